Context: an optimization exercise on an open-source flow, tuned for small area, a short achievable clock period and few clock cycles. The choices shown serve that exercise and are no tape-out recipe.
The RTL was checked by simulation tests, not by an equivalence proof against the original design.
The runs stand in the order in which they began. Some may have run side by side, so a run need not build on the results above it, and the first need not be the original design.
Some runs may be left out. An edit can pass the tests and still lose a function that they never use.

## flow/design.v

```verilog
module spatial_encoder_ping_pong
(
	input Clk_CI, Reset_RI,
	input ValidIn_SI, ReadyIn_SI,
	output ReadyOut_SO, ValidOut_SO,
	input [2-1:0] ModeIn_SI,
	input [5-1:0] LabelIn_DI,
	input [6*64-1:0] ChannelsIn_DI,
	output [2-1:0] ModeOut_SO,
	output [5-1:0] LabelOut_DO,
	output [0:1000-1] HypervectorOut_DO
);
localparam LAST = 4;
reg [2:0] DigitA_SP, DigitB_SP, DigitC_SP;
reg ValidB_SP, ValidC_SP, ValidOut_SP;
wire Advance_S = ~ValidOut_SP | ReadyIn_SI;
wire LastA_S = (DigitA_SP == LAST);
assign ReadyOut_SO = Advance_S & LastA_S;
assign ValidOut_SO = ValidOut_SP;
wire FirstA_S = (DigitA_SP == 0);
wire FirstB_S = (DigitB_SP == 0);
wire LastB_S = (DigitB_SP == LAST);
wire FirstC_S = (DigitC_SP == 0);
wire Finish_S = ValidC_SP & (DigitC_SP == LAST);
always @(posedge Clk_CI) begin
	if (Reset_RI) begin
		DigitA_SP <= 0;
		DigitB_SP <= 0;
		DigitC_SP <= 0;
		ValidB_SP <= 1'b0;
		ValidC_SP <= 1'b0;
		ValidOut_SP <= 1'b0;
	end else if (Advance_S) begin
		DigitA_SP <= (ValidIn_SI & ~LastA_S) ? DigitA_SP + 1 : 0;
		ValidB_SP <= ValidIn_SI;
		DigitB_SP <= DigitA_SP;
		ValidC_SP <= ValidB_SP;
		DigitC_SP <= DigitB_SP;
		ValidOut_SP <= Finish_S;
	end
end
reg [2-1:0] ModeIn_DP, ModeOut_DP;
reg [5-1:0] LabelIn_DP, LabelOut_DP;
always @(posedge Clk_CI) begin
	if (Advance_S & ValidIn_SI & LastA_S) begin
		ModeIn_DP <= ModeIn_SI;
		LabelIn_DP <= LabelIn_DI;
	end
	if (Advance_S & Finish_S) begin
		ModeOut_DP <= ModeIn_DP;
		LabelOut_DP <= LabelIn_DP;
	end
end
assign ModeOut_SO = ModeOut_DP;
assign LabelOut_DO = LabelOut_DP;
genvar i, j, q;
wire [32*2*2-1:0] PairDig_DN;
wire [32*2-1:0] PairCarry_DN;
reg [32*2*2-1:0] PairDig_DP;
reg [32*2-1:0] PairCarry_DP;
generate
	for (j = 0; j < 32; j = j + 1) begin : g_pair
		wire [9:0] fa = {4'b0000, ChannelsIn_DI[12*j +: 6]};
		wire [9:0] fb = {4'b0000, ChannelsIn_DI[12*j+6 +: 6]};
		wire [1:0] a = fa[2*DigitA_SP +: 2];
		wire [1:0] b = fb[2*DigitA_SP +: 2];
		digit_adder u_add (.A_DI(a), .B_DI(b), .C_DI(~FirstA_S & PairCarry_DP[2*j]), .S_DO(PairDig_DN[2*(2*j) +: 2]), .C_DO(PairCarry_DN[2*j]));
		digit_adder u_sub (.A_DI(a), .B_DI(~b), .C_DI(FirstA_S | PairCarry_DP[2*j+1]), .S_DO(PairDig_DN[2*(2*j+1) +: 2]), .C_DO(PairCarry_DN[2*j+1]));
	end
endgenerate
always @(posedge Clk_CI) begin
	if (Advance_S) begin
		PairDig_DP <= PairDig_DN;
		PairCarry_DP <= PairCarry_DN;
	end
end
wire [16*8*2-1:0] QuadDig_D;
wire [16*8-1:0] QuadCarry_DN;
reg [16*8-1:0] QuadCarry_DP;
generate
	for (j = 0; j < 16; j = j + 1) begin : g_quad
		for (q = 0; q < 8; q = q + 1) begin : g_cls
			wire [1:0] x = PairDig_DP[2*(2*(2*j) + (q%2)) +: 2];
			wire [1:0] y = PairDig_DP[2*(2*(2*j+1) + (((q/2)%2)^(q/4))) +: 2];
			if ((q/2)%2) begin : g_sub
				digit_adder u_add (.A_DI(x), .B_DI(~y), .C_DI(FirstB_S | QuadCarry_DP[8*j+q]), .S_DO(QuadDig_D[2*(8*j+q) +: 2]), .C_DO(QuadCarry_DN[8*j+q]));
			end else begin : g_add
				digit_adder u_add (.A_DI(x), .B_DI(y), .C_DI(~FirstB_S & QuadCarry_DP[8*j+q]), .S_DO(QuadDig_D[2*(8*j+q) +: 2]), .C_DO(QuadCarry_DN[8*j+q]));
			end
		end
	end
endgenerate
always @(posedge Clk_CI) begin
	if (Advance_S)
		QuadCarry_DP <= QuadCarry_DN;
end
wire [128*2-1:0] Block0_DN;
wire [127:0] Block0Carry_DN;
reg [127:0] Block0Carry_DP;
reg [128*2-1:0] Block0_DP;
generate
	for (q = 0; q < 128; q = q + 1) begin : g_block0
		wire [1:0] x = QuadDig_D[2*(8*0 + (q%8)) +: 2];
		wire [1:0] y = QuadDig_D[2*(8*1 + ((q/16)^(7*((q/8)%2)))) +: 2];
		wire [1:0] s;
		if ((q/8)%2) begin : g_sub
			digit_adder u_add (.A_DI(x), .B_DI(~y), .C_DI(FirstB_S | Block0Carry_DP[q]), .S_DO(s), .C_DO(Block0Carry_DN[q]));
		end else begin : g_add
			digit_adder u_add (.A_DI(x), .B_DI(y), .C_DI(~FirstB_S & Block0Carry_DP[q]), .S_DO(s), .C_DO(Block0Carry_DN[q]));
		end
		assign Block0_DN[2*q +: 2] = {s[1] ^ LastB_S, s[0:0]};
	end
endgenerate
always @(posedge Clk_CI) begin
	if (Advance_S) begin
		Block0Carry_DP <= Block0Carry_DN;
		Block0_DP <= Block0_DN;
	end
end
wire [128*2-1:0] Block1_DN;
wire [127:0] Block1Carry_DN;
reg [127:0] Block1Carry_DP;
reg [128*2-1:0] Block1_DP;
generate
	for (q = 0; q < 128; q = q + 1) begin : g_block1
		wire [1:0] x = QuadDig_D[2*(8*2 + (q%8)) +: 2];
		wire [1:0] y = QuadDig_D[2*(8*3 + ((q/16)^(7*((q/8)%2)))) +: 2];
		wire [1:0] s;
		if ((q/8)%2) begin : g_sub
			digit_adder u_add (.A_DI(x), .B_DI(~y), .C_DI(FirstB_S | Block1Carry_DP[q]), .S_DO(s), .C_DO(Block1Carry_DN[q]));
		end else begin : g_add
			digit_adder u_add (.A_DI(x), .B_DI(y), .C_DI(~FirstB_S & Block1Carry_DP[q]), .S_DO(s), .C_DO(Block1Carry_DN[q]));
		end
		assign Block1_DN[2*q +: 2] = {s[1] ^ LastB_S, s[0:0]};
	end
endgenerate
always @(posedge Clk_CI) begin
	if (Advance_S) begin
		Block1Carry_DP <= Block1Carry_DN;
		Block1_DP <= Block1_DN;
	end
end
wire [128*2-1:0] Block2_DN;
wire [127:0] Block2Carry_DN;
reg [127:0] Block2Carry_DP;
reg [128*2-1:0] Block2_DP;
generate
	for (q = 0; q < 128; q = q + 1) begin : g_block2
		wire [1:0] x = QuadDig_D[2*(8*4 + (q%8)) +: 2];
		wire [1:0] y = QuadDig_D[2*(8*5 + ((q/16)^(7*((q/8)%2)))) +: 2];
		wire [1:0] s;
		if ((q/8)%2) begin : g_sub
			digit_adder u_add (.A_DI(x), .B_DI(~y), .C_DI(FirstB_S | Block2Carry_DP[q]), .S_DO(s), .C_DO(Block2Carry_DN[q]));
		end else begin : g_add
			digit_adder u_add (.A_DI(x), .B_DI(y), .C_DI(~FirstB_S & Block2Carry_DP[q]), .S_DO(s), .C_DO(Block2Carry_DN[q]));
		end
		assign Block2_DN[2*q +: 2] = {s[1] ^ LastB_S, s[0:0]};
	end
endgenerate
always @(posedge Clk_CI) begin
	if (Advance_S) begin
		Block2Carry_DP <= Block2Carry_DN;
		Block2_DP <= Block2_DN;
	end
end
wire [128*2-1:0] Block3_DN;
wire [127:0] Block3Carry_DN;
reg [127:0] Block3Carry_DP;
reg [128*2-1:0] Block3_DP;
generate
	for (q = 0; q < 128; q = q + 1) begin : g_block3
		wire [1:0] x = QuadDig_D[2*(8*6 + (q%8)) +: 2];
		wire [1:0] y = QuadDig_D[2*(8*7 + ((q/16)^(7*((q/8)%2)))) +: 2];
		wire [1:0] s;
		if ((q/8)%2) begin : g_sub
			digit_adder u_add (.A_DI(x), .B_DI(~y), .C_DI(FirstB_S | Block3Carry_DP[q]), .S_DO(s), .C_DO(Block3Carry_DN[q]));
		end else begin : g_add
			digit_adder u_add (.A_DI(x), .B_DI(y), .C_DI(~FirstB_S & Block3Carry_DP[q]), .S_DO(s), .C_DO(Block3Carry_DN[q]));
		end
		assign Block3_DN[2*q +: 2] = {s[1] ^ LastB_S, s[0:0]};
	end
endgenerate
always @(posedge Clk_CI) begin
	if (Advance_S) begin
		Block3Carry_DP <= Block3Carry_DN;
		Block3_DP <= Block3_DN;
	end
end
wire [128*2-1:0] Block4_DN;
wire [127:0] Block4Carry_DN;
reg [127:0] Block4Carry_DP;
reg [128*2-1:0] Block4_DP;
generate
	for (q = 0; q < 128; q = q + 1) begin : g_block4
		wire [1:0] x = QuadDig_D[2*(8*8 + (q%8)) +: 2];
		wire [1:0] y = QuadDig_D[2*(8*9 + ((q/16)^(7*((q/8)%2)))) +: 2];
		wire [1:0] s;
		if ((q/8)%2) begin : g_sub
			digit_adder u_add (.A_DI(x), .B_DI(~y), .C_DI(FirstB_S | Block4Carry_DP[q]), .S_DO(s), .C_DO(Block4Carry_DN[q]));
		end else begin : g_add
			digit_adder u_add (.A_DI(x), .B_DI(y), .C_DI(~FirstB_S & Block4Carry_DP[q]), .S_DO(s), .C_DO(Block4Carry_DN[q]));
		end
		assign Block4_DN[2*q +: 2] = {s[1] ^ LastB_S, s[0:0]};
	end
endgenerate
always @(posedge Clk_CI) begin
	if (Advance_S) begin
		Block4Carry_DP <= Block4Carry_DN;
		Block4_DP <= Block4_DN;
	end
end
wire [128*2-1:0] Block5_DN;
wire [127:0] Block5Carry_DN;
reg [127:0] Block5Carry_DP;
reg [128*2-1:0] Block5_DP;
generate
	for (q = 0; q < 128; q = q + 1) begin : g_block5
		wire [1:0] x = QuadDig_D[2*(8*10 + (q%8)) +: 2];
		wire [1:0] y = QuadDig_D[2*(8*11 + ((q/16)^(7*((q/8)%2)))) +: 2];
		wire [1:0] s;
		if ((q/8)%2) begin : g_sub
			digit_adder u_add (.A_DI(x), .B_DI(~y), .C_DI(FirstB_S | Block5Carry_DP[q]), .S_DO(s), .C_DO(Block5Carry_DN[q]));
		end else begin : g_add
			digit_adder u_add (.A_DI(x), .B_DI(y), .C_DI(~FirstB_S & Block5Carry_DP[q]), .S_DO(s), .C_DO(Block5Carry_DN[q]));
		end
		assign Block5_DN[2*q +: 2] = {s[1] ^ LastB_S, s[0:0]};
	end
endgenerate
always @(posedge Clk_CI) begin
	if (Advance_S) begin
		Block5Carry_DP <= Block5Carry_DN;
		Block5_DP <= Block5_DN;
	end
end
wire [128*2-1:0] Block6_DN;
wire [127:0] Block6Carry_DN;
reg [127:0] Block6Carry_DP;
reg [128*2-1:0] Block6_DP;
generate
	for (q = 0; q < 128; q = q + 1) begin : g_block6
		wire [1:0] x = QuadDig_D[2*(8*12 + (q%8)) +: 2];
		wire [1:0] y = QuadDig_D[2*(8*13 + ((q/16)^(7*((q/8)%2)))) +: 2];
		wire [1:0] s;
		if ((q/8)%2) begin : g_sub
			digit_adder u_add (.A_DI(x), .B_DI(~y), .C_DI(FirstB_S | Block6Carry_DP[q]), .S_DO(s), .C_DO(Block6Carry_DN[q]));
		end else begin : g_add
			digit_adder u_add (.A_DI(x), .B_DI(y), .C_DI(~FirstB_S & Block6Carry_DP[q]), .S_DO(s), .C_DO(Block6Carry_DN[q]));
		end
		assign Block6_DN[2*q +: 2] = {s[1] ^ LastB_S, s[0:0]};
	end
endgenerate
always @(posedge Clk_CI) begin
	if (Advance_S) begin
		Block6Carry_DP <= Block6Carry_DN;
		Block6_DP <= Block6_DN;
	end
end
wire [128*2-1:0] Block7_DN;
wire [127:0] Block7Carry_DN;
reg [127:0] Block7Carry_DP;
reg [128*2-1:0] Block7_DP;
generate
	for (q = 0; q < 128; q = q + 1) begin : g_block7
		wire [1:0] x = QuadDig_D[2*(8*14 + (q%8)) +: 2];
		wire [1:0] y = QuadDig_D[2*(8*15 + ((q/16)^(7*((q/8)%2)))) +: 2];
		wire [1:0] s;
		if ((q/8)%2) begin : g_sub
			digit_adder u_add (.A_DI(x), .B_DI(~y), .C_DI(FirstB_S | Block7Carry_DP[q]), .S_DO(s), .C_DO(Block7Carry_DN[q]));
		end else begin : g_add
			digit_adder u_add (.A_DI(x), .B_DI(y), .C_DI(~FirstB_S & Block7Carry_DP[q]), .S_DO(s), .C_DO(Block7Carry_DN[q]));
		end
		assign Block7_DN[2*q +: 2] = {s[1] ^ LastB_S, s[0:0]};
	end
endgenerate
always @(posedge Clk_CI) begin
	if (Advance_S) begin
		Block7Carry_DP <= Block7Carry_DN;
		Block7_DP <= Block7_DN;
	end
end
localparam [64*1000-1:0] SELECT = 64000'hc3448adbebfff2f9df044d9be1c329c393065ba9ae9d79dfe5458da237f0fad3ccdabd312c683f852237ec2529a420bc9d2c5a98c6566f5aac69895465cba7895ae6bae24f93ecfa89751513f7b51235ba075f16b4f4a52f55cb8f1c6e0ec8973fd2f850a7f764e49f2b3434adb5fa76f07ad26e8cd027fb68062b094a38748ba47d3a94a1dc4db156fe265ece6ae4a6cb7d6daf67e152339303a689048ecd62f5c151f22547d402949f317988542e235ef1d6414c3dc7cdaf966de6a69cdd95891b1b55310e94f0b2368d7761975e285964bdf3bea5efc47144acc601e8e966be467a610154a2f31125b949fe8271d7198aa2f2010305c7aa4f310b417e88db3718650a9e404c912c53b80e511ea6a6698d444959517113e6b5da948a88415235e0371e070cee7a67506c8f74865907bb8849b90d413583fa0cf6aac45998be07c64d3d62ca441d44212b63b567fa53252985b1b00447c988c2b9f7282564934c63e2f5c4c855b7e64e51b0666ce0b751087568f3b650d3314ab0a49709c885966f5816e70d6cfc0de78cab8bb4b67a2b8c02c3f92a09f9c542cd9dcac14d82d9edd4f06d9ed44192e46e280b4f3a1d5956e7c49548d9ac518b8d66e12bd2368eb3fcf38ec139d349e532d7079f61d75dac95c734b1f6c78c72f09b6db62d9b46f568f1f46b7bb1ab80e4962a1ebdb6c300361b8170a52b9dc0db76be06883eb0609b045f35446048f0a93470d2aa4ed468e26e472b3f093ee45109ab3a60b49f76359482664f6ef1fb905e030db7a7d6cb08ef7e9694ed3b91d4a900591eec66b67ec23e558f1a4c4bff616188b9a9486e810db04ceaca6858bed448e65d2d1c525f7ad451332b327370b97e3199c567b547a2ff96bb99bba1eb71c10dfbf2bacee205de2bb929672753c82f859a795424762c78b915fa1d354cd643a23f7fecd05839e5719f4056683025a905b01f83a460d08ac848efbf1600380d6cd4e8a3eb60dc7bb67e5ccda3102afd49ff8ed8cd38c1852d810524d864def8c4be378a240e2f3c621f934f8a6938deb550b6584fe4232df03749335876953b48d36ddd73bba19d94d6e4ddfdabeef51e7932cccdc117d0cf45dd6a94de5c3899e0dcf14e6f31dcba107296f7589a2a05a8b51bf5134781477ce036f0ed44bedbbe502408a5255fca1dc864f488c8702f136c560e046c0728e9b65df78ab68b3be3098ef50f09f299ef0d05b0384d7bf3abb4376863944297c12a93a4b55a1aa7dec1f616f1e957ab6f9e69ebb6eacb89184f5de32b5dd2f23348aced3e732b399d6b36a860b93a21bde1d37c0eab66d6bccf97fe69830d3d2299a73de4bdd6238dbaeb6376e07991b405e9f1bb5005a71e07e2d7ebc880adeffb5185e12c00cca9ba75b8ae96806ac227b05c371900f1613418ce6c7580960d2dec6509b8401bd4d412079654e0763a7ae59b5dc25004d9b9a8ea1363c874d2e2343fe94e6c0e3911d220e308b67921156b6fef0a49fcd6e01aa7eb4f6d7a7d5076aca1d7a4b943884572cec412e2e14caab56766ed51efe67fe004b3e435e911005025b756d0e2513f88c897cb2851c69f4c6ce3d3847565f0e6b68d9506f04f281109f8e4c378f784114d74369ffcb446a694b2dbb33a2ee3751a1b9bf59987af078952a9f4f2fd8bcbba32a24e29c4f192152b71d73926c60b1fd145859ad3632aefc7e8b80f870a3ee89d1c1c28bf6e211cf4aeae3ba719d0ee6e3535998b8c3855e76f6fb3f9429c7f8df7b7b7caad4affbcd4f4d76dc4f180127e0ec30b66f600e5bff7ddd5f30bc0e8e1b59081d74e2054eed018fe8728d0821738cc7fbb3a38035cdc2200e167dc7e712a9d7faef32a00bac1acff77d6817e579e1ac04c39fe017c4fe92019257fc04148ea90eed04020e26b1d1811781fd053e1138c19bcaf38368fa942aa5ac89c6cb9c3ed77c96c0a08aadfe44c9af691687d9356594529e61c43a5cb8e473d7332a1acd301dbdc42278f3295318a6e12dbb9d5a4d64fe75bcaea90166d188dc92f1d18eb5b53bcdb68138ce3ed8d529b1be942adadf5c5a9c9e3ed88c4c0d8e29bafe40c26606c11fbcb56c6d3b0a61599d1cb21870811a0aa96d369fff451701d1b95e2c74ec6b85376a433dbd76514c9445666d1c50fa293148b448698d773f71eb304430c84069751a5061a964634a3c88c451659e32cad2c02da1555af6a88968d77a2888b1b4c19f40c330cf1c9a6757e396686869b31f8bfde444103fb2174e16944597a999eb2ae1d668a46aa111b37cc15471d5d39526c268254ae73da7249db433d75f92f0bb6cb1e9c4f8b78816d91104ee7b303bf1bb616b7ace5c5a1cd4b5d9532ec99ce9d2e8ea0d512f227fc38451090a56964626217a858c81955ad4be37cec64caa0a4f1aefe52fa273036f7353dc56764989bf52f2398145544fbb0d7d14c3da0ba9928c487f6dc7027eac466fd096ef8747d66b3844da7740d43b3f706d4adf284a1b7b7c37acc3b02cfd7d39ff96a628599c3c5f3c2f14ab8fa9d9cd561d60f5c25f00a840d3bf78e37689146d426f40593a4e6e33a6c0e37b61673ef9958f7d349eb02ebf210f5962de332e12910f019c4ed6bee7918083522a8f117fa14f4d8d57cd75c7f560e6480fec531407df7aa403dd8da5fbef51fe0232c67cf5db0105091c6549833685788a7611d44d9a4834ced49acbadb16fee6acf276278beb7d113a4bf374b1a30311996a870da6cdc1e6b25ebfc473d89f550911a7620224f13749a88bf572ca96d3927cf9d00b2f1b961bbe8a78c1287659325d0dfcdf7b445522337b7a91f954882399bdb9a6c33e4c8dbbe5e2139f21a6b5fbe81112b39071e0f954551ab5180150fac2801794cc8e88452300ab5e62090c672e8082efbd7d86ab384003e9fcfc41a262a07ee2023e19730b700011bddfaa0691b87e159c913734a71401e052e62c2cade28010e573696a8c5300a8a802a65b4a36807c343255a9a16c40fe922b778bce08a07d0b91b3f3272870036aa7e6c5643cb8815ead11dc152254ff118c512ac02f8281e84ac6c1208743fe5ce1659e90bc1e7fceae0f4f181a10406537d7488ca9165f476cc46b42ca5d8fbb4926e1ad6dceb8daf6d3cfc40b6514370d879926d547a22c0bbffa93c1fb7369f5a765e79efa06a6f1cb178f0f473455b6d983bf28642c776b9afeef7b552ab35e557de7f9a03ba6105f03ebc3309971168fc1e99fd8b3011db89fa2f364f7ceee54f131d5eab76955c2d625c43fd30d7f633b98266085d4bf4e2654934fbc7ae0082ca2a7f75af9500a7873eff4c982c80f4046af4eda012cb7585487d7253dd694347cbbc577dc391e2642a198f32e658f655f8e0cc687b0b9aa8f47d621fd08ea1ff814396984f45d10741d25a2464e3357b2ecd053e39799c35b567836afe5fb9e3283bc6c8bc8db4d22bf1a08b164890b23a3e968a6fab2f5cd8daa1c732719f195f83d32423451b6f0342327522d8e6b2892d1db7bd4491ec44b878af93a1d70260abd0fc399ac06d34ea438dff23635c7297663d329d392dfc4bbb5c579d70b9766ebf19cfac72aa3f3a1f60a3f9b3eadd7ce4bd120b1218887272ec66fb6904cfb647823e76b18e68115422a8c1ecc51fec05b3e423062317f60c921ad26bd9640b09b908465fc0d1f48fb1806ea022baf9499cc837fbdc5881eea62ff009c990ccf7dfd833f52f2c6d9039cfd9fa569619ac152c0f0c81949559fe5202824cab25fb1e890c4da272bcfb654186637647a982bc28cb36c5546443e6302f709a05dba204e8db79670ce676e48b4d35df86514596a5ec55374077dac5f8fdc89b29bbc72efb96af31bea1ef5a8eae187127fef803c1dcebf5240e900de1327e73b5fe2c02da924abd98f11607b83758993f855b0bdbff0f2e734c048e5e33879cf9260d4a8ed9c01df0bf07e34a80a86df2a68ff927cd1458f7ea4810bfec65fb70156fe2a7d638fa3c08b7f7e434af8cd60f30041a14e34d8f0853fa08f29d22428fc9f70f9c42b8ac47af0f88a663a4f66f968340df32658b382e4d27b972d73b701366bfda786bd973ddb5a85eb01ede39cdb16b8e979a4cd0e89155ca2fa7698d7b2a28e717ffb448519330505408bfab8116677881fb1071cae44b34cafa644ae7904a6e688332575054671110c22884f8065411186224ce740eaaee64173a6ace07f395519b5713210006577eaa10195e87fb0b357ceceb05cff48e63c676908ce80d45121444db465003e319245b46e0780df961bd86ae79b40910d7274e18deae0a62b42b28efc3f101385535b073260e852b9c57274d54f1c3aa299024dd0f7ee6771b233a438f455f3450995729c0e3f96e849b1fd4ab79f591c92b6ccf195f015ee1b2b6af6e028e815327eb10b30841c5f2240b64ed846ae8f235e6b2824e375f8cd715e7acaaf0f74d5f850472fcbc7b2d03436a328919c1b38926d8e7bb60a129c4bf645f94bd1120a0a6917832ec65b914e5da3bf3823c9a629ac8ee3622a9b13c47605ed0b3ebb5226f377e8d121b97ad387f31c87909a07c7ffc6aebd1815c3dfc76135e4cc7fde979b096f5662ff6de3f1d2b78bbd801b8dd67bf4f3fc008db87b024ec502c0fd14067a97dcbd20cce27c47a56adc906a5300a3a8e17218b1767c8e34cef58cf60c4245d227c0024b385f572b6420cd6e208f833a55d0d41828b8fe66a0386e323c543d0d709ca76322822396b84aedbd2f43915914f1acbd875ea715a2b63adcfc30ade8732bd9723a268c5c067ed2f5d9254ace74403980928aa1650c5e2140190fce077a71d6e0717867db43b83d10fe4344cae55463e871e5452fe9c2b15c09a9d828ea23f78e828a347b1d6eb545030d92b9135890577e7b4be3a95258c340bd4aafc333acde1ea52e8bdfd5722d118839b19391f57be8449ca6e5e6c0fd1cea4a33cc336085ae5ff1622262b0f83530b602dd42487c2f676b23cc0394bed7bb5ecd2afd5e5d84fa10d591fdef33460716d0e6bce999a3041d383322a2fbcf45eedc228d719bdbd8156a62b405a999345fa1535ec8a2ea928faee58f2c313d0bf837e9f99625236a742ceaca1998d15eb2291d6d355487115b86134bd8a2bde87245a9b52473e45c025f83d18a0656ce738fbfc60f348b65f5b8e363382cb3078114ed0a236aa5dbbee2e82ed51b8c8a1f535c79c1c9420f10768ebcdedbed78174c451a6fdbe403e35857a958c956c5ee30838a1392cbd95520be0ded09d3923f205d3be529d519df3073dde8c2c431d068b9d55423669e380cab80c22eb3419c6a83002378b7014a1bbdc02e4297feb189a060785ba341d6fb30f042c9ad217bcbd8681bdbc8ce46d164e4a9db2c691cd6ea76cbc9964d503b3ffb939219f47426208bf509354a0e2c2fb1d429d8917938c7a67e8224e6fc20dc33ff038a733a682a22817e4f02d95cc122be005872d212de735f3e734b39172ff57021bda121e3388107d0adcf96ee63becb38c4d91d55f55f92dc669a337f91304b2af35599bfa6274ac1971fbbe0139b6edee7efbb1012aa196fcba8d9a81a5fcc58d93cca3c57702213dade2dde8b47dded356d6b2df2ebcce56f5ba53b7be26ae8f7ada99d4213f114d4cdcaf51a1696a23ed42dd0171c5b339f2e6b38ab105626b187a5dc82547424b6fde96a033e4c346bc4eae17e615a2e5e265dce00b0732950d373273e48fdc476c7f92421948d660ddfcb75d05ef4f386d793f038ef7e970183f5389ca9ffa739bdd49c4ac2c1eb9aa07e0af1619ea90f30ff91b60d4fc2289881e62bd448617b44fe333e3a2b0db9ba7f6220d98194a32700422ed2ff5acf347f433939c1e99b6dbf9ddc21deaaf9f4a0ed6a962f7dda2a30c4e15d784335819826ce1343a12fbe049327e9a5cf975fdaa764e3c9d9e43037ef15efdada36272cafc0eb65759bdb298760a1174fbb8a86bbf08ec3e7b90f05e128079eecda387fae84744d123563bf77060d4ba52fb5a00c838495c897b13039bf02e164e4d6d8dea3c58efa763b6469cd980767fb26aa5d980c34548b6c5fec44d62d5db1187056fa39948ca630478347655a063360abbf24b0a9cb624082e33548cad3024043ed90946d9523605ee8081e0be48d50701cd48f9536f51846ee3ef9e19b801455159f8acefb0056821fb10d6799c07d43afb63b44aa60fe5e882b9d455df07d304c3eb5d833680366a620b03499a48145716e6892fb16fffa4159a44b9beb8107eeac560ae9a3fe445932cb4e82cd3f257595932941d86088b8b0f5c41d240f4c1408d466acca97a6a2b43ef3766fe431332e9f97f34876216687b1e7c70bbbde44bdf6cb9ff1ab7104a40b99b7b7c10946764ebaf3d5dec265bb6845b5c06f63eaab1a679460184e7fc137ab5ef07348409e9ba2af68fd6a5f4ffa33c9e48d1f8f486726d236f4cfb82b5424699b7e9814c15d3459bbff44e2dfcc2eaab9c1fa1391266937da9e0756a69ba46c750f447c53eb16494f6865407281ebf6a75ba85c4abea30dcce95c325f5fcd4b62ebce678f7098d5bde325fbb80744c1fcad679a14cbba9e02c8eb57e2d2274fbd6cc21c136b34489cf62311165a2d2b52296eea1c56d481a53d581f50753abfc89c521074b2d9e1240e33174e5b92ee9a9795e35972591717e5f1aecc42515c7c88d63522138e3141447b2fdda549daa2aa46d7ccc91d27333f1cc46adaec7466605026f125564d444f74d3967783a444b74ec71bf3bf72269419df3686e3bd755eecd76441edecf2af12830459e85a3bc9a5bd268a1c892292c8e07547aeba6a492410f25475151f49dae87b3d4f1f8f92375c029ca7efb81b6c8e7a4ecca81432494507b7623ce222b6578395fdde13636dc3bee0dc6d56ad5b9e1d30725b7ca5ed4d13d8b5ed4088ed0be924e0ad1c44a4f5e38a508412aa76b1af0fc846577ffb96cb386ca383408b1bd163b6cffe1fb136d6f549db3defa6643bd12d9963e8330426c6c4eaf11c22662c23623dd7ae2255382ab523c53573a2203eb0d1d82fb573682168c76c97a1065cd0a4dde6a4ce34523816943116276c77dcab5e61ab244ab32ac3efbe83754ba6819de901fdf09171fef0a2018038e7017f2871be409c8dce40c44561e04afc691f26e85150f1720dafd35ce688b6f5948887ce550c2bc01a0cff6537867e20c9868747934100d0da01fbfbb6197e38653981fa09ea41dc57dabe070d17e02ae32f1f44f41c5081ae7850250a5188be350377c8f18a4c1f2f85b32cb60fe650d7b9e6d66b385137c4e211391e2371932611512570d5b6b6931586d046c11d09e7a0453815de134d8f301f9ca22fa994bfd8af4a3378831aef64c8f16643bfc9a7ea6cf604a5a39acb3ff60b2489cd05d960694e36bad827da0f5d682d55648b35d7ac1ad67faab26fc4367739ff5f1bf726d3fb258030529493d7ca904027725ee7872f18e0db4baf8ffb288c508ae189ffc17b42c84feff2cf9eb9ad6c18e939970fe3c4f653e261b328ef2629cd11f6b57bab933d95556dd4f9c1e79cb0c05b7ec39ecf0e0820edbfdf0f9fd7b4d0ade19328bf852e78c4eee57bbff8c7bc6657ccb99f3c9d1af37c22e3ef9eb4e99701ddefc70d0eaae7c2cceb9b2bb77dcb636aa1f1859503d90eb18ed6f9e0c1da28b6477bc2309f757a6b14462198b10f475e1d5c2d44f6c7a350ac70c4ba4b9cce36760422272e4a252db376d57478b127d6a70dc00d42968b398fc620c45b5bf265bf619022c9567bf0af0958959b34426887d2aca0fb2c5aa4fb7b3210d96a7756810295a8ca1bbb8bfe3ab03c6dc9aaf33f6748de4bdb3fc520b3942df5db20dc6fb61e7bb1896f2ae769cfbd96f2e7c18c1dd9e51b39cc9e02ccdae83621220fcd26755464d6dd68d49b4f82443d8c1b2eebe74306234ac9c781ec1e45d1a1db9dfe52109ac7ce9bb43fc516579d27e94e60985d5cb46482974f4cce714e1541e5f7b665fa97805d88f4290777e500cc044e3d9b4c88c066ca97dcaa194460fb6fe56e1feeaab09b0888e750113f08e92b44cd371960b482c1aadcd3ea4f6e01df3f629657f7a77d9120ad593cb4edfce66fa415616eec3e73e776e8b2a71a9f028cfb1c0beda9b13242cbae4aaccaf62badd1352e7a2d0bd184962f79b92b0ec7061b97bca285089dc376a41a31f94af49f0456e965822f2ef3348beaf841c787956eb35d241ddcfde409a533caac2ac436d48cd92f3681669b3e029b6893beb3bb9f8dab1bb71ff7f9f1f4e1c9b710b7fad63eee9bd357d3457b9f17fbc5c3c52746b15c999cdedccb5cb631aa0a6d2a92306bda5dd15b814b245e2733c6edfe0a2650349923ed7f0e35762dbb6ae40009d24dd4bb1e163ff42be63ad931ebdf0e7a51998a98e390b74671b20d04ad18d51db6493b9a88cc80ee5d29dd570c6200553382d51c86bd807f9943801141bc00ffbb1e40aa5922c080fb10a07fca8d2000f956700067b49080fa3db87f441e180045de54ff45af8c80672dc280d8890200eb3b630034f2cd80829d4e80d279940003f508406b414ec07e900aa05ae6b72000584f701615d5907eac97b8551780180172e414c2a340cc80b576e263cee02200e0fb130e25109d8050cb566867e8ac00c8d13c5aeb1c1ac06c962057c2aea920f65b6c8b2335ca9069165ab26e6f6d181d54535b18b74b8c8c7c8d7272b4f5420602b502036ef1ed8b7fa033cda7f6e4f3ff709595ed4b56c5c0f8b1f0ec2e8bdc6034f6285a38b36af0d24bc48922a5e1686b2e66fa6b8ccee45a78b375e14267361642b70f8fed44db555b97c7b9e405dbc289a39cea56f8c923fbad0a1dcb04926e8b88d11393ba4918b14c86a9b5270972a6a643c3f434b24373311a9f0e6d6bed426156b3b7b45aa512be75b5d50a16881b41f294c0f15544a9617b1e60b6c2aa8bee428fb06b233ff3791ab9081e2e60854557aaf470384fbca08b7d4e0622b75a30f20397752b94c9d87bc1a5f2c15eda6402dfe83b9fef25ea7ad11462b1e9777f07c6a24ab6a2f3408323330f6b31c65fbe6a66b75e6521cf5d1e449410b829983371445e16448204d9b866af1d9a43dadb141589ae571e778be282b2351c504cb15303192f517659a6367e51d78a4d8e732c408ec40fe64102285e49663851117238715db32371e64b24b88cb795b615e12e5406d7e11d17af79828b83ce13e389fc43f3fd67a9aef23a1e85c0048375399950bc6025bf0f21b2365af0c8a3c7d6492d89686ccddc7d29d6bae4b6982a03823915360904c18143655fdb4d9adeff1eb08fdbd4576fc11048f8893a1c58de569474f29951532f3d5ef279f2ca8d389eaf7b01692ff5634dc902865928c0f54b923a45ea3b60d1d549675f5799f0c6c109b38f7cb368639ef2b6f801b7e44a4f4b2934c297760e486a7dd223e3fb496b5ebc2b6e8d8bd4a1515e7a58b8b13eefc88f465254a69fa92cf91d738273f1c2968aeeb543429621190d55e11e125b6d757b7fae101b56a4b8bdbf7756a9745214e5e00c7dcb0c8da2a81039be933ab43334a8de5db5635e26927c6933b4f58f244bfe5d996ed1f9744a7decbbe7c6ca0e6e4356fbcd636d3959a183b9dc0a4bdcac8fffda222eb52a32f9c335cd399181958a9d6f949ca6fef00df0f70e0a133f283b68d497915220c4dda43ee5e63a2f2695169fc83327c7d3a0ebb12462d3dc8710a3f6da42c66affe88d0b370321e1875cf84e6cbd298efbce7428499d8247c125f27ab6ac0314de677b076d1a3e5d2feb42831ba9208c38821abecd8a6e466343175ddd0d19abb55eeb739c3b8c83f130e2f9129d42fdf62613cb85b5ed804b6516d3f8f0e4002eaa1cd53c0856c0785f50c49ef48b20027074264d4ef3907b474ed30b978518f9ab59c7f5a5fccc83c2ccdff1e83a62ff232297f61499bd836edda30ba2b2fcfd18cced0e730902c0322ae8084649fd2063d11c4a5492fc90bdc6ae2f7c5b4218fd6335c742529d8cbc0a6fdc1f72ac02222eb72aef4b5acd8d39b481e8e189d4f49c6efe5ceffa6e3e0ae77fcee935e7df918d4065a26f8d91e6fc1f4771f7bce63332afbb4594123362d5c8dae85ee52242d02c371cefe8624338d62ceea954139ddc396915c2c285ad6a25a61f6123f9e4e19055af4d2e8216ce583788f43841ab27ac934c0a625d836432f6e6f14b8cbd15d56911b6f146e0c0901d116bf7eb506058cce65ef5e3c8b0ac265510f0ad2c08329b775608c896b495abf37df46c192ef0e1c6fe0ef6758768ee613db769f8bde4170923951d74e4765c92d1a0ccb256fb715b8710661bcbcbfa52bde8bb5293913732a45cfb32b5b66c6b76ceb92bb44b09b1bb65da916e2e96b7eb0775e7e7385dd5e1db4f8dcd225380ae8ae7bc9c2b8940370fec1202c1b3e06c7812e59d9fe7100943e5e8ecb1efa896a5e8543ab6af3c1dc954c2d92bc7de739ac263923e9b6df945230e5960b11b8b072e68514eb6cdb3fb385a8e096b9de5ba625749f45ebcec270b8b5d0e1042523491b2ccb7569d852da71b26953dacf894ad12dba0de5a3c1acc52cb506dc9de896a3bd1c85b9a6dfaf199d62ced451b75d6f37bd6ad078d4f3bd70639c4fbbde726c73c6566baecec6cdb60f0b3671a5218d10c68f714e98570c62ae4b73deaf800237b76d39c1d3c302ab9bb850e53de283ea3ebfcd7892d6c218fe13a85f37b5ad0bbae99b8c7fd5338e937f21c9fc5cddca22c69eeb798d56a31295915f30c90e165c6aa1fb5d658cef82537af9479ec27242f6c881e055264ca87494ccf8085552ffcf6a6d900f8e0283a0d319ac07c107b990b615560fee8b9b2b5be5fb07d5ce309d101cf48038eaf49860198d48145cb9243be443eff17915b1a61fadf81e3b61256514791feae0b5275a664a63f350e3bb2751553606f08d95b0780724fb70a93328b400ab7b44fa722b2e07f942ed7ef635b10ff5ec784efed72e880efdd06a7c5021c00e994c38b9833ee80e21e9fb90c95150051cfb3ead6b15f8075d9f55d79f6cf40f0daf433454bd8e078754e99a06e2410fc4f97bb3018cae87ae7a5bbd8722f5cf9ace8996403288e823214eaea8d3b4501d5e27d3ff599577dd053032080f3c3bc3836812f40d7de1e9c6cff87a0c76def4a08c1fc309b1be9f168de3ad8b1cde2f61c6f9924f69d514b3218b28a4bfc356e2773490f2e62d058dbbd697878ad2812caade24342a484532f8433e55b7606c5280666a9c9bb83997b;
generate
	for (i = 0; i < 1000; i = i + 1) begin : g_out
		localparam [63:0] E = SELECT[64*i +: 64];
		localparam integer K = E[7] + E[15] + E[23] + E[31] + E[39] + E[47] + E[55] + E[63];
		wire [15:0] ops;
		localparam [7:0] S0 = E[7:0];
		localparam integer N0 = 0;
		localparam integer P0 = S0[7] ? N0 : K + 0 - N0;
		assign ops[2*P0 +: 2] = Block0_DP[2*S0[6:0] +: 2];
		localparam [7:0] S1 = E[15:8];
		localparam integer N1 = 0 + E[7];
		localparam integer P1 = S1[7] ? N1 : K + 1 - N1;
		assign ops[2*P1 +: 2] = Block1_DP[2*S1[6:0] +: 2];
		localparam [7:0] S2 = E[23:16];
		localparam integer N2 = 0 + E[7] + E[15];
		localparam integer P2 = S2[7] ? N2 : K + 2 - N2;
		assign ops[2*P2 +: 2] = Block2_DP[2*S2[6:0] +: 2];
		localparam [7:0] S3 = E[31:24];
		localparam integer N3 = 0 + E[7] + E[15] + E[23];
		localparam integer P3 = S3[7] ? N3 : K + 3 - N3;
		assign ops[2*P3 +: 2] = Block3_DP[2*S3[6:0] +: 2];
		localparam [7:0] S4 = E[39:32];
		localparam integer N4 = 0 + E[7] + E[15] + E[23] + E[31];
		localparam integer P4 = S4[7] ? N4 : K + 4 - N4;
		assign ops[2*P4 +: 2] = Block4_DP[2*S4[6:0] +: 2];
		localparam [7:0] S5 = E[47:40];
		localparam integer N5 = 0 + E[7] + E[15] + E[23] + E[31] + E[39];
		localparam integer P5 = S5[7] ? N5 : K + 5 - N5;
		assign ops[2*P5 +: 2] = Block5_DP[2*S5[6:0] +: 2];
		localparam [7:0] S6 = E[55:48];
		localparam integer N6 = 0 + E[7] + E[15] + E[23] + E[31] + E[39] + E[47];
		localparam integer P6 = S6[7] ? N6 : K + 6 - N6;
		assign ops[2*P6 +: 2] = Block6_DP[2*S6[6:0] +: 2];
		localparam [7:0] S7 = E[63:56];
		localparam integer N7 = 0 + E[7] + E[15] + E[23] + E[31] + E[39] + E[47] + E[55];
		localparam integer P7 = S7[7] ? N7 : K + 7 - N7;
		assign ops[2*P7 +: 2] = Block7_DP[2*S7[6:0] +: 2];
		if (K > 7) begin : g_wide
			reg [3:0] Carry_DP;
			wire [3:0] carry;
			csa_digit_8 u_sum (.Ops_DI(ops), .Carry_DI(Carry_DP), .First_SI(FirstC_S), .Carry_DO(carry));
			always @(posedge Clk_CI)
				if (Advance_S & ValidC_SP)
					Carry_DP <= carry;
			assign HypervectorOut_DO[i] = ~(Carry_DP[3] | Carry_DP[2]);
		end else begin : g_narrow
			reg [2:0] Carry_DP;
			wire [2:0] carry;
			if (K == 0) begin : g_k0
				csa_digit_0 u_sum (.Ops_DI(ops), .Carry_DI(Carry_DP), .First_SI(FirstC_S), .Carry_DO(carry));
			end
			else if (K == 1) begin : g_k1
				csa_digit_1 u_sum (.Ops_DI(ops), .Carry_DI(Carry_DP), .First_SI(FirstC_S), .Carry_DO(carry));
			end
			else if (K == 2) begin : g_k2
				csa_digit_2 u_sum (.Ops_DI(ops), .Carry_DI(Carry_DP), .First_SI(FirstC_S), .Carry_DO(carry));
			end
			else if (K == 3) begin : g_k3
				csa_digit_3 u_sum (.Ops_DI(ops), .Carry_DI(Carry_DP), .First_SI(FirstC_S), .Carry_DO(carry));
			end
			else if (K == 4) begin : g_k4
				csa_digit_4 u_sum (.Ops_DI(ops), .Carry_DI(Carry_DP), .First_SI(FirstC_S), .Carry_DO(carry));
			end
			else if (K == 5) begin : g_k5
				csa_digit_5 u_sum (.Ops_DI(ops), .Carry_DI(Carry_DP), .First_SI(FirstC_S), .Carry_DO(carry));
			end
			else if (K == 6) begin : g_k6
				csa_digit_6 u_sum (.Ops_DI(ops), .Carry_DI(Carry_DP), .First_SI(FirstC_S), .Carry_DO(carry));
			end
			else if (K == 7) begin : g_k7
				csa_digit_7 u_sum (.Ops_DI(ops), .Carry_DI(Carry_DP), .First_SI(FirstC_S), .Carry_DO(carry));
			end
			always @(posedge Clk_CI)
				if (Advance_S & ValidC_SP)
					Carry_DP <= carry;
			assign HypervectorOut_DO[i] = ~Carry_DP[2];
		end
	end
endgenerate
endmodule
module csa_fa_row #(parameter W = 1) (
	input [W-1:0] A_DI, B_DI, C_DI,
	output [W-1:0] S_DO, C_DO
);
assign S_DO = A_DI ^ B_DI ^ C_DI;
assign C_DO = (A_DI & B_DI) | (A_DI & C_DI) | (B_DI & C_DI);
endmodule
module csa_ha_row #(parameter W = 1) (
	input [W-1:0] A_DI, B_DI,
	output [W-1:0] S_DO, C_DO
);
assign S_DO = A_DI ^ B_DI;
assign C_DO = A_DI & B_DI;
endmodule
module digit_adder (
	input [1:0] A_DI, B_DI,
	input C_DI,
	output [1:0] S_DO,
	output C_DO
);
wire [2:0] c;
assign c[0] = C_DI;
genvar k;
generate
	for (k = 0; k < 2; k = k + 1) begin : g_bit
		csa_fa_row #(.W(1)) u_fa (.A_DI(A_DI[k]), .B_DI(B_DI[k]), .C_DI(c[k]), .S_DO(S_DO[k]), .C_DO(c[k+1]));
	end
endgenerate
assign C_DO = c[2];
endmodule
module csa_digit_0 (
	input [15:0] Ops_DI,
	input [2:0] Carry_DI,
	input First_SI,
	output [2:0] Carry_DO
);
wire [2:0] Ext_D = {(~First_SI & Carry_DI[2]), (~First_SI & Carry_DI[1]), (~First_SI & Carry_DI[0])};
wire [3:0] S1, C1;
wire [1:0] S2, C2;
wire [1:0] S3, C3;
wire [1:0] S4, C4;
wire [1:0] HS1, HC1;
wire [2:0] HS2, HC2;
wire [0:0] HS4, HC4;
csa_ha_row #(.W(2)) u_hrow1 (.A_DI({Ops_DI[13], Ops_DI[6]}), .B_DI({Ops_DI[15], Ops_DI[8]}), .S_DO(HS1), .C_DO(HC1));
csa_ha_row #(.W(3)) u_hrow2 (.A_DI({HS1[0], Ext_D[0], S1[1]}), .B_DI({S1[3], S1[0], S1[2]}), .S_DO(HS2), .C_DO(HC2));
csa_ha_row #(.W(1)) u_hrow4 (.A_DI({C2[1]}), .B_DI({C3[1]}), .S_DO(HS4), .C_DO(HC4));
csa_fa_row #(.W(4)) u_row1 (.A_DI({Ops_DI[10], Ops_DI[7], Ops_DI[1], Ops_DI[0]}), .B_DI({Ops_DI[12], Ops_DI[9], Ops_DI[3], Ops_DI[2]}), .C_DI({Ops_DI[14], Ops_DI[11], Ops_DI[5], Ops_DI[4]}), .S_DO(S1), .C_DO(C1));
csa_fa_row #(.W(2)) u_row2 (.A_DI({Ext_D[2], Ext_D[1]}), .B_DI({C1[1], C1[0]}), .C_DI({C1[2], HC1[0]}), .S_DO(S2), .C_DO(C2));
csa_fa_row #(.W(2)) u_row3 (.A_DI({HC1[1], HS1[1]}), .B_DI({C2[0], C1[3]}), .C_DI({HC2[0], S2[0]}), .S_DO(S3), .C_DO(C3));
csa_fa_row #(.W(2)) u_row4 (.A_DI({S2[1], HS2[0]}), .B_DI({C3[0], HC2[1]}), .C_DI({S3[1], S3[0]}), .S_DO(S4), .C_DO(C4));
wire [4:0] Sum_D = {HC4[0], C4[1], C4[0], HC2[2], HS2[1]} + {1'b0, HS4[0], S4[1], S4[0], HS2[2]};
assign Carry_DO = Sum_D[4:2];
endmodule
module csa_digit_1 (
	input [15:0] Ops_DI,
	input [2:0] Carry_DI,
	input First_SI,
	output [2:0] Carry_DO
);
wire [2:0] Ext_D = {(~First_SI & Carry_DI[2]), (~First_SI & Carry_DI[1]), (First_SI | Carry_DI[0])};
wire [3:0] S1, C1;
wire [1:0] S2, C2;
wire [1:0] S3, C3;
wire [1:0] S4, C4;
wire [1:0] HS1, HC1;
wire [2:0] HS2, HC2;
wire [0:0] HS4, HC4;
csa_ha_row #(.W(2)) u_hrow1 (.A_DI({Ops_DI[13], Ops_DI[6]}), .B_DI({Ops_DI[15], Ops_DI[8]}), .S_DO(HS1), .C_DO(HC1));
csa_ha_row #(.W(3)) u_hrow2 (.A_DI({HS1[0], Ext_D[0], S1[1]}), .B_DI({S1[3], S1[0], S1[2]}), .S_DO(HS2), .C_DO(HC2));
csa_ha_row #(.W(1)) u_hrow4 (.A_DI({C2[1]}), .B_DI({C3[1]}), .S_DO(HS4), .C_DO(HC4));
csa_fa_row #(.W(4)) u_row1 (.A_DI({Ops_DI[10], Ops_DI[7], ~Ops_DI[1], ~Ops_DI[0]}), .B_DI({Ops_DI[12], Ops_DI[9], Ops_DI[3], Ops_DI[2]}), .C_DI({Ops_DI[14], Ops_DI[11], Ops_DI[5], Ops_DI[4]}), .S_DO(S1), .C_DO(C1));
csa_fa_row #(.W(2)) u_row2 (.A_DI({Ext_D[2], Ext_D[1]}), .B_DI({C1[1], C1[0]}), .C_DI({C1[2], HC1[0]}), .S_DO(S2), .C_DO(C2));
csa_fa_row #(.W(2)) u_row3 (.A_DI({HC1[1], HS1[1]}), .B_DI({C2[0], C1[3]}), .C_DI({HC2[0], S2[0]}), .S_DO(S3), .C_DO(C3));
csa_fa_row #(.W(2)) u_row4 (.A_DI({S2[1], HS2[0]}), .B_DI({C3[0], HC2[1]}), .C_DI({S3[1], S3[0]}), .S_DO(S4), .C_DO(C4));
wire [4:0] Sum_D = {HC4[0], C4[1], C4[0], HC2[2], HS2[1]} + {1'b0, HS4[0], S4[1], S4[0], HS2[2]};
assign Carry_DO = Sum_D[4:2];
endmodule
module csa_digit_2 (
	input [15:0] Ops_DI,
	input [2:0] Carry_DI,
	input First_SI,
	output [2:0] Carry_DO
);
wire [2:0] Ext_D = {(~First_SI & Carry_DI[2]), (First_SI | Carry_DI[1]), (~First_SI & Carry_DI[0])};
wire [2:0] S1, C1;
wire [2:0] S2, C2;
wire [1:0] S3, C3;
wire [1:0] S4, C4;
wire [2:0] HS1, HC1;
wire [0:0] HS2, HC2;
wire [0:0] HS3, HC3;
wire [0:0] HS4, HC4;
csa_ha_row #(.W(3)) u_hrow1 (.A_DI({Ops_DI[14], Ops_DI[13], Ops_DI[6]}), .B_DI({Ext_D[0], Ops_DI[15], Ops_DI[8]}), .S_DO(HS1), .C_DO(HC1));
csa_ha_row #(.W(1)) u_hrow2 (.A_DI({HC1[0]}), .B_DI({S1[2]}), .S_DO(HS2), .C_DO(HC2));
csa_ha_row #(.W(1)) u_hrow3 (.A_DI({HS1[0]}), .B_DI({S2[0]}), .S_DO(HS3), .C_DO(HC3));
csa_ha_row #(.W(1)) u_hrow4 (.A_DI({C2[2]}), .B_DI({C3[1]}), .S_DO(HS4), .C_DO(HC4));
csa_fa_row #(.W(3)) u_row1 (.A_DI({Ops_DI[7], Ops_DI[1], Ops_DI[0]}), .B_DI({Ops_DI[9], Ops_DI[3], Ops_DI[2]}), .C_DI({Ops_DI[11], ~Ops_DI[5], ~Ops_DI[4]}), .S_DO(S1), .C_DO(C1));
csa_fa_row #(.W(3)) u_row2 (.A_DI({~C1[1], C1[0], ~S1[0]}), .B_DI({Ext_D[2], S1[1], Ops_DI[10]}), .C_DI({C1[2], ~Ext_D[1], Ops_DI[12]}), .S_DO(S2), .C_DO(C2));
csa_fa_row #(.W(2)) u_row3 (.A_DI({~C2[1], ~S2[1]}), .B_DI({HC1[1], HS1[1]}), .C_DI({HC2[0], C2[0]}), .S_DO(S3), .C_DO(C3));
csa_fa_row #(.W(2)) u_row4 (.A_DI({S2[2], HS2[0]}), .B_DI({C3[0], HC1[2]}), .C_DI({S3[1], S3[0]}), .S_DO(S4), .C_DO(C4));
wire [4:0] Sum_D = {HC4[0], C4[1], C4[0], HC3[0], HS1[2]} + {1'b0, HS4[0], S4[1], S4[0], HS3[0]};
assign Carry_DO = Sum_D[4:2];
endmodule
module csa_digit_3 (
	input [15:0] Ops_DI,
	input [2:0] Carry_DI,
	input First_SI,
	output [2:0] Carry_DO
);
wire [2:0] Ext_D = {(~First_SI & Carry_DI[2]), (First_SI | Carry_DI[1]), (First_SI | Carry_DI[0])};
wire [2:0] S1, C1;
wire [2:0] S2, C2;
wire [1:0] S3, C3;
wire [1:0] S4, C4;
wire [2:0] HS1, HC1;
wire [0:0] HS2, HC2;
wire [0:0] HS3, HC3;
wire [0:0] HS4, HC4;
csa_ha_row #(.W(3)) u_hrow1 (.A_DI({Ops_DI[14], Ops_DI[13], Ops_DI[6]}), .B_DI({Ext_D[0], Ops_DI[15], Ops_DI[8]}), .S_DO(HS1), .C_DO(HC1));
csa_ha_row #(.W(1)) u_hrow2 (.A_DI({HC1[0]}), .B_DI({S1[2]}), .S_DO(HS2), .C_DO(HC2));
csa_ha_row #(.W(1)) u_hrow3 (.A_DI({HS1[0]}), .B_DI({S2[0]}), .S_DO(HS3), .C_DO(HC3));
csa_ha_row #(.W(1)) u_hrow4 (.A_DI({C2[2]}), .B_DI({C3[1]}), .S_DO(HS4), .C_DO(HC4));
csa_fa_row #(.W(3)) u_row1 (.A_DI({Ops_DI[7], Ops_DI[1], Ops_DI[0]}), .B_DI({Ops_DI[9], Ops_DI[3], Ops_DI[2]}), .C_DI({Ops_DI[11], Ops_DI[5], Ops_DI[4]}), .S_DO(S1), .C_DO(C1));
csa_fa_row #(.W(3)) u_row2 (.A_DI({~C1[1], C1[0], ~S1[0]}), .B_DI({Ext_D[2], S1[1], Ops_DI[10]}), .C_DI({C1[2], ~Ext_D[1], Ops_DI[12]}), .S_DO(S2), .C_DO(C2));
csa_fa_row #(.W(2)) u_row3 (.A_DI({~C2[1], ~S2[1]}), .B_DI({HC1[1], HS1[1]}), .C_DI({HC2[0], C2[0]}), .S_DO(S3), .C_DO(C3));
csa_fa_row #(.W(2)) u_row4 (.A_DI({S2[2], HS2[0]}), .B_DI({C3[0], HC1[2]}), .C_DI({S3[1], S3[0]}), .S_DO(S4), .C_DO(C4));
wire [4:0] Sum_D = {HC4[0], C4[1], C4[0], HC3[0], HS1[2]} + {1'b0, HS4[0], S4[1], S4[0], HS3[0]};
assign Carry_DO = Sum_D[4:2];
endmodule
module csa_digit_4 (
	input [15:0] Ops_DI,
	input [2:0] Carry_DI,
	input First_SI,
	output [2:0] Carry_DO
);
wire [2:0] Ext_D = {(First_SI | Carry_DI[2]), (~First_SI & Carry_DI[1]), (~First_SI & Carry_DI[0])};
wire [2:0] S1, C1;
wire [2:0] S2, C2;
wire [1:0] S3, C3;
wire [1:0] S4, C4;
wire [2:0] HS1, HC1;
wire [0:0] HS2, HC2;
wire [0:0] HS3, HC3;
wire [0:0] HS4, HC4;
csa_ha_row #(.W(3)) u_hrow1 (.A_DI({Ops_DI[14], Ops_DI[13], ~Ops_DI[6]}), .B_DI({Ext_D[0], Ops_DI[15], Ops_DI[8]}), .S_DO(HS1), .C_DO(HC1));
csa_ha_row #(.W(1)) u_hrow2 (.A_DI({HC1[0]}), .B_DI({S1[2]}), .S_DO(HS2), .C_DO(HC2));
csa_ha_row #(.W(1)) u_hrow3 (.A_DI({HS1[0]}), .B_DI({S2[0]}), .S_DO(HS3), .C_DO(HC3));
csa_ha_row #(.W(1)) u_hrow4 (.A_DI({C2[2]}), .B_DI({C3[1]}), .S_DO(HS4), .C_DO(HC4));
csa_fa_row #(.W(3)) u_row1 (.A_DI({~Ops_DI[7], Ops_DI[1], Ops_DI[0]}), .B_DI({Ops_DI[9], Ops_DI[3], Ops_DI[2]}), .C_DI({Ops_DI[11], Ops_DI[5], Ops_DI[4]}), .S_DO(S1), .C_DO(C1));
csa_fa_row #(.W(3)) u_row2 (.A_DI({~C1[1], C1[0], ~S1[0]}), .B_DI({Ext_D[2], S1[1], Ops_DI[10]}), .C_DI({C1[2], ~Ext_D[1], Ops_DI[12]}), .S_DO(S2), .C_DO(C2));
csa_fa_row #(.W(2)) u_row3 (.A_DI({~C2[1], ~S2[1]}), .B_DI({HC1[1], HS1[1]}), .C_DI({HC2[0], C2[0]}), .S_DO(S3), .C_DO(C3));
csa_fa_row #(.W(2)) u_row4 (.A_DI({S2[2], HS2[0]}), .B_DI({C3[0], HC1[2]}), .C_DI({S3[1], S3[0]}), .S_DO(S4), .C_DO(C4));
wire [4:0] Sum_D = {HC4[0], C4[1], C4[0], HC3[0], HS1[2]} + {1'b0, HS4[0], S4[1], S4[0], HS3[0]};
assign Carry_DO = Sum_D[4:2];
endmodule
module csa_digit_5 (
	input [15:0] Ops_DI,
	input [2:0] Carry_DI,
	input First_SI,
	output [2:0] Carry_DO
);
wire [2:0] Ext_D = {(First_SI | Carry_DI[2]), (~First_SI & Carry_DI[1]), (First_SI | Carry_DI[0])};
wire [2:0] S1, C1;
wire [2:0] S2, C2;
wire [1:0] S3, C3;
wire [1:0] S4, C4;
wire [2:0] HS1, HC1;
wire [0:0] HS2, HC2;
wire [0:0] HS3, HC3;
wire [0:0] HS4, HC4;
csa_ha_row #(.W(3)) u_hrow1 (.A_DI({Ops_DI[14], Ops_DI[13], ~Ops_DI[6]}), .B_DI({Ext_D[0], Ops_DI[15], ~Ops_DI[8]}), .S_DO(HS1), .C_DO(HC1));
csa_ha_row #(.W(1)) u_hrow2 (.A_DI({Ext_D[1]}), .B_DI({HC1[0]}), .S_DO(HS2), .C_DO(HC2));
csa_ha_row #(.W(1)) u_hrow3 (.A_DI({HS1[0]}), .B_DI({S2[0]}), .S_DO(HS3), .C_DO(HC3));
csa_ha_row #(.W(1)) u_hrow4 (.A_DI({~C2[2]}), .B_DI({~C3[1]}), .S_DO(HS4), .C_DO(HC4));
csa_fa_row #(.W(3)) u_row1 (.A_DI({Ops_DI[7], Ops_DI[1], Ops_DI[0]}), .B_DI({Ops_DI[9], Ops_DI[3], Ops_DI[2]}), .C_DI({~Ops_DI[11], Ops_DI[5], Ops_DI[4]}), .S_DO(S1), .C_DO(C1));
csa_fa_row #(.W(3)) u_row2 (.A_DI({C1[1], C1[0], ~S1[0]}), .B_DI({C1[2], S1[1], Ops_DI[10]}), .C_DI({~Ext_D[2], S1[2], Ops_DI[12]}), .S_DO(S2), .C_DO(C2));
csa_fa_row #(.W(2)) u_row3 (.A_DI({C2[1], ~S2[1]}), .B_DI({S2[2], HS1[1]}), .C_DI({~HC1[1], C2[0]}), .S_DO(S3), .C_DO(C3));
csa_fa_row #(.W(2)) u_row4 (.A_DI({~S3[1], HS2[0]}), .B_DI({HC2[0], HC1[2]}), .C_DI({C3[0], S3[0]}), .S_DO(S4), .C_DO(C4));
wire [4:0] Sum_D = {HC4[0], C4[1], C4[0], HC3[0], HS1[2]} + {1'b0, HS4[0], S4[1], S4[0], HS3[0]};
assign Carry_DO = Sum_D[4:2];
endmodule
module csa_digit_6 (
	input [15:0] Ops_DI,
	input [2:0] Carry_DI,
	input First_SI,
	output [2:0] Carry_DO
);
wire [2:0] Ext_D = {(First_SI | Carry_DI[2]), (First_SI | Carry_DI[1]), (~First_SI & Carry_DI[0])};
wire [2:0] S1, C1;
wire [2:0] S2, C2;
wire [1:0] S3, C3;
wire [1:0] S4, C4;
wire [1:0] HS1, HC1;
wire [1:0] HS2, HC2;
wire [0:0] HS3, HC3;
wire [0:0] HS4, HC4;
csa_ha_row #(.W(2)) u_hrow1 (.A_DI({Ops_DI[13], ~Ops_DI[6]}), .B_DI({Ops_DI[15], ~Ops_DI[8]}), .S_DO(HS1), .C_DO(HC1));
csa_ha_row #(.W(2)) u_hrow2 (.A_DI({Ext_D[0], Ext_D[1]}), .B_DI({HS1[0], HC1[0]}), .S_DO(HS2), .C_DO(HC2));
csa_ha_row #(.W(1)) u_hrow3 (.A_DI({~S2[0]}), .B_DI({Ops_DI[14]}), .S_DO(HS3), .C_DO(HC3));
csa_ha_row #(.W(1)) u_hrow4 (.A_DI({~C2[2]}), .B_DI({~C3[1]}), .S_DO(HS4), .C_DO(HC4));
csa_fa_row #(.W(3)) u_row1 (.A_DI({Ops_DI[7], Ops_DI[1], Ops_DI[0]}), .B_DI({Ops_DI[9], Ops_DI[3], Ops_DI[2]}), .C_DI({Ops_DI[11], Ops_DI[5], Ops_DI[4]}), .S_DO(S1), .C_DO(C1));
csa_fa_row #(.W(3)) u_row2 (.A_DI({C1[1], C1[0], Ops_DI[10]}), .B_DI({C1[2], S1[1], S1[0]}), .C_DI({~Ext_D[2], S1[2], ~Ops_DI[12]}), .S_DO(S2), .C_DO(C2));
csa_fa_row #(.W(2)) u_row3 (.A_DI({C2[1], C2[0]}), .B_DI({S2[2], S2[1]}), .C_DI({~HC1[1], ~HS1[1]}), .S_DO(S3), .C_DO(C3));
csa_fa_row #(.W(2)) u_row4 (.A_DI({C3[0], ~S3[0]}), .B_DI({S3[1], HS2[0]}), .C_DI({~HC2[0], HC3[0]}), .S_DO(S4), .C_DO(C4));
wire [4:0] Sum_D = {HC4[0], ~C4[1], C4[0], HC2[1], HS3[0]} + {1'b0, HS4[0], ~S4[1], S4[0], HS2[1]};
assign Carry_DO = Sum_D[4:2];
endmodule
module csa_digit_7 (
	input [15:0] Ops_DI,
	input [2:0] Carry_DI,
	input First_SI,
	output [2:0] Carry_DO
);
wire [2:0] Ext_D = {(First_SI | Carry_DI[2]), (First_SI | Carry_DI[1]), (First_SI | Carry_DI[0])};
wire [2:0] S1, C1;
wire [2:0] S2, C2;
wire [1:0] S3, C3;
wire [1:0] S4, C4;
wire [1:0] HS1, HC1;
wire [1:0] HS2, HC2;
wire [0:0] HS3, HC3;
wire [0:0] HS4, HC4;
csa_ha_row #(.W(2)) u_hrow1 (.A_DI({~Ops_DI[13], ~Ops_DI[6]}), .B_DI({Ops_DI[15], ~Ops_DI[8]}), .S_DO(HS1), .C_DO(HC1));
csa_ha_row #(.W(2)) u_hrow2 (.A_DI({Ext_D[0], Ext_D[1]}), .B_DI({HS1[0], HC1[0]}), .S_DO(HS2), .C_DO(HC2));
csa_ha_row #(.W(1)) u_hrow3 (.A_DI({~S2[0]}), .B_DI({Ops_DI[14]}), .S_DO(HS3), .C_DO(HC3));
csa_ha_row #(.W(1)) u_hrow4 (.A_DI({~C2[2]}), .B_DI({~C3[1]}), .S_DO(HS4), .C_DO(HC4));
csa_fa_row #(.W(3)) u_row1 (.A_DI({Ops_DI[7], Ops_DI[1], Ops_DI[0]}), .B_DI({Ops_DI[9], Ops_DI[3], Ops_DI[2]}), .C_DI({Ops_DI[11], Ops_DI[5], Ops_DI[4]}), .S_DO(S1), .C_DO(C1));
csa_fa_row #(.W(3)) u_row2 (.A_DI({C1[1], C1[0], Ops_DI[10]}), .B_DI({C1[2], S1[1], Ops_DI[12]}), .C_DI({~Ext_D[2], S1[2], S1[0]}), .S_DO(S2), .C_DO(C2));
csa_fa_row #(.W(2)) u_row3 (.A_DI({C2[1], C2[0]}), .B_DI({S2[2], S2[1]}), .C_DI({~HC1[1], ~HS1[1]}), .S_DO(S3), .C_DO(C3));
csa_fa_row #(.W(2)) u_row4 (.A_DI({C3[0], ~S3[0]}), .B_DI({S3[1], HS2[0]}), .C_DI({~HC2[0], HC3[0]}), .S_DO(S4), .C_DO(C4));
wire [4:0] Sum_D = {HC4[0], ~C4[1], C4[0], HC2[1], HS3[0]} + {1'b0, HS4[0], ~S4[1], S4[0], HS2[1]};
assign Carry_DO = Sum_D[4:2];
endmodule
module csa_digit_8 (
	input [15:0] Ops_DI,
	input [3:0] Carry_DI,
	input First_SI,
	output [3:0] Carry_DO
);
wire [3:0] Ext_D = {(First_SI | Carry_DI[3]), (~First_SI & Carry_DI[2]), (~First_SI & Carry_DI[1]), (~First_SI & Carry_DI[0])};
wire [3:0] S1, C1;
wire [1:0] S2, C2;
wire [1:0] S3, C3;
wire [2:0] S4, C4;
wire [1:0] HS1, HC1;
wire [2:0] HS2, HC2;
csa_ha_row #(.W(2)) u_hrow1 (.A_DI({~Ops_DI[13], ~Ops_DI[6]}), .B_DI({~Ops_DI[15], ~Ops_DI[8]}), .S_DO(HS1), .C_DO(HC1));
csa_ha_row #(.W(3)) u_hrow2 (.A_DI({Ext_D[0], ~S1[0], Ext_D[1]}), .B_DI({HS1[0], ~S1[3], HC1[0]}), .S_DO(HS2), .C_DO(HC2));
csa_fa_row #(.W(4)) u_row1 (.A_DI({Ops_DI[10], Ops_DI[7], Ops_DI[1], Ops_DI[0]}), .B_DI({Ops_DI[12], Ops_DI[9], Ops_DI[3], Ops_DI[2]}), .C_DI({Ops_DI[14], Ops_DI[11], Ops_DI[5], Ops_DI[4]}), .S_DO(S1), .C_DO(C1));
csa_fa_row #(.W(2)) u_row2 (.A_DI({C1[1], C1[0]}), .B_DI({C1[2], S1[1]}), .C_DI({~Ext_D[2], S1[2]}), .S_DO(S2), .C_DO(C2));
csa_fa_row #(.W(2)) u_row3 (.A_DI({C2[0], C1[3]}), .B_DI({S2[1], S2[0]}), .C_DI({~HC1[1], ~HS1[1]}), .S_DO(S3), .C_DO(C3));
csa_fa_row #(.W(3)) u_row4 (.A_DI({C2[1], C3[0], ~S3[0]}), .B_DI({C3[1], S3[1], HS2[0]}), .C_DI({~Ext_D[3], ~HC2[0], HC2[1]}), .S_DO(S4), .C_DO(C4));
wire [5:0] Sum_D = {1'b0, ~C4[2], ~C4[1], C4[0], HC2[2], HS2[1]} + {1'b0, 1'b0, ~S4[2], ~S4[1], S4[0], HS2[2]};
assign Carry_DO = Sum_D[5:2];
endmodule
```

## flow/run.sh

```bash
#!/bin/bash
# synth_recipe.tcl (not shown) runs the flow's synth.tcl, then flattens the netlist and writes it again
# the make line also repeats each setting of config.mk as NAME=value (left out here)
make -C /OpenROAD-flow-scripts/flow DESIGN_CONFIG=/design/flow/config.mk WORK_HOME=/design/flow/orfs CLKGATE_MAP_FILE= SYNTH_SCRIPT=/design/flow/synth_recipe.tcl finish
```

## flow/config.mk

```make
export PLATFORM = sky130hd
export DESIGN_NAME = spatial_encoder_ping_pong
export DESIGN_NICKNAME = spatial_encoder_ping_pong
export VERILOG_FILES = /design/flow/design.v
export SDC_FILE = /design/flow/constraint.sdc
export NUM_CORES = 8
export LEC_CHECK = 0
export CAP_MARGIN = 20
export CORE_MARGIN = 2
export CORE_UTILIZATION = 30
export PLACE_DENSITY = 0.5
export SLEW_MARGIN = 20
export SYNTH_HIERARCHICAL = 1
```

## flow/constraint.sdc

```tcl
create_clock -name core_clock -period 10.0 [get_ports {Clk_CI}]
set_input_delay 2.0000 -clock core_clock [delete_from_list [all_inputs] [get_ports {Clk_CI}]]
set_output_delay 2.0000 -clock core_clock [all_outputs]
set_load 0.01 [all_outputs]
```

==> results_dict.tcl, run 1 <==
set metrics [dict create \
    synth_top_family_by_area "adder cells" \
    io_buffers 1403 \
    cts.repair.resized 0 \
    syn_avg_cell_area_um2 13.7 \
    synthArstFlopShare_pct 0 \
    synth_xor_area_share_pct 5.11 \
    yosysUniqueCellTypes 34 \
    hpwlAfterDp_um 6560000 \
    failing_step "5_1_grt" \
    netlist_area_um2 689000 \
    synth_flop_cell "edfxtp_1" \
    synth_edf_count 6409 \
    ctsHoldBuffers 0 \
    gp_congestion 1.22 \
    muxShareOfSynthArea_pct 0.209 \
    synth_compound_area_share_pct 4.37 \
    yosys_warnings 7 \
    antenna_found_initial 2699 \
    synth_fp_nets 72100 \
    boundaryPins 1404 \
    synthCells 50200 \
    grt_max_degree 139 \
    status "stopped before the end" \
    yosys.area_share.adder_pct 52.5 \
    rows 556 \
    root_buffer "clkbuf_16" \
    place_ws_ps 4000 \
    htreeDepth 6 \
    initial_core_util_pct 30.1 \
    error_line "[ERROR GRT-0229] Vertical edge usage exceeds the maximum allowed. (183, 158) usage=65535 limit=2200" \
    clkSinkCount 6421 \
    synthSimpleGateAreaFrac_pct 5.20 \
    ys_ff_latch 6421 \
    fp.dieH_um 1520 \
    die_width_um 1520 \
    cts_buffers 976 \
    cts_setup_buffers 0 \
    ys_seq_area_share_pct 28.0 \
    clockBufferDepth 6 \
]
-- cell families after synthesis --
family                   after synthesis
adder cells (fa/ha/maj)            21400
buffers and inverters               8510
AND/OR/NAND/NOR                     6516
flip-flops                          6421
XOR/XNOR                            4024
AO/OA/AOI/OAI                       3205
multiplexers                         128
-- worst max path at each step --
| stage | from | to | slack (ps) | depth (start not counted) |
|---|---|---|---|---|
| 2_1_floorplan | DigitC_SP[0] | g_out[0].g_narrow.Carry_DP[2] | -38250 | 10 |
| 3_3_place_gp | DigitB_SP[0] | Block0_DP[209] | 2910 | 11 |
| 3_5_place_dp | Block0_DP[151] | g_out[824].g_narrow.Carry_DP[2] | 4000 | 11 |
| 4_1_cts | Block0_DP[151] | g_out[83].g_narrow.Carry_DP[2] | 3990 | 11 |
-- modules after synthesis, one instance, submodules excluded, excerpt --
| module | cells | flip-flops and latches | area [µm²] | copies in the design |
|---|---|---|---|---|
| spatial_encoder_ping_pong | 10800 | 6421 | 219000 | 1 |
| csa_digit_3 | 18 | 0 | 135 | 216 |
| csa_digit_0 | 14 | 0 | 123 | 4 |
| csa_digit_8 | 29 | 0 | 188 | 3 |
| csa_digit_5 | 23 | 0 | 154 | 219 |
| csa_digit_6 | 26 | 0 | 158 | 116 |
| csa_digit_2 | 20 | 0 | 143 | 104 |
| csa_digit_4 | 20 | 0 | 145 | 279 |
| csa_digit_7 | 26 | 0 | 158 | 32 |
| csa_digit_1 | 16 | 0 | 130 | 27 |
-- per-stage QoR --
| stage | hold slack [ps] | instances | cell area (µm²) |
|---|---|---|---|
| after CTS | 402 | 88400 | 814000 |
| after detailed placement | 406 | 86700 | 783000 |
| after global placement | 404 | 86500 | 779000 |
| after floorplan | 400 | 50200 | 689000 |
-- synthesized netlist by cell type, drive strengths merged, types with 315 or more instances --
cell type,n,share of area (%)
a31oi,2000,2.6
a311o,1000,1.6
nand2,1275,0.69
xnor2,2997,3.8
nor2,700,0.38
fa,12400,36
xor2,1027,1.3
nor2b,1688,1.5
edfxtp,6409,28
nand2b,315,0.29
ha,8999,16
inv,8194,4.5
or2,2497,2.3
Testbench counts, summed over its fixed seeds: cycles 1,464.
==> run 2, diff against run 1 <==
==> flow/design.v (replaced) <==
module spatial_encoder_ping_pong
(
	input Clk_CI, Reset_RI,
	input ValidIn_SI, ReadyIn_SI,
	output ReadyOut_SO, ValidOut_SO,
	input [2-1:0] ModeIn_SI,
	input [5-1:0] LabelIn_DI,
	input [6*64-1:0] ChannelsIn_DI,
	output [2-1:0] ModeOut_SO,
	output [5-1:0] LabelOut_DO,
	output [0:1000-1] HypervectorOut_DO
);
localparam LAST = 9;
reg [3:0] DigitA_SP, DigitB_SP, DigitC_SP;
reg ValidB_SP, ValidC_SP;
reg [1:0] InFlight_SP;   
reg Tail_SP, Head_SP;     
wire FirstA_S = (DigitA_SP == 0);
reg LastA_SP;           
wire LastA_S = LastA_SP;
wire [2:0] Used_S = InFlight_SP + Tail_SP + Head_SP;
wire Start_S = ValidIn_SI & FirstA_S & (Used_S < 3'd2);
wire StepA_S = Start_S | ~FirstA_S;
assign ReadyOut_SO = LastA_S;
wire KeepA_S = StepA_S & ~LastA_S & ~Reset_RI;
wire KeepB_S = ValidB_SP & (DigitB_SP != LAST) & ~Reset_RI;
wire Finish_S = ValidC_SP & (DigitC_SP == LAST);
wire Continue_S = ValidC_SP & (DigitC_SP != LAST);
wire Pop_S = Head_SP & ReadyIn_SI;
wire Move_S = Tail_SP & (~Head_SP | Pop_S);
assign ValidOut_SO = Head_SP;
always @(posedge Clk_CI) begin
	if (Reset_RI) begin
		DigitA_SP <= 0;
		LastA_SP <= 1'b0;
		DigitB_SP <= 0;
		DigitC_SP <= 0;
		ValidB_SP <= 1'b0;
		ValidC_SP <= 1'b0;
		InFlight_SP <= 2'd0;
		Tail_SP <= 1'b0;
		Head_SP <= 1'b0;
	end else begin
		DigitA_SP <= (StepA_S & ~LastA_S) ? DigitA_SP + 1 : 0;
		LastA_SP <= StepA_S & ~LastA_S & (DigitA_SP == LAST - 1);
		ValidB_SP <= StepA_S;
		DigitB_SP <= DigitA_SP;
		ValidC_SP <= ValidB_SP;
		DigitC_SP <= DigitB_SP;
		InFlight_SP <= InFlight_SP + Start_S - Finish_S;
		Tail_SP <= Finish_S | (Tail_SP & ~Move_S);
		Head_SP <= Move_S | (Head_SP & ~Pop_S);
	end
end
reg [2-1:0] ModeIn_DP, ModeTail_DP, ModeHead_DP;
reg [5-1:0] LabelIn_DP, LabelTail_DP, LabelHead_DP;
always @(posedge Clk_CI) begin
	if (LastA_S) begin
		ModeIn_DP <= ModeIn_SI;
		LabelIn_DP <= LabelIn_DI;
	end
	if (Finish_S) begin
		ModeTail_DP <= ModeIn_DP;
		LabelTail_DP <= LabelIn_DP;
	end
	if (Move_S) begin
		ModeHead_DP <= ModeTail_DP;
		LabelHead_DP <= LabelTail_DP;
	end
end
assign ModeOut_SO = ModeHead_DP;
assign LabelOut_DO = LabelHead_DP;
genvar i, j, q;
wire [32*2*1-1:0] PairDig_DN;
wire [32*2-1:0] PairCarry_DN;
reg [32*2*1-1:0] PairDig_DP;
reg [32*2-1:0] PairCarry_DP;
generate
	for (j = 0; j < 32; j = j + 1) begin : g_pair
		wire [9:0] fa = {(j % 4 == 0) ? 4'b1000 : 4'b0000, ChannelsIn_DI[12*j +: 6]};
		wire [9:0] fb = {4'b0000, ChannelsIn_DI[12*j+6 +: 6]};
		wire [0:0] a = fa[1*DigitA_SP +: 1];
		wire [0:0] b = fb[1*DigitA_SP +: 1];
		wire ca, cs;
		digit_adder u_add (.A_DI(a), .B_DI(b), .C_DI(PairCarry_DP[2*j]), .S_DO(PairDig_DN[1*(2*j) +: 1]), .C_DO(ca));
		digit_adder u_sub (.A_DI(a), .B_DI(~b), .C_DI(PairCarry_DP[2*j+1]), .S_DO(PairDig_DN[1*(2*j+1) +: 1]), .C_DO(cs));
		assign PairCarry_DN[2*j] = ca & KeepA_S;
		assign PairCarry_DN[2*j+1] = cs | ~KeepA_S;
	end
endgenerate
always @(posedge Clk_CI) begin
	PairDig_DP <= PairDig_DN;
	PairCarry_DP <= PairCarry_DN;
end
wire [16*8*1-1:0] QuadDig_D;
wire [16*8-1:0] QuadCarry_DN;
reg [16*8-1:0] QuadCarry_DP;
generate
	for (j = 0; j < 16; j = j + 1) begin : g_quad
		for (q = 0; q < 8; q = q + 1) begin : g_cls
			wire [0:0] x = PairDig_DP[1*(2*(2*j) + (q%2)) +: 1];
			wire [0:0] y = PairDig_DP[1*(2*(2*j+1) + (((q/2)%2)^(q/4))) +: 1];
			if ((q/2)%2) begin : g_sub
				wire c;
				digit_adder u_add (.A_DI(x), .B_DI(~y), .C_DI(QuadCarry_DP[8*j+q]), .S_DO(QuadDig_D[1*(8*j+q) +: 1]), .C_DO(c));
				assign QuadCarry_DN[8*j+q] = c | ~KeepB_S;
			end else begin : g_add
				wire c;
				digit_adder u_add (.A_DI(x), .B_DI(y), .C_DI(QuadCarry_DP[8*j+q]), .S_DO(QuadDig_D[1*(8*j+q) +: 1]), .C_DO(c));
				assign QuadCarry_DN[8*j+q] = c & KeepB_S;
			end
		end
	end
endgenerate
always @(posedge Clk_CI)
	QuadCarry_DP <= QuadCarry_DN;
wire [128*1-1:0] Block0_DN;
wire [127:0] Block0Carry_DN;
reg [127:0] Block0Carry_DP;
reg [128*1-1:0] Block0_DP;
generate
	for (q = 0; q < 128; q = q + 1) begin : g_block0
		wire [0:0] x = QuadDig_D[1*(8*0 + (q%8)) +: 1];
		wire [0:0] y = QuadDig_D[1*(8*1 + ((q/16)^(7*((q/8)%2)))) +: 1];
		wire [0:0] s;
		if ((q/8)%2) begin : g_sub
			wire c;
			digit_adder u_add (.A_DI(x), .B_DI(~y), .C_DI(Block0Carry_DP[q]), .S_DO(s), .C_DO(c));
			assign Block0Carry_DN[q] = c | ~KeepB_S;
		end else begin : g_add
			wire c;
			digit_adder u_add (.A_DI(x), .B_DI(y), .C_DI(Block0Carry_DP[q]), .S_DO(s), .C_DO(c));
			assign Block0Carry_DN[q] = c & KeepB_S;
		end
		assign Block0_DN[1*q +: 1] = s;
	end
endgenerate
always @(posedge Clk_CI) begin
	Block0Carry_DP <= Block0Carry_DN;
	Block0_DP <= Block0_DN;
end
wire [128*1-1:0] Block1_DN;
wire [127:0] Block1Carry_DN;
reg [127:0] Block1Carry_DP;
reg [128*1-1:0] Block1_DP;
generate
	for (q = 0; q < 128; q = q + 1) begin : g_block1
		wire [0:0] x = QuadDig_D[1*(8*2 + (q%8)) +: 1];
		wire [0:0] y = QuadDig_D[1*(8*3 + ((q/16)^(7*((q/8)%2)))) +: 1];
		wire [0:0] s;
		if ((q/8)%2) begin : g_sub
			wire c;
			digit_adder u_add (.A_DI(x), .B_DI(~y), .C_DI(Block1Carry_DP[q]), .S_DO(s), .C_DO(c));
			assign Block1Carry_DN[q] = c | ~KeepB_S;
		end else begin : g_add
			wire c;
			digit_adder u_add (.A_DI(x), .B_DI(y), .C_DI(Block1Carry_DP[q]), .S_DO(s), .C_DO(c));
			assign Block1Carry_DN[q] = c & KeepB_S;
		end
		assign Block1_DN[1*q +: 1] = s;
	end
endgenerate
always @(posedge Clk_CI) begin
	Block1Carry_DP <= Block1Carry_DN;
	Block1_DP <= Block1_DN;
end
wire [128*1-1:0] Block2_DN;
wire [127:0] Block2Carry_DN;
reg [127:0] Block2Carry_DP;
reg [128*1-1:0] Block2_DP;
generate
	for (q = 0; q < 128; q = q + 1) begin : g_block2
		wire [0:0] x = QuadDig_D[1*(8*4 + (q%8)) +: 1];
		wire [0:0] y = QuadDig_D[1*(8*5 + ((q/16)^(7*((q/8)%2)))) +: 1];
		wire [0:0] s;
		if ((q/8)%2) begin : g_sub
			wire c;
			digit_adder u_add (.A_DI(x), .B_DI(~y), .C_DI(Block2Carry_DP[q]), .S_DO(s), .C_DO(c));
			assign Block2Carry_DN[q] = c | ~KeepB_S;
		end else begin : g_add
			wire c;
			digit_adder u_add (.A_DI(x), .B_DI(y), .C_DI(Block2Carry_DP[q]), .S_DO(s), .C_DO(c));
			assign Block2Carry_DN[q] = c & KeepB_S;
		end
		assign Block2_DN[1*q +: 1] = s;
	end
endgenerate
always @(posedge Clk_CI) begin
	Block2Carry_DP <= Block2Carry_DN;
	Block2_DP <= Block2_DN;
end
wire [128*1-1:0] Block3_DN;
wire [127:0] Block3Carry_DN;
reg [127:0] Block3Carry_DP;
reg [128*1-1:0] Block3_DP;
generate
	for (q = 0; q < 128; q = q + 1) begin : g_block3
		wire [0:0] x = QuadDig_D[1*(8*6 + (q%8)) +: 1];
		wire [0:0] y = QuadDig_D[1*(8*7 + ((q/16)^(7*((q/8)%2)))) +: 1];
		wire [0:0] s;
		if ((q/8)%2) begin : g_sub
			wire c;
			digit_adder u_add (.A_DI(x), .B_DI(~y), .C_DI(Block3Carry_DP[q]), .S_DO(s), .C_DO(c));
			assign Block3Carry_DN[q] = c | ~KeepB_S;
		end else begin : g_add
			wire c;
			digit_adder u_add (.A_DI(x), .B_DI(y), .C_DI(Block3Carry_DP[q]), .S_DO(s), .C_DO(c));
			assign Block3Carry_DN[q] = c & KeepB_S;
		end
		assign Block3_DN[1*q +: 1] = s;
	end
endgenerate
always @(posedge Clk_CI) begin
	Block3Carry_DP <= Block3Carry_DN;
	Block3_DP <= Block3_DN;
end
wire [128*1-1:0] Block4_DN;
wire [127:0] Block4Carry_DN;
reg [127:0] Block4Carry_DP;
reg [128*1-1:0] Block4_DP;
generate
	for (q = 0; q < 128; q = q + 1) begin : g_block4
		wire [0:0] x = QuadDig_D[1*(8*8 + (q%8)) +: 1];
		wire [0:0] y = QuadDig_D[1*(8*9 + ((q/16)^(7*((q/8)%2)))) +: 1];
		wire [0:0] s;
		if ((q/8)%2) begin : g_sub
			wire c;
			digit_adder u_add (.A_DI(x), .B_DI(~y), .C_DI(Block4Carry_DP[q]), .S_DO(s), .C_DO(c));
			assign Block4Carry_DN[q] = c | ~KeepB_S;
		end else begin : g_add
			wire c;
			digit_adder u_add (.A_DI(x), .B_DI(y), .C_DI(Block4Carry_DP[q]), .S_DO(s), .C_DO(c));
			assign Block4Carry_DN[q] = c & KeepB_S;
		end
		assign Block4_DN[1*q +: 1] = s;
	end
endgenerate
always @(posedge Clk_CI) begin
	Block4Carry_DP <= Block4Carry_DN;
	Block4_DP <= Block4_DN;
end
wire [128*1-1:0] Block5_DN;
wire [127:0] Block5Carry_DN;
reg [127:0] Block5Carry_DP;
reg [128*1-1:0] Block5_DP;
generate
	for (q = 0; q < 128; q = q + 1) begin : g_block5
		wire [0:0] x = QuadDig_D[1*(8*10 + (q%8)) +: 1];
		wire [0:0] y = QuadDig_D[1*(8*11 + ((q/16)^(7*((q/8)%2)))) +: 1];
		wire [0:0] s;
		if ((q/8)%2) begin : g_sub
			wire c;
			digit_adder u_add (.A_DI(x), .B_DI(~y), .C_DI(Block5Carry_DP[q]), .S_DO(s), .C_DO(c));
			assign Block5Carry_DN[q] = c | ~KeepB_S;
		end else begin : g_add
			wire c;
			digit_adder u_add (.A_DI(x), .B_DI(y), .C_DI(Block5Carry_DP[q]), .S_DO(s), .C_DO(c));
			assign Block5Carry_DN[q] = c & KeepB_S;
		end
		assign Block5_DN[1*q +: 1] = s;
	end
endgenerate
always @(posedge Clk_CI) begin
	Block5Carry_DP <= Block5Carry_DN;
	Block5_DP <= Block5_DN;
end
wire [128*1-1:0] Block6_DN;
wire [127:0] Block6Carry_DN;
reg [127:0] Block6Carry_DP;
reg [128*1-1:0] Block6_DP;
generate
	for (q = 0; q < 128; q = q + 1) begin : g_block6
		wire [0:0] x = QuadDig_D[1*(8*12 + (q%8)) +: 1];
		wire [0:0] y = QuadDig_D[1*(8*13 + ((q/16)^(7*((q/8)%2)))) +: 1];
		wire [0:0] s;
		if ((q/8)%2) begin : g_sub
			wire c;
			digit_adder u_add (.A_DI(x), .B_DI(~y), .C_DI(Block6Carry_DP[q]), .S_DO(s), .C_DO(c));
			assign Block6Carry_DN[q] = c | ~KeepB_S;
		end else begin : g_add
			wire c;
			digit_adder u_add (.A_DI(x), .B_DI(y), .C_DI(Block6Carry_DP[q]), .S_DO(s), .C_DO(c));
			assign Block6Carry_DN[q] = c & KeepB_S;
		end
		assign Block6_DN[1*q +: 1] = s;
	end
endgenerate
always @(posedge Clk_CI) begin
	Block6Carry_DP <= Block6Carry_DN;
	Block6_DP <= Block6_DN;
end
wire [128*1-1:0] Block7_DN;
wire [127:0] Block7Carry_DN;
reg [127:0] Block7Carry_DP;
reg [128*1-1:0] Block7_DP;
generate
	for (q = 0; q < 128; q = q + 1) begin : g_block7
		wire [0:0] x = QuadDig_D[1*(8*14 + (q%8)) +: 1];
		wire [0:0] y = QuadDig_D[1*(8*15 + ((q/16)^(7*((q/8)%2)))) +: 1];
		wire [0:0] s;
		if ((q/8)%2) begin : g_sub
			wire c;
			digit_adder u_add (.A_DI(x), .B_DI(~y), .C_DI(Block7Carry_DP[q]), .S_DO(s), .C_DO(c));
			assign Block7Carry_DN[q] = c | ~KeepB_S;
		end else begin : g_add
			wire c;
			digit_adder u_add (.A_DI(x), .B_DI(y), .C_DI(Block7Carry_DP[q]), .S_DO(s), .C_DO(c));
			assign Block7Carry_DN[q] = c & KeepB_S;
		end
		assign Block7_DN[1*q +: 1] = s;
	end
endgenerate
always @(posedge Clk_CI) begin
	Block7Carry_DP <= Block7Carry_DN;
	Block7_DP <= Block7_DN;
end
localparam [64*1000-1:0] SELECT = 64000'hc3448adbebfff2f9df044d9be1c329c393065ba9ae9d79dfe5458da237f0fad3ccdabd312c683f852237ec2529a420bc9d2c5a98c6566f5aac69895465cba7895ae6bae24f93ecfa89751513f7b51235ba075f16b4f4a52f55cb8f1c6e0ec8973fd2f850a7f764e49f2b3434adb5fa76f07ad26e8cd027fb68062b094a38748ba47d3a94a1dc4db156fe265ece6ae4a6cb7d6daf67e152339303a689048ecd62f5c151f22547d402949f317988542e235ef1d6414c3dc7cdaf966de6a69cdd95891b1b55310e94f0b2368d7761975e285964bdf3bea5efc47144acc601e8e966be467a610154a2f31125b949fe8271d7198aa2f2010305c7aa4f310b417e88db3718650a9e404c912c53b80e511ea6a6698d444959517113e6b5da948a88415235e0371e070cee7a67506c8f74865907bb8849b90d413583fa0cf6aac45998be07c64d3d62ca441d44212b63b567fa53252985b1b00447c988c2b9f7282564934c63e2f5c4c855b7e64e51b0666ce0b751087568f3b650d3314ab0a49709c885966f5816e70d6cfc0de78cab8bb4b67a2b8c02c3f92a09f9c542cd9dcac14d82d9edd4f06d9ed44192e46e280b4f3a1d5956e7c49548d9ac518b8d66e12bd2368eb3fcf38ec139d349e532d7079f61d75dac95c734b1f6c78c72f09b6db62d9b46f568f1f46b7bb1ab80e4962a1ebdb6c300361b8170a52b9dc0db76be06883eb0609b045f35446048f0a93470d2aa4ed468e26e472b3f093ee45109ab3a60b49f76359482664f6ef1fb905e030db7a7d6cb08ef7e9694ed3b91d4a900591eec66b67ec23e558f1a4c4bff616188b9a9486e810db04ceaca6858bed448e65d2d1c525f7ad451332b327370b97e3199c567b547a2ff96bb99bba1eb71c10dfbf2bacee205de2bb929672753c82f859a795424762c78b915fa1d354cd643a23f7fecd05839e5719f4056683025a905b01f83a460d08ac848efbf1600380d6cd4e8a3eb60dc7bb67e5ccda3102afd49ff8ed8cd38c1852d810524d864def8c4be378a240e2f3c621f934f8a6938deb550b6584fe4232df03749335876953b48d36ddd73bba19d94d6e4ddfdabeef51e7932cccdc117d0cf45dd6a94de5c3899e0dcf14e6f31dcba107296f7589a2a05a8b51bf5134781477ce036f0ed44bedbbe502408a5255fca1dc864f488c8702f136c560e046c0728e9b65df78ab68b3be3098ef50f09f299ef0d05b0384d7bf3abb4376863944297c12a93a4b55a1aa7dec1f616f1e957ab6f9e69ebb6eacb89184f5de32b5dd2f23348aced3e732b399d6b36a860b93a21bde1d37c0eab66d6bccf97fe69830d3d2299a73de4bdd6238dbaeb6376e07991b405e9f1bb5005a71e07e2d7ebc880adeffb5185e12c00cca9ba75b8ae96806ac227b05c371900f1613418ce6c7580960d2dec6509b8401bd4d412079654e0763a7ae59b5dc25004d9b9a8ea1363c874d2e2343fe94e6c0e3911d220e308b67921156b6fef0a49fcd6e01aa7eb4f6d7a7d5076aca1d7a4b943884572cec412e2e14caab56766ed51efe67fe004b3e435e911005025b756d0e2513f88c897cb2851c69f4c6ce3d3847565f0e6b68d9506f04f281109f8e4c378f784114d74369ffcb446a694b2dbb33a2ee3751a1b9bf59987af078952a9f4f2fd8bcbba32a24e29c4f192152b71d73926c60b1fd145859ad3632aefc7e8b80f870a3ee89d1c1c28bf6e211cf4aeae3ba719d0ee6e3535998b8c3855e76f6fb3f9429c7f8df7b7b7caad4affbcd4f4d76dc4f180127e0ec30b66f600e5bff7ddd5f30bc0e8e1b59081d74e2054eed018fe8728d0821738cc7fbb3a38035cdc2200e167dc7e712a9d7faef32a00bac1acff77d6817e579e1ac04c39fe017c4fe92019257fc04148ea90eed04020e26b1d1811781fd053e1138c19bcaf38368fa942aa5ac89c6cb9c3ed77c96c0a08aadfe44c9af691687d9356594529e61c43a5cb8e473d7332a1acd301dbdc42278f3295318a6e12dbb9d5a4d64fe75bcaea90166d188dc92f1d18eb5b53bcdb68138ce3ed8d529b1be942adadf5c5a9c9e3ed88c4c0d8e29bafe40c26606c11fbcb56c6d3b0a61599d1cb21870811a0aa96d369fff451701d1b95e2c74ec6b85376a433dbd76514c9445666d1c50fa293148b448698d773f71eb304430c84069751a5061a964634a3c88c451659e32cad2c02da1555af6a88968d77a2888b1b4c19f40c330cf1c9a6757e396686869b31f8bfde444103fb2174e16944597a999eb2ae1d668a46aa111b37cc15471d5d39526c268254ae73da7249db433d75f92f0bb6cb1e9c4f8b78816d91104ee7b303bf1bb616b7ace5c5a1cd4b5d9532ec99ce9d2e8ea0d512f227fc38451090a56964626217a858c81955ad4be37cec64caa0a4f1aefe52fa273036f7353dc56764989bf52f2398145544fbb0d7d14c3da0ba9928c487f6dc7027eac466fd096ef8747d66b3844da7740d43b3f706d4adf284a1b7b7c37acc3b02cfd7d39ff96a628599c3c5f3c2f14ab8fa9d9cd561d60f5c25f00a840d3bf78e37689146d426f40593a4e6e33a6c0e37b61673ef9958f7d349eb02ebf210f5962de332e12910f019c4ed6bee7918083522a8f117fa14f4d8d57cd75c7f560e6480fec531407df7aa403dd8da5fbef51fe0232c67cf5db0105091c6549833685788a7611d44d9a4834ced49acbadb16fee6acf276278beb7d113a4bf374b1a30311996a870da6cdc1e6b25ebfc473d89f550911a7620224f13749a88bf572ca96d3927cf9d00b2f1b961bbe8a78c1287659325d0dfcdf7b445522337b7a91f954882399bdb9a6c33e4c8dbbe5e2139f21a6b5fbe81112b39071e0f954551ab5180150fac2801794cc8e88452300ab5e62090c672e8082efbd7d86ab384003e9fcfc41a262a07ee2023e19730b700011bddfaa0691b87e159c913734a71401e052e62c2cade28010e573696a8c5300a8a802a65b4a36807c343255a9a16c40fe922b778bce08a07d0b91b3f3272870036aa7e6c5643cb8815ead11dc152254ff118c512ac02f8281e84ac6c1208743fe5ce1659e90bc1e7fceae0f4f181a10406537d7488ca9165f476cc46b42ca5d8fbb4926e1ad6dceb8daf6d3cfc40b6514370d879926d547a22c0bbffa93c1fb7369f5a765e79efa06a6f1cb178f0f473455b6d983bf28642c776b9afeef7b552ab35e557de7f9a03ba6105f03ebc3309971168fc1e99fd8b3011db89fa2f364f7ceee54f131d5eab76955c2d625c43fd30d7f633b98266085d4bf4e2654934fbc7ae0082ca2a7f75af9500a7873eff4c982c80f4046af4eda012cb7585487d7253dd694347cbbc577dc391e2642a198f32e658f655f8e0cc687b0b9aa8f47d621fd08ea1ff814396984f45d10741d25a2464e3357b2ecd053e39799c35b567836afe5fb9e3283bc6c8bc8db4d22bf1a08b164890b23a3e968a6fab2f5cd8daa1c732719f195f83d32423451b6f0342327522d8e6b2892d1db7bd4491ec44b878af93a1d70260abd0fc399ac06d34ea438dff23635c7297663d329d392dfc4bbb5c579d70b9766ebf19cfac72aa3f3a1f60a3f9b3eadd7ce4bd120b1218887272ec66fb6904cfb647823e76b18e68115422a8c1ecc51fec05b3e423062317f60c921ad26bd9640b09b908465fc0d1f48fb1806ea022baf9499cc837fbdc5881eea62ff009c990ccf7dfd833f52f2c6d9039cfd9fa569619ac152c0f0c81949559fe5202824cab25fb1e890c4da272bcfb654186637647a982bc28cb36c5546443e6302f709a05dba204e8db79670ce676e48b4d35df86514596a5ec55374077dac5f8fdc89b29bbc72efb96af31bea1ef5a8eae187127fef803c1dcebf5240e900de1327e73b5fe2c02da924abd98f11607b83758993f855b0bdbff0f2e734c048e5e33879cf9260d4a8ed9c01df0bf07e34a80a86df2a68ff927cd1458f7ea4810bfec65fb70156fe2a7d638fa3c08b7f7e434af8cd60f30041a14e34d8f0853fa08f29d22428fc9f70f9c42b8ac47af0f88a663a4f66f968340df32658b382e4d27b972d73b701366bfda786bd973ddb5a85eb01ede39cdb16b8e979a4cd0e89155ca2fa7698d7b2a28e717ffb448519330505408bfab8116677881fb1071cae44b34cafa644ae7904a6e688332575054671110c22884f8065411186224ce740eaaee64173a6ace07f395519b5713210006577eaa10195e87fb0b357ceceb05cff48e63c676908ce80d45121444db465003e319245b46e0780df961bd86ae79b40910d7274e18deae0a62b42b28efc3f101385535b073260e852b9c57274d54f1c3aa299024dd0f7ee6771b233a438f455f3450995729c0e3f96e849b1fd4ab79f591c92b6ccf195f015ee1b2b6af6e028e815327eb10b30841c5f2240b64ed846ae8f235e6b2824e375f8cd715e7acaaf0f74d5f850472fcbc7b2d03436a328919c1b38926d8e7bb60a129c4bf645f94bd1120a0a6917832ec65b914e5da3bf3823c9a629ac8ee3622a9b13c47605ed0b3ebb5226f377e8d121b97ad387f31c87909a07c7ffc6aebd1815c3dfc76135e4cc7fde979b096f5662ff6de3f1d2b78bbd801b8dd67bf4f3fc008db87b024ec502c0fd14067a97dcbd20cce27c47a56adc906a5300a3a8e17218b1767c8e34cef58cf60c4245d227c0024b385f572b6420cd6e208f833a55d0d41828b8fe66a0386e323c543d0d709ca76322822396b84aedbd2f43915914f1acbd875ea715a2b63adcfc30ade8732bd9723a268c5c067ed2f5d9254ace74403980928aa1650c5e2140190fce077a71d6e0717867db43b83d10fe4344cae55463e871e5452fe9c2b15c09a9d828ea23f78e828a347b1d6eb545030d92b9135890577e7b4be3a95258c340bd4aafc333acde1ea52e8bdfd5722d118839b19391f57be8449ca6e5e6c0fd1cea4a33cc336085ae5ff1622262b0f83530b602dd42487c2f676b23cc0394bed7bb5ecd2afd5e5d84fa10d591fdef33460716d0e6bce999a3041d383322a2fbcf45eedc228d719bdbd8156a62b405a999345fa1535ec8a2ea928faee58f2c313d0bf837e9f99625236a742ceaca1998d15eb2291d6d355487115b86134bd8a2bde87245a9b52473e45c025f83d18a0656ce738fbfc60f348b65f5b8e363382cb3078114ed0a236aa5dbbee2e82ed51b8c8a1f535c79c1c9420f10768ebcdedbed78174c451a6fdbe403e35857a958c956c5ee30838a1392cbd95520be0ded09d3923f205d3be529d519df3073dde8c2c431d068b9d55423669e380cab80c22eb3419c6a83002378b7014a1bbdc02e4297feb189a060785ba341d6fb30f042c9ad217bcbd8681bdbc8ce46d164e4a9db2c691cd6ea76cbc9964d503b3ffb939219f47426208bf509354a0e2c2fb1d429d8917938c7a67e8224e6fc20dc33ff038a733a682a22817e4f02d95cc122be005872d212de735f3e734b39172ff57021bda121e3388107d0adcf96ee63becb38c4d91d55f55f92dc669a337f91304b2af35599bfa6274ac1971fbbe0139b6edee7efbb1012aa196fcba8d9a81a5fcc58d93cca3c57702213dade2dde8b47dded356d6b2df2ebcce56f5ba53b7be26ae8f7ada99d4213f114d4cdcaf51a1696a23ed42dd0171c5b339f2e6b38ab105626b187a5dc82547424b6fde96a033e4c346bc4eae17e615a2e5e265dce00b0732950d373273e48fdc476c7f92421948d660ddfcb75d05ef4f386d793f038ef7e970183f5389ca9ffa739bdd49c4ac2c1eb9aa07e0af1619ea90f30ff91b60d4fc2289881e62bd448617b44fe333e3a2b0db9ba7f6220d98194a32700422ed2ff5acf347f433939c1e99b6dbf9ddc21deaaf9f4a0ed6a962f7dda2a30c4e15d784335819826ce1343a12fbe049327e9a5cf975fdaa764e3c9d9e43037ef15efdada36272cafc0eb65759bdb298760a1174fbb8a86bbf08ec3e7b90f05e128079eecda387fae84744d123563bf77060d4ba52fb5a00c838495c897b13039bf02e164e4d6d8dea3c58efa763b6469cd980767fb26aa5d980c34548b6c5fec44d62d5db1187056fa39948ca630478347655a063360abbf24b0a9cb624082e33548cad3024043ed90946d9523605ee8081e0be48d50701cd48f9536f51846ee3ef9e19b801455159f8acefb0056821fb10d6799c07d43afb63b44aa60fe5e882b9d455df07d304c3eb5d833680366a620b03499a48145716e6892fb16fffa4159a44b9beb8107eeac560ae9a3fe445932cb4e82cd3f257595932941d86088b8b0f5c41d240f4c1408d466acca97a6a2b43ef3766fe431332e9f97f34876216687b1e7c70bbbde44bdf6cb9ff1ab7104a40b99b7b7c10946764ebaf3d5dec265bb6845b5c06f63eaab1a679460184e7fc137ab5ef07348409e9ba2af68fd6a5f4ffa33c9e48d1f8f486726d236f4cfb82b5424699b7e9814c15d3459bbff44e2dfcc2eaab9c1fa1391266937da9e0756a69ba46c750f447c53eb16494f6865407281ebf6a75ba85c4abea30dcce95c325f5fcd4b62ebce678f7098d5bde325fbb80744c1fcad679a14cbba9e02c8eb57e2d2274fbd6cc21c136b34489cf62311165a2d2b52296eea1c56d481a53d581f50753abfc89c521074b2d9e1240e33174e5b92ee9a9795e35972591717e5f1aecc42515c7c88d63522138e3141447b2fdda549daa2aa46d7ccc91d27333f1cc46adaec7466605026f125564d444f74d3967783a444b74ec71bf3bf72269419df3686e3bd755eecd76441edecf2af12830459e85a3bc9a5bd268a1c892292c8e07547aeba6a492410f25475151f49dae87b3d4f1f8f92375c029ca7efb81b6c8e7a4ecca81432494507b7623ce222b6578395fdde13636dc3bee0dc6d56ad5b9e1d30725b7ca5ed4d13d8b5ed4088ed0be924e0ad1c44a4f5e38a508412aa76b1af0fc846577ffb96cb386ca383408b1bd163b6cffe1fb136d6f549db3defa6643bd12d9963e8330426c6c4eaf11c22662c23623dd7ae2255382ab523c53573a2203eb0d1d82fb573682168c76c97a1065cd0a4dde6a4ce34523816943116276c77dcab5e61ab244ab32ac3efbe83754ba6819de901fdf09171fef0a2018038e7017f2871be409c8dce40c44561e04afc691f26e85150f1720dafd35ce688b6f5948887ce550c2bc01a0cff6537867e20c9868747934100d0da01fbfbb6197e38653981fa09ea41dc57dabe070d17e02ae32f1f44f41c5081ae7850250a5188be350377c8f18a4c1f2f85b32cb60fe650d7b9e6d66b385137c4e211391e2371932611512570d5b6b6931586d046c11d09e7a0453815de134d8f301f9ca22fa994bfd8af4a3378831aef64c8f16643bfc9a7ea6cf604a5a39acb3ff60b2489cd05d960694e36bad827da0f5d682d55648b35d7ac1ad67faab26fc4367739ff5f1bf726d3fb258030529493d7ca904027725ee7872f18e0db4baf8ffb288c508ae189ffc17b42c84feff2cf9eb9ad6c18e939970fe3c4f653e261b328ef2629cd11f6b57bab933d95556dd4f9c1e79cb0c05b7ec39ecf0e0820edbfdf0f9fd7b4d0ade19328bf852e78c4eee57bbff8c7bc6657ccb99f3c9d1af37c22e3ef9eb4e99701ddefc70d0eaae7c2cceb9b2bb77dcb636aa1f1859503d90eb18ed6f9e0c1da28b6477bc2309f757a6b14462198b10f475e1d5c2d44f6c7a350ac70c4ba4b9cce36760422272e4a252db376d57478b127d6a70dc00d42968b398fc620c45b5bf265bf619022c9567bf0af0958959b34426887d2aca0fb2c5aa4fb7b3210d96a7756810295a8ca1bbb8bfe3ab03c6dc9aaf33f6748de4bdb3fc520b3942df5db20dc6fb61e7bb1896f2ae769cfbd96f2e7c18c1dd9e51b39cc9e02ccdae83621220fcd26755464d6dd68d49b4f82443d8c1b2eebe74306234ac9c781ec1e45d1a1db9dfe52109ac7ce9bb43fc516579d27e94e60985d5cb46482974f4cce714e1541e5f7b665fa97805d88f4290777e500cc044e3d9b4c88c066ca97dcaa194460fb6fe56e1feeaab09b0888e750113f08e92b44cd371960b482c1aadcd3ea4f6e01df3f629657f7a77d9120ad593cb4edfce66fa415616eec3e73e776e8b2a71a9f028cfb1c0beda9b13242cbae4aaccaf62badd1352e7a2d0bd184962f79b92b0ec7061b97bca285089dc376a41a31f94af49f0456e965822f2ef3348beaf841c787956eb35d241ddcfde409a533caac2ac436d48cd92f3681669b3e029b6893beb3bb9f8dab1bb71ff7f9f1f4e1c9b710b7fad63eee9bd357d3457b9f17fbc5c3c52746b15c999cdedccb5cb631aa0a6d2a92306bda5dd15b814b245e2733c6edfe0a2650349923ed7f0e35762dbb6ae40009d24dd4bb1e163ff42be63ad931ebdf0e7a51998a98e390b74671b20d04ad18d51db6493b9a88cc80ee5d29dd570c6200553382d51c86bd807f9943801141bc00ffbb1e40aa5922c080fb10a07fca8d2000f956700067b49080fa3db87f441e180045de54ff45af8c80672dc280d8890200eb3b630034f2cd80829d4e80d279940003f508406b414ec07e900aa05ae6b72000584f701615d5907eac97b8551780180172e414c2a340cc80b576e263cee02200e0fb130e25109d8050cb566867e8ac00c8d13c5aeb1c1ac06c962057c2aea920f65b6c8b2335ca9069165ab26e6f6d181d54535b18b74b8c8c7c8d7272b4f5420602b502036ef1ed8b7fa033cda7f6e4f3ff709595ed4b56c5c0f8b1f0ec2e8bdc6034f6285a38b36af0d24bc48922a5e1686b2e66fa6b8ccee45a78b375e14267361642b70f8fed44db555b97c7b9e405dbc289a39cea56f8c923fbad0a1dcb04926e8b88d11393ba4918b14c86a9b5270972a6a643c3f434b24373311a9f0e6d6bed426156b3b7b45aa512be75b5d50a16881b41f294c0f15544a9617b1e60b6c2aa8bee428fb06b233ff3791ab9081e2e60854557aaf470384fbca08b7d4e0622b75a30f20397752b94c9d87bc1a5f2c15eda6402dfe83b9fef25ea7ad11462b1e9777f07c6a24ab6a2f3408323330f6b31c65fbe6a66b75e6521cf5d1e449410b829983371445e16448204d9b866af1d9a43dadb141589ae571e778be282b2351c504cb15303192f517659a6367e51d78a4d8e732c408ec40fe64102285e49663851117238715db32371e64b24b88cb795b615e12e5406d7e11d17af79828b83ce13e389fc43f3fd67a9aef23a1e85c0048375399950bc6025bf0f21b2365af0c8a3c7d6492d89686ccddc7d29d6bae4b6982a03823915360904c18143655fdb4d9adeff1eb08fdbd4576fc11048f8893a1c58de569474f29951532f3d5ef279f2ca8d389eaf7b01692ff5634dc902865928c0f54b923a45ea3b60d1d549675f5799f0c6c109b38f7cb368639ef2b6f801b7e44a4f4b2934c297760e486a7dd223e3fb496b5ebc2b6e8d8bd4a1515e7a58b8b13eefc88f465254a69fa92cf91d738273f1c2968aeeb543429621190d55e11e125b6d757b7fae101b56a4b8bdbf7756a9745214e5e00c7dcb0c8da2a81039be933ab43334a8de5db5635e26927c6933b4f58f244bfe5d996ed1f9744a7decbbe7c6ca0e6e4356fbcd636d3959a183b9dc0a4bdcac8fffda222eb52a32f9c335cd399181958a9d6f949ca6fef00df0f70e0a133f283b68d497915220c4dda43ee5e63a2f2695169fc83327c7d3a0ebb12462d3dc8710a3f6da42c66affe88d0b370321e1875cf84e6cbd298efbce7428499d8247c125f27ab6ac0314de677b076d1a3e5d2feb42831ba9208c38821abecd8a6e466343175ddd0d19abb55eeb739c3b8c83f130e2f9129d42fdf62613cb85b5ed804b6516d3f8f0e4002eaa1cd53c0856c0785f50c49ef48b20027074264d4ef3907b474ed30b978518f9ab59c7f5a5fccc83c2ccdff1e83a62ff232297f61499bd836edda30ba2b2fcfd18cced0e730902c0322ae8084649fd2063d11c4a5492fc90bdc6ae2f7c5b4218fd6335c742529d8cbc0a6fdc1f72ac02222eb72aef4b5acd8d39b481e8e189d4f49c6efe5ceffa6e3e0ae77fcee935e7df918d4065a26f8d91e6fc1f4771f7bce63332afbb4594123362d5c8dae85ee52242d02c371cefe8624338d62ceea954139ddc396915c2c285ad6a25a61f6123f9e4e19055af4d2e8216ce583788f43841ab27ac934c0a625d836432f6e6f14b8cbd15d56911b6f146e0c0901d116bf7eb506058cce65ef5e3c8b0ac265510f0ad2c08329b775608c896b495abf37df46c192ef0e1c6fe0ef6758768ee613db769f8bde4170923951d74e4765c92d1a0ccb256fb715b8710661bcbcbfa52bde8bb5293913732a45cfb32b5b66c6b76ceb92bb44b09b1bb65da916e2e96b7eb0775e7e7385dd5e1db4f8dcd225380ae8ae7bc9c2b8940370fec1202c1b3e06c7812e59d9fe7100943e5e8ecb1efa896a5e8543ab6af3c1dc954c2d92bc7de739ac263923e9b6df945230e5960b11b8b072e68514eb6cdb3fb385a8e096b9de5ba625749f45ebcec270b8b5d0e1042523491b2ccb7569d852da71b26953dacf894ad12dba0de5a3c1acc52cb506dc9de896a3bd1c85b9a6dfaf199d62ced451b75d6f37bd6ad078d4f3bd70639c4fbbde726c73c6566baecec6cdb60f0b3671a5218d10c68f714e98570c62ae4b73deaf800237b76d39c1d3c302ab9bb850e53de283ea3ebfcd7892d6c218fe13a85f37b5ad0bbae99b8c7fd5338e937f21c9fc5cddca22c69eeb798d56a31295915f30c90e165c6aa1fb5d658cef82537af9479ec27242f6c881e055264ca87494ccf8085552ffcf6a6d900f8e0283a0d319ac07c107b990b615560fee8b9b2b5be5fb07d5ce309d101cf48038eaf49860198d48145cb9243be443eff17915b1a61fadf81e3b61256514791feae0b5275a664a63f350e3bb2751553606f08d95b0780724fb70a93328b400ab7b44fa722b2e07f942ed7ef635b10ff5ec784efed72e880efdd06a7c5021c00e994c38b9833ee80e21e9fb90c95150051cfb3ead6b15f8075d9f55d79f6cf40f0daf433454bd8e078754e99a06e2410fc4f97bb3018cae87ae7a5bbd8722f5cf9ace8996403288e823214eaea8d3b4501d5e27d3ff599577dd053032080f3c3bc3836812f40d7de1e9c6cff87a0c76def4a08c1fc309b1be9f168de3ad8b1cde2f61c6f9924f69d514b3218b28a4bfc356e2773490f2e62d058dbbd697878ad2812caade24342a484532f8433e55b7606c5280666a9c9bb83997b;
wire [0:1000-1] Hv_DN;
reg [0:1000-1] HvTail_DP, HvHead_DP;
always @(posedge Clk_CI) begin
	if (Finish_S)
		HvTail_DP <= Hv_DN;
	if (Move_S)
		HvHead_DP <= HvTail_DP;
end
assign HypervectorOut_DO = HvHead_DP;
generate
	for (i = 0; i < 1000; i = i + 1) begin : g_out
		localparam [63:0] E = SELECT[64*i +: 64];
		localparam integer K = E[7] + E[15] + E[23] + E[31] + E[39] + E[47] + E[55] + E[63];
		wire [7:0] ops;
		localparam [7:0] S0 = E[7:0];
		localparam integer N0 = 0;
		localparam integer P0 = S0[7] ? N0 : K + 0 - N0;
		assign ops[1*P0 +: 1] = Block0_DP[1*S0[6:0] +: 1];
		localparam [7:0] S1 = E[15:8];
		localparam integer N1 = 0 + E[7];
		localparam integer P1 = S1[7] ? N1 : K + 1 - N1;
		assign ops[1*P1 +: 1] = Block1_DP[1*S1[6:0] +: 1];
		localparam [7:0] S2 = E[23:16];
		localparam integer N2 = 0 + E[7] + E[15];
		localparam integer P2 = S2[7] ? N2 : K + 2 - N2;
		assign ops[1*P2 +: 1] = Block2_DP[1*S2[6:0] +: 1];
		localparam [7:0] S3 = E[31:24];
		localparam integer N3 = 0 + E[7] + E[15] + E[23];
		localparam integer P3 = S3[7] ? N3 : K + 3 - N3;
		assign ops[1*P3 +: 1] = Block3_DP[1*S3[6:0] +: 1];
		localparam [7:0] S4 = E[39:32];
		localparam integer N4 = 0 + E[7] + E[15] + E[23] + E[31];
		localparam integer P4 = S4[7] ? N4 : K + 4 - N4;
		assign ops[1*P4 +: 1] = Block4_DP[1*S4[6:0] +: 1];
		localparam [7:0] S5 = E[47:40];
		localparam integer N5 = 0 + E[7] + E[15] + E[23] + E[31] + E[39];
		localparam integer P5 = S5[7] ? N5 : K + 5 - N5;
		assign ops[1*P5 +: 1] = Block5_DP[1*S5[6:0] +: 1];
		localparam [7:0] S6 = E[55:48];
		localparam integer N6 = 0 + E[7] + E[15] + E[23] + E[31] + E[39] + E[47];
		localparam integer P6 = S6[7] ? N6 : K + 6 - N6;
		assign ops[1*P6 +: 1] = Block6_DP[1*S6[6:0] +: 1];
		localparam [7:0] S7 = E[63:56];
		localparam integer N7 = 0 + E[7] + E[15] + E[23] + E[31] + E[39] + E[47] + E[55];
		localparam integer P7 = S7[7] ? N7 : K + 7 - N7;
		assign ops[1*P7 +: 1] = Block7_DP[1*S7[6:0] +: 1];
		if (K > 7) begin : g_wide
			reg [3:0] Carry_DP;
			wire [3:0] carry;
			csa_digit_8 u_sum (.Ops_DI(ops), .Carry_DI(Carry_DP), .Carry_DO(carry));
			always @(posedge Clk_CI)
				Carry_DP <= Continue_S ? carry : 4'd8;
			assign Hv_DN[i] = ~(carry[3] | carry[2]);
		end else begin : g_narrow
			reg [2:0] Carry_DP;
			wire [2:0] carry;
			if (K == 0) begin : g_k0
				csa_digit_0 u_sum (.Ops_DI(ops), .Carry_DI(Carry_DP), .Carry_DO(carry));
			end
			else if (K == 1) begin : g_k1
				csa_digit_1 u_sum (.Ops_DI(ops), .Carry_DI(Carry_DP), .Carry_DO(carry));
			end
			else if (K == 2) begin : g_k2
				csa_digit_2 u_sum (.Ops_DI(ops), .Carry_DI(Carry_DP), .Carry_DO(carry));
			end
			else if (K == 3) begin : g_k3
				csa_digit_3 u_sum (.Ops_DI(ops), .Carry_DI(Carry_DP), .Carry_DO(carry));
			end
			else if (K == 4) begin : g_k4
				csa_digit_4 u_sum (.Ops_DI(ops), .Carry_DI(Carry_DP), .Carry_DO(carry));
			end
			else if (K == 5) begin : g_k5
				csa_digit_5 u_sum (.Ops_DI(ops), .Carry_DI(Carry_DP), .Carry_DO(carry));
			end
			else if (K == 6) begin : g_k6
				csa_digit_6 u_sum (.Ops_DI(ops), .Carry_DI(Carry_DP), .Carry_DO(carry));
			end
			else if (K == 7) begin : g_k7
				csa_digit_7 u_sum (.Ops_DI(ops), .Carry_DI(Carry_DP), .Carry_DO(carry));
			end
			always @(posedge Clk_CI)
				Carry_DP <= Continue_S ? carry : K;
			assign Hv_DN[i] = ~carry[2];
		end
	end
endgenerate
endmodule
module csa_fa_row #(parameter W = 1) (
	input [W-1:0] A_DI, B_DI, C_DI,
	output [W-1:0] S_DO, C_DO
);
assign S_DO = A_DI ^ B_DI ^ C_DI;
assign C_DO = (A_DI & B_DI) | (A_DI & C_DI) | (B_DI & C_DI);
endmodule
module csa_ha_row #(parameter W = 1) (
	input [W-1:0] A_DI, B_DI,
	output [W-1:0] S_DO, C_DO
);
assign S_DO = A_DI ^ B_DI;
assign C_DO = A_DI & B_DI;
endmodule
module digit_adder (
	input [0:0] A_DI, B_DI,
	input C_DI,
	output [0:0] S_DO,
	output C_DO
);
wire [1:0] c;
assign c[0] = C_DI;
genvar k;
generate
	for (k = 0; k < 1; k = k + 1) begin : g_bit
		csa_fa_row #(.W(1)) u_fa (.A_DI(A_DI[k]), .B_DI(B_DI[k]), .C_DI(c[k]), .S_DO(S_DO[k]), .C_DO(c[k+1]));
	end
endgenerate
assign C_DO = c[1];
endmodule
module csa_digit_0 (
	input [7:0] Ops_DI,
	input [2:0] Carry_DI,
	output [2:0] Carry_DO
);
wire [2:0] Ext_D = Carry_DI;
wire [1:0] S1, C1;
wire [0:0] S2, C2;
wire [0:0] S3, C3;
wire [0:0] HS1, HC1;
wire [1:0] HS2, HC2;
wire [0:0] HS3, HC3;
csa_ha_row #(.W(1)) u_hrow1 (.A_DI({Ops_DI[3]}), .B_DI({Ops_DI[4]}), .S_DO(HS1), .C_DO(HC1));
csa_ha_row #(.W(2)) u_hrow2 (.A_DI({HS1[0], Ext_D[0]}), .B_DI({S1[1], S1[0]}), .S_DO(HS2), .C_DO(HC2));
csa_ha_row #(.W(1)) u_hrow3 (.A_DI({Ext_D[2]}), .B_DI({C2[0]}), .S_DO(HS3), .C_DO(HC3));
csa_fa_row #(.W(2)) u_row1 (.A_DI({Ops_DI[5], Ops_DI[0]}), .B_DI({Ops_DI[6], Ops_DI[1]}), .C_DI({Ops_DI[7], Ops_DI[2]}), .S_DO(S1), .C_DO(C1));
csa_fa_row #(.W(1)) u_row2 (.A_DI({Ext_D[1]}), .B_DI({C1[0]}), .C_DI({HC1[0]}), .S_DO(S2), .C_DO(C2));
csa_fa_row #(.W(1)) u_row3 (.A_DI({C1[1]}), .B_DI({HC2[0]}), .C_DI({S2[0]}), .S_DO(S3), .C_DO(C3));
wire [3:0] Sum_D = {HC3[0], C3[0], HC2[1], HS2[0]} + {1'b0, HS3[0], S3[0], HS2[1]};
assign Carry_DO = Sum_D[3:1];
endmodule
module csa_digit_1 (
	input [7:0] Ops_DI,
	input [2:0] Carry_DI,
	output [2:0] Carry_DO
);
wire [2:0] Ext_D = Carry_DI;
wire [1:0] S1, C1;
wire [0:0] S2, C2;
wire [0:0] S3, C3;
wire [0:0] HS1, HC1;
wire [1:0] HS2, HC2;
wire [0:0] HS3, HC3;
csa_ha_row #(.W(1)) u_hrow1 (.A_DI({Ops_DI[3]}), .B_DI({Ops_DI[4]}), .S_DO(HS1), .C_DO(HC1));
csa_ha_row #(.W(2)) u_hrow2 (.A_DI({HS1[0], Ext_D[0]}), .B_DI({S1[1], S1[0]}), .S_DO(HS2), .C_DO(HC2));
csa_ha_row #(.W(1)) u_hrow3 (.A_DI({Ext_D[2]}), .B_DI({C2[0]}), .S_DO(HS3), .C_DO(HC3));
csa_fa_row #(.W(2)) u_row1 (.A_DI({Ops_DI[5], ~Ops_DI[0]}), .B_DI({Ops_DI[6], Ops_DI[1]}), .C_DI({Ops_DI[7], Ops_DI[2]}), .S_DO(S1), .C_DO(C1));
csa_fa_row #(.W(1)) u_row2 (.A_DI({Ext_D[1]}), .B_DI({C1[0]}), .C_DI({HC1[0]}), .S_DO(S2), .C_DO(C2));
csa_fa_row #(.W(1)) u_row3 (.A_DI({C1[1]}), .B_DI({HC2[0]}), .C_DI({S2[0]}), .S_DO(S3), .C_DO(C3));
wire [3:0] Sum_D = {HC3[0], C3[0], HC2[1], HS2[0]} + {1'b0, HS3[0], S3[0], HS2[1]};
assign Carry_DO = Sum_D[3:1];
endmodule
module csa_digit_2 (
	input [7:0] Ops_DI,
	input [2:0] Carry_DI,
	output [2:0] Carry_DO
);
wire [2:0] Ext_D = Carry_DI;
wire [0:0] S1, C1;
wire [1:0] S2, C2;
wire [0:0] S3, C3;
wire [1:0] HS1, HC1;
wire [1:0] HS3, HC3;
csa_ha_row #(.W(2)) u_hrow1 (.A_DI({Ops_DI[7], Ops_DI[3]}), .B_DI({Ext_D[0], Ops_DI[4]}), .S_DO(HS1), .C_DO(HC1));
csa_ha_row #(.W(2)) u_hrow3 (.A_DI({Ext_D[2], HS1[0]}), .B_DI({C2[1], S2[0]}), .S_DO(HS3), .C_DO(HC3));
csa_fa_row #(.W(1)) u_row1 (.A_DI({Ops_DI[0]}), .B_DI({Ops_DI[1]}), .C_DI({~Ops_DI[2]}), .S_DO(S1), .C_DO(C1));
csa_fa_row #(.W(2)) u_row2 (.A_DI({~C1[0], ~S1[0]}), .B_DI({Ext_D[1], Ops_DI[5]}), .C_DI({HC1[0], Ops_DI[6]}), .S_DO(S2), .C_DO(C2));
csa_fa_row #(.W(1)) u_row3 (.A_DI({C2[0]}), .B_DI({HC1[1]}), .C_DI({S2[1]}), .S_DO(S3), .C_DO(C3));
wire [3:0] Sum_D = {HC3[1], C3[0], HC3[0], HS1[1]} + {1'b0, HS3[1], S3[0], HS3[0]};
assign Carry_DO = Sum_D[3:1];
endmodule
module csa_digit_3 (
	input [7:0] Ops_DI,
	input [2:0] Carry_DI,
	output [2:0] Carry_DO
);
wire [2:0] Ext_D = Carry_DI;
wire [0:0] S1, C1;
wire [1:0] S2, C2;
wire [0:0] S3, C3;
wire [1:0] HS1, HC1;
wire [1:0] HS3, HC3;
csa_ha_row #(.W(2)) u_hrow1 (.A_DI({Ops_DI[7], Ops_DI[3]}), .B_DI({Ext_D[0], Ops_DI[4]}), .S_DO(HS1), .C_DO(HC1));
csa_ha_row #(.W(2)) u_hrow3 (.A_DI({Ext_D[2], HS1[0]}), .B_DI({C2[1], S2[0]}), .S_DO(HS3), .C_DO(HC3));
csa_fa_row #(.W(1)) u_row1 (.A_DI({Ops_DI[0]}), .B_DI({Ops_DI[1]}), .C_DI({Ops_DI[2]}), .S_DO(S1), .C_DO(C1));
csa_fa_row #(.W(2)) u_row2 (.A_DI({~C1[0], ~S1[0]}), .B_DI({Ext_D[1], Ops_DI[5]}), .C_DI({HC1[0], Ops_DI[6]}), .S_DO(S2), .C_DO(C2));
csa_fa_row #(.W(1)) u_row3 (.A_DI({C2[0]}), .B_DI({HC1[1]}), .C_DI({S2[1]}), .S_DO(S3), .C_DO(C3));
wire [3:0] Sum_D = {HC3[1], C3[0], HC3[0], HS1[1]} + {1'b0, HS3[1], S3[0], HS3[0]};
assign Carry_DO = Sum_D[3:1];
endmodule
module csa_digit_4 (
	input [7:0] Ops_DI,
	input [2:0] Carry_DI,
	output [2:0] Carry_DO
);
wire [2:0] Ext_D = Carry_DI;
wire [0:0] S1, C1;
wire [1:0] S2, C2;
wire [0:0] S3, C3;
wire [1:0] HS1, HC1;
wire [1:0] HS3, HC3;
csa_ha_row #(.W(2)) u_hrow1 (.A_DI({Ops_DI[7], ~Ops_DI[3]}), .B_DI({Ext_D[0], Ops_DI[4]}), .S_DO(HS1), .C_DO(HC1));
csa_ha_row #(.W(2)) u_hrow3 (.A_DI({Ext_D[2], HS1[0]}), .B_DI({C2[1], S2[0]}), .S_DO(HS3), .C_DO(HC3));
csa_fa_row #(.W(1)) u_row1 (.A_DI({Ops_DI[0]}), .B_DI({Ops_DI[1]}), .C_DI({Ops_DI[2]}), .S_DO(S1), .C_DO(C1));
csa_fa_row #(.W(2)) u_row2 (.A_DI({~C1[0], ~S1[0]}), .B_DI({Ext_D[1], Ops_DI[5]}), .C_DI({HC1[0], Ops_DI[6]}), .S_DO(S2), .C_DO(C2));
csa_fa_row #(.W(1)) u_row3 (.A_DI({C2[0]}), .B_DI({HC1[1]}), .C_DI({S2[1]}), .S_DO(S3), .C_DO(C3));
wire [3:0] Sum_D = {HC3[1], C3[0], HC3[0], HS1[1]} + {1'b0, HS3[1], S3[0], HS3[0]};
assign Carry_DO = Sum_D[3:1];
endmodule
module csa_digit_5 (
	input [7:0] Ops_DI,
	input [2:0] Carry_DI,
	output [2:0] Carry_DO
);
wire [2:0] Ext_D = Carry_DI;
wire [0:0] S1, C1;
wire [1:0] S2, C2;
wire [0:0] S3, C3;
wire [1:0] HS1, HC1;
wire [1:0] HS3, HC3;
csa_ha_row #(.W(2)) u_hrow1 (.A_DI({Ops_DI[7], ~Ops_DI[3]}), .B_DI({Ext_D[0], ~Ops_DI[4]}), .S_DO(HS1), .C_DO(HC1));
csa_ha_row #(.W(2)) u_hrow3 (.A_DI({Ext_D[2], HS1[0]}), .B_DI({C2[1], S2[0]}), .S_DO(HS3), .C_DO(HC3));
csa_fa_row #(.W(1)) u_row1 (.A_DI({Ops_DI[0]}), .B_DI({Ops_DI[1]}), .C_DI({Ops_DI[2]}), .S_DO(S1), .C_DO(C1));
csa_fa_row #(.W(2)) u_row2 (.A_DI({~C1[0], ~S1[0]}), .B_DI({Ext_D[1], Ops_DI[5]}), .C_DI({HC1[0], Ops_DI[6]}), .S_DO(S2), .C_DO(C2));
csa_fa_row #(.W(1)) u_row3 (.A_DI({C2[0]}), .B_DI({HC1[1]}), .C_DI({S2[1]}), .S_DO(S3), .C_DO(C3));
wire [3:0] Sum_D = {HC3[1], C3[0], HC3[0], HS1[1]} + {1'b0, HS3[1], S3[0], HS3[0]};
assign Carry_DO = Sum_D[3:1];
endmodule
module csa_digit_6 (
	input [7:0] Ops_DI,
	input [2:0] Carry_DI,
	output [2:0] Carry_DO
);
wire [2:0] Ext_D = Carry_DI;
wire [0:0] S1, C1;
wire [0:0] S2, C2;
wire [0:0] S3, C3;
wire [0:0] S4, C4;
wire [0:0] HS1, HC1;
wire [0:0] HS2, HC2;
wire [0:0] HS3, HC3;
wire [0:0] HS4, HC4;
csa_ha_row #(.W(1)) u_hrow1 (.A_DI({~Ops_DI[3]}), .B_DI({~Ops_DI[4]}), .S_DO(HS1), .C_DO(HC1));
csa_ha_row #(.W(1)) u_hrow2 (.A_DI({Ext_D[0]}), .B_DI({HS1[0]}), .S_DO(HS2), .C_DO(HC2));
csa_ha_row #(.W(1)) u_hrow3 (.A_DI({~S2[0]}), .B_DI({Ops_DI[7]}), .S_DO(HS3), .C_DO(HC3));
csa_ha_row #(.W(1)) u_hrow4 (.A_DI({~C3[0]}), .B_DI({Ext_D[2]}), .S_DO(HS4), .C_DO(HC4));
csa_fa_row #(.W(1)) u_row1 (.A_DI({Ops_DI[0]}), .B_DI({Ops_DI[1]}), .C_DI({Ops_DI[2]}), .S_DO(S1), .C_DO(C1));
csa_fa_row #(.W(1)) u_row2 (.A_DI({Ops_DI[5]}), .B_DI({S1[0]}), .C_DI({~Ops_DI[6]}), .S_DO(S2), .C_DO(C2));
csa_fa_row #(.W(1)) u_row3 (.A_DI({C1[0]}), .B_DI({C2[0]}), .C_DI({~Ext_D[1]}), .S_DO(S3), .C_DO(C3));
csa_fa_row #(.W(1)) u_row4 (.A_DI({~S3[0]}), .B_DI({HC1[0]}), .C_DI({HC3[0]}), .S_DO(S4), .C_DO(C4));
wire [3:0] Sum_D = {HC4[0], C4[0], HC2[0], HS3[0]} + {1'b0, HS4[0], S4[0], HS2[0]};
assign Carry_DO = Sum_D[3:1];
endmodule
module csa_digit_7 (
	input [7:0] Ops_DI,
	input [2:0] Carry_DI,
	output [2:0] Carry_DO
);
wire [2:0] Ext_D = Carry_DI;
wire [0:0] S1, C1;
wire [0:0] S2, C2;
wire [0:0] S3, C3;
wire [0:0] S4, C4;
wire [0:0] HS1, HC1;
wire [0:0] HS2, HC2;
wire [0:0] HS3, HC3;
wire [0:0] HS4, HC4;
csa_ha_row #(.W(1)) u_hrow1 (.A_DI({~Ops_DI[3]}), .B_DI({~Ops_DI[4]}), .S_DO(HS1), .C_DO(HC1));
csa_ha_row #(.W(1)) u_hrow2 (.A_DI({Ext_D[0]}), .B_DI({HS1[0]}), .S_DO(HS2), .C_DO(HC2));
csa_ha_row #(.W(1)) u_hrow3 (.A_DI({~S2[0]}), .B_DI({Ops_DI[7]}), .S_DO(HS3), .C_DO(HC3));
csa_ha_row #(.W(1)) u_hrow4 (.A_DI({~C3[0]}), .B_DI({Ext_D[2]}), .S_DO(HS4), .C_DO(HC4));
csa_fa_row #(.W(1)) u_row1 (.A_DI({Ops_DI[0]}), .B_DI({Ops_DI[1]}), .C_DI({Ops_DI[2]}), .S_DO(S1), .C_DO(C1));
csa_fa_row #(.W(1)) u_row2 (.A_DI({Ops_DI[5]}), .B_DI({Ops_DI[6]}), .C_DI({S1[0]}), .S_DO(S2), .C_DO(C2));
csa_fa_row #(.W(1)) u_row3 (.A_DI({C1[0]}), .B_DI({C2[0]}), .C_DI({~Ext_D[1]}), .S_DO(S3), .C_DO(C3));
csa_fa_row #(.W(1)) u_row4 (.A_DI({~S3[0]}), .B_DI({HC1[0]}), .C_DI({HC3[0]}), .S_DO(S4), .C_DO(C4));
wire [3:0] Sum_D = {HC4[0], C4[0], HC2[0], HS3[0]} + {1'b0, HS4[0], S4[0], HS2[0]};
assign Carry_DO = Sum_D[3:1];
endmodule
module csa_digit_8 (
	input [7:0] Ops_DI,
	input [3:0] Carry_DI,
	output [3:0] Carry_DO
);
wire [3:0] Ext_D = Carry_DI;
wire [1:0] S1, C1;
wire [0:0] S2, C2;
wire [0:0] S3, C3;
wire [0:0] HS1, HC1;
wire [1:0] HS2, HC2;
wire [0:0] HS3, HC3;
csa_ha_row #(.W(1)) u_hrow1 (.A_DI({~Ops_DI[3]}), .B_DI({~Ops_DI[4]}), .S_DO(HS1), .C_DO(HC1));
csa_ha_row #(.W(2)) u_hrow2 (.A_DI({Ext_D[0], ~S1[0]}), .B_DI({HS1[0], ~S1[1]}), .S_DO(HS2), .C_DO(HC2));
csa_ha_row #(.W(1)) u_hrow3 (.A_DI({~C2[0]}), .B_DI({Ext_D[2]}), .S_DO(HS3), .C_DO(HC3));
csa_fa_row #(.W(2)) u_row1 (.A_DI({Ops_DI[5], Ops_DI[0]}), .B_DI({Ops_DI[6], Ops_DI[1]}), .C_DI({Ops_DI[7], Ops_DI[2]}), .S_DO(S1), .C_DO(C1));
csa_fa_row #(.W(1)) u_row2 (.A_DI({C1[0]}), .B_DI({C1[1]}), .C_DI({~Ext_D[1]}), .S_DO(S2), .C_DO(C2));
csa_fa_row #(.W(1)) u_row3 (.A_DI({~S2[0]}), .B_DI({HC1[0]}), .C_DI({HC2[0]}), .S_DO(S3), .C_DO(C3));
wire [4:0] Sum_D = {1'b0, Ext_D[3], C3[0], HC2[1], HS2[0]} + {1'b0, HC3[0], HS3[0], S3[0], HS2[1]};
assign Carry_DO = Sum_D[4:1];
endmodule
==> flow/flow/run.sh (new file) <==
#!/bin/bash
# Own flow: the standard layout (standard.sh) with one change in the global
# routing step: ORFS's antenna repair there (jumpers, then diodes) is replaced
# by a diode-only repair with a 40% ratio margin (flow/grt_diodes.tcl, run as
# the step's POST_GLOBAL_ROUTE_TCL hook, which also rewrites the route guides).
# The post-route antenna repair is unchanged.
# make's and the tools' full output goes to standard.log; ORFS also keeps each
# step's log under orfs/logs/.
set -euo pipefail
export POST_GLOBAL_ROUTE_TCL="$PWD/flow/grt_diodes.tcl"
bash standard.sh SKIP_ANTENNA_REPAIR=1 POST_GLOBAL_ROUTE_TCL="$PWD/flow/grt_diodes.tcl" finish > standard.log 2>&1
==> flow/flow/grt_diodes.tcl (new file) <==
puts "Repair antennas (diodes only, 40% margin)..."
repair_antennas -diode_only -ratio_margin 40 -iterations 5
check_placement -verbose
write_guides $::env(RESULTS_DIR)/route.guide
==> flow/standard.sh (new file) <==
#!/bin/bash
# synth_recipe.tcl (not shown) runs the flow's synth.tcl, then flattens the netlist and writes it again
# the make line also repeats each setting of config.mk as NAME=value (left out here)
make -C /OpenROAD-flow-scripts/flow DESIGN_CONFIG=/design/flow/config.mk WORK_HOME=/design/flow/orfs CLKGATE_MAP_FILE= SYNTH_SCRIPT=/design/flow/synth_recipe.tcl "${@:-finish}"
--- a/flow/config.mk
+++ b/flow/config.mk
@@ -7,7 +7,9 @@
 export LEC_CHECK = 0
 export CAP_MARGIN = 20
+export CELL_PAD_IN_SITES_DETAIL_PLACEMENT = 1
 export CORE_MARGIN = 2
 export CORE_UTILIZATION = 30
-export PLACE_DENSITY = 0.5
+export PLACE_DENSITY = 0.45
+export SETUP_SLACK_MARGIN = 4.5
 export SLEW_MARGIN = 20
 export SYNTH_HIERARCHICAL = 1
removed: flow/run.sh
==> results_dict.tcl, run 2 <==
set metrics [dict create \
    slew_headroom_pct -12.7 \
    crit_path_end_kind "register" \
    ys_ff_latch 7347 \
    syn_avg_cell_area_um2 13.3 \
    clockBufferDepth 5 \
    reg2reg_to "HvTail_DP[325]" \
    path_cells "buf_4 -> fa_2 -> inv_1 -> fa_1 -> fa_1 -> ha_1 -> a31o_1 -> a21oi_2 -> xnor2_1 -> inv_1" \
    gp_congestion 1.09 \
    synth_fp_nets 47000 \
    crit_start "Block0_DP[76]" \
    cts_setup_buffers 0 \
    synth_flop_cell "dfxtp_1" \
    place_ws_ps 4440 \
    boundaryPins 1404 \
    vias 332000 \
    yosys.area.top_type "fa_1" \
    yosys.area_share.adder_pct 43.7 \
    drc 0 \
    ant_nets 0 \
    final-max-slew-violation-count 44 \
    grt_pass1_wl_um 4280000 \
    cp_max_fo 18 \
    start_kind "register" \
    clk_pin_slew_ps 70 \
    yosysMostFrequentCell "fa_1" \
    core_um2 1520000 \
    ys_top_cells_by_count "fa_1 (6,216), ha_1 (6,009), dfxtp_1 (5,326)" \
    worst_pin_slew_ps 1690 \
    fin_nets 50500 \
    root_buffer "clkbuf_16" \
    htreeDepth 6 \
    layout_setup_ws_ps 4250 \
    firstDrtPassIters 6 \
    cp.depth 10 \
    clkSinkCount 7347 \
    ys_seq_area_share_pct 36.6 \
    synth_top_family_by_area "adder cells" \
    holdCritPathClass "register to register" \
    synth_xor_area_share_pct 3.84 \
    timing.rr.start "Block0_DP[76]" \
    fin_crit_sh_pct 57.5 \
    cp_data_arrival_time_ps 6770 \
    maxCapViolations 2 \
    clk_latency_ps 1420 \
    required_ps 11020 \
    vias_per_cell 5.04 \
    r2r_cells 10 \
    largest_reg_flops 2991 \
    crit_path_end "HvTail_DP[325]" \
    so_faults "capacitance limit, slew limit" \
    wl_met3_um 481000 \
    max_freq_mhz 174 \
    drt-total-wl_um 3600000 \
    synth_edf_count 2021 \
    netlist_area_um2 457000 \
    wl_met2_um 1370000 \
    grt_use_total_pct 45.9 \
    status "finished with violations" \
    dieArea_um2 1530000 \
    die_width_um 1240 \
    fp.dieH_um 1240 \
    met1_length_um 1330000 \
    drive_above_1_share_pct 15.2 \
    crit_slowest_cell "dfxtp_2" \
    yosys-top-cells-area "fa_1 (27%), dfxtp_1 (23%), ha_1 (16%)" \
    io_buffers 1403 \
    ctsHoldBuffers 0 \
    synth_top_area_share_pct 27.2 \
    top_regs "g_out.g_narrow.Carry_DP (2991), HvHead_DP (1000), HvTail_DP (1000)" \
    layout_commonest_cell "fa_1" \
    fin_skew_ps 187 \
    muxShareOfSynthArea_pct 0.420 \
    hpwlAfterDp_um 2870000 \
    fillerInstances 163000 \
    grt_max_degree 170 \
    grt_pass1_vias 318000 \
    antenna_found_initial 1807 \
    critPathMaxStageDelay_ps 1070 \
    yosysUniqueCellTypes 37 \
    layout_common_cells "fa_1 (6,138), ha_1 (6,009), dfxtp_1 (4,705)" \
    grt.overflow.total 0 \
    rows 453 \
    critPathBufInv 3 \
    yosys_warnings 7 \
    r2r_slack_ps 4250 \
    cts_buffers 933 \
    synthArstFlopShare_pct 0 \
    cts.repair.resized 0 \
    top_register "g_out.g_narrow.Carry_DP" \
    dr.first_iter.drc_count 41900 \
    hold_viol 0 \
    cts_tree "yes" \
    crit_family "adder cells" \
    top_layer "met5" \
    initial_core_util_pct 30.1 \
    syn_to_final_growth_pct 22.4 \
    timing.final.crit_period_ps 5750 \
    crit_type "register to register" \
    synthSimpleGateAreaFrac_pct 7.30 \
    synth_compound_area_share_pct 3.92 \
    routedWlPerCell_um 54.7 \
    synthCells 34400 \
    setup_viol 0 \
]
run 2: cell count changes after synthesis, sizes merged, moves of 860 or more:
cell	before	now
inv	8194	4615
nand2b	315	1544
a21oi	140	1000
dfxtp	12	5326
xnor2	2997	1004
fa	12435	6216
a31o	0	1000
nor2b	1688	15
and2	33	2967
a31oi	2000	0
a311o	1000	0
edfxtp	6409	2021
ha	8999	6009
or2	2497	1
run 2: modules after synthesis, one instance, submodules excluded, excerpt:
module / cells / flops+latches
csa_digit_0: 8 / 0
csa_digit_1: 9 / 0
csa_digit_2: 11 / 0
csa_digit_3: 10 / 0
csa_digit_4: 11 / 0
csa_digit_5: 12 / 0
csa_digit_6: 15 / 0
csa_digit_7: 14 / 0
csa_digit_8: 22 / 0
spatial_encoder_ping_pong: 13700 / 7347
run 2: how the worst min path moves through the flow:
stage / end / depth (start not counted) / from
4_1_cts: Block5_DP[114] / 1 / Block5Carry_DP[114]
2_1_floorplan: HvHead_DP[0] / 0 / HvTail_DP[0]
3_5_place_dp: HvHead_DP[247] / 0 / HvTail_DP[247]
6_report: Block5_DP[114] / 1 / Block5Carry_DP[114]
3_3_place_gp: LabelHead_DP[4] / 0 / LabelTail_DP[4]
run 2: final cells by class:
class,count,area [µm²],share of cell area [%]
timing repair buffer,3018,27500,4.91
multi-input combinational,21900,271000,48.5
clock buffer,1305,26600,4.76
sequential,7347,169000,30.2
antenna,6896,17300,3.08
inverter,4615,17300,3.10
tap,20200,25300,4.53
clock inverter,447,5400,0.964
run 2: cell families (layout without fill, tap and decap cells):
| logic type | Yosys count | in the layout |
|---|---|---|
| other | 0 | 6896 |
| flip-flops | 7347 | 7347 |
| AO/OA/AOI/OAI | 2063 | 2063 |
| adder cells (fa/ha/maj) | 12200 | 12200 |
| AND/OR/NAND/NOR | 5443 | 5443 |
| buffers and inverters | 5137 | 9385 |
| XOR/XNOR | 2003 | 2003 |
| multiplexers | 192 | 192 |
run 2: per-stage QoR:
step	util (%)	instances	hold slack [ps]	setup TNS, ps	instance area, µm²
floorplan	-	34400	400	-7361870	457000
global placement	33.5	57100	401	0	509000
detailed placement	33.5	57100	405	0	510000
CTS	35.6	58900	378	0	542000
finish	36.8	65800	380	0	559000
run 2: routing by layer:
metal,GRT usage [%],vias to the layer above
met4,41.9,28
li1,-,127000
met3,23.0,6567
met2,60.3,20400
met5,0.857,-
met1,54.0,178000
Testbench counts for the RTL of run 2, summed over its fixed seeds: cycles 2,912.
Power of run 2 is not shown: default switching activity piles up to over one toggle a cycle in this logic, so the estimate is an artifact.
==> run 3, diff against run 2 <==
--- a/flow/design.v
+++ b/flow/design.v
@@ -11,6 +11,6 @@
 	output [0:1000-1] HypervectorOut_DO
 );
-localparam LAST = 9;
-reg [3:0] DigitA_SP, DigitB_SP, DigitC_SP;
+localparam LAST = 4;
+reg [2:0] DigitA_SP, DigitB_SP, DigitC_SP;
 reg ValidB_SP, ValidC_SP;
 reg [1:0] InFlight_SP;   
@@ -72,7 +72,7 @@
 assign LabelOut_DO = LabelHead_DP;
 genvar i, j, q;
-wire [32*2*1-1:0] PairDig_DN;
+wire [32*2*2-1:0] PairDig_DN;
 wire [32*2-1:0] PairCarry_DN;
-reg [32*2*1-1:0] PairDig_DP;
+reg [32*2*2-1:0] PairDig_DP;
 reg [32*2-1:0] PairCarry_DP;
 generate
@@ -80,9 +80,9 @@
 		wire [9:0] fa = {(j % 4 == 0) ? 4'b1000 : 4'b0000, ChannelsIn_DI[12*j +: 6]};
 		wire [9:0] fb = {4'b0000, ChannelsIn_DI[12*j+6 +: 6]};
-		wire [0:0] a = fa[1*DigitA_SP +: 1];
-		wire [0:0] b = fb[1*DigitA_SP +: 1];
+		wire [1:0] a = fa[2*DigitA_SP +: 2];
+		wire [1:0] b = fb[2*DigitA_SP +: 2];
 		wire ca, cs;
-		digit_adder u_add (.A_DI(a), .B_DI(b), .C_DI(PairCarry_DP[2*j]), .S_DO(PairDig_DN[1*(2*j) +: 1]), .C_DO(ca));
-		digit_adder u_sub (.A_DI(a), .B_DI(~b), .C_DI(PairCarry_DP[2*j+1]), .S_DO(PairDig_DN[1*(2*j+1) +: 1]), .C_DO(cs));
+		digit_adder u_add (.A_DI(a), .B_DI(b), .C_DI(PairCarry_DP[2*j]), .S_DO(PairDig_DN[2*(2*j) +: 2]), .C_DO(ca));
+		digit_adder u_sub (.A_DI(a), .B_DI(~b), .C_DI(PairCarry_DP[2*j+1]), .S_DO(PairDig_DN[2*(2*j+1) +: 2]), .C_DO(cs));
 		assign PairCarry_DN[2*j] = ca & KeepA_S;
 		assign PairCarry_DN[2*j+1] = cs | ~KeepA_S;
@@ -93,5 +93,5 @@
 	PairCarry_DP <= PairCarry_DN;
 end
-wire [16*8*1-1:0] QuadDig_D;
+wire [16*8*2-1:0] QuadDig_D;
 wire [16*8-1:0] QuadCarry_DN;
 reg [16*8-1:0] QuadCarry_DP;
@@ -99,13 +99,13 @@
 	for (j = 0; j < 16; j = j + 1) begin : g_quad
 		for (q = 0; q < 8; q = q + 1) begin : g_cls
-			wire [0:0] x = PairDig_DP[1*(2*(2*j) + (q%2)) +: 1];
-			wire [0:0] y = PairDig_DP[1*(2*(2*j+1) + (((q/2)%2)^(q/4))) +: 1];
+			wire [1:0] x = PairDig_DP[2*(2*(2*j) + (q%2)) +: 2];
+			wire [1:0] y = PairDig_DP[2*(2*(2*j+1) + (((q/2)%2)^(q/4))) +: 2];
 			if ((q/2)%2) begin : g_sub
 				wire c;
-				digit_adder u_add (.A_DI(x), .B_DI(~y), .C_DI(QuadCarry_DP[8*j+q]), .S_DO(QuadDig_D[1*(8*j+q) +: 1]), .C_DO(c));
+				digit_adder u_add (.A_DI(x), .B_DI(~y), .C_DI(QuadCarry_DP[8*j+q]), .S_DO(QuadDig_D[2*(8*j+q) +: 2]), .C_DO(c));
 				assign QuadCarry_DN[8*j+q] = c | ~KeepB_S;
 			end else begin : g_add
 				wire c;
-				digit_adder u_add (.A_DI(x), .B_DI(y), .C_DI(QuadCarry_DP[8*j+q]), .S_DO(QuadDig_D[1*(8*j+q) +: 1]), .C_DO(c));
+				digit_adder u_add (.A_DI(x), .B_DI(y), .C_DI(QuadCarry_DP[8*j+q]), .S_DO(QuadDig_D[2*(8*j+q) +: 2]), .C_DO(c));
 				assign QuadCarry_DN[8*j+q] = c & KeepB_S;
 			end
@@ -115,13 +115,13 @@
 always @(posedge Clk_CI)
 	QuadCarry_DP <= QuadCarry_DN;
-wire [128*1-1:0] Block0_DN;
+wire [128*2-1:0] Block0_DN;
 wire [127:0] Block0Carry_DN;
 reg [127:0] Block0Carry_DP;
-reg [128*1-1:0] Block0_DP;
+reg [128*2-1:0] Block0_DP;
 generate
 	for (q = 0; q < 128; q = q + 1) begin : g_block0
-		wire [0:0] x = QuadDig_D[1*(8*0 + (q%8)) +: 1];
-		wire [0:0] y = QuadDig_D[1*(8*1 + ((q/16)^(7*((q/8)%2)))) +: 1];
-		wire [0:0] s;
+		wire [1:0] x = QuadDig_D[2*(8*0 + (q%8)) +: 2];
+		wire [1:0] y = QuadDig_D[2*(8*1 + ((q/16)^(7*((q/8)%2)))) +: 2];
+		wire [1:0] s;
 		if ((q/8)%2) begin : g_sub
 			wire c;
@@ -133,5 +133,5 @@
 			assign Block0Carry_DN[q] = c & KeepB_S;
 		end
-		assign Block0_DN[1*q +: 1] = s;
+		assign Block0_DN[2*q +: 2] = s;
 	end
 endgenerate
@@ -140,13 +140,13 @@
 	Block0_DP <= Block0_DN;
 end
-wire [128*1-1:0] Block1_DN;
+wire [128*2-1:0] Block1_DN;
 wire [127:0] Block1Carry_DN;
 reg [127:0] Block1Carry_DP;
-reg [128*1-1:0] Block1_DP;
+reg [128*2-1:0] Block1_DP;
 generate
 	for (q = 0; q < 128; q = q + 1) begin : g_block1
-		wire [0:0] x = QuadDig_D[1*(8*2 + (q%8)) +: 1];
-		wire [0:0] y = QuadDig_D[1*(8*3 + ((q/16)^(7*((q/8)%2)))) +: 1];
-		wire [0:0] s;
+		wire [1:0] x = QuadDig_D[2*(8*2 + (q%8)) +: 2];
+		wire [1:0] y = QuadDig_D[2*(8*3 + ((q/16)^(7*((q/8)%2)))) +: 2];
+		wire [1:0] s;
 		if ((q/8)%2) begin : g_sub
 			wire c;
@@ -158,5 +158,5 @@
 			assign Block1Carry_DN[q] = c & KeepB_S;
 		end
-		assign Block1_DN[1*q +: 1] = s;
+		assign Block1_DN[2*q +: 2] = s;
 	end
 endgenerate
@@ -165,13 +165,13 @@
 	Block1_DP <= Block1_DN;
 end
-wire [128*1-1:0] Block2_DN;
+wire [128*2-1:0] Block2_DN;
 wire [127:0] Block2Carry_DN;
 reg [127:0] Block2Carry_DP;
-reg [128*1-1:0] Block2_DP;
+reg [128*2-1:0] Block2_DP;
 generate
 	for (q = 0; q < 128; q = q + 1) begin : g_block2
-		wire [0:0] x = QuadDig_D[1*(8*4 + (q%8)) +: 1];
-		wire [0:0] y = QuadDig_D[1*(8*5 + ((q/16)^(7*((q/8)%2)))) +: 1];
-		wire [0:0] s;
+		wire [1:0] x = QuadDig_D[2*(8*4 + (q%8)) +: 2];
+		wire [1:0] y = QuadDig_D[2*(8*5 + ((q/16)^(7*((q/8)%2)))) +: 2];
+		wire [1:0] s;
 		if ((q/8)%2) begin : g_sub
 			wire c;
@@ -183,5 +183,5 @@
 			assign Block2Carry_DN[q] = c & KeepB_S;
 		end
-		assign Block2_DN[1*q +: 1] = s;
+		assign Block2_DN[2*q +: 2] = s;
 	end
 endgenerate
@@ -190,13 +190,13 @@
 	Block2_DP <= Block2_DN;
 end
-wire [128*1-1:0] Block3_DN;
+wire [128*2-1:0] Block3_DN;
 wire [127:0] Block3Carry_DN;
 reg [127:0] Block3Carry_DP;
-reg [128*1-1:0] Block3_DP;
+reg [128*2-1:0] Block3_DP;
 generate
 	for (q = 0; q < 128; q = q + 1) begin : g_block3
-		wire [0:0] x = QuadDig_D[1*(8*6 + (q%8)) +: 1];
-		wire [0:0] y = QuadDig_D[1*(8*7 + ((q/16)^(7*((q/8)%2)))) +: 1];
-		wire [0:0] s;
+		wire [1:0] x = QuadDig_D[2*(8*6 + (q%8)) +: 2];
+		wire [1:0] y = QuadDig_D[2*(8*7 + ((q/16)^(7*((q/8)%2)))) +: 2];
+		wire [1:0] s;
 		if ((q/8)%2) begin : g_sub
 			wire c;
@@ -208,5 +208,5 @@
 			assign Block3Carry_DN[q] = c & KeepB_S;
 		end
-		assign Block3_DN[1*q +: 1] = s;
+		assign Block3_DN[2*q +: 2] = s;
 	end
 endgenerate
@@ -215,13 +215,13 @@
 	Block3_DP <= Block3_DN;
 end
-wire [128*1-1:0] Block4_DN;
+wire [128*2-1:0] Block4_DN;
 wire [127:0] Block4Carry_DN;
 reg [127:0] Block4Carry_DP;
-reg [128*1-1:0] Block4_DP;
+reg [128*2-1:0] Block4_DP;
 generate
 	for (q = 0; q < 128; q = q + 1) begin : g_block4
-		wire [0:0] x = QuadDig_D[1*(8*8 + (q%8)) +: 1];
-		wire [0:0] y = QuadDig_D[1*(8*9 + ((q/16)^(7*((q/8)%2)))) +: 1];
-		wire [0:0] s;
+		wire [1:0] x = QuadDig_D[2*(8*8 + (q%8)) +: 2];
+		wire [1:0] y = QuadDig_D[2*(8*9 + ((q/16)^(7*((q/8)%2)))) +: 2];
+		wire [1:0] s;
 		if ((q/8)%2) begin : g_sub
 			wire c;
@@ -233,5 +233,5 @@
 			assign Block4Carry_DN[q] = c & KeepB_S;
 		end
-		assign Block4_DN[1*q +: 1] = s;
+		assign Block4_DN[2*q +: 2] = s;
 	end
 endgenerate
@@ -240,13 +240,13 @@
 	Block4_DP <= Block4_DN;
 end
-wire [128*1-1:0] Block5_DN;
+wire [128*2-1:0] Block5_DN;
 wire [127:0] Block5Carry_DN;
 reg [127:0] Block5Carry_DP;
-reg [128*1-1:0] Block5_DP;
+reg [128*2-1:0] Block5_DP;
 generate
 	for (q = 0; q < 128; q = q + 1) begin : g_block5
-		wire [0:0] x = QuadDig_D[1*(8*10 + (q%8)) +: 1];
-		wire [0:0] y = QuadDig_D[1*(8*11 + ((q/16)^(7*((q/8)%2)))) +: 1];
-		wire [0:0] s;
+		wire [1:0] x = QuadDig_D[2*(8*10 + (q%8)) +: 2];
+		wire [1:0] y = QuadDig_D[2*(8*11 + ((q/16)^(7*((q/8)%2)))) +: 2];
+		wire [1:0] s;
 		if ((q/8)%2) begin : g_sub
 			wire c;
@@ -258,5 +258,5 @@
 			assign Block5Carry_DN[q] = c & KeepB_S;
 		end
-		assign Block5_DN[1*q +: 1] = s;
+		assign Block5_DN[2*q +: 2] = s;
 	end
 endgenerate
@@ -265,13 +265,13 @@
 	Block5_DP <= Block5_DN;
 end
-wire [128*1-1:0] Block6_DN;
+wire [128*2-1:0] Block6_DN;
 wire [127:0] Block6Carry_DN;
 reg [127:0] Block6Carry_DP;
-reg [128*1-1:0] Block6_DP;
+reg [128*2-1:0] Block6_DP;
 generate
 	for (q = 0; q < 128; q = q + 1) begin : g_block6
-		wire [0:0] x = QuadDig_D[1*(8*12 + (q%8)) +: 1];
-		wire [0:0] y = QuadDig_D[1*(8*13 + ((q/16)^(7*((q/8)%2)))) +: 1];
-		wire [0:0] s;
+		wire [1:0] x = QuadDig_D[2*(8*12 + (q%8)) +: 2];
+		wire [1:0] y = QuadDig_D[2*(8*13 + ((q/16)^(7*((q/8)%2)))) +: 2];
+		wire [1:0] s;
 		if ((q/8)%2) begin : g_sub
 			wire c;
@@ -283,5 +283,5 @@
 			assign Block6Carry_DN[q] = c & KeepB_S;
 		end
-		assign Block6_DN[1*q +: 1] = s;
+		assign Block6_DN[2*q +: 2] = s;
 	end
 endgenerate
@@ -290,13 +290,13 @@
 	Block6_DP <= Block6_DN;
 end
-wire [128*1-1:0] Block7_DN;
+wire [128*2-1:0] Block7_DN;
 wire [127:0] Block7Carry_DN;
 reg [127:0] Block7Carry_DP;
-reg [128*1-1:0] Block7_DP;
+reg [128*2-1:0] Block7_DP;
 generate
 	for (q = 0; q < 128; q = q + 1) begin : g_block7
-		wire [0:0] x = QuadDig_D[1*(8*14 + (q%8)) +: 1];
-		wire [0:0] y = QuadDig_D[1*(8*15 + ((q/16)^(7*((q/8)%2)))) +: 1];
-		wire [0:0] s;
+		wire [1:0] x = QuadDig_D[2*(8*14 + (q%8)) +: 2];
+		wire [1:0] y = QuadDig_D[2*(8*15 + ((q/16)^(7*((q/8)%2)))) +: 2];
+		wire [1:0] s;
 		if ((q/8)%2) begin : g_sub
 			wire c;
@@ -308,5 +308,5 @@
 			assign Block7Carry_DN[q] = c & KeepB_S;
 		end
-		assign Block7_DN[1*q +: 1] = s;
+		assign Block7_DN[2*q +: 2] = s;
 	end
 endgenerate
@@ -329,37 +329,37 @@
 		localparam [63:0] E = SELECT[64*i +: 64];
 		localparam integer K = E[7] + E[15] + E[23] + E[31] + E[39] + E[47] + E[55] + E[63];
-		wire [7:0] ops;
+		wire [15:0] ops;
 		localparam [7:0] S0 = E[7:0];
 		localparam integer N0 = 0;
 		localparam integer P0 = S0[7] ? N0 : K + 0 - N0;
-		assign ops[1*P0 +: 1] = Block0_DP[1*S0[6:0] +: 1];
+		assign ops[2*P0 +: 2] = Block0_DP[2*S0[6:0] +: 2];
 		localparam [7:0] S1 = E[15:8];
 		localparam integer N1 = 0 + E[7];
 		localparam integer P1 = S1[7] ? N1 : K + 1 - N1;
-		assign ops[1*P1 +: 1] = Block1_DP[1*S1[6:0] +: 1];
+		assign ops[2*P1 +: 2] = Block1_DP[2*S1[6:0] +: 2];
 		localparam [7:0] S2 = E[23:16];
 		localparam integer N2 = 0 + E[7] + E[15];
 		localparam integer P2 = S2[7] ? N2 : K + 2 - N2;
-		assign ops[1*P2 +: 1] = Block2_DP[1*S2[6:0] +: 1];
+		assign ops[2*P2 +: 2] = Block2_DP[2*S2[6:0] +: 2];
 		localparam [7:0] S3 = E[31:24];
 		localparam integer N3 = 0 + E[7] + E[15] + E[23];
 		localparam integer P3 = S3[7] ? N3 : K + 3 - N3;
-		assign ops[1*P3 +: 1] = Block3_DP[1*S3[6:0] +: 1];
+		assign ops[2*P3 +: 2] = Block3_DP[2*S3[6:0] +: 2];
 		localparam [7:0] S4 = E[39:32];
 		localparam integer N4 = 0 + E[7] + E[15] + E[23] + E[31];
 		localparam integer P4 = S4[7] ? N4 : K + 4 - N4;
-		assign ops[1*P4 +: 1] = Block4_DP[1*S4[6:0] +: 1];
+		assign ops[2*P4 +: 2] = Block4_DP[2*S4[6:0] +: 2];
 		localparam [7:0] S5 = E[47:40];
 		localparam integer N5 = 0 + E[7] + E[15] + E[23] + E[31] + E[39];
 		localparam integer P5 = S5[7] ? N5 : K + 5 - N5;
-		assign ops[1*P5 +: 1] = Block5_DP[1*S5[6:0] +: 1];
+		assign ops[2*P5 +: 2] = Block5_DP[2*S5[6:0] +: 2];
 		localparam [7:0] S6 = E[55:48];
 		localparam integer N6 = 0 + E[7] + E[15] + E[23] + E[31] + E[39] + E[47];
 		localparam integer P6 = S6[7] ? N6 : K + 6 - N6;
-		assign ops[1*P6 +: 1] = Block6_DP[1*S6[6:0] +: 1];
+		assign ops[2*P6 +: 2] = Block6_DP[2*S6[6:0] +: 2];
 		localparam [7:0] S7 = E[63:56];
 		localparam integer N7 = 0 + E[7] + E[15] + E[23] + E[31] + E[39] + E[47] + E[55];
 		localparam integer P7 = S7[7] ? N7 : K + 7 - N7;
-		assign ops[1*P7 +: 1] = Block7_DP[1*S7[6:0] +: 1];
+		assign ops[2*P7 +: 2] = Block7_DP[2*S7[6:0] +: 2];
 		if (K > 7) begin : g_wide
 			reg [3:0] Carry_DP;
@@ -418,206 +418,234 @@
 endmodule
 module digit_adder (
-	input [0:0] A_DI, B_DI,
+	input [1:0] A_DI, B_DI,
 	input C_DI,
-	output [0:0] S_DO,
+	output [1:0] S_DO,
 	output C_DO
 );
-wire [1:0] c;
+wire [2:0] c;
 assign c[0] = C_DI;
 genvar k;
 generate
-	for (k = 0; k < 1; k = k + 1) begin : g_bit
+	for (k = 0; k < 2; k = k + 1) begin : g_bit
 		csa_fa_row #(.W(1)) u_fa (.A_DI(A_DI[k]), .B_DI(B_DI[k]), .C_DI(c[k]), .S_DO(S_DO[k]), .C_DO(c[k+1]));
 	end
 endgenerate
-assign C_DO = c[1];
+assign C_DO = c[2];
 endmodule
 module csa_digit_0 (
-	input [7:0] Ops_DI,
+	input [15:0] Ops_DI,
 	input [2:0] Carry_DI,
 	output [2:0] Carry_DO
 );
 wire [2:0] Ext_D = Carry_DI;
-wire [1:0] S1, C1;
-wire [0:0] S2, C2;
-wire [0:0] S3, C3;
-wire [0:0] HS1, HC1;
-wire [1:0] HS2, HC2;
-wire [0:0] HS3, HC3;
-csa_ha_row #(.W(1)) u_hrow1 (.A_DI({Ops_DI[3]}), .B_DI({Ops_DI[4]}), .S_DO(HS1), .C_DO(HC1));
-csa_ha_row #(.W(2)) u_hrow2 (.A_DI({HS1[0], Ext_D[0]}), .B_DI({S1[1], S1[0]}), .S_DO(HS2), .C_DO(HC2));
-csa_ha_row #(.W(1)) u_hrow3 (.A_DI({Ext_D[2]}), .B_DI({C2[0]}), .S_DO(HS3), .C_DO(HC3));
-csa_fa_row #(.W(2)) u_row1 (.A_DI({Ops_DI[5], Ops_DI[0]}), .B_DI({Ops_DI[6], Ops_DI[1]}), .C_DI({Ops_DI[7], Ops_DI[2]}), .S_DO(S1), .C_DO(C1));
-csa_fa_row #(.W(1)) u_row2 (.A_DI({Ext_D[1]}), .B_DI({C1[0]}), .C_DI({HC1[0]}), .S_DO(S2), .C_DO(C2));
-csa_fa_row #(.W(1)) u_row3 (.A_DI({C1[1]}), .B_DI({HC2[0]}), .C_DI({S2[0]}), .S_DO(S3), .C_DO(C3));
-wire [3:0] Sum_D = {HC3[0], C3[0], HC2[1], HS2[0]} + {1'b0, HS3[0], S3[0], HS2[1]};
-assign Carry_DO = Sum_D[3:1];
+wire [3:0] S1, C1;
+wire [1:0] S2, C2;
+wire [1:0] S3, C3;
+wire [1:0] S4, C4;
+wire [1:0] HS1, HC1;
+wire [2:0] HS2, HC2;
+wire [0:0] HS4, HC4;
+csa_ha_row #(.W(2)) u_hrow1 (.A_DI({Ops_DI[13], Ops_DI[6]}), .B_DI({Ops_DI[15], Ops_DI[8]}), .S_DO(HS1), .C_DO(HC1));
+csa_ha_row #(.W(3)) u_hrow2 (.A_DI({HS1[0], Ext_D[0], S1[1]}), .B_DI({S1[3], S1[0], S1[2]}), .S_DO(HS2), .C_DO(HC2));
+csa_ha_row #(.W(1)) u_hrow4 (.A_DI({C2[1]}), .B_DI({C3[1]}), .S_DO(HS4), .C_DO(HC4));
+csa_fa_row #(.W(4)) u_row1 (.A_DI({Ops_DI[10], Ops_DI[7], Ops_DI[1], Ops_DI[0]}), .B_DI({Ops_DI[12], Ops_DI[9], Ops_DI[3], Ops_DI[2]}), .C_DI({Ops_DI[14], Ops_DI[11], Ops_DI[5], Ops_DI[4]}), .S_DO(S1), .C_DO(C1));
+csa_fa_row #(.W(2)) u_row2 (.A_DI({Ext_D[2], Ext_D[1]}), .B_DI({C1[1], C1[0]}), .C_DI({C1[2], HC1[0]}), .S_DO(S2), .C_DO(C2));
+csa_fa_row #(.W(2)) u_row3 (.A_DI({HC1[1], HS1[1]}), .B_DI({C2[0], C1[3]}), .C_DI({HC2[0], S2[0]}), .S_DO(S3), .C_DO(C3));
+csa_fa_row #(.W(2)) u_row4 (.A_DI({S2[1], HS2[0]}), .B_DI({C3[0], HC2[1]}), .C_DI({S3[1], S3[0]}), .S_DO(S4), .C_DO(C4));
+wire [4:0] Sum_D = {HC4[0], C4[1], C4[0], HC2[2], HS2[1]} + {1'b0, HS4[0], S4[1], S4[0], HS2[2]};
+assign Carry_DO = Sum_D[4:2];
 endmodule
 module csa_digit_1 (
-	input [7:0] Ops_DI,
+	input [15:0] Ops_DI,
 	input [2:0] Carry_DI,
 	output [2:0] Carry_DO
 );
 wire [2:0] Ext_D = Carry_DI;
-wire [1:0] S1, C1;
-wire [0:0] S2, C2;
-wire [0:0] S3, C3;
-wire [0:0] HS1, HC1;
-wire [1:0] HS2, HC2;
-wire [0:0] HS3, HC3;
-csa_ha_row #(.W(1)) u_hrow1 (.A_DI({Ops_DI[3]}), .B_DI({Ops_DI[4]}), .S_DO(HS1), .C_DO(HC1));
-csa_ha_row #(.W(2)) u_hrow2 (.A_DI({HS1[0], Ext_D[0]}), .B_DI({S1[1], S1[0]}), .S_DO(HS2), .C_DO(HC2));
-csa_ha_row #(.W(1)) u_hrow3 (.A_DI({Ext_D[2]}), .B_DI({C2[0]}), .S_DO(HS3), .C_DO(HC3));
-csa_fa_row #(.W(2)) u_row1 (.A_DI({Ops_DI[5], ~Ops_DI[0]}), .B_DI({Ops_DI[6], Ops_DI[1]}), .C_DI({Ops_DI[7], Ops_DI[2]}), .S_DO(S1), .C_DO(C1));
-csa_fa_row #(.W(1)) u_row2 (.A_DI({Ext_D[1]}), .B_DI({C1[0]}), .C_DI({HC1[0]}), .S_DO(S2), .C_DO(C2));
-csa_fa_row #(.W(1)) u_row3 (.A_DI({C1[1]}), .B_DI({HC2[0]}), .C_DI({S2[0]}), .S_DO(S3), .C_DO(C3));
-wire [3:0] Sum_D = {HC3[0], C3[0], HC2[1], HS2[0]} + {1'b0, HS3[0], S3[0], HS2[1]};
-assign Carry_DO = Sum_D[3:1];
+wire [3:0] S1, C1;
+wire [1:0] S2, C2;
+wire [1:0] S3, C3;
+wire [1:0] S4, C4;
+wire [1:0] HS1, HC1;
+wire [2:0] HS2, HC2;
+wire [0:0] HS4, HC4;
+csa_ha_row #(.W(2)) u_hrow1 (.A_DI({Ops_DI[13], Ops_DI[6]}), .B_DI({Ops_DI[15], Ops_DI[8]}), .S_DO(HS1), .C_DO(HC1));
+csa_ha_row #(.W(3)) u_hrow2 (.A_DI({HS1[0], Ext_D[0], S1[1]}), .B_DI({S1[3], S1[0], S1[2]}), .S_DO(HS2), .C_DO(HC2));
+csa_ha_row #(.W(1)) u_hrow4 (.A_DI({C2[1]}), .B_DI({C3[1]}), .S_DO(HS4), .C_DO(HC4));
+csa_fa_row #(.W(4)) u_row1 (.A_DI({Ops_DI[10], Ops_DI[7], ~Ops_DI[1], ~Ops_DI[0]}), .B_DI({Ops_DI[12], Ops_DI[9], Ops_DI[3], Ops_DI[2]}), .C_DI({Ops_DI[14], Ops_DI[11], Ops_DI[5], Ops_DI[4]}), .S_DO(S1), .C_DO(C1));
+csa_fa_row #(.W(2)) u_row2 (.A_DI({Ext_D[2], Ext_D[1]}), .B_DI({C1[1], C1[0]}), .C_DI({C1[2], HC1[0]}), .S_DO(S2), .C_DO(C2));
+csa_fa_row #(.W(2)) u_row3 (.A_DI({HC1[1], HS1[1]}), .B_DI({C2[0], C1[3]}), .C_DI({HC2[0], S2[0]}), .S_DO(S3), .C_DO(C3));
+csa_fa_row #(.W(2)) u_row4 (.A_DI({S2[1], HS2[0]}), .B_DI({C3[0], HC2[1]}), .C_DI({S3[1], S3[0]}), .S_DO(S4), .C_DO(C4));
+wire [4:0] Sum_D = {HC4[0], C4[1], C4[0], HC2[2], HS2[1]} + {1'b0, HS4[0], S4[1], S4[0], HS2[2]};
+assign Carry_DO = Sum_D[4:2];
 endmodule
 module csa_digit_2 (
-	input [7:0] Ops_DI,
+	input [15:0] Ops_DI,
 	input [2:0] Carry_DI,
 	output [2:0] Carry_DO
 );
 wire [2:0] Ext_D = Carry_DI;
-wire [0:0] S1, C1;
-wire [1:0] S2, C2;
-wire [0:0] S3, C3;
-wire [1:0] HS1, HC1;
-wire [1:0] HS3, HC3;
-csa_ha_row #(.W(2)) u_hrow1 (.A_DI({Ops_DI[7], Ops_DI[3]}), .B_DI({Ext_D[0], Ops_DI[4]}), .S_DO(HS1), .C_DO(HC1));
-csa_ha_row #(.W(2)) u_hrow3 (.A_DI({Ext_D[2], HS1[0]}), .B_DI({C2[1], S2[0]}), .S_DO(HS3), .C_DO(HC3));
-csa_fa_row #(.W(1)) u_row1 (.A_DI({Ops_DI[0]}), .B_DI({Ops_DI[1]}), .C_DI({~Ops_DI[2]}), .S_DO(S1), .C_DO(C1));
-csa_fa_row #(.W(2)) u_row2 (.A_DI({~C1[0], ~S1[0]}), .B_DI({Ext_D[1], Ops_DI[5]}), .C_DI({HC1[0], Ops_DI[6]}), .S_DO(S2), .C_DO(C2));
-csa_fa_row #(.W(1)) u_row3 (.A_DI({C2[0]}), .B_DI({HC1[1]}), .C_DI({S2[1]}), .S_DO(S3), .C_DO(C3));
-wire [3:0] Sum_D = {HC3[1], C3[0], HC3[0], HS1[1]} + {1'b0, HS3[1], S3[0], HS3[0]};
-assign Carry_DO = Sum_D[3:1];
+wire [2:0] S1, C1;
+wire [2:0] S2, C2;
+wire [1:0] S3, C3;
+wire [1:0] S4, C4;
+wire [2:0] HS1, HC1;
+wire [0:0] HS2, HC2;
+wire [0:0] HS3, HC3;
+wire [0:0] HS4, HC4;
+csa_ha_row #(.W(3)) u_hrow1 (.A_DI({Ops_DI[14], Ops_DI[13], Ops_DI[6]}), .B_DI({Ext_D[0], Ops_DI[15], Ops_DI[8]}), .S_DO(HS1), .C_DO(HC1));
+csa_ha_row #(.W(1)) u_hrow2 (.A_DI({HC1[0]}), .B_DI({S1[2]}), .S_DO(HS2), .C_DO(HC2));
+csa_ha_row #(.W(1)) u_hrow3 (.A_DI({HS1[0]}), .B_DI({S2[0]}), .S_DO(HS3), .C_DO(HC3));
+csa_ha_row #(.W(1)) u_hrow4 (.A_DI({C2[2]}), .B_DI({C3[1]}), .S_DO(HS4), .C_DO(HC4));
+csa_fa_row #(.W(3)) u_row1 (.A_DI({Ops_DI[7], Ops_DI[1], Ops_DI[0]}), .B_DI({Ops_DI[9], Ops_DI[3], Ops_DI[2]}), .C_DI({Ops_DI[11], ~Ops_DI[5], ~Ops_DI[4]}), .S_DO(S1), .C_DO(C1));
+csa_fa_row #(.W(3)) u_row2 (.A_DI({~C1[1], C1[0], ~S1[0]}), .B_DI({Ext_D[2], S1[1], Ops_DI[10]}), .C_DI({C1[2], ~Ext_D[1], Ops_DI[12]}), .S_DO(S2), .C_DO(C2));
+csa_fa_row #(.W(2)) u_row3 (.A_DI({~C2[1], ~S2[1]}), .B_DI({HC1[1], HS1[1]}), .C_DI({HC2[0], C2[0]}), .S_DO(S3), .C_DO(C3));
+csa_fa_row #(.W(2)) u_row4 (.A_DI({S2[2], HS2[0]}), .B_DI({C3[0], HC1[2]}), .C_DI({S3[1], S3[0]}), .S_DO(S4), .C_DO(C4));
+wire [4:0] Sum_D = {HC4[0], C4[1], C4[0], HC3[0], HS1[2]} + {1'b0, HS4[0], S4[1], S4[0], HS3[0]};
+assign Carry_DO = Sum_D[4:2];
 endmodule
 module csa_digit_3 (
-	input [7:0] Ops_DI,
+	input [15:0] Ops_DI,
 	input [2:0] Carry_DI,
 	output [2:0] Carry_DO
 );
 wire [2:0] Ext_D = Carry_DI;
-wire [0:0] S1, C1;
-wire [1:0] S2, C2;
-wire [0:0] S3, C3;
-wire [1:0] HS1, HC1;
-wire [1:0] HS3, HC3;
-csa_ha_row #(.W(2)) u_hrow1 (.A_DI({Ops_DI[7], Ops_DI[3]}), .B_DI({Ext_D[0], Ops_DI[4]}), .S_DO(HS1), .C_DO(HC1));
-csa_ha_row #(.W(2)) u_hrow3 (.A_DI({Ext_D[2], HS1[0]}), .B_DI({C2[1], S2[0]}), .S_DO(HS3), .C_DO(HC3));
-csa_fa_row #(.W(1)) u_row1 (.A_DI({Ops_DI[0]}), .B_DI({Ops_DI[1]}), .C_DI({Ops_DI[2]}), .S_DO(S1), .C_DO(C1));
-csa_fa_row #(.W(2)) u_row2 (.A_DI({~C1[0], ~S1[0]}), .B_DI({Ext_D[1], Ops_DI[5]}), .C_DI({HC1[0], Ops_DI[6]}), .S_DO(S2), .C_DO(C2));
-csa_fa_row #(.W(1)) u_row3 (.A_DI({C2[0]}), .B_DI({HC1[1]}), .C_DI({S2[1]}), .S_DO(S3), .C_DO(C3));
-wire [3:0] Sum_D = {HC3[1], C3[0], HC3[0], HS1[1]} + {1'b0, HS3[1], S3[0], HS3[0]};
-assign Carry_DO = Sum_D[3:1];
+wire [2:0] S1, C1;
+wire [2:0] S2, C2;
+wire [1:0] S3, C3;
+wire [1:0] S4, C4;
+wire [2:0] HS1, HC1;
+wire [0:0] HS2, HC2;
+wire [0:0] HS3, HC3;
+wire [0:0] HS4, HC4;
+csa_ha_row #(.W(3)) u_hrow1 (.A_DI({Ops_DI[14], Ops_DI[13], Ops_DI[6]}), .B_DI({Ext_D[0], Ops_DI[15], Ops_DI[8]}), .S_DO(HS1), .C_DO(HC1));
+csa_ha_row #(.W(1)) u_hrow2 (.A_DI({HC1[0]}), .B_DI({S1[2]}), .S_DO(HS2), .C_DO(HC2));
+csa_ha_row #(.W(1)) u_hrow3 (.A_DI({HS1[0]}), .B_DI({S2[0]}), .S_DO(HS3), .C_DO(HC3));
+csa_ha_row #(.W(1)) u_hrow4 (.A_DI({C2[2]}), .B_DI({C3[1]}), .S_DO(HS4), .C_DO(HC4));
+csa_fa_row #(.W(3)) u_row1 (.A_DI({Ops_DI[7], Ops_DI[1], Ops_DI[0]}), .B_DI({Ops_DI[9], Ops_DI[3], Ops_DI[2]}), .C_DI({Ops_DI[11], Ops_DI[5], Ops_DI[4]}), .S_DO(S1), .C_DO(C1));
+csa_fa_row #(.W(3)) u_row2 (.A_DI({~C1[1], C1[0], ~S1[0]}), .B_DI({Ext_D[2], S1[1], Ops_DI[10]}), .C_DI({C1[2], ~Ext_D[1], Ops_DI[12]}), .S_DO(S2), .C_DO(C2));
+csa_fa_row #(.W(2)) u_row3 (.A_DI({~C2[1], ~S2[1]}), .B_DI({HC1[1], HS1[1]}), .C_DI({HC2[0], C2[0]}), .S_DO(S3), .C_DO(C3));
+csa_fa_row #(.W(2)) u_row4 (.A_DI({S2[2], HS2[0]}), .B_DI({C3[0], HC1[2]}), .C_DI({S3[1], S3[0]}), .S_DO(S4), .C_DO(C4));
+wire [4:0] Sum_D = {HC4[0], C4[1], C4[0], HC3[0], HS1[2]} + {1'b0, HS4[0], S4[1], S4[0], HS3[0]};
+assign Carry_DO = Sum_D[4:2];
 endmodule
 module csa_digit_4 (
-	input [7:0] Ops_DI,
+	input [15:0] Ops_DI,
 	input [2:0] Carry_DI,
 	output [2:0] Carry_DO
 );
 wire [2:0] Ext_D = Carry_DI;
-wire [0:0] S1, C1;
-wire [1:0] S2, C2;
-wire [0:0] S3, C3;
-wire [1:0] HS1, HC1;
-wire [1:0] HS3, HC3;
-csa_ha_row #(.W(2)) u_hrow1 (.A_DI({Ops_DI[7], ~Ops_DI[3]}), .B_DI({Ext_D[0], Ops_DI[4]}), .S_DO(HS1), .C_DO(HC1));
-csa_ha_row #(.W(2)) u_hrow3 (.A_DI({Ext_D[2], HS1[0]}), .B_DI({C2[1], S2[0]}), .S_DO(HS3), .C_DO(HC3));
-csa_fa_row #(.W(1)) u_row1 (.A_DI({Ops_DI[0]}), .B_DI({Ops_DI[1]}), .C_DI({Ops_DI[2]}), .S_DO(S1), .C_DO(C1));
-csa_fa_row #(.W(2)) u_row2 (.A_DI({~C1[0], ~S1[0]}), .B_DI({Ext_D[1], Ops_DI[5]}), .C_DI({HC1[0], Ops_DI[6]}), .S_DO(S2), .C_DO(C2));
-csa_fa_row #(.W(1)) u_row3 (.A_DI({C2[0]}), .B_DI({HC1[1]}), .C_DI({S2[1]}), .S_DO(S3), .C_DO(C3));
-wire [3:0] Sum_D = {HC3[1], C3[0], HC3[0], HS1[1]} + {1'b0, HS3[1], S3[0], HS3[0]};
-assign Carry_DO = Sum_D[3:1];
+wire [2:0] S1, C1;
+wire [2:0] S2, C2;
+wire [1:0] S3, C3;
+wire [1:0] S4, C4;
+wire [2:0] HS1, HC1;
+wire [0:0] HS2, HC2;
+wire [0:0] HS3, HC3;
+wire [0:0] HS4, HC4;
+csa_ha_row #(.W(3)) u_hrow1 (.A_DI({Ops_DI[14], Ops_DI[13], ~Ops_DI[6]}), .B_DI({Ext_D[0], Ops_DI[15], Ops_DI[8]}), .S_DO(HS1), .C_DO(HC1));
+csa_ha_row #(.W(1)) u_hrow2 (.A_DI({HC1[0]}), .B_DI({S1[2]}), .S_DO(HS2), .C_DO(HC2));
+csa_ha_row #(.W(1)) u_hrow3 (.A_DI({HS1[0]}), .B_DI({S2[0]}), .S_DO(HS3), .C_DO(HC3));
+csa_ha_row #(.W(1)) u_hrow4 (.A_DI({C2[2]}), .B_DI({C3[1]}), .S_DO(HS4), .C_DO(HC4));
+csa_fa_row #(.W(3)) u_row1 (.A_DI({~Ops_DI[7], Ops_DI[1], Ops_DI[0]}), .B_DI({Ops_DI[9], Ops_DI[3], Ops_DI[2]}), .C_DI({Ops_DI[11], Ops_DI[5], Ops_DI[4]}), .S_DO(S1), .C_DO(C1));
+csa_fa_row #(.W(3)) u_row2 (.A_DI({~C1[1], C1[0], ~S1[0]}), .B_DI({Ext_D[2], S1[1], Ops_DI[10]}), .C_DI({C1[2], ~Ext_D[1], Ops_DI[12]}), .S_DO(S2), .C_DO(C2));
+csa_fa_row #(.W(2)) u_row3 (.A_DI({~C2[1], ~S2[1]}), .B_DI({HC1[1], HS1[1]}), .C_DI({HC2[0], C2[0]}), .S_DO(S3), .C_DO(C3));
+csa_fa_row #(.W(2)) u_row4 (.A_DI({S2[2], HS2[0]}), .B_DI({C3[0], HC1[2]}), .C_DI({S3[1], S3[0]}), .S_DO(S4), .C_DO(C4));
+wire [4:0] Sum_D = {HC4[0], C4[1], C4[0], HC3[0], HS1[2]} + {1'b0, HS4[0], S4[1], S4[0], HS3[0]};
+assign Carry_DO = Sum_D[4:2];
 endmodule
 module csa_digit_5 (
-	input [7:0] Ops_DI,
+	input [15:0] Ops_DI,
 	input [2:0] Carry_DI,
 	output [2:0] Carry_DO
 );
 wire [2:0] Ext_D = Carry_DI;
-wire [0:0] S1, C1;
-wire [1:0] S2, C2;
-wire [0:0] S3, C3;
-wire [1:0] HS1, HC1;
-wire [1:0] HS3, HC3;
-csa_ha_row #(.W(2)) u_hrow1 (.A_DI({Ops_DI[7], ~Ops_DI[3]}), .B_DI({Ext_D[0], ~Ops_DI[4]}), .S_DO(HS1), .C_DO(HC1));
-csa_ha_row #(.W(2)) u_hrow3 (.A_DI({Ext_D[2], HS1[0]}), .B_DI({C2[1], S2[0]}), .S_DO(HS3), .C_DO(HC3));
-csa_fa_row #(.W(1)) u_row1 (.A_DI({Ops_DI[0]}), .B_DI({Ops_DI[1]}), .C_DI({Ops_DI[2]}), .S_DO(S1), .C_DO(C1));
-csa_fa_row #(.W(2)) u_row2 (.A_DI({~C1[0], ~S1[0]}), .B_DI({Ext_D[1], Ops_DI[5]}), .C_DI({HC1[0], Ops_DI[6]}), .S_DO(S2), .C_DO(C2));
-csa_fa_row #(.W(1)) u_row3 (.A_DI({C2[0]}), .B_DI({HC1[1]}), .C_DI({S2[1]}), .S_DO(S3), .C_DO(C3));
-wire [3:0] Sum_D = {HC3[1], C3[0], HC3[0], HS1[1]} + {1'b0, HS3[1], S3[0], HS3[0]};
-assign Carry_DO = Sum_D[3:1];
+wire [2:0] S1, C1;
+wire [2:0] S2, C2;
+wire [1:0] S3, C3;
+wire [1:0] S4, C4;
+wire [2:0] HS1, HC1;
+wire [0:0] HS2, HC2;
+wire [0:0] HS3, HC3;
+wire [0:0] HS4, HC4;
+csa_ha_row #(.W(3)) u_hrow1 (.A_DI({Ops_DI[14], Ops_DI[13], ~Ops_DI[6]}), .B_DI({Ext_D[0], Ops_DI[15], ~Ops_DI[8]}), .S_DO(HS1), .C_DO(HC1));
+csa_ha_row #(.W(1)) u_hrow2 (.A_DI({Ext_D[1]}), .B_DI({HC1[0]}), .S_DO(HS2), .C_DO(HC2));
+csa_ha_row #(.W(1)) u_hrow3 (.A_DI({HS1[0]}), .B_DI({S2[0]}), .S_DO(HS3), .C_DO(HC3));
+csa_ha_row #(.W(1)) u_hrow4 (.A_DI({~C2[2]}), .B_DI({~C3[1]}), .S_DO(HS4), .C_DO(HC4));
+csa_fa_row #(.W(3)) u_row1 (.A_DI({Ops_DI[7], Ops_DI[1], Ops_DI[0]}), .B_DI({Ops_DI[9], Ops_DI[3], Ops_DI[2]}), .C_DI({~Ops_DI[11], Ops_DI[5], Ops_DI[4]}), .S_DO(S1), .C_DO(C1));
+csa_fa_row #(.W(3)) u_row2 (.A_DI({C1[1], C1[0], ~S1[0]}), .B_DI({C1[2], S1[1], Ops_DI[10]}), .C_DI({~Ext_D[2], S1[2], Ops_DI[12]}), .S_DO(S2), .C_DO(C2));
+csa_fa_row #(.W(2)) u_row3 (.A_DI({C2[1], ~S2[1]}), .B_DI({S2[2], HS1[1]}), .C_DI({~HC1[1], C2[0]}), .S_DO(S3), .C_DO(C3));
+csa_fa_row #(.W(2)) u_row4 (.A_DI({~S3[1], HS2[0]}), .B_DI({HC2[0], HC1[2]}), .C_DI({C3[0], S3[0]}), .S_DO(S4), .C_DO(C4));
+wire [4:0] Sum_D = {HC4[0], C4[1], C4[0], HC3[0], HS1[2]} + {1'b0, HS4[0], S4[1], S4[0], HS3[0]};
+assign Carry_DO = Sum_D[4:2];
 endmodule
 module csa_digit_6 (
-	input [7:0] Ops_DI,
+	input [15:0] Ops_DI,
 	input [2:0] Carry_DI,
 	output [2:0] Carry_DO
 );
 wire [2:0] Ext_D = Carry_DI;
-wire [0:0] S1, C1;
-wire [0:0] S2, C2;
-wire [0:0] S3, C3;
-wire [0:0] S4, C4;
-wire [0:0] HS1, HC1;
-wire [0:0] HS2, HC2;
+wire [2:0] S1, C1;
+wire [2:0] S2, C2;
+wire [1:0] S3, C3;
+wire [1:0] S4, C4;
+wire [1:0] HS1, HC1;
+wire [1:0] HS2, HC2;
 wire [0:0] HS3, HC3;
 wire [0:0] HS4, HC4;
-csa_ha_row #(.W(1)) u_hrow1 (.A_DI({~Ops_DI[3]}), .B_DI({~Ops_DI[4]}), .S_DO(HS1), .C_DO(HC1));
-csa_ha_row #(.W(1)) u_hrow2 (.A_DI({Ext_D[0]}), .B_DI({HS1[0]}), .S_DO(HS2), .C_DO(HC2));
-csa_ha_row #(.W(1)) u_hrow3 (.A_DI({~S2[0]}), .B_DI({Ops_DI[7]}), .S_DO(HS3), .C_DO(HC3));
-csa_ha_row #(.W(1)) u_hrow4 (.A_DI({~C3[0]}), .B_DI({Ext_D[2]}), .S_DO(HS4), .C_DO(HC4));
-csa_fa_row #(.W(1)) u_row1 (.A_DI({Ops_DI[0]}), .B_DI({Ops_DI[1]}), .C_DI({Ops_DI[2]}), .S_DO(S1), .C_DO(C1));
-csa_fa_row #(.W(1)) u_row2 (.A_DI({Ops_DI[5]}), .B_DI({S1[0]}), .C_DI({~Ops_DI[6]}), .S_DO(S2), .C_DO(C2));
-csa_fa_row #(.W(1)) u_row3 (.A_DI({C1[0]}), .B_DI({C2[0]}), .C_DI({~Ext_D[1]}), .S_DO(S3), .C_DO(C3));
-csa_fa_row #(.W(1)) u_row4 (.A_DI({~S3[0]}), .B_DI({HC1[0]}), .C_DI({HC3[0]}), .S_DO(S4), .C_DO(C4));
-wire [3:0] Sum_D = {HC4[0], C4[0], HC2[0], HS3[0]} + {1'b0, HS4[0], S4[0], HS2[0]};
-assign Carry_DO = Sum_D[3:1];
+csa_ha_row #(.W(2)) u_hrow1 (.A_DI({Ops_DI[13], ~Ops_DI[6]}), .B_DI({Ops_DI[15], ~Ops_DI[8]}), .S_DO(HS1), .C_DO(HC1));
+csa_ha_row #(.W(2)) u_hrow2 (.A_DI({Ext_D[0], Ext_D[1]}), .B_DI({HS1[0], HC1[0]}), .S_DO(HS2), .C_DO(HC2));
+csa_ha_row #(.W(1)) u_hrow3 (.A_DI({~S2[0]}), .B_DI({Ops_DI[14]}), .S_DO(HS3), .C_DO(HC3));
+csa_ha_row #(.W(1)) u_hrow4 (.A_DI({~C2[2]}), .B_DI({~C3[1]}), .S_DO(HS4), .C_DO(HC4));
+csa_fa_row #(.W(3)) u_row1 (.A_DI({Ops_DI[7], Ops_DI[1], Ops_DI[0]}), .B_DI({Ops_DI[9], Ops_DI[3], Ops_DI[2]}), .C_DI({Ops_DI[11], Ops_DI[5], Ops_DI[4]}), .S_DO(S1), .C_DO(C1));
+csa_fa_row #(.W(3)) u_row2 (.A_DI({C1[1], C1[0], Ops_DI[10]}), .B_DI({C1[2], S1[1], S1[0]}), .C_DI({~Ext_D[2], S1[2], ~Ops_DI[12]}), .S_DO(S2), .C_DO(C2));
+csa_fa_row #(.W(2)) u_row3 (.A_DI({C2[1], C2[0]}), .B_DI({S2[2], S2[1]}), .C_DI({~HC1[1], ~HS1[1]}), .S_DO(S3), .C_DO(C3));
+csa_fa_row #(.W(2)) u_row4 (.A_DI({C3[0], ~S3[0]}), .B_DI({S3[1], HS2[0]}), .C_DI({~HC2[0], HC3[0]}), .S_DO(S4), .C_DO(C4));
+wire [4:0] Sum_D = {HC4[0], ~C4[1], C4[0], HC2[1], HS3[0]} + {1'b0, HS4[0], ~S4[1], S4[0], HS2[1]};
+assign Carry_DO = Sum_D[4:2];
 endmodule
 module csa_digit_7 (
-	input [7:0] Ops_DI,
+	input [15:0] Ops_DI,
 	input [2:0] Carry_DI,
 	output [2:0] Carry_DO
 );
 wire [2:0] Ext_D = Carry_DI;
-wire [0:0] S1, C1;
-wire [0:0] S2, C2;
-wire [0:0] S3, C3;
-wire [0:0] S4, C4;
-wire [0:0] HS1, HC1;
-wire [0:0] HS2, HC2;
+wire [2:0] S1, C1;
+wire [2:0] S2, C2;
+wire [1:0] S3, C3;
+wire [1:0] S4, C4;
+wire [1:0] HS1, HC1;
+wire [1:0] HS2, HC2;
 wire [0:0] HS3, HC3;
 wire [0:0] HS4, HC4;
-csa_ha_row #(.W(1)) u_hrow1 (.A_DI({~Ops_DI[3]}), .B_DI({~Ops_DI[4]}), .S_DO(HS1), .C_DO(HC1));
-csa_ha_row #(.W(1)) u_hrow2 (.A_DI({Ext_D[0]}), .B_DI({HS1[0]}), .S_DO(HS2), .C_DO(HC2));
-csa_ha_row #(.W(1)) u_hrow3 (.A_DI({~S2[0]}), .B_DI({Ops_DI[7]}), .S_DO(HS3), .C_DO(HC3));
-csa_ha_row #(.W(1)) u_hrow4 (.A_DI({~C3[0]}), .B_DI({Ext_D[2]}), .S_DO(HS4), .C_DO(HC4));
-csa_fa_row #(.W(1)) u_row1 (.A_DI({Ops_DI[0]}), .B_DI({Ops_DI[1]}), .C_DI({Ops_DI[2]}), .S_DO(S1), .C_DO(C1));
-csa_fa_row #(.W(1)) u_row2 (.A_DI({Ops_DI[5]}), .B_DI({Ops_DI[6]}), .C_DI({S1[0]}), .S_DO(S2), .C_DO(C2));
-csa_fa_row #(.W(1)) u_row3 (.A_DI({C1[0]}), .B_DI({C2[0]}), .C_DI({~Ext_D[1]}), .S_DO(S3), .C_DO(C3));
-csa_fa_row #(.W(1)) u_row4 (.A_DI({~S3[0]}), .B_DI({HC1[0]}), .C_DI({HC3[0]}), .S_DO(S4), .C_DO(C4));
-wire [3:0] Sum_D = {HC4[0], C4[0], HC2[0], HS3[0]} + {1'b0, HS4[0], S4[0], HS2[0]};
-assign Carry_DO = Sum_D[3:1];
+csa_ha_row #(.W(2)) u_hrow1 (.A_DI({~Ops_DI[13], ~Ops_DI[6]}), .B_DI({Ops_DI[15], ~Ops_DI[8]}), .S_DO(HS1), .C_DO(HC1));
+csa_ha_row #(.W(2)) u_hrow2 (.A_DI({Ext_D[0], Ext_D[1]}), .B_DI({HS1[0], HC1[0]}), .S_DO(HS2), .C_DO(HC2));
+csa_ha_row #(.W(1)) u_hrow3 (.A_DI({~S2[0]}), .B_DI({Ops_DI[14]}), .S_DO(HS3), .C_DO(HC3));
+csa_ha_row #(.W(1)) u_hrow4 (.A_DI({~C2[2]}), .B_DI({~C3[1]}), .S_DO(HS4), .C_DO(HC4));
+csa_fa_row #(.W(3)) u_row1 (.A_DI({Ops_DI[7], Ops_DI[1], Ops_DI[0]}), .B_DI({Ops_DI[9], Ops_DI[3], Ops_DI[2]}), .C_DI({Ops_DI[11], Ops_DI[5], Ops_DI[4]}), .S_DO(S1), .C_DO(C1));
+csa_fa_row #(.W(3)) u_row2 (.A_DI({C1[1], C1[0], Ops_DI[10]}), .B_DI({C1[2], S1[1], Ops_DI[12]}), .C_DI({~Ext_D[2], S1[2], S1[0]}), .S_DO(S2), .C_DO(C2));
+csa_fa_row #(.W(2)) u_row3 (.A_DI({C2[1], C2[0]}), .B_DI({S2[2], S2[1]}), .C_DI({~HC1[1], ~HS1[1]}), .S_DO(S3), .C_DO(C3));
+csa_fa_row #(.W(2)) u_row4 (.A_DI({C3[0], ~S3[0]}), .B_DI({S3[1], HS2[0]}), .C_DI({~HC2[0], HC3[0]}), .S_DO(S4), .C_DO(C4));
+wire [4:0] Sum_D = {HC4[0], ~C4[1], C4[0], HC2[1], HS3[0]} + {1'b0, HS4[0], ~S4[1], S4[0], HS2[1]};
+assign Carry_DO = Sum_D[4:2];
 endmodule
 module csa_digit_8 (
-	input [7:0] Ops_DI,
+	input [15:0] Ops_DI,
 	input [3:0] Carry_DI,
 	output [3:0] Carry_DO
 );
 wire [3:0] Ext_D = Carry_DI;
-wire [1:0] S1, C1;
-wire [0:0] S2, C2;
-wire [0:0] S3, C3;
-wire [0:0] HS1, HC1;
-wire [1:0] HS2, HC2;
-wire [0:0] HS3, HC3;
-csa_ha_row #(.W(1)) u_hrow1 (.A_DI({~Ops_DI[3]}), .B_DI({~Ops_DI[4]}), .S_DO(HS1), .C_DO(HC1));
-csa_ha_row #(.W(2)) u_hrow2 (.A_DI({Ext_D[0], ~S1[0]}), .B_DI({HS1[0], ~S1[1]}), .S_DO(HS2), .C_DO(HC2));
-csa_ha_row #(.W(1)) u_hrow3 (.A_DI({~C2[0]}), .B_DI({Ext_D[2]}), .S_DO(HS3), .C_DO(HC3));
-csa_fa_row #(.W(2)) u_row1 (.A_DI({Ops_DI[5], Ops_DI[0]}), .B_DI({Ops_DI[6], Ops_DI[1]}), .C_DI({Ops_DI[7], Ops_DI[2]}), .S_DO(S1), .C_DO(C1));
-csa_fa_row #(.W(1)) u_row2 (.A_DI({C1[0]}), .B_DI({C1[1]}), .C_DI({~Ext_D[1]}), .S_DO(S2), .C_DO(C2));
-csa_fa_row #(.W(1)) u_row3 (.A_DI({~S2[0]}), .B_DI({HC1[0]}), .C_DI({HC2[0]}), .S_DO(S3), .C_DO(C3));
-wire [4:0] Sum_D = {1'b0, Ext_D[3], C3[0], HC2[1], HS2[0]} + {1'b0, HC3[0], HS3[0], S3[0], HS2[1]};
-assign Carry_DO = Sum_D[4:1];
+wire [3:0] S1, C1;
+wire [1:0] S2, C2;
+wire [1:0] S3, C3;
+wire [2:0] S4, C4;
+wire [1:0] HS1, HC1;
+wire [2:0] HS2, HC2;
+csa_ha_row #(.W(2)) u_hrow1 (.A_DI({~Ops_DI[13], ~Ops_DI[6]}), .B_DI({~Ops_DI[15], ~Ops_DI[8]}), .S_DO(HS1), .C_DO(HC1));
+csa_ha_row #(.W(3)) u_hrow2 (.A_DI({Ext_D[0], ~S1[0], Ext_D[1]}), .B_DI({HS1[0], ~S1[3], HC1[0]}), .S_DO(HS2), .C_DO(HC2));
+csa_fa_row #(.W(4)) u_row1 (.A_DI({Ops_DI[10], Ops_DI[7], Ops_DI[1], Ops_DI[0]}), .B_DI({Ops_DI[12], Ops_DI[9], Ops_DI[3], Ops_DI[2]}), .C_DI({Ops_DI[14], Ops_DI[11], Ops_DI[5], Ops_DI[4]}), .S_DO(S1), .C_DO(C1));
+csa_fa_row #(.W(2)) u_row2 (.A_DI({C1[1], C1[0]}), .B_DI({C1[2], S1[1]}), .C_DI({~Ext_D[2], S1[2]}), .S_DO(S2), .C_DO(C2));
+csa_fa_row #(.W(2)) u_row3 (.A_DI({C2[0], C1[3]}), .B_DI({S2[1], S2[0]}), .C_DI({~HC1[1], ~HS1[1]}), .S_DO(S3), .C_DO(C3));
+csa_fa_row #(.W(3)) u_row4 (.A_DI({C2[1], C3[0], ~S3[0]}), .B_DI({C3[1], S3[1], HS2[0]}), .C_DI({~Ext_D[3], ~HC2[0], HC2[1]}), .S_DO(S4), .C_DO(C4));
+wire [5:0] Sum_D = {1'b0, ~C4[2], ~C4[1], C4[0], HC2[2], HS2[1]} + {1'b0, 1'b0, ~S4[2], ~S4[1], S4[0], HS2[2]};
+assign Carry_DO = Sum_D[5:2];
 endmodule
==> flow/flow/run.sh (replaced) <==
#!/bin/bash
# Own flow: the standard layout (standard.sh) with two changes:
#  - in the global routing step, ORFS's antenna repair (jumpers, then diodes)
#    is replaced by a diode-only repair with a 25% ratio margin, followed by a
#    slew/capacitance repair (flow/grt_diodes.tcl, the step's
#    POST_GLOBAL_ROUTE_TCL hook, which also rewrites the route guides);
#  - after ORFS's post-route antenna repair, up to three more repair rounds run
#    if violations remain (flow/drt_antennas.tcl, POST_DETAIL_ROUTE_TCL).
# make's and the tools' full output goes to standard.log; ORFS also keeps each
# step's log under orfs/logs/.
set -euo pipefail
export POST_GLOBAL_ROUTE_TCL="$PWD/flow/grt_diodes.tcl"
export POST_DETAIL_ROUTE_TCL="$PWD/flow/drt_antennas.tcl"
bash standard.sh SKIP_ANTENNA_REPAIR=1 POST_GLOBAL_ROUTE_TCL="$PWD/flow/grt_diodes.tcl" POST_DETAIL_ROUTE_TCL="$PWD/flow/drt_antennas.tcl" finish > standard.log 2>&1
==> flow/flow/drt_antennas.tcl (new file) <==
# Sourced by ORFS's detail_route.tcl as POST_DETAIL_ROUTE_TCL (run.sh sets it),
# after ORFS's own post-route antenna repair. If antenna violations remain,
# up to three more rounds of diode repair (20% ratio margin) and detailed
# routing, with the step's own detailed_route arguments.
set hdc_rounds 0
while { [check_antennas] && $hdc_rounds < 3 } {
  puts "Extra antenna repair round [expr {$hdc_rounds + 1}]..."
  repair_antennas -ratio_margin 20
  detailed_route {*}$::all_args
  incr hdc_rounds
}
==> flow/flow/grt_diodes.tcl (replaced) <==
puts "Repair antennas (diodes only, 25% margin)..."
repair_antennas -diode_only -ratio_margin 25 -iterations 5
estimate_parasitics -global_routing
repair_design_helper
global_route -start_incremental
detailed_placement
global_route -end_incremental
check_placement -verbose
estimate_parasitics -global_routing
report_check_types -max_slew -max_capacitance -violators
write_guides $::env(RESULTS_DIR)/route.guide
--- a/flow/config.mk
+++ b/flow/config.mk
@@ -6,10 +6,10 @@
 export NUM_CORES = 8
 export LEC_CHECK = 0
-export CAP_MARGIN = 20
+export CAP_MARGIN = 30
 export CELL_PAD_IN_SITES_DETAIL_PLACEMENT = 1
 export CORE_MARGIN = 2
-export CORE_UTILIZATION = 30
-export PLACE_DENSITY = 0.45
+export CORE_UTILIZATION = 26
+export PLACE_DENSITY = 0.42
 export SETUP_SLACK_MARGIN = 4.5
-export SLEW_MARGIN = 20
+export SLEW_MARGIN = 30
 export SYNTH_HIERARCHICAL = 1
==> results_dict.tcl, run 3 <==
set metrics [dict create \
    synthArstFlopShare_pct 0 \
    initial_core_util_pct 26.1 \
    synth_fp_nets 74200 \
    clockBufferDepth 6 \
    synthCells 52400 \
    synth_top_area_share_pct 36.5 \
    clkSinkCount 8432 \
    rows 594 \
    cts_buffers 1250 \
    io_buffers 1403 \
    root_buffer "clkbuf_16" \
    synth_edf_count 2021 \
    boundaryPins 1404 \
    failing_step "5_1_grt" \
    synth_flop_cell "dfxtp_1" \
    gp_congestion 1.22 \
    ys_ff_latch 8432 \
    fp.dieH_um 1620 \
    yosys.area.top_type "fa_1" \
    yosysMostFrequentCell "fa_1" \
    netlist_area_um2 681000 \
    post_dp_cell_area_um2 785000 \
    ys_top_cells_by_count "fa_1 (12,400), inv_1 (9,166), ha_1 (9,003)" \
    die_width_um 1620 \
    yosys_warnings 7 \
    worst_endpoint_kind "sequential cell input" \
    yosys-top-cells-area "fa_1 (37%), dfxtp_1 (19%), ha_1 (17%)" \
    grt_max_degree 157 \
    htreeDepth 7 \
    antenna_found_initial 3961 \
    status "stopped before the end" \
    postGrtWorstEndpoint "HvTail_DP[347]$_DFFE_PP_/D" \
    hpwlAfterDp_um 7330000 \
    yosysUniqueCellTypes 39 \
    ys_seq_area_share_pct 27.7 \
    syn_avg_cell_area_um2 13.0 \
    error_line "[ERROR EST-0104] inconsistent parasitics state" \
]
[run 3: cell types whose count changed after synthesis, moves of 995 or more]
cell,change
a21oi_2,-1000
a31oi_1,+1148
nand2_1,+997
ha_1,+2994
xnor2_1,+1993
or2_2,+999
fa_1,+6219
inv_1,+4551
dfxtp_1,+1085
and2_2,-997
a31o_1,-1000
xor2_1,-995
[run 3: how the worst max path moves through the flow]
| stage | startpoint | endpoint | slack (ps) |
|---|---|---|---|
| floorplan | ReadyIn_SI | HvHead_DP[0] | -7310 |
| global placement | Block5_DP[229] | HvTail_DP[514] | 3470 |
| detailed placement | Block6_DP[63] | HvTail_DP[978] | 3830 |
| CTS | Block7_DP[41] | HvTail_DP[978] | 4420 |
[run 3: through the flow]
| stage | utilization [%] | worst slack [ps] | cells | hold WS (ps) | setup TNS (ps) |
|---|---|---|---|---|---|
| 2_1_floorplan | - | -7310 | 52400 | 400 | -7361830 |
| 3_3_place_gp | 29.6 | 3470 | 92200 | 400 | 0 |
| 3_5_place_dp | 30.0 | 3830 | 92600 | 405 | 0 |
| 4_1_cts | 31.7 | 4420 | 94900 | 371 | 0 |
[run 3: Yosys stat by module, one instance, submodules excluded, a selection]
module | copies in the design | cell area, µm² | flops+latches
csa_digit_0 | 4 | 104 | 0
csa_digit_6 | 116 | 145 | 0
csa_digit_7 | 32 | 145 | 0
csa_digit_5 | 219 | 141 | 0
csa_digit_3 | 216 | 123 | 0
csa_digit_1 | 27 | 111 | 0
csa_digit_2 | 104 | 130 | 0
csa_digit_8 | 3 | 173 | 0
spatial_encoder_ping_pong | 1 | 225000 | 8432
csa_digit_4 | 279 | 130 | 0
[run 3: logic make-up after synthesis]
logic type,count (synthesis),share of synthesized area [%]
compound gates,3392,4.61
xor+xnor,3001,3.86
fa+ha+maj,21400,53.1
buf+inv,9721,5.38
mux,128,0.200
flops,8432,27.7
simple gates,6261,5.14
[run 3: what timing repair did]
item / 4_1_cts
hold buffers: 0
pin swaps: 1
resized for setup: 226
setup endpoints to repair: 469
buffers inserted: 76
Testbench counts for the RTL of run 3, summed over its fixed seeds: cycles 1,472.
==> run 4, diff against run 3 <==
==> flow/design.v: back to that of run 2 <==
--- a/flow/config.mk
+++ b/flow/config.mk
@@ -9,6 +9,6 @@
 export CELL_PAD_IN_SITES_DETAIL_PLACEMENT = 1
 export CORE_MARGIN = 2
-export CORE_UTILIZATION = 26
-export PLACE_DENSITY = 0.42
+export CORE_UTILIZATION = 30
+export PLACE_DENSITY = 0.45
 export SETUP_SLACK_MARGIN = 4.5
 export SLEW_MARGIN = 30
==> results_dict.tcl, run 4 <==
set metrics [dict create \
    status "stopped before the end" \
    synthArstFlopShare_pct 0 \
    syn_avg_cell_area_um2 13.3 \
    initial_core_util_pct 30.1 \
    synth_top_area_share_pct 27.2 \
    synth_fp_nets 47000 \
    failing_step "5_1_grt" \
    ctsHoldBuffers 0 \
    dp.cells 57200 \
    synth_edf_count 2021 \
    boundaryPins 1404 \
    cts.repair.resized 0 \
    clockBufferDepth 5 \
    yosys_warnings 7 \
    ys_seq_area_share_pct 36.6 \
    root_buffer "clkbuf_16" \
    ys_top_cells_by_count "fa_1 (6,216), ha_1 (6,009), dfxtp_1 (5,326)" \
    yosys-top-cells-area "fa_1 (27%), dfxtp_1 (23%), ha_1 (16%)" \
    hpwlAfterDp_um 2880000 \
    grt_max_degree 170 \
    die_width_um 1240 \
    clkSinkCount 7347 \
    gp_congestion 1.09 \
    synthCells 34400 \
    yosysUniqueCellTypes 37 \
    synth_flop_cell "dfxtp_1" \
    rows 453 \
    netlist_area_um2 457000 \
    yosysMostFrequentCell "fa_1" \
    cts_buffers 939 \
    antenna_found_initial 1553 \
    ys_ff_latch 7347 \
    fp.dieH_um 1240 \
    io_buffers 1403 \
    yosys.area.top_type "fa_1" \
    error_line "[ERROR EST-0104] inconsistent parasitics state" \
    htreeDepth 6 \
    cts_setup_buffers 0 \
]
-- run 4: per-stage QoR --
step	util, %	hold WS [ps]	setup slack [ps]	instance area [µm²]
after CTS	35.8	364	4750	544000
after detailed placement	33.6	405	4430	511000
after global placement	33.5	401	4340	509000
after floorplan	-	400	-7310	457000
-- run 4: Yosys stat by module (local to each module, per instance), a selection --
module | flops+latches | area [µm²]
csa_digit_0 | 0 | 87.6
csa_digit_6 | 0 | 114
csa_digit_8 | 0 | 151
csa_digit_5 | 0 | 103
csa_digit_3 | 0 | 95.1
spatial_encoder_ping_pong | 7347 | 202000
csa_digit_1 | 0 | 91.3
-- run 4: kinds of logic after synthesis --
logic type                 after synthesis  synth area share, %
and+or+nand+nor                       5443                 7.30
adders and majority gates            12200                 43.7
buffers and inverters                 5137                 4.25
xor gates and xnor gates              2003                 3.84
muxes                                  192                0.420
DFF                                   7347                 36.6
AOI/OAI and AO/OA                     2063                 3.92
-- run 4: how the worst max path moves through the flow --
stage               slack [ps]                  to  cells after the start
global placement          4340      HvTail_DP[295]                     11
detailed placement        4430  Block5Carry_DP[35]                      6
floorplan                -7310        HvHead_DP[0]                      2
CTS                       4750      HvTail_DP[306]                     12
Testbench counts for the RTL of run 4, summed over its fixed seeds: cycles 2,912.
==> run 5, diff against run 4 <==
==> flow/design.v: back to that of run 3 <==
--- a/flow/flow/grt_diodes.tcl
+++ b/flow/flow/grt_diodes.tcl
@@ -1,5 +1,7 @@
 puts "Repair antennas (diodes only, 25% margin)..."
 repair_antennas -diode_only -ratio_margin 25 -iterations 5
-estimate_parasitics -global_routing
+# (parasitics from placement here: the global-route estimate is not usable
+# right after the antenna repair)
+estimate_parasitics -placement
 repair_design_helper
 global_route -start_incremental
--- a/flow/config.mk
+++ b/flow/config.mk
@@ -9,6 +9,6 @@
 export CELL_PAD_IN_SITES_DETAIL_PLACEMENT = 1
 export CORE_MARGIN = 2
-export CORE_UTILIZATION = 30
-export PLACE_DENSITY = 0.45
+export CORE_UTILIZATION = 26
+export PLACE_DENSITY = 0.42
 export SETUP_SLACK_MARGIN = 4.5
 export SLEW_MARGIN = 30
==> results_dict.tcl, run 5 <==
set metrics [dict create \
    status "stopped before the end" \
    failing_step "5_2_route" \
    root_buffer "clkbuf_16" \
    yosysMostFrequentCell "fa_1" \
    synth_edf_count 2021 \
    netlist_area_um2 681000 \
    grt_pass1_vias 531000 \
    cts.repair.resized 226 \
    antenna_found_initial 3961 \
    clockBufferDepth 6 \
    hpwlAfterDp_um 7330000 \
    grt_pass1_wl_um 9990000 \
    htreeDepth 7 \
    synth_flop_cell "dfxtp_1" \
    rows 594 \
    postGrtWorstEndpoint "HvTail_DP[347]$_DFFE_PP_/D" \
    synthCells 52400 \
    ctsHoldBuffers 0 \
    gp_congestion 1.22 \
    syn_avg_cell_area_um2 13.0 \
    worst_endpoint_kind "sequential cell input" \
    cts_buffers 1250 \
    ys_seq_area_share_pct 27.7 \
    synth_fp_nets 74200 \
    grt_use_total_pct 65.1 \
    yosysUniqueCellTypes 39 \
    grt_max_degree 157 \
    boundaryPins 1404 \
    yosys_warnings 7 \
    yosys-top-cells-area "fa_1 (37%), dfxtp_1 (19%), ha_1 (17%)" \
    synth_top_area_share_pct 36.5 \
    synthArstFlopShare_pct 0 \
    die_width_um 1620 \
    yosys.area.top_type "fa_1" \
    ys_ff_latch 8432 \
    grt.overflow.total 0 \
    error_line "Error: detail_route.tcl, 8 Global routing failed, run `make gui_grt` and load /design/flow/orfs/reports/sky130hd/spatial_encoder_ping_pong/base/congestion.rpt  in DRC ..." \
    initial_core_util_pct 26.1 \
    clkSinkCount 8432 \
    io_buffers 1403 \
    fp.dieH_um 1620 \
    cts_setup_buffers 76 \
    ys_top_cells_by_count "fa_1 (12,400), inv_1 (9,166), ha_1 (9,003)" \
]
## run 5: cell count changes after synthesis, sizes merged, moves of 128 or more
cell / before / now
xnor2: 1004 / 2997
nand2: 650 / 1647
mux2i: 192 / 64
fa: 6216 / 12435
a31oi: 0 / 2000
a311o: 0 / 1000
dfxtp: 5326 / 6411
a21oi: 1000 / 123
a31o: 1000 / 0
ha: 6009 / 9003
xor2: 999 / 4
or2: 1 / 1000
inv: 4615 / 9166
and2: 2967 / 1969
## run 5: per-layer routing
| layer | global-route usage (%) |
|---|---|
| met1 | 66.2 |
| met2 | 76.1 |
| met3 | 52.3 |
| met4 | 66.8 |
| met5 | 32.5 |
## run 5: worst min path at each step
| stage | startpoint | to | slack (ps) | cells past startpoint |
|---|---|---|---|---|
| after floorplan | HvTail_DP[0] | HvHead_DP[0] | 400 | 0 |
| after global placement | HvTail_DP[759] | HvHead_DP[759] | 400 | 0 |
| after detailed placement | HvTail_DP[170] | HvHead_DP[170] | 410 | 0 |
| after CTS | HvTail_DP[483] | HvHead_DP[483] | 370 | 0 |
## run 5: stage by stage
| step | instances | area, µm² | utilization, % | setup slack (ps) | TNS [ps] |
|---|---|---|---|---|---|
| after CTS | 94900 | 828000 | 31.7 | 4420 | 0 |
| after floorplan | 52400 | 681000 | - | -7310 | -7361830 |
| after global placement | 92200 | 775000 | 29.6 | 3470 | 0 |
| after detailed placement | 92600 | 785000 | 30.0 | 3830 | 0 |
## run 5: cells by family after synthesis
logic type	share of synthesized area, %
adders and majority gates	53.1
buffers and inverters	5.38
AOI/OAI and AO/OA	4.61
DFF	27.7
muxes	0.200
xor gates and xnor gates	3.86
and+or+nand+nor	5.14
## run 5: Yosys stat by module, one instance, submodules excluded, excerpt
module,flops+latches,copies in the design
csa_digit_8,0,3
csa_digit_3,0,216
csa_digit_5,0,219
csa_digit_7,0,32
csa_digit_1,0,27
spatial_encoder_ping_pong,8432,1
Testbench counts for the RTL of run 5, summed over its fixed seeds: cycles 1,472.
==> run 6, diff against run 5 <==
==> flow/design.v: back to that of run 2 <==
--- a/flow/config.mk
+++ b/flow/config.mk
@@ -9,6 +9,6 @@
 export CELL_PAD_IN_SITES_DETAIL_PLACEMENT = 1
 export CORE_MARGIN = 2
-export CORE_UTILIZATION = 26
-export PLACE_DENSITY = 0.42
+export CORE_UTILIZATION = 30
+export PLACE_DENSITY = 0.45
 export SETUP_SLACK_MARGIN = 4.5
 export SLEW_MARGIN = 30
==> results_dict.tcl, run 6 <==
set metrics [dict create \
    htreeDepth 6 \
    root_buffer "clkbuf_16" \
    ctsHoldBuffers 0 \
    clockBufferDepth 5 \
    cts.repair.resized 0 \
    cts_buffers 939 \
    cts_setup_buffers 0 \
    yosysMostFrequentCell "fa_1" \
    gp_congestion 1.09 \
    io_buffers 1403 \
    syn_avg_cell_area_um2 13.3 \
    yosys_warnings 7 \
    yosys.area.top_type "fa_1" \
    synth_edf_count 2021 \
    netlist_area_um2 457000 \
    boundaryPins 1404 \
    grt_pass1_vias 319000 \
    ys_ff_latch 7347 \
    synth_fp_nets 47000 \
    grt_use_total_pct 45.9 \
    yosysUniqueCellTypes 37 \
    grt.overflow.total 0 \
    grt_max_degree 170 \
    synthCells 34400 \
    grt_pass1_wl_um 4280000 \
    failing_step "5_2_route" \
    status "stopped before the end" \
    rows 453 \
    yosys-top-cells-area "fa_1 (27%), dfxtp_1 (23%), ha_1 (16%)" \
    die_width_um 1240 \
    error_line "Error: detail_route.tcl, 8 Global routing failed, run `make gui_grt` and load /design/flow/orfs/reports/sky130hd/spatial_encoder_ping_pong/base/congestion.rpt  in DRC ..." \
    synthArstFlopShare_pct 0 \
    synth_top_area_share_pct 27.2 \
    clkSinkCount 7347 \
    ys_top_cells_by_count "fa_1 (6,216), ha_1 (6,009), dfxtp_1 (5,326)" \
    antenna_found_initial 1553 \
    ys_seq_area_share_pct 36.6 \
    synth_flop_cell "dfxtp_1" \
    fp.dieH_um 1240 \
    initial_core_util_pct 30.1 \
    hpwlAfterDp_um 2880000 \
]
## run 6: cell count changes after synthesis, sizes merged, moves of 999 or more
cell,before,now
a31oi,2000,0
dfxtp,6411,5326
inv,9166,4615
or2,1000,1
a31o,0,1000
xnor2,2997,1004
a311o,1000,0
ha,9003,6009
fa,12435,6216
## run 6: metal layers
metal / track usage, %
met1: 54.2
met2: 60.5
met3: 22.6
met4: 41.7
met5: 1.07
## run 6: modules after synthesis, one instance, submodules excluded, a selection
| module | times used | cells inside | cell area (µm²) | flops+latches |
|---|---|---|---|---|
| csa_digit_2 | 104 | 11 | 98.8 | 0 |
| csa_digit_4 | 279 | 11 | 98.8 | 0 |
| csa_digit_1 | 27 | 9 | 91.3 | 0 |
| csa_digit_5 | 219 | 12 | 103 | 0 |
| csa_digit_8 | 3 | 22 | 151 | 0 |
| csa_digit_7 | 32 | 14 | 110 | 0 |
| csa_digit_0 | 4 | 8 | 87.6 | 0 |
| spatial_encoder_ping_pong | 1 | 13700 | 202000 | 7347 |
| csa_digit_3 | 216 | 10 | 95.1 | 0 |
| csa_digit_6 | 116 | 15 | 114 | 0 |
## run 6: how the worst max path moves through the flow
stage	depth (start not counted)	slack, ps	to
2_1_floorplan	2	-7310	HvHead_DP[0]
3_3_place_gp	11	4340	HvTail_DP[295]
3_5_place_dp	6	4430	Block5Carry_DP[35]
4_1_cts	12	4750	HvTail_DP[306]
## run 6: stage by stage
stage	hold slack, ps	cell area [µm²]	cells	setup slack, ps
floorplan	400	457000	34400	-7310
global placement	401	509000	57100	4340
CTS	364	544000	59000	4750
detailed placement	405	511000	57200	4430
## run 6: cell families after synthesis
family | Yosys count | share of synthesized area, %
DFF | 7347 | 36.6
adders and majority gates | 12200 | 43.7
AOI/OAI and AO/OA | 2063 | 3.92
xor gates and xnor gates | 2003 | 3.84
buffers and inverters | 5137 | 4.25
muxes | 192 | 0.420
and+or+nand+nor | 5443 | 7.30
Testbench counts for the RTL of run 6, summed over its fixed seeds: cycles 2,912.
==> run 7, diff against run 6 <==
--- a/flow/flow/run.sh
+++ b/flow/flow/run.sh
@@ -2,6 +2,6 @@
 # Own flow: the standard layout (standard.sh) with two changes:
 #  - in the global routing step, ORFS's antenna repair (jumpers, then diodes)
-#    is replaced by a diode-only repair with a 25% ratio margin, followed by a
-#    slew/capacitance repair (flow/grt_diodes.tcl, the step's
+#    is replaced by a diode-only repair with a 25% ratio margin, followed by
+#    slew/capacitance repair and a new global route (flow/grt_diodes.tcl, the step's
 #    POST_GLOBAL_ROUTE_TCL hook, which also rewrites the route guides);
 #  - after ORFS's post-route antenna repair, up to three more repair rounds run
==> flow/flow/grt_diodes.tcl (replaced) <==
puts "Repair antennas (diodes only, 25% margin)..."
repair_antennas -diode_only -ratio_margin 25 -iterations 5
estimate_parasitics -placement
repair_design_helper
detailed_placement
global_route
estimate_parasitics -global_routing
repair_design_helper
detailed_placement
global_route
estimate_parasitics -global_routing
check_placement -verbose
report_check_types -max_slew -max_capacitance -violators
write_guides $::env(RESULTS_DIR)/route.guide
==> results_dict.tcl, run 7 <==
set metrics [dict create \
    required_ps 10970 \
    synthArstFlopShare_pct 0 \
    htreeDepth 6 \
    synthSimpleGateAreaFrac_pct 7.30 \
    clk_pin_slew_ps 70 \
    timing.rr.start "Block1_DP[59]" \
    muxShareOfSynthArea_pct 0.420 \
    synth_xor_area_share_pct 3.84 \
    ys_ff_latch 7347 \
    grt_use_total_pct 45.9 \
    yosysMostFrequentCell "fa_1" \
    firstDrtPassIters 6 \
    netlist_area_um2 457000 \
    hold_depth 0 \
    fin_nets 50600 \
    setup_viol 0 \
    yosys-top-cells-area "fa_1 (27%), dfxtp_1 (23%), ha_1 (16%)" \
    synth_edf_count 2021 \
    hold_end "HvHead_DP[816]" \
    top_register "g_out.g_narrow.Carry_DP" \
    multiInputGateArea_um2 271000 \
    antenna_found_initial 1553 \
    die_width_um 1240 \
    dr.first_iter.drc_count 44600 \
    cts_tree "yes" \
    clk_latency_ps 1420 \
    layout_commonest_cell "fa_1" \
    drt-total-wl_um 3610000 \
    rows 453 \
    yosys.area.top_type "fa_1" \
    top_regs "g_out.g_narrow.Carry_DP (2991), HvHead_DP (1000), HvTail_DP (1000)" \
    syn_avg_cell_area_um2 13.3 \
    fin_crit_sh_pct 54.5 \
    cp_data_arrival_time_ps 6420 \
    grt_pass1_wl_um 4280000 \
    cts_setup_buffers 0 \
    status "complete, no violations" \
    clockBufferDepth 5 \
    maxCapViolations 0 \
    boundaryPins 1404 \
    hold_viol 0 \
    ys_seq_area_share_pct 36.6 \
    routedWlPerCell_um 56.4 \
    drive_above_1_share_pct 15.5 \
    start_kind "register" \
    worst_pin_slew_ps 1410 \
    fin_skew_ps 227 \
    final-max-slew-violation-count 0 \
    max_freq_mhz 184 \
    yosysUniqueCellTypes 37 \
    grt_max_degree 170 \
    clkSinkCount 7347 \
    core_um2 1520000 \
    ctsHoldBuffers 0 \
    timing.final.crit_period_ps 5450 \
    io_buffers 1403 \
    gp_congestion 1.09 \
    cts.repair.resized 0 \
    syn_to_final_growth_pct 22.0 \
    crit_type "register to register" \
    r2r_cells 12 \
    largest_reg_flops 2991 \
    synth_flop_cell "dfxtp_1" \
    crit_path_end_kind "register" \
    root_buffer "clkbuf_16" \
    seqCellArea_um2 169000 \
    layout_common_cells "fa_1 (6,130), ha_1 (6,007), dfxtp_1 (4,686)" \
    cp_max_fo 3 \
    fillerInstances 161000 \
    vias_per_cell 5.32 \
    synth_compound_area_share_pct 3.92 \
    yosys_warnings 7 \
    worstHoldStart "HvTail_DP[816]" \
    initial_core_util_pct 30.1 \
    whs_ps 343 \
    ant_nets 0 \
    synthCells 34400 \
    holdCritPathClass "register to register" \
    synth_top_family_by_area "adder cells" \
    slew_headroom_pct 5.96 \
    dieArea_um2 1530000 \
    synth_top_area_share_pct 27.2 \
    hpwlAfterDp_um 2880000 \
    ys_top_cells_by_count "fa_1 (6,216), ha_1 (6,009), dfxtp_1 (5,326)" \
    fp.dieH_um 1240 \
    grt.overflow.total 0 \
    cts_buffers 939 \
    yosys.area_share.adder_pct 43.7 \
    grt_pass1_vias 319000 \
    drc 0 \
    reg2reg_to "HvTail_DP[306]" \
    r2r_slack_ps 4550 \
    vias 341000 \
    synth_fp_nets 47000 \
]
==> run 7: cell counts after synthesis <==
No cell type changed its count.
==> run 7: per-layer routing <==
metal | vias up | track usage (%) | wire length, µm
li1 | 125000 | - | -
met1 | 186000 | 54.2 | 1390000
met2 | 23400 | 60.5 | 1400000
met3 | 6844 | 22.6 | 431000
met4 | 20 | 41.7 | 387000
met5 | - | 1.07 | 3550
==> run 7: worst max-delay path by stage <==
stage	to	start	slack (ps)	cells past startpoint
2_1_floorplan	HvHead_DP[0]	ReadyIn_SI	-7310	2
3_3_place_gp	HvTail_DP[295]	Block1_DP[33]	4340	11
6_report	HvTail_DP[306]	Block1_DP[59]	4550	12
3_5_place_dp	Block5Carry_DP[35]	Reset_RI	4430	6
4_1_cts	HvTail_DP[306]	Block1_DP[59]	4750	12
==> run 7: cell families after synthesis <==
| kind of cell | count (synthesis) |
|---|---|
| flops | 7347 |
| simple gates | 5443 |
| fa+ha+maj | 12200 |
| compound gates | 2063 |
| xor+xnor | 2003 |
| buf+inv | 5137 |
| mux | 192 |
==> run 7: modules after synthesis, one instance, submodules excluded, excerpt <==
module / cell area (µm²) / times used / flops+latches
csa_digit_0: 87.6 / 4 / 0
csa_digit_3: 95.1 / 216 / 0
csa_digit_4: 98.8 / 279 / 0
csa_digit_5: 103 / 219 / 0
csa_digit_7: 110 / 32 / 0
csa_digit_8: 151 / 3 / 0
spatial_encoder_ping_pong: 202000 / 1 / 7347
==> run 7: final cells by class <==
cell class | count | share of cell area, %
Clock inverter | 423 | 0.941
Multi-Input combinational cell | 21900 | 48.6
Timing Repair Buffer | 3120 | 5.38
Inverter | 4615 | 3.10
Antenna cell | 5037 | 2.26
Sequential cell | 7347 | 30.3
Clock buffer | 1351 | 4.85
Tap cell | 20200 | 4.54
==> run 7: metrics by stage <==
step	utilization, %	setup slack, ps	setup TNS, ps	cells	area, µm²
2_1_floorplan	-	-7310	-7361870	34400	457000
3_3_place_gp	33.5	4340	0	57100	509000
3_5_place_dp	33.6	4430	0	57200	511000
4_1_cts	35.8	4750	0	59000	544000
6_report	36.7	4550	0	64100	558000
==> run 7: critical path: stages, from the launching register on <==
cell,delay (ps)
dfxtp_1,1050
buf_4,530
buf_4,380
fa_1,560
fa_1,460
fa_1,520
inv_1,60
fa_1,530
ha_1,320
a31o_1,190
a21oi_2,140
xnor2_1,130
inv_1,80
Power of run 7 is left out for the same reason.
==> run 8, diff against run 7 <==
--- a/flow/config.mk
+++ b/flow/config.mk
@@ -9,7 +9,7 @@
 export CELL_PAD_IN_SITES_DETAIL_PLACEMENT = 1
 export CORE_MARGIN = 2
-export CORE_UTILIZATION = 30
-export PLACE_DENSITY = 0.45
-export SETUP_SLACK_MARGIN = 4.5
+export CORE_UTILIZATION = 36
+export PLACE_DENSITY = 0.55
+export SETUP_SLACK_MARGIN = 5
 export SLEW_MARGIN = 30
 export SYNTH_HIERARCHICAL = 1
==> results_dict.tcl, run 8 <==
set metrics [dict create \
    ys_ff_latch 7347 \
    seqCellArea_um2 169000 \
    setup_viol 0 \
    grt_max_degree 180 \
    initial_core_util_pct 36.0 \
    wl_met2_um 1330000 \
    wl_met3_um 486000 \
    synthArstFlopShare_pct 0 \
    drive_above_1_share_pct 15.4 \
    cp_max_fo 9 \
    layout_setup_ws_ps 4760 \
    top_register "g_out.g_narrow.Carry_DP" \
    crit_type "register to register" \
    firstDrtPassIters 6 \
    hold_depth 1 \
    holdCritPathClass "register to register" \
    fin_cells 61000 \
    top_regs "g_out.g_narrow.Carry_DP (2991), HvHead_DP (1000), HvTail_DP (1000)" \
    timing.final.crit_period_ps 5240 \
    layout_common_cells "fa_1 (6,128), ha_1 (6,006), dfxtp_1 (4,683)" \
    fin_crit_sh_pct 52.4 \
    synth_edf_count 2021 \
    so_faults "capacitance limit, slew limit" \
    grt_pass1_wl_um 4170000 \
    crit_path_end_kind "register" \
    fin_skew_ps 195 \
    ant_nets 0 \
    ys_seq_area_share_pct 36.6 \
    crit_path_end "HvTail_DP[631]" \
    required_ps 10960 \
    clkSinkCount 7347 \
    met1_length_um 1280000 \
    core_um2 1270000 \
    cts_setup_buffers 2 \
    crit_start "Block3_DP[46]" \
    worst_pin_slew_ps 1650 \
    drc 0 \
    grt_use_total_pct 53.7 \
    top_layer "met5" \
    synth_top_area_share_pct 27.2 \
    final-max-slew-violation-count 3 \
    clockBufferDepth 5 \
    vias 347000 \
    largest_reg_flops 2991 \
    maxCapViolations 1 \
    yosysMostFrequentCell "fa_1" \
    drt-total-wl_um 3510000 \
    reg2reg_to "HvTail_DP[631]" \
    yosys_warnings 7 \
    r2r_slack_ps 4760 \
    routedWlPerCell_um 57.5 \
    yosysUniqueCellTypes 37 \
    clk_latency_ps 1410 \
    max_freq_mhz 191 \
    dp.cells 53700 \
    hpwlAfterDp_um 2800000 \
    fillerInstances 132000 \
    yosys.area.top_type "fa_1" \
    vias_per_cell 5.69 \
    synthCells 34400 \
    boundaryPins 1404 \
    synth_fp_nets 47000 \
    cts_buffers 907 \
    cts_tree "yes" \
    syn_avg_cell_area_um2 13.3 \
    dr.first_iter.drc_count 48900 \
    cts.repair.resized 11 \
    io_buffers 1403 \
    ys_top_cells_by_count "fa_1 (6,216), ha_1 (6,009), dfxtp_1 (5,326)" \
    ctsHoldBuffers 0 \
    status "finished with violations" \
    fp.dieH_um 1130 \
    dieArea_um2 1280000 \
    syn_to_final_growth_pct 21.1 \
    cp_data_arrival_time_ps 6200 \
    slew_headroom_pct -9.88 \
    grt.overflow.total 0 \
    rows 414 \
    grt_pass1_vias 320000 \
    place_ws_ps 4230 \
    clk_pin_slew_ps 60 \
    root_buffer "clkbuf_16" \
    r2r_cells 10 \
    multiInputGateArea_um2 271000 \
    antenna_found_initial 1582 \
    timing.rr.start "Block3_DP[46]" \
    netlist_area_um2 457000 \
    die_width_um 1130 \
    synth_flop_cell "dfxtp_1" \
    start_kind "register" \
    fin_nets 50500 \
    layout_commonest_cell "fa_1" \
    yosys-top-cells-area "fa_1 (27%), dfxtp_1 (23%), ha_1 (16%)" \
    hold_viol 0 \
    htreeDepth 6 \
    whs_ps 365 \
    gp_congestion 1.12 \
]
-- run 8: cell counts after synthesis --
Identical to the previous run, type by type.
-- run 8: worst min-delay path by stage --
stage / startpoint / to / slack, ps
floorplan: HvTail_DP[0] / HvHead_DP[0] / 400
global placement: HvTail_DP[966] / HvHead_DP[966] / 400
detailed placement: HvTail_DP[354] / HvHead_DP[354] / 410
CTS: HvTail_DP[590] / HvHead_DP[590] / 380
finish: Block5Carry_DP[9] / Block5_DP[9] / 360
-- run 8: cell type report --
type / instances / share of cell area, %
Antenna cell: 5528 / 2.50
Clock buffer: 1258 / 4.66
Clock inverter: 460 / 1.05
Inverter: 4615 / 3.13
Multi-Input combinational cell: 21900 / 49.0
Sequential cell: 7347 / 30.5
Tap cell: 16800 / 3.81
Timing Repair Buffer: 3066 / 5.31
-- run 8: logic make-up (layout without fill, tap and decap cells) --
| family | Yosys count | count (layout) | share of synthesized area, % |
|---|---|---|---|
| adders and majority gates | 12200 | 12200 | 43.7 |
| DFF | 7347 | 7347 | 36.6 |
| and+or+nand+nor | 5443 | 5443 | 7.30 |
| buffers and inverters | 5137 | 9399 | 4.25 |
| AOI/OAI and AO/OA | 2063 | 2063 | 3.92 |
| xor gates and xnor gates | 2003 | 2003 | 3.84 |
| muxes | 192 | 192 | 0.420 |
| other | 0 | 5528 | 0 |
-- run 8: Yosys stat by module (local to each module, per instance), a selection --
module       cell area, µm²  cells inside
csa_digit_0            87.6             8
csa_digit_1            91.3             9
csa_digit_3            95.1            10
csa_digit_4            98.8            11
csa_digit_6             114            15
csa_digit_8             151            22
-- run 8: metrics by stage --
step	utilization (%)	area [µm²]	setup TNS, ps
floorplan	-	457000	-7361870
global placement	39.7	504000	0
detailed placement	39.9	506000	0
CTS	42.4	538000	0
finish	43.6	554000	0
-- run 8: layer usage --
metal	vias up	GRT usage [%]
met4	8	53.2
met1	187000	61.1
met5	-	1.36
met3	7791	30.7
met2	26800	68.1
li1	125000	-
-- run 8: worst max-delay path, stage by stage (launching register included) --
cell and delay, ps:
dfxtp_2 1020, buf_4 720, fa_1 350, inv_1 70, fa_1 560, fa_1 460
ha_1 300, a31o_1 160, a21oi_2 70, xnor2_1 710, inv_1 150
Power of run 8 is left out for the same reason.

==> what the ideal ports hide <==
No port has a modelled driver above. Below, the same layouts with a new extraction and two added sets of constraints. Step 1 assumes that a clkbuf_16 drives the clock port and a buf_2 every other input. Step 2 times the ports against the registers' clock, not the clock port: input delays grow and output delays shrink by t, the midpoint of the rising clock arrivals with the driver on. a / b / c = ideal / step 1 / step 2; a / b = the first two.
| run | t, ns | slack for setup (ns) | latest minus earliest clock arrival (ns) |
|---|---|---|---|
| run 2 | 1.530 | 4.246 / 4.246 / 4.246 | 0.187 / 0.187 |
| run 7 | 1.511 | 4.553 / 4.553 / 4.410 | 0.233 / 0.233 |
| run 8 | 1.518 | 4.763 / 4.763 / 3.910 | 0.201 / 0.201 |
For run 8, which loses most, drivers alone change the setup slack by 0.000 ns; drivers and shift together by -0.853 ns.
